This is an optimization exercise on Yosys and OpenROAD, whose aim is small area, a short achievable clock period and few clock cycles, not a production implementation.
RTL that was checked went through simulation tests only; none was proved equivalent to the original.
Order is by start time. A run may have started before the one above it ended, and the first run may already hold edits.
The series may have gaps, and a smaller design here may also do less where the tests do not look.
Function not checked in run 2: the RTL went through the layout flow alone.

`flow/config.mk`:
```
export PLATFORM = sky130hd
export DESIGN_NAME = LASER
export DESIGN_NICKNAME = LASER
export VERILOG_FILES = /design/flow/design.v
export SDC_FILE = /design/flow/constraint.sdc
export NUM_CORES = 4
export LEC_CHECK = 0
export CAP_MARGIN = 20
export CORE_MARGIN = 2
export CORE_UTILIZATION = 40
export SLEW_MARGIN = 20
```
`flow/constraint.sdc`:
```
create_clock -name core_clock -period 10.0 [get_ports {CLK}]
set_input_delay 2.0000 -clock core_clock [delete_from_list [all_inputs] [get_ports {CLK}]]
set_output_delay 2.0000 -clock core_clock [all_outputs]
set_load 0.01 [all_outputs]
```
`flow/run.sh`:
```
#!/bin/bash
# synth_recipe.tcl (not shown) runs the flow's synth.tcl, then flattens the netlist and writes it again
# the make line also repeats each setting of config.mk as NAME=value (left out here)
make -C /OpenROAD-flow-scripts/flow DESIGN_CONFIG=/design/flow/config.mk WORK_HOME=/design/flow/orfs CLKGATE_MAP_FILE= SYNTH_SCRIPT=/design/flow/synth_recipe.tcl finish
```
`flow/design.v`:
```
module LASER (
input CLK,
input RST,
input [3:0] X,
input [3:0] Y,
output reg [3:0] C1X,
output reg [3:0] C1Y,
output reg [3:0] C2X,
output reg [3:0] C2Y,
output reg DONE);
reg [3:0] X_reg [0:39];
reg [3:0] Y_reg [0:39];
reg [2:0] c_state ,n_state ;
reg [7:0] c_counter, n_counter;
reg [5:0] c_counter1, n_counter1;
reg [5:0] cir_count,n_cir_count,cir_count_2;
reg [5:0] max_cir_count;
reg [6:0] old_cir_count;
reg [7:0] max_address;
wire [8:0] dis1,dis2;
reg  label_reg [0:39];
parameter IDLE = 3'd0, TAKE = 3'd1, FIND_1 = 3'd2,COMPARE = 3'd3,CONVERGE = 3'd4,LABEL = 3'd5,FINISH = 3'd7;
integer i;
always @(posedge CLK or posedge RST)begin
	if(RST)begin
		c_state <= IDLE;
	end
	else begin
		c_state <= n_state;
	end
end
always @(*)begin
	case(c_state)
		IDLE : 
			n_state = TAKE;
		TAKE :
			n_state = (c_counter == 6'd39) ? FIND_1 : TAKE;
		FIND_1 :
			n_state = (c_counter1 == 6'd38) ? COMPARE : FIND_1;
		COMPARE :
			n_state = (c_counter == 8'd255) ? CONVERGE : FIND_1;
		CONVERGE:
			n_state = (max_cir_count + cir_count_2 == old_cir_count) ? FINISH : LABEL;
		LABEL:
			n_state = (c_counter1 == 6'd38) ? FIND_1 : LABEL ;
		FINISH:
			n_state = IDLE;
		default:
			n_state = c_state;
	endcase
end
always @(posedge CLK or posedge RST)begin
	if(RST)begin
		for (i = 0 ; i <=39 ; i = i + 1)
			X_reg[i] <= 0;
	end
	else begin
		case(c_state)
			IDLE :
				X_reg[0] <= X;
			TAKE :
				X_reg[c_counter] <= X;
			default:
				for (i = 0 ; i <=39 ; i = i + 1)
					X_reg[i] <= X_reg[i];
		endcase
	end
end
always @(posedge CLK or posedge RST)begin
	if(RST)begin
		for (i = 0 ; i <=39 ; i = i + 1)
			Y_reg[i] <= 0;
	end
	else begin
		case(c_state)
			IDLE :
				Y_reg[0] <= Y;
			TAKE :
				Y_reg[c_counter] <= Y;
			default:
				for (i = 0 ; i <=39 ; i = i + 1)
					Y_reg[i] <= Y_reg[i];
		endcase
	end
end
always @(posedge CLK or posedge RST)begin
	if(RST)begin
		c_counter <= 1;
	end
	else begin
		c_counter <= n_counter;
	end
end
always @(*)begin
	case(c_state)
		TAKE : 
			n_counter = (c_counter == 6'd39) ? 0 : c_counter + 1;
		COMPARE :
			n_counter = (c_counter == 8'd255) ? 0 : c_counter + 1;
		CONVERGE :
			n_counter = {C1Y,C1X};
		LABEL :
			n_counter = (c_counter1 == 6'd38) ? 0 : c_counter; 
		FINISH :
			n_counter = 1;
		default:
			n_counter = c_counter;
	endcase
end
always @(posedge CLK or posedge RST)begin
	if(RST)begin
		c_counter1 <= 0;
	end
	else begin
		c_counter1 <= n_counter1;
	end
end
always @(*)begin
	case(c_state)
		FIND_1 :
			n_counter1 = (c_counter1 == 6'd38) ? 0 : c_counter1 + 2;
		LABEL :
			n_counter1 = (c_counter1 == 6'd38) ? 0 : c_counter1 + 2;
		FINISH :
			n_counter1 = 0;
		default:
			n_counter1 = c_counter1;
	endcase
end
assign dis1 = (X_reg[c_counter1] - c_counter[3:0]) * (X_reg[c_counter1] - c_counter[3:0])
+ (Y_reg[c_counter1] - c_counter[7:4]) * (Y_reg[c_counter1] - c_counter[7:4]) | {8{label_reg[c_counter1]}};
assign dis2 = (X_reg[c_counter1 + 1] - c_counter[3:0]) * (X_reg[c_counter1 + 1] - c_counter[3:0])
+ (Y_reg[c_counter1 + 1] - c_counter[7:4]) * (Y_reg[c_counter1 + 1] - c_counter[7:4]) | {8{label_reg[c_counter1 + 1]}};
always @(posedge CLK or posedge RST)begin
	if(RST)begin
		cir_count <= 0;
	end
	else begin
		cir_count <= n_cir_count;
	end
end
always @(posedge CLK or posedge RST)begin
	if(RST)begin
		cir_count_2 <= 0;
	end
	else begin
		case(c_state)
			CONVERGE:
				cir_count_2 <= max_cir_count;
			FINISH :
				cir_count_2 <= 0;
			default :
				cir_count_2 <= cir_count_2;
		endcase
	end
end
always @(*)begin
	case(c_state)
		FIND_1 :begin
			if((dis1 <= 5'd16) && (dis2 <= 5'd16))
				n_cir_count = cir_count + 2;
			else if((dis1 <= 5'd16) || (dis2 <= 5'd16))
				n_cir_count = cir_count + 1;
			else
				n_cir_count = cir_count;
		end
		COMPARE :
			n_cir_count = 0;
		default: 
			n_cir_count = cir_count;
	endcase
end
always @(posedge CLK or posedge RST)begin
	if(RST)begin
		max_cir_count <= 0;
	end
	else begin
		case(c_state)
			COMPARE:begin
				if(cir_count >= max_cir_count)
					max_cir_count <= cir_count ;
				else
					max_cir_count <= max_cir_count;
			end
			CONVERGE:begin
				max_cir_count <= 0;
			end
			default :
				max_cir_count <= max_cir_count;
		endcase
	end
end
always @(posedge CLK or posedge RST)begin
	if(RST)begin
		old_cir_count <= 0;
	end
	else begin
		case(c_state)
			CONVERGE:
				old_cir_count <= max_cir_count + cir_count_2;
			FINISH:
				old_cir_count <= 0;
			default :
				old_cir_count <= old_cir_count;
		endcase
	end
end
always @(posedge CLK or posedge RST)begin
	if(RST)begin
		max_address <= 0;
	end
	else begin
		case(c_state)
			COMPARE:begin
				if(cir_count  >= max_cir_count)
					max_address <= c_counter;
			end
			default
				max_address <= max_address;
		endcase
	end
end
always @(posedge CLK or posedge RST)begin
	if(RST)begin
		for(i = 0 ; i <=39 ; i = i + 1)
			label_reg[i] <= 0;
	end
	else begin
		case(c_state)
			CONVERGE:
				for(i = 0 ; i <=39 ; i = i + 1)
					label_reg[i] <= 0;			
			LABEL: begin
				if(dis1 <= 5'd16)
					label_reg[c_counter1] <= 1;
				else
					label_reg[c_counter1] <=label_reg[c_counter1];
				if(dis2 <= 5'd16)
					label_reg[c_counter1 + 1] <= 1;
				else
					label_reg[c_counter1 + 1] <=label_reg[c_counter1 + 1];				
			end
			default:
				for(i = 0 ; i <=39 ; i = i + 1)
						label_reg[i] <= label_reg[i];			
		endcase
	end
end
always @(posedge CLK or posedge RST)begin
	if(RST)begin
		C1X <= 0;
		C1Y <= 0;
	end
	else begin
		case(c_state)
			COMPARE :begin
				if(cir_count >= max_cir_count)begin
					C1X <= c_counter[3:0];
					C1Y <= c_counter[7:4];
				end
				else begin
					C1X <= C1X; 
					C1Y <= C1Y;
				end
			end
			default:begin
				C1X <= C1X; 
				C1Y <= C1Y;
			end
		endcase
	end
end
always @(posedge CLK or posedge RST)begin
	if(RST)begin
		C2X <= 0;
		C2Y <= 0;
	end
	else begin
		case(c_state)
			LABEL :begin
				C2X <= C1X; 
				C2Y <= C1Y;				
			end
			default:begin
				C2X <= C2X; 
				C2Y <= C2Y;
			end
		endcase
	end
end
always @(posedge CLK or posedge RST)begin
	if(RST)begin 
		DONE <= 0;
	end
	else begin
		if(c_state == CONVERGE)begin
			if(max_cir_count + cir_count_2 == old_cir_count)
				DONE <= 1;
			else begin
				DONE <= 0;
			end
		end
		else begin
			DONE <=0;
		end
	end
end
endmodule
```
==> run notes, run 1 <==
Die area - 0.0583 mm^2
Setup-failing EPs final - 0
Setup Skew - 0.0545 ns
Reg2reg setup slack - 0.67 ns
# Post-CTS Setup Buffers - 0
Share of cells above drive strength 1 - 23.6%
Synth Area in Simple Gates - 9.03%
Mapped Area - 0.0226 mm^2
Crit path max fanout - 19
Filler cells - 5169
FFs w/ async S/R, synth - 100%
Area grow syn2layout - 12.9%
Placed cells - 2699
Slew of the pin with the lowest slew margin - 1.14 ns
Post-synthesis compound-gate area fraction - 11.4%
Gr usage total - 22.6%
Slowest CP cell - dfrtp_1
H-tree levels - 2
RSZ-0062 raised after global routing - no
Final Instance Count excl. Fillers - 2781
Critical path data arrival time - 9.81 ns
Clock latency (worst-skew pair) - 0.62 ns
Mean post-synth cell area - 11.5 um^2
Pin count of the biggest net entering global routing - 180
Via count - 16100
Critical path type - flip-flop to flip-flop
Initial core utilization - 40.3%
Final number of max-transition violations - 0
Nets - 2146
Final Wtd Congestion - 0.885
Die width - 242 um
Final ANT Viol Nets - 0
Overflow after GRT - 0
Vias per inst - 5.77
Max clock buf depth - 3
FF+latch count, synth - 418
Total wire length - 66.0 mm
Number of antenna diodes - 0
CTS tree - done
Sequential Area - 0.0105 mm^2
Status - timing/DRC/antenna clean
Syn Nets - 2120
# port buffers - 26
Synthesized instance count - 1966
Final worst slack - 0.666 ns
Area of the multi-input gates - 0.0112 mm^2
Post-synth cell types - 70
DR WL/cell - 23.7 um
I/O pin cnt - 27
Total of warnings raised by yosys - 4
Max-Cap Viols - 0
Fmax - 107 MHz
First-pass GRT wire length - 101 mm
Fin crit share - 93.3%
Rows - 87
Post-CTS sizing - 0
Initial antenna violation count - 1
Main combinational cell family by area after synthesis - multiplexers
Worst min-delay path category - flip-flop to flip-flop
Final Critical Period - 9.33 ns
Worst EP required - 10.48 ns
DR iter-0 viols - 1418
Seq/Total Area, Yosys - 46.3%
Crit path launch type - flip-flop
Post-synth EDFFs - 0
First-pass DRT Iterations - 6
DR DRC count - 0
Post-synthesis mux area share - 16.9%
Final hold viol count - 0
Root Buffer - clkbuf_16
Vias in the first global route - 16300
DP Worst Slack - 0.759 ns
Post-synthesis adder-cell area fraction - 10.4%
Hold_buf cts - 0
DP HPWL - 44.6 mm
Critical path endpoint category - flip-flop
Largest stage delay, worst path - 0.67 ns
Die H - 242 um
Ys flop type - dfrtp_1
Clock Sinks - 418
Reg clk slew, reported paths - 0.06 ns
Synth Area in XOR/XNOR - 1.93%
Max_slew headroom - 23.7%
Setup_tns - 0 ns
CTS buffer count - 46
Core area - 0.0561 mm^2
## cells in the mapped netlist, drive strengths merged (6+ instances only)
cell type	number	share of area (%)
nor3	18	0.42
nand3	39	0.86
nor2	83	1.4
mux2	329	16
a21o	11	0.37
dfrtp	417	46
and3	7	0.19
nand2b	12	0.33
nand3b	6	0.20
or3	6	0.17
o21ai	56	1.2
nand4	40	1.1
a22oi	99	3.3
a221oi	26	1.0
xnor2	25	0.97
a22o	60	2.3
a222oi	7	0.31
nor2b	11	0.30
ha	75	4.2
mux2i	12	0.53
a21oi	35	0.78
a211oi	13	0.43
and2	6	0.17
nand2	177	2.9
clkbuf	93	1.5
buf	12	0.26
fa	69	6.1
inv	126	2.1
nor3b	7	0.23
xor2	17	0.66
## layer usage
metal	GRT usage (%)	share of wire [%]	up-vias
met3	4.89	7.2	135
met4	8.55	3.7	2
met5	0	0.018	-
met2	35.2	46	590
li1	-	-	7081
met1	30.9	44	8243
## cell usage in the layout (no fill, tap or decap), drive strengths merged, types with 26 or more instances in the layout
| master | count |
|---|---|
| dfrtp | 417 |
| mux2 | 329 |
| nand2 | 177 |
| inv | 126 |
| a22oi | 99 |
| nor2 | 83 |
| ha | 75 |
| fa | 69 |
| clkbuf | 65 |
| a22o | 60 |
| buf | 57 |
| o21ai | 56 |
| nand4 | 40 |
| nand3 | 39 |
| a21oi | 35 |
| a221oi | 26 |
| clkdlybuf4s50 | 26 |
## cell families after synthesis
| family | after synthesis |
|---|---|
| buffers and inverters | 232 |
| DFF | 418 |
| adders and majority gates | 147 |
| muxes | 341 |
| xor gates and xnor gates | 45 |
| AOI/OAI and AO/OA | 352 |
| and+or+nand+nor | 431 |
## path summary, 6_finish.rpt
check	end	depth (start not counted)	from
setup / recovery	cir_count[4]	33	c_counter1[5]
hold / removal	C2X[1]	2	C2X[1]
setup reg to reg	cir_count[4]	33	c_counter1[5]
hold reg to reg	C2X[1]	2	C2X[1]
max in group asynchronous	cir_count[3]	3	RST
min in group asynchronous	X_reg[7][2]	2	RST
## area by class of cell
type / count / area share (%)
Inverter: 127 / 1.89
Timing Repair Buffer: 83 / 2.93
Tap cell: 756 / 3.71
Clock inverter: 16 / 1.07
Multi-Input combinational cell: 1316 / 44.1
Clock buffer: 65 / 5.27
Sequential cell: 418 / 41.0
## critical path: cells and delay by family, from the launching register on
| kind | cells | cell delay [ns] |
|---|---|---|
| buf+inv | 6 | 0.55 |
| compound gates | 8 | 2.27 |
| simple gates | 10 | 2.32 |
| fa+ha+maj | 7 | 2.95 |
| flops | 1 | 0.67 |
| xor+xnor | 2 | 0.46 |
## per-stage QoR
| stage | util, % | cell area (um^2) | hold WS, ns |
|---|---|---|---|
| 2_1_floorplan | - | 22600 | 0.441 |
| 3_3_place_gp | 42.5 | 23800 | 0.456 |
| 3_5_place_dp | 42.5 | 23800 | 0.462 |
| 4_1_cts | 45.4 | 25500 | 0.476 |
| 5_1_grt | 45.5 | 25500 | 0.496 |
| 6_report | 45.5 | 25500 | 0.470 |
Testbench counts, summed over its fixed seeds: cycles 869,925.
Power of run 1 is not shown: the default activity estimate is doubtful for this run.
==> run 2, diff against run 1 <==
==> flow/design.v (replaced) <==
module LASER (
input CLK,
input RST,
input [3:0] X,
input [3:0] Y,
output [3:0] C1X,
output [3:0] C1Y,
output [3:0] C2X,
output [3:0] C2Y,
output reg DONE);
localparam S_LOAD = 3'd0, S_SCAN = 3'd1, S_DRAIN = 3'd2, S_LABEL = 3'd3, S_DONE = 3'd4;
reg [2:0] state;
reg [5:0] ld_cnt;
reg [4:0] seg;       
reg [3:0] rx [0:39];
reg [3:0] ry [0:39];
reg       rl [0:39];
reg        s2_valid;
reg [4:0] s2_seg;
reg [5:0]  cnt_r [0:7];
reg [5:0]  M, Mp1, Mp2;
reg [7:0]  B, Bp;
assign C1X = B[3:0];
assign C1Y = B[7:4];
assign C2X = Bp[3:0];
assign C2Y = Bp[7:4];
wire labeling = (state == S_LABEL);
wire [3:0] row = labeling ? B[7:4] : seg[4:1];
wire [0:0] half = labeling ? B[3:3] : seg[0:0];
wire [7:0] bx_oh = 8'd1 << B[2:0];
wire [7:0] mask [0:39];
wire [39:0] inside_b;
genvar gi, gj;
generate
for (gi = 0; gi < 40; gi = gi + 1) begin : pt
	wire [3:0] px = rx[gi];
	wire [3:0] py = ry[gi];
	wire [4:0] e = {1'b0, py} - {1'b0, row};
	reg c0, c12, c3, c4;
	always @(*) begin
		c0 = 1'b0; c12 = 1'b0; c3 = 1'b0; c4 = 1'b0;
		case (e)
			5'd0: c0 = 1'b1;
			5'd1, 5'd2, 5'd31, 5'd30: c12 = 1'b1;
			5'd3, 5'd29: c3 = 1'b1;
			5'd4, 5'd28: c4 = 1'b1;
			default: ;
		endcase
	end
	wire [2:0] r = c0 ? 3'd4 : c12 ? 3'd3 : c3 ? 3'd2 : 3'd0;
	wire near = c0 | c12 | c3 | c4;
	wire [4:0] lo = {1'b0, px} - {2'b00, r};
	wire [4:0] hi = {1'b0, px} + {2'b00, r};
	wire [7:0] tl, th;
	therm_le3 u_tl (.u(lo[2:0]), .t(tl));
	therm_ge3 u_th (.u(hi[2:0]), .t(th));
	wire [7:0] tl8 = half[0] ? (tl | {8{~lo[3]}}) : (tl & {8{~lo[3]}});
	wire [7:0] th8 = half[0] ? (th & {8{hi[3]}}) : (th | {8{hi[3]}});
	wire [7:0] m = (tl8 | {8{lo[4]}}) & (th8 | {8{hi[4]}}) & {8{near}};
	assign mask[gi] = m & {8{~rl[gi]}};
	assign inside_b[gi] = |(m & bx_oh);
end
endgenerate
wire [5:0] cnt [0:7];
generate
for (gj = 0; gj < 8; gj = gj + 1) begin : pcol
	wire [39:0] bits;
	for (gi = 0; gi < 40; gi = gi + 1) begin : b
		assign bits[gi] = mask[gi][gj];
	end
	pc40 u_pc (.a(bits), .s(cnt[gj]));
end
endgenerate
wire [5:0] lv_c [0:14];
wire [2:0] lv_i [0:14];
generate
for (gj = 0; gj < 8; gj = gj + 1) begin : lv0
	assign lv_c[gj] = cnt_r[gj];
	assign lv_i[gj] = gj;
end
for (gj = 0; gj < 7; gj = gj + 1) begin : lvn
	wire right = lv_c[2*gj+1] >= lv_c[2*gj];
	assign lv_c[8+gj] = right ? lv_c[2*gj+1] : lv_c[2*gj];
	assign lv_i[8+gj] = right ? lv_i[2*gj+1] : lv_i[2*gj];
end
endgenerate
wire [5:0] rmax = lv_c[14];
wire [2:0] rcol = lv_i[14];
wire take = (rmax >= M);
wire finish = take ? (rmax == Mp2) : (M == Mp2);
integer i, j;
always @(posedge CLK or posedge RST) begin
	if (RST) begin
		state <= S_LOAD;
		ld_cnt <= 6'd0;
		seg <= 5'd0;
		s2_valid <= 1'b0;
		s2_seg <= 5'd0;
		DONE <= 1'b0;
		M <= 6'd0;
		Mp1 <= 6'd0;
		Mp2 <= 6'd0;
		B <= 8'd0;
		Bp <= 8'd0;
	end else begin
		DONE <= 1'b0;
		s2_valid <= (state == S_SCAN);
		s2_seg <= seg;
		case (state)
			S_LOAD: begin
				ld_cnt <= ld_cnt + 6'd1;
				seg <= 5'd0;
				M <= 6'd0;
				Mp1 <= 6'd0;
				Mp2 <= 6'd0;
				if (ld_cnt == 6'd39) begin
					ld_cnt <= 6'd0;
					state <= S_SCAN;
				end
			end
			S_SCAN: begin
				seg <= seg + 5'd1;
				if (seg == {5{1'b1}})
					state <= S_DRAIN;
			end
			S_DRAIN: begin
				if (finish) begin
					DONE <= 1'b1;
					state <= S_DONE;
				end else
					state <= S_LABEL;
			end
			S_LABEL: begin
				Mp2 <= Mp1;
				Mp1 <= M;
				M <= 6'd0;
				Bp <= B;
				state <= S_SCAN;
			end
			default: begin
				state <= S_LOAD;
			end
		endcase
		if (s2_valid && take) begin
			M <= rmax;
			B <= {s2_seg, rcol};
		end
	end
end
always @(posedge CLK) begin
	for (j = 0; j < 8; j = j + 1)
		cnt_r[j] <= cnt[j];
	for (i = 1; i < 40; i = i + 1) begin
		rx[i] <= rx[i-1];
		ry[i] <= ry[i-1];
		rl[i] <= labeling ? inside_b[i-1] : rl[i-1];
	end
	if (state == S_LOAD) begin
		rx[0] <= X;
		ry[0] <= Y;
		rl[0] <= 1'b0;
	end else begin
		rx[0] <= rx[39];
		ry[0] <= ry[39];
		rl[0] <= labeling ? inside_b[39] : rl[39];
	end
end
endmodule
module therm_le3 (input [2:0] u, output [7:0] t);
wire [3:0] t2 = {1'b1, ~(u[1] & u[0]), ~u[1], ~(u[1] | u[0])};
assign t = {{4{~u[2]}} | t2, {4{~u[2]}} & t2};
endmodule
module therm_le4 (input [3:0] u, output [15:0] t);
wire [7:0] t3;
therm_le3 u3 (.u(u[2:0]), .t(t3));
assign t = {{8{~u[3]}} | t3, {8{~u[3]}} & t3};
endmodule
module therm_ge3 (input [2:0] u, output [7:0] t);
wire [7:0] n;
therm_le3 u_n (.u(~u), .t(n));
genvar k;
generate
for (k = 0; k < 8; k = k + 1) begin : rev
	assign t[k] = n[7 - k];
end
endgenerate
endmodule
module therm_ge4 (input [3:0] u, output [15:0] t);
wire [15:0] n;
therm_le4 u_n (.u(~u), .t(n));
genvar k;
generate
for (k = 0; k < 16; k = k + 1) begin : rev
	assign t[k] = n[15 - k];
end
endgenerate
endmodule
module pc40 (input [39:0] a, output [5:0] s);
	wire t1 = a[0] ^ a[1] ^ a[2];
	wire t2 = (a[0] & a[1]) | (a[0] & a[2]) | (a[1] & a[2]);
	wire t3 = a[3] ^ a[4] ^ a[5];
	wire t4 = (a[3] & a[4]) | (a[3] & a[5]) | (a[4] & a[5]);
	wire t5 = a[6] ^ a[7] ^ a[8];
	wire t6 = (a[6] & a[7]) | (a[6] & a[8]) | (a[7] & a[8]);
	wire t7 = a[9] ^ a[10] ^ a[11];
	wire t8 = (a[9] & a[10]) | (a[9] & a[11]) | (a[10] & a[11]);
	wire t9 = a[12] ^ a[13] ^ a[14];
	wire t10 = (a[12] & a[13]) | (a[12] & a[14]) | (a[13] & a[14]);
	wire t11 = a[15] ^ a[16] ^ a[17];
	wire t12 = (a[15] & a[16]) | (a[15] & a[17]) | (a[16] & a[17]);
	wire t13 = a[18] ^ a[19] ^ a[20];
	wire t14 = (a[18] & a[19]) | (a[18] & a[20]) | (a[19] & a[20]);
	wire t15 = a[21] ^ a[22] ^ a[23];
	wire t16 = (a[21] & a[22]) | (a[21] & a[23]) | (a[22] & a[23]);
	wire t17 = a[24] ^ a[25] ^ a[26];
	wire t18 = (a[24] & a[25]) | (a[24] & a[26]) | (a[25] & a[26]);
	wire t19 = a[27] ^ a[28] ^ a[29];
	wire t20 = (a[27] & a[28]) | (a[27] & a[29]) | (a[28] & a[29]);
	wire t21 = a[30] ^ a[31] ^ a[32];
	wire t22 = (a[30] & a[31]) | (a[30] & a[32]) | (a[31] & a[32]);
	wire t23 = a[33] ^ a[34] ^ a[35];
	wire t24 = (a[33] & a[34]) | (a[33] & a[35]) | (a[34] & a[35]);
	wire t25 = a[36] ^ a[37] ^ a[38];
	wire t26 = (a[36] & a[37]) | (a[36] & a[38]) | (a[37] & a[38]);
	wire t27 = t1 ^ t3 ^ t5;
	wire t28 = (t1 & t3) | (t1 & t5) | (t3 & t5);
	wire t29 = t7 ^ t9 ^ t11;
	wire t30 = (t7 & t9) | (t7 & t11) | (t9 & t11);
	wire t31 = t13 ^ t15 ^ t17;
	wire t32 = (t13 & t15) | (t13 & t17) | (t15 & t17);
	wire t33 = t19 ^ t21 ^ t23;
	wire t34 = (t19 & t21) | (t19 & t23) | (t21 & t23);
	wire t35 = t25 ^ a[39];
	wire t36 = t25 & a[39];
	wire t37 = t2 ^ t4 ^ t6;
	wire t38 = (t2 & t4) | (t2 & t6) | (t4 & t6);
	wire t39 = t8 ^ t10 ^ t12;
	wire t40 = (t8 & t10) | (t8 & t12) | (t10 & t12);
	wire t41 = t14 ^ t16 ^ t18;
	wire t42 = (t14 & t16) | (t14 & t18) | (t16 & t18);
	wire t43 = t20 ^ t22 ^ t24;
	wire t44 = (t20 & t22) | (t20 & t24) | (t22 & t24);
	wire t45 = t27 ^ t29 ^ t31;
	wire t46 = (t27 & t29) | (t27 & t31) | (t29 & t31);
	wire t47 = t33 ^ t35;
	wire t48 = t33 & t35;
	wire t49 = t28 ^ t30 ^ t32;
	wire t50 = (t28 & t30) | (t28 & t32) | (t30 & t32);
	wire t51 = t34 ^ t36 ^ t37;
	wire t52 = (t34 & t36) | (t34 & t37) | (t36 & t37);
	wire t53 = t39 ^ t41 ^ t43;
	wire t54 = (t39 & t41) | (t39 & t43) | (t41 & t43);
	wire t55 = t38 ^ t40 ^ t42;
	wire t56 = (t38 & t40) | (t38 & t42) | (t40 & t42);
	wire t57 = t45 ^ t47;
	wire t58 = t45 & t47;
	wire t59 = t46 ^ t48 ^ t49;
	wire t60 = (t46 & t48) | (t46 & t49) | (t48 & t49);
	wire t61 = t51 ^ t53 ^ t26;
	wire t62 = (t51 & t53) | (t51 & t26) | (t53 & t26);
	wire t63 = t50 ^ t52 ^ t54;
	wire t64 = (t50 & t52) | (t50 & t54) | (t52 & t54);
	wire t65 = t55 ^ t44;
	wire t66 = t55 & t44;
	wire t67 = t58 ^ t59 ^ t61;
	wire t68 = (t58 & t59) | (t58 & t61) | (t59 & t61);
	wire t69 = t60 ^ t62 ^ t63;
	wire t70 = (t60 & t62) | (t60 & t63) | (t62 & t63);
	wire t71 = t64 ^ t66 ^ t56;
	wire t72 = (t64 & t66) | (t64 & t56) | (t66 & t56);
	wire t73 = t68 ^ t69 ^ t65;
	wire t74 = (t68 & t69) | (t68 & t65) | (t69 & t65);
	wire t75 = t70 ^ t71;
	wire t76 = t70 & t71;
	wire t77 = t74 ^ t75;
	wire t78 = t74 & t75;
	wire t79 = t76 ^ t72;
	wire t80 = t76 & t72;
	wire t81 = t78 ^ t79;
	wire t82 = t78 & t79;
	wire t83 = t82 ^ t80;
	wire t84 = t82 & t80;
	assign s = {t83, t81, t77, t73, t67, t57};
endmodule
==> run 2 against run 1 <==
Still clean on timing, DRC and antenna. Register-to-register slack got worse by 0.15 ns. Clock skew decreased by 0.015 ns. Die area increased to 2.6 times the previous value. Utilization decreased by 2.0 points. Critical path depth decreased by 4. Count of clock-buffer cells in the layout increased by 16. Critical path type unchanged. Largest cell class unchanged. Highest routed layer is now met4.
==> run notes, run 2 <==
Post-synth EDFFs - 0
Vias in the first global route - 51700
Critical path's top delay family - adder cells
Most numerous cell in the Yosys netlist - inv_1
I/O pin cnt - 27
Synth cell count leaders - inv_1, nand2_1, nor2_1
First-pass DRT Iterations - 6
FFs w/ async S/R, synth - 11.9%
Final number of max-transition violations - 0
Vias per inst - 5.85
Setup_tns - 0 ns
Max clock buf depth - 3
Ys flop type - dfxtp_1
Initial antenna violation count - 9
Status - timing/DRC/antenna clean
DR DRC count - 0
Via count - 54700
Top cells by area, synth - dfxtp_1, fa_1, ha_1
Die H - 386 um
Syn Nets - 8479
Setup Skew - 0.0394 ns
DP HPWL - 156 mm
Die area - 0.149 mm^2
Max_slew headroom - 23.5%
Crit path launch type - flip-flop
Setup-failing EPs final - 0
Worst min-delay path category - flip-flop to flip-flop
Worst EP required - 10.58 ns
Mean post-synth cell area - 7.78 um^2
Crit path max fanout - 19
Root Buffer - clkbuf_16
# port buffers - 26
Clock Sinks - 463
Overflow after GRT - 0
Critical path endpoint category - flip-flop
Largest stage delay, worst path - 0.57 ns
Fmax - 105 MHz
CTS buffer count - 67
Final Wtd Congestion - 1.01
Most common cell after layout, fill and taps aside - inv_1
Synth top area share - 14.0%
Nets - 8359
DR iter-0 viols - 4957
Post-synth top area cell - dfxtp_1
CTS tree - done
Mapped Area - 0.0584 mm^2
Pin count of the biggest net entering global routing - 98
Synthesized instance count - 7498
Critical path type - flip-flop to flip-flop
Final ANT Viol Nets - 0
Clock latency (worst-skew pair) - 0.70 ns
Rows - 140
FF+latch count, synth - 463
Gr usage total - 26.2%
H-tree levels - 3
Reg clk slew, reported paths - 0.06 ns
DR WL/cell - 21.2 um
Total of warnings raised by yosys - 9
Initial core utilization - 40.2%
Buf/Inv on CP - 5
First-pass GRT wire length - 304 mm
Most common cell on crit path - fa_1
Max-Cap Viols - 0
Slew of the pin with the lowest slew margin - 1.14 ns
Fin crit share - 94.8%
Share of cells above drive strength 1 - 5.07%
Die width - 386 um
Final Critical Period - 9.48 ns
Most frequent cells in the layout - inv_1, nand2_1, ha_1, nor2_1, o21ai_0
Final hold viol count - 0
Slowest CP cell - fa_1
Hold_buf cts - 0
Final core occ - 43.4%
Seq/Total Area, Yosys - 16.4%
Critical path data arrival time - 10.06 ns
Total wire length - 198 mm
Area grow syn2layout - 8.08%
Post-synth cell types - 100
Core area - 0.145 mm^2
Placed cells - 9224
Final Instance Count excl. Fillers - 9348
## run 2: cell type report
cell class | instances | area, um^2
clock buffer | 81 | 1820
timing repair buffer | 113 | 1090
inverter | 943 | 3540
fill | 14400 | 82100
clock inverter | 39 | 531
tap | 1917 | 2400
sequential | 463 | 9550
multi-input combinational | 5790 | 44100
antenna | 2 | 5.00
## run 2: kinds of logic (layout without fill, tap and decap cells)
group,after synthesis,after routing,share of synthesized area [%]
and+or+nand+nor,2360,2360,20.0
AOI/OAI and AO/OA,2162,2162,24.7
buffers and inverters,1245,1176,8.30
adders and majority gates,1016,1016,26.6
DFF,463,463,16.4
xor gates and xnor gates,175,175,2.67
muxes,77,77,1.40
other,0,2,0
## run 2: worst paths after layout
kind,start,end,slack (ns),cells past startpoint
worst min register to register,ry[19][0],ry[20][0],0.35,0
worst max register to register,state[2],cnt_r[2][4],0.52,29
worst max-delay path,state[2],cnt_r[2][4],0.52,29
worst min-delay path,ry[19][0],ry[20][0],0.35,0
min in group asynchronous,RST,Bp[6],1.85,3
max in group asynchronous,RST,B[1],7.57,3
## run 2: worst reg2reg max path, delay by kind of cell, from the launching register on
| kind | cells | cell delay (ns) |
|---|---|---|
| AO/OA/AOI/OAI | 6 | 1.77 |
| flip-flops | 1 | 0.50 |
| adder cells (fa/ha/maj) | 11 | 4.58 |
| XOR/XNOR | 1 | 0.18 |
| buffers and inverters | 5 | 0.64 |
| multiplexers | 1 | 0.40 |
| AND/OR/NAND/NOR | 5 | 1.30 |
## run 2: through the flow
step,area [um^2],hold slack [ns],setup slack [ns]
floorplan,58400,0.326,0.0111
global route,63100,0.358,-0.00419
finish,63100,0.351,0.517
global placement,60600,0.339,0.446
detailed placement,60700,0.342,0.254
CTS,63000,0.354,0.227
## run 2: per-layer routing
layer | up-vias | track usage, % | share of wire (%)
li1 | 26100 | - | -
met1 | 26300 | 35.8 | 45
met2 | 1920 | 42.0 | 44
met3 | 347 | 3.95 | 7.1
met4 | 0 | 9.09 | 3.8
met5 | - | 0 | 0
## run 2: repair_timing
| item | 4_1_cts | 5_1_grt |
|---|---|---|
| endpoints found under the hold margin | 0 | 0 |
| buffers inserted | 0 | 2 |
| gates resized for setup | 0 | 13 |
| endpoints found under the setup margin | 0 | 15 |
Power of run 2 is not shown: the default activity estimate is doubtful for this run.
==> run 3, diff against run 2 <==
--- a/flow/design.v
+++ b/flow/design.v
@@ -12,11 +12,11 @@
 reg [2:0] state;
 reg [5:0] ld_cnt;
-reg [4:0] seg;       
+reg [3:0] cy;
 reg [3:0] rx [0:39];
 reg [3:0] ry [0:39];
 reg       rl [0:39];
 reg        s2_valid;
-reg [4:0] s2_seg;
-reg [5:0]  cnt_r [0:7];
+reg [3:0]  s2_row;
+reg [5:0]  cnt_r [0:15];
 reg [5:0]  M, Mp1, Mp2;
 reg [7:0]  B, Bp;
@@ -26,9 +26,8 @@
 assign C2Y = Bp[7:4];
 wire labeling = (state == S_LABEL);
-wire [3:0] row = labeling ? B[7:4] : seg[4:1];
-wire [0:0] half = labeling ? B[3:3] : seg[0:0];
-wire [7:0] bx_oh = 8'd1 << B[2:0];
-wire [7:0] mask [0:39];
+wire [3:0] row = labeling ? B[7:4] : cy;
+wire [15:0] mask [0:39];
 wire [39:0] inside_b;
+wire [15:0] bx_oh = 16'd1 << B[3:0];
 genvar gi, gj;
 generate
@@ -52,17 +51,15 @@
 	wire [4:0] lo = {1'b0, px} - {2'b00, r};
 	wire [4:0] hi = {1'b0, px} + {2'b00, r};
-	wire [7:0] tl, th;
-	therm_le3 u_tl (.u(lo[2:0]), .t(tl));
-	therm_ge3 u_th (.u(hi[2:0]), .t(th));
-	wire [7:0] tl8 = half[0] ? (tl | {8{~lo[3]}}) : (tl & {8{~lo[3]}});
-	wire [7:0] th8 = half[0] ? (th & {8{hi[3]}}) : (th | {8{hi[3]}});
-	wire [7:0] m = (tl8 | {8{lo[4]}}) & (th8 | {8{hi[4]}}) & {8{near}};
-	assign mask[gi] = m & {8{~rl[gi]}};
+	wire [15:0] tl, th;
+	therm_le u_tl (.u(lo[3:0]), .t(tl));
+	therm_ge u_th (.u(hi[3:0]), .t(th));
+	wire [15:0] m = (tl | {16{lo[4]}}) & (th | {16{hi[4]}}) & {16{near}};
+	assign mask[gi] = m & {16{~rl[gi]}};
 	assign inside_b[gi] = |(m & bx_oh);
 end
 endgenerate
-wire [5:0] cnt [0:7];
-generate
-for (gj = 0; gj < 8; gj = gj + 1) begin : pcol
+wire [5:0] cnt [0:15];
+generate
+for (gj = 0; gj < 16; gj = gj + 1) begin : pcol
 	wire [39:0] bits;
 	for (gi = 0; gi < 40; gi = gi + 1) begin : b
@@ -72,29 +69,29 @@
 end
 endgenerate
-wire [5:0] lv_c [0:14];
-wire [2:0] lv_i [0:14];
-generate
-for (gj = 0; gj < 8; gj = gj + 1) begin : lv0
+integer i, j;
+wire [5:0] lv_c [0:30];
+wire [3:0] lv_i [0:30];
+generate
+for (gj = 0; gj < 16; gj = gj + 1) begin : lv0
 	assign lv_c[gj] = cnt_r[gj];
 	assign lv_i[gj] = gj;
 end
-for (gj = 0; gj < 7; gj = gj + 1) begin : lvn
+for (gj = 0; gj < 15; gj = gj + 1) begin : lvn
 	wire right = lv_c[2*gj+1] >= lv_c[2*gj];
-	assign lv_c[8+gj] = right ? lv_c[2*gj+1] : lv_c[2*gj];
-	assign lv_i[8+gj] = right ? lv_i[2*gj+1] : lv_i[2*gj];
-end
-endgenerate
-wire [5:0] rmax = lv_c[14];
-wire [2:0] rcol = lv_i[14];
+	assign lv_c[16+gj] = right ? lv_c[2*gj+1] : lv_c[2*gj];
+	assign lv_i[16+gj] = right ? lv_i[2*gj+1] : lv_i[2*gj];
+end
+endgenerate
+wire [5:0] rmax = lv_c[30];
+wire [3:0] rcol = lv_i[30];
 wire take = (rmax >= M);
 wire finish = take ? (rmax == Mp2) : (M == Mp2);
-integer i, j;
 always @(posedge CLK or posedge RST) begin
 	if (RST) begin
 		state <= S_LOAD;
 		ld_cnt <= 6'd0;
-		seg <= 5'd0;
+		cy <= 4'd0;
 		s2_valid <= 1'b0;
-		s2_seg <= 5'd0;
+		s2_row <= 4'd0;
 		DONE <= 1'b0;
 		M <= 6'd0;
@@ -106,9 +103,9 @@
 		DONE <= 1'b0;
 		s2_valid <= (state == S_SCAN);
-		s2_seg <= seg;
+		s2_row <= cy;
 		case (state)
 			S_LOAD: begin
 				ld_cnt <= ld_cnt + 6'd1;
-				seg <= 5'd0;
+				cy <= 4'd0;
 				M <= 6'd0;
 				Mp1 <= 6'd0;
@@ -120,6 +117,6 @@
 			end
 			S_SCAN: begin
-				seg <= seg + 5'd1;
-				if (seg == {5{1'b1}})
+				cy <= cy + 4'd1;
+				if (cy == 4'd15)
 					state <= S_DRAIN;
 			end
@@ -144,10 +141,10 @@
 		if (s2_valid && take) begin
 			M <= rmax;
-			B <= {s2_seg, rcol};
+			B <= {s2_row, rcol};
 		end
 	end
 end
 always @(posedge CLK) begin
-	for (j = 0; j < 8; j = j + 1)
+	for (j = 0; j < 16; j = j + 1)
 		cnt_r[j] <= cnt[j];
 	for (i = 1; i < 40; i = i + 1) begin
@@ -166,33 +163,4 @@
 	end
 end
-endmodule
-module therm_le3 (input [2:0] u, output [7:0] t);
-wire [3:0] t2 = {1'b1, ~(u[1] & u[0]), ~u[1], ~(u[1] | u[0])};
-assign t = {{4{~u[2]}} | t2, {4{~u[2]}} & t2};
-endmodule
-module therm_le4 (input [3:0] u, output [15:0] t);
-wire [7:0] t3;
-therm_le3 u3 (.u(u[2:0]), .t(t3));
-assign t = {{8{~u[3]}} | t3, {8{~u[3]}} & t3};
-endmodule
-module therm_ge3 (input [2:0] u, output [7:0] t);
-wire [7:0] n;
-therm_le3 u_n (.u(~u), .t(n));
-genvar k;
-generate
-for (k = 0; k < 8; k = k + 1) begin : rev
-	assign t[k] = n[7 - k];
-end
-endgenerate
-endmodule
-module therm_ge4 (input [3:0] u, output [15:0] t);
-wire [15:0] n;
-therm_le4 u_n (.u(~u), .t(n));
-genvar k;
-generate
-for (k = 0; k < 16; k = k + 1) begin : rev
-	assign t[k] = n[15 - k];
-end
-endgenerate
 endmodule
 module pc40 (input [39:0] a, output [5:0] s);
@@ -283,2 +251,17 @@
 	assign s = {t83, t81, t77, t73, t67, t57};
 endmodule
+module therm_le (input [3:0] u, output [15:0] t);
+wire [3:0] t2 = {1'b1, ~(u[1] & u[0]), ~u[1], ~(u[1] | u[0])};
+wire [7:0] t3 = {{4{~u[2]}} | t2, {4{~u[2]}} & t2};
+assign t = {{8{~u[3]}} | t3, {8{~u[3]}} & t3};
+endmodule
+module therm_ge (input [3:0] u, output [15:0] t);
+wire [15:0] n;
+therm_le u_n (.u(~u), .t(n));
+genvar k;
+generate
+for (k = 0; k < 16; k = k + 1) begin : rev
+	assign t[k] = n[15 - k];
+end
+endgenerate
+endmodule
==> run 3 against run 2 <==
Global-route usage rose by 6.8 points. Count of clock-buffer cells in the layout grew 12. Via count up 14%. Routed wire length rose by 44%. Worst hold slack worse by 0.0034 ns. Flip-flop and latch count is 46 higher. Non-clock buffer count rose by 10. Utilization increased by 0.42 points. Worst setup slack worse by 0.088 ns. Critical path type unchanged.
==> run notes, run 3 <==
Post-synth top area cell - fa_1
I/O pin cnt - 27
Clock latency (worst-skew pair) - 0.69 ns
First-pass DRT Iterations - 9
Most common cell after layout, fill and taps aside - inv_1
Initial antenna violation count - 13
H-tree levels - 3
Syn Nets - 9660
Placed inst area - 0.0698 mm^2
Vias per inst - 5.91
Worst EP required - 10.58 ns
RSZ-0062 raised after global routing - no
Synth cell count leaders - inv_1, nor2_1, ha_1
Ys flop type - dfxtp_1
First-pass GRT wire length - 410 mm
Critical path type - flip-flop to flip-flop
Die area - 0.170 mm^2
CTS buffer count - 71
Setup-failing EPs final - 0
Final worst slack - 0.429 ns
Most frequent cells in the layout - inv_1, nor2_1, ha_1, fa_1, nand2_1
Final number of max-transition violations - 0
Worst Hold Launch - ry[31][0]
Fmax - 104 MHz
Overflow after GRT - 0
Root Buffer - clkbuf_16
Gr usage total - 33.0%
Reg clk slew, reported paths - 0.06 ns
Hold path depth - 0
Slowest CP cell - fa_1
Mean post-synth cell area - 8.05 um^2
Max-Cap Viols - 0
Initial core utilization - 40.4%
Final instance area - 0.0725 mm^2
Setup_tns - 0 ns
Seq/Total Area, Yosys - 15.7%
Max_slew headroom - 21.5%
DR DRC count - 0
DP Worst Slack - 0.202 ns
Vias in the first global route - 60300
Synthesized instance count - 8280
Max clock buf depth - 3
Rows - 149
Largest stage delay, worst path - 0.60 ns
Setup Skew - 0.0295 ns
FF+latch count, synth - 509
Pin count of the biggest net entering global routing - 54
Hold_buf cts - 0
DR iter-0 viols - 7373
Core area - 0.165 mm^2
Share of cells above drive strength 1 - 4.96%
Crit path launch type - flip-flop
Total wire length - 284 mm
Via count - 62200
Most numerous cell in the Yosys netlist - inv_1
Slew of the pin with the lowest slew margin - 1.17 ns
DP HPWL - 235 mm
Die H - 412 um
Status - timing/DRC/antenna clean
Fin crit share - 95.7%
Post-synth cell types - 97
DR WL/cell - 27.0 um
Worst-case reg-to-reg path depth - 38
Critical path origin - state[0]
Area grow syn2layout - 8.69%
Synth top area share - 19.9%
FFs w/ async S/R, synth - 10.4%
Nets - 9647
Mapped Area - 0.0667 mm^2
# port buffers - 26
Post-synth EDFFs - 0
Top cells by area, synth - fa_1, dfxtp_1, ha_1
Worst min-delay path category - flip-flop to flip-flop
Final Wtd Congestion - 1.09
Final ANT Viol Nets - 0
Critical path data arrival time - 10.16 ns
Final hold viol count - 0
Most common cell on crit path - fa_1
Clock Sinks - 509
Crit path max fanout - 12
Reg2reg start - state[0]
Critical path endpoint category - flip-flop
Reg2reg setup slack - 0.43 ns
Placed cells - 10400
Total of warnings raised by yosys - 9
Final Critical Period - 9.57 ns
CTS tree - done
Final Instance Count excl. Fillers - 10500
Die width - 412 um
## run 3: cell count changes after synthesis, sizes merged, moves of 78 or more
| cell | previous run | this run |
|---|---|---|
| ha | 582 | 706 |
| buf | 111 | 15 |
| xnor2 | 113 | 191 |
| nor2 | 588 | 977 |
| inv | 942 | 1191 |
| fa | 389 | 664 |
| o22ai | 49 | 140 |
| a21o | 80 | 205 |
## run 3: per-stage QoR
stage	utilization, %	hold WS (ns)
global route	43.8	0.358
finish	43.9	0.347
detailed placement	42.3	0.336
global placement	42.2	0.337
floorplan	-	0.329
CTS	43.8	0.349
## run 3: final timing paths
check | end
worst max-delay path | cnt_r[8][4]
worst min-delay path | ry[32][0]
worst max register to register | cnt_r[8][4]
worst min register to register | ry[32][0]
max in group asynchronous | M[1]
min in group asynchronous | Bp[7]
## run 3: layout make-up
type,count,area [um^2]
antenna,9,22.5
clock buffer,93,2040
clock inverter,32,437
fill,16400,92700
inverter,1193,4480
multi-input combinational,6369,51200
sequential,509,10500
tap,2189,2740
timing repair buffer,123,1080
## run 3: logic make-up (layout without fill, tap and decap cells)
kind of cell    Yosys count  count (layout)  synth area share, %
buf+inv                1402            1441                 7.92
compound gates         2073            2073                 20.3
xor+xnor                297             297                 3.91
fa+ha+maj              1373            1373                 33.2
simple gates           2537            2537                 17.5
mux                      89              89                 1.42
flops                   509             509                 15.7
other cells               0               9                    0
## run 3: per-layer routing
| metal | wire length, um | GRT usage [%] | up-vias | part of all wire [%] |
|---|---|---|---|---|
| met5 | 13 | 0 | - | 0.0046 |
| met4 | 13700 | 14.0 | 2 | 4.8 |
| met3 | 27000 | 6.48 | 646 | 9.5 |
| met2 | 121000 | 49.9 | 3172 | 43 |
| met1 | 122000 | 45.7 | 30300 | 43 |
| li1 | - | - | 28100 | - |
## run 3: what timing repair did
item                       4_1_cts  5_1_grt
setup endpoints to repair        0       49
gates resized for setup          0       30
buffers inserted                 0        2
## run 3: worst max-delay path: cells and delay by family (launching register included)
family	cells	cell delay, ns
fa+ha+maj	11	4.39
buf+inv	10	1.08
simple gates	12	2.65
flops	1	0.47
compound gates	3	0.44
xor+xnor	2	0.38
Testbench counts for the RTL of run 3, summed over its fixed seeds: cycles 4,818.
Power of run 3 is not shown: the default activity estimate is doubtful for this run.
==> run 4, diff against run 3 <==
--- a/flow/design.v
+++ b/flow/design.v
@@ -9,11 +9,14 @@
 output [3:0] C2Y,
 output reg DONE);
-localparam S_LOAD = 3'd0, S_SCAN = 3'd1, S_DRAIN = 3'd2, S_LABEL = 3'd3, S_DONE = 3'd4;
+localparam S_LOAD = 3'd0, S_SCAN = 3'd1, S_DRAIN = 3'd2, S_PRE = 3'd3, S_LABEL = 3'd4, S_DONE = 3'd5, S_FILL = 3'd6, S_DRAIN2 = 3'd7;
 reg [2:0] state;
 reg [5:0] ld_cnt;
-reg [3:0] cy;
+reg [3:0] row;           
+reg [3:0] nrow;          
 reg [3:0] rx [0:39];
 reg [3:0] ry [0:39];
 reg       rl [0:39];
+reg [3:0] rlo [0:39];
+reg [3:0] rhi [0:39];
 reg        s2_valid;
 reg [3:0]  s2_row;
@@ -26,34 +29,74 @@
 assign C2Y = Bp[7:4];
 wire labeling = (state == S_LABEL);
-wire [3:0] row = labeling ? B[7:4] : cy;
-wire [15:0] mask [0:39];
-wire [39:0] inside_b;
+wire loading = (state == S_LOAD);
 wire [15:0] bx_oh = 16'd1 << B[3:0];
+wire [3:0] in_x [0:39];
+wire [3:0] in_y [0:39];
+wire       in_l [0:39];
+wire [39:0] inside_b;
 genvar gi, gj;
 generate
+for (gi = 0; gi < 40; gi = gi + 1) begin : rin
+	if (gi == 0) begin : first
+		assign in_x[gi] = loading ? X : rx[39];
+		assign in_y[gi] = loading ? Y : ry[39];
+		assign in_l[gi] = loading ? 1'b0 : labeling ? inside_b[39] : rl[39];
+	end else begin : rest
+		assign in_x[gi] = rx[gi-1];
+		assign in_y[gi] = ry[gi-1];
+		assign in_l[gi] = labeling ? inside_b[gi-1] : rl[gi-1];
+	end
+end
+endgenerate
+wire [3:0] nlo [0:39];
+wire [3:0] nhi [0:39];
+wire gate_l = (state != S_PRE);    
+generate
+for (gi = 0; gi < 40; gi = gi + 1) begin : cls
+	wire [3:0] px = rx[(gi + 39) % 40];
+	wire [3:0] py = ry[(gi + 39) % 40];
+	wire [3:0] nr = ~nrow;
+	wire [4:0] sc;
+	wire [3:0] s;
+	assign sc[0] = 1'b1;
+	for (gj = 0; gj < 4; gj = gj + 1) begin : sb
+		assign s[gj] = py[gj] ^ nr[gj] ^ sc[gj];
+		assign sc[gj+1] = (py[gj] & nr[gj]) | (sc[gj] & (py[gj] ^ nr[gj]));
+	end
+	wire pos = sc[4];
+	wire lo4 = ~s[3] & ~s[2];
+	wire hi12 = s[3] & s[2];
+	wire c0  = pos & lo4 & ~s[1] & ~s[0];
+	wire c12 = pos & lo4 & (s[1] ^ s[0]) | ~pos & hi12 & s[1];
+	wire c3  = pos & lo4 & s[1] & s[0] | ~pos & hi12 & ~s[1] & s[0];
+	wire c4  = pos & ~s[3] & s[2] & ~s[1] & ~s[0] | ~pos & hi12 & ~s[1] & ~s[0];
+	wire on = (c0 | c12 | c3 | c4) & ~(gate_l & in_l[gi]);
+	wire [3:0] rr = {1'b0, c0, c12 | c3, c12};
+	wire [3:0] nrr = ~rr;
+	wire [4:0] ch, cl;
+	wire [3:0] lo, hi;
+	assign ch[0] = 1'b0;
+	assign cl[0] = 1'b1;
+	for (gj = 0; gj < 4; gj = gj + 1) begin : ad
+		assign hi[gj] = px[gj] ^ rr[gj] ^ ch[gj];
+		assign ch[gj+1] = (px[gj] & rr[gj]) | (ch[gj] & (px[gj] ^ rr[gj]));
+		assign lo[gj] = px[gj] ^ nrr[gj] ^ cl[gj];
+		assign cl[gj+1] = (px[gj] & nrr[gj]) | (cl[gj] & (px[gj] ^ nrr[gj]));
+	end
+	assign nlo[gi] = ~on ? 4'd15 : ~cl[4] ? 4'd0 : lo;
+	assign nhi[gi] = ~on ? 4'd0 : ch[4] ? 4'd15 : hi;
+end
+endgenerate
+wire [15:0] mask [0:39];
+generate
 for (gi = 0; gi < 40; gi = gi + 1) begin : pt
-	wire [3:0] px = rx[gi];
-	wire [3:0] py = ry[gi];
-	wire [4:0] e = {1'b0, py} - {1'b0, row};
-	reg c0, c12, c3, c4;
-	always @(*) begin
-		c0 = 1'b0; c12 = 1'b0; c3 = 1'b0; c4 = 1'b0;
-		case (e)
-			5'd0: c0 = 1'b1;
-			5'd1, 5'd2, 5'd31, 5'd30: c12 = 1'b1;
-			5'd3, 5'd29: c3 = 1'b1;
-			5'd4, 5'd28: c4 = 1'b1;
-			default: ;
-		endcase
+	wire [15:0] tl, tg;
+	therm_le4 u_tl (.u(rlo[gi]), .t(tg));    
+	therm_le4 u_th (.u(~rhi[gi]), .t(tl));   
+	wire [15:0] m;
+	for (gj = 0; gj < 16; gj = gj + 1) begin : col
+		assign m[gj] = tg[gj] & tl[15 - gj];
 	end
-	wire [2:0] r = c0 ? 3'd4 : c12 ? 3'd3 : c3 ? 3'd2 : 3'd0;
-	wire near = c0 | c12 | c3 | c4;
-	wire [4:0] lo = {1'b0, px} - {2'b00, r};
-	wire [4:0] hi = {1'b0, px} + {2'b00, r};
-	wire [15:0] tl, th;
-	therm_le u_tl (.u(lo[3:0]), .t(tl));
-	therm_ge u_th (.u(hi[3:0]), .t(th));
-	wire [15:0] m = (tl | {16{lo[4]}}) & (th | {16{hi[4]}}) & {16{near}};
-	assign mask[gi] = m & {16{~rl[gi]}};
+	assign mask[gi] = m;
 	assign inside_b[gi] = |(m & bx_oh);
 end
@@ -69,7 +112,23 @@
 end
 endgenerate
-integer i, j;
+function ge6;
+	input [5:0] a, b;
+	reg [5:0] g, e;
+	reg g10, e10, g32, e32, g54, e54;
+	begin
+		g = a & ~b;
+		e = ~(a ^ b);
+		g10 = g[1] | e[1] & (a[0] | ~b[0]);
+		g32 = g[3] | e[3] & g[2];  e32 = e[3] & e[2];
+		g54 = g[5] | e[5] & g[4];  e54 = e[5] & e[4];
+		ge6 = g54 | e54 & (g32 | e32 & g10);
+	end
+endfunction
 wire [5:0] lv_c [0:30];
 wire [3:0] lv_i [0:30];
+reg  [5:0] q_c [0:3];
+reg  [3:0] q_i [0:3];
+reg        s3_valid;
+reg  [3:0] s3_row;
 generate
 for (gj = 0; gj < 16; gj = gj + 1) begin : lv0
@@ -78,20 +137,41 @@
 end
 for (gj = 0; gj < 15; gj = gj + 1) begin : lvn
-	wire right = lv_c[2*gj+1] >= lv_c[2*gj];
-	assign lv_c[16+gj] = right ? lv_c[2*gj+1] : lv_c[2*gj];
-	assign lv_i[16+gj] = right ? lv_i[2*gj+1] : lv_i[2*gj];
+	wire [5:0] lc, rc;
+	wire [3:0] li, ri;
+	if (gj == 12 || gj == 13) begin : reg_in
+		assign lc = q_c[2*gj-24];
+		assign rc = q_c[2*gj-23];
+		assign li = q_i[2*gj-24];
+		assign ri = q_i[2*gj-23];
+	end else begin : comb_in
+		assign lc = lv_c[2*gj];
+		assign rc = lv_c[2*gj+1];
+		assign li = lv_i[2*gj];
+		assign ri = lv_i[2*gj+1];
+	end
+	wire right = ge6(rc, lc);
+	assign lv_c[16+gj] = right ? rc : lc;
+	assign lv_i[16+gj] = right ? ri : li;
 end
 endgenerate
+always @(posedge CLK) begin
+	q_c[0] <= lv_c[24]; q_c[1] <= lv_c[25]; q_c[2] <= lv_c[26]; q_c[3] <= lv_c[27];
+	q_i[0] <= lv_i[24]; q_i[1] <= lv_i[25]; q_i[2] <= lv_i[26]; q_i[3] <= lv_i[27];
+end
 wire [5:0] rmax = lv_c[30];
 wire [3:0] rcol = lv_i[30];
-wire take = (rmax >= M);
+wire take = ge6(rmax, M);
 wire finish = take ? (rmax == Mp2) : (M == Mp2);
+integer i, j;
 always @(posedge CLK or posedge RST) begin
 	if (RST) begin
 		state <= S_LOAD;
 		ld_cnt <= 6'd0;
-		cy <= 4'd0;
+		row <= 4'd0;
+		nrow <= 4'd0;
 		s2_valid <= 1'b0;
 		s2_row <= 4'd0;
+		s3_valid <= 1'b0;
+		s3_row <= 4'd0;
 		DONE <= 1'b0;
 		M <= 6'd0;
@@ -103,9 +183,12 @@
 		DONE <= 1'b0;
 		s2_valid <= (state == S_SCAN);
-		s2_row <= cy;
+		s2_row <= row;
+		s3_valid <= s2_valid;
+		s3_row <= s2_row;
 		case (state)
 			S_LOAD: begin
 				ld_cnt <= ld_cnt + 6'd1;
-				cy <= 4'd0;
+				row <= 4'd0;
+				nrow <= 4'd0;
 				M <= 6'd0;
 				Mp1 <= 6'd0;
@@ -113,18 +196,31 @@
 				if (ld_cnt == 6'd39) begin
 					ld_cnt <= 6'd0;
-					state <= S_SCAN;
+					state <= S_FILL;
 				end
 			end
+			S_FILL: begin
+				nrow <= 4'd1;
+				state <= S_SCAN;
+			end
 			S_SCAN: begin
-				cy <= cy + 4'd1;
-				if (cy == 4'd15)
+				row <= row + 4'd1;
+				nrow <= nrow + 4'd1;
+				if (row == 4'd15)
 					state <= S_DRAIN;
 			end
 			S_DRAIN: begin
+				state <= S_DRAIN2;
+			end
+			S_DRAIN2: begin
+				nrow <= (s3_valid && take) ? s3_row : B[7:4];
 				if (finish) begin
 					DONE <= 1'b1;
 					state <= S_DONE;
 				end else
-					state <= S_LABEL;
+					state <= S_PRE;
+			end
+			S_PRE: begin
+				nrow <= 4'd0;
+				state <= S_LABEL;
 			end
 			S_LABEL: begin
@@ -133,4 +229,6 @@
 				M <= 6'd0;
 				Bp <= B;
+				row <= 4'd0;
+				nrow <= 4'd1;
 				state <= S_SCAN;
 			end
@@ -139,7 +237,7 @@
 			end
 		endcase
-		if (s2_valid && take) begin
+		if (s3_valid && take) begin
 			M <= rmax;
-			B <= {s2_row, rcol};
+			B <= {s3_row, rcol};
 		end
 	end
@@ -148,20 +246,18 @@
 	for (j = 0; j < 16; j = j + 1)
 		cnt_r[j] <= cnt[j];
-	for (i = 1; i < 40; i = i + 1) begin
-		rx[i] <= rx[i-1];
-		ry[i] <= ry[i-1];
-		rl[i] <= labeling ? inside_b[i-1] : rl[i-1];
-	end
-	if (state == S_LOAD) begin
-		rx[0] <= X;
-		ry[0] <= Y;
-		rl[0] <= 1'b0;
-	end else begin
-		rx[0] <= rx[39];
-		ry[0] <= ry[39];
-		rl[0] <= labeling ? inside_b[39] : rl[39];
+	for (i = 0; i < 40; i = i + 1) begin
+		rx[i] <= in_x[i];
+		ry[i] <= in_y[i];
+		rl[i] <= in_l[i];
+		rlo[i] <= nlo[i];
+		rhi[i] <= nhi[i];
 	end
 end
 endmodule
+module therm_le4 (input [3:0] u, output [15:0] t);
+wire [3:0] t2 = {1'b1, ~(u[1] & u[0]), ~u[1], ~(u[1] | u[0])};
+wire [7:0] t3 = {{4{~u[2]}} | t2, {4{~u[2]}} & t2};
+assign t = {{8{~u[3]}} | t3, {8{~u[3]}} & t3};
+endmodule
 module pc40 (input [39:0] a, output [5:0] s);
 	wire t1 = a[0] ^ a[1] ^ a[2];
@@ -251,17 +347,2 @@
 	assign s = {t83, t81, t77, t73, t67, t57};
 endmodule
-module therm_le (input [3:0] u, output [15:0] t);
-wire [3:0] t2 = {1'b1, ~(u[1] & u[0]), ~u[1], ~(u[1] | u[0])};
-wire [7:0] t3 = {{4{~u[2]}} | t2, {4{~u[2]}} & t2};
-assign t = {{8{~u[3]}} | t3, {8{~u[3]}} & t3};
-endmodule
-module therm_ge (input [3:0] u, output [15:0] t);
-wire [15:0] n;
-therm_le u_n (.u(~u), .t(n));
-genvar k;
-generate
-for (k = 0; k < 16; k = k + 1) begin : rev
-	assign t[k] = n[15 - k];
-end
-endgenerate
-endmodule
--- a/flow/config.mk
+++ b/flow/config.mk
@@ -6,6 +6,8 @@
 export NUM_CORES = 4
 export LEC_CHECK = 0
+export ABC_CLOCK_PERIOD_IN_PS = 4500
 export CAP_MARGIN = 20
 export CORE_MARGIN = 2
 export CORE_UTILIZATION = 40
+export SETUP_SLACK_MARGIN = 5
 export SLEW_MARGIN = 20
==> run 4 against run 3 <==
Worst hold slack better by 0.0018 ns. Clock skew increased by 0.0096 ns. Sequential share of layout area grew 11 points. Non-clock buffer count up 26. Cell area down 0.16%. Area after synthesis down 5.2%. Count of clock-buffer cells in the layout rose by 35. Routed wire length fell by 16%. First-iteration DRC count decreased by 26%. Utilization increased by 2.3 points. Via count fell by 19%. Critical endpoint is now cnt_r[3][4]. Critical path depth decreased by 24.
==> run notes, run 4 <==
Most common cell after layout, fill and taps aside - inv_1
# port buffers - 26
Total wire length - 238 mm
RSZ-0062 raised after global routing - yes
Post-synth cell types - 75
Critical path's top delay family - adder cells
Clock Sinks - 870
Mapped Area - 0.0632 mm^2
Final Critical Period - 5.03 ns
Initial core utilization - 40.4%
H-tree levels - 3
CP Cell Sequence - nor2_1 -> a21boi_1 -> fa_2 -> fa_1 -> inv_1 -> fa_1 -> fa_1 -> fa_1 -> fa_1 -> inv_1 -> ha_1 -> inv_1 -> fa_1 -> inv_1
First-pass GRT wire length - 339 mm
Syn Nets - 7809
Buf/Inv on CP - 4
FFs w/ async S/R, synth - 7.13%
Status - timing/DRC/antenna clean
Fmax - 199 MHz
Critical path data arrival time - 5.64 ns
Rows - 145
Largest stage delay, worst path - 0.59 ns
Slowest CP cell - fa_2
Share of cells above drive strength 1 - 15.7%
Vias in the first global route - 49100
Synth cell count leaders - inv_1, fa_1, dfxtp_1
Most common cell on crit path - fa_1
Top cells by area, synth - fa_1, dfxtp_1, inv_1
Main combinational cell family by area after synthesis - adder cells
Area grow syn2layout - 14.5%
Final ANT Viol Nets - 0
Core area - 0.157 mm^2
Total of warnings raised by yosys - 17
Setup-failing EPs final - 0
Post-synthesis mux area share - 1.35%
Critical path type - flip-flop to flip-flop
Max-Cap Viols - 0
Ys flop type - dfxtp_1
Final hold viol count - 0
CTS buffer count - 100
Post-synthesis adder-cell area fraction - 32.0%
Post-synthesis compound-gate area fraction - 18.8%
Synthesized instance count - 6675
Post-synth EDFFs - 0
DR DRC count - 0
Final instance area - 0.0723 mm^2
Hold_buf cts - 0
Pin count of the biggest net entering global routing - 63
Post-synth top area cell - fa_1
Initial antenna violation count - 6
Max_slew headroom - 20.9%
Fin crit share - 50.3%
DP HPWL - 192 mm
Critical path endpoint category - flip-flop
Synth Area in Simple Gates - 10.8%
Most numerous cell in the Yosys netlist - inv_1
Most frequent cells in the layout - inv_1, fa_1, dfxtp_1, nand2_1, a21oi_1
FF+latch count, synth - 870
Seq/Total Area, Yosys - 28.0%
Placed inst area - 0.0655 mm^2
Nets - 7775
Slew of the pin with the lowest slew margin - 1.17 ns
I/O pin cnt - 27
Max clock buf depth - 3
Final number of max-transition violations - 0
Die H - 402 um
Overflow after GRT - 0
DR iter-0 viols - 5452
First-pass DRT Iterations - 6
CTS tree - done
Final Wtd Congestion - 1.09
Die width - 402 um
Die area - 0.161 mm^2
Root Buffer - clkbuf_16
Vias per inst - 5.73
Synth top area share - 26.1%
Synth Area in XOR/XNOR - 0.693%
Crit path max fanout - 11
Via count - 50300
Crit path launch type - flip-flop
Worst EP required - 10.61 ns
Clock latency (worst-skew pair) - 0.75 ns
Hold WS - 0.349 ns
Setup_tns - 0 ns
Reg clk slew, reported paths - 0.06 ns
Setup Skew - 0.0391 ns
Gr usage total - 29.0%
DR WL/cell - 27.1 um
Worst min-delay path category - flip-flop to flip-flop
Mean post-synth cell area - 9.47 um^2
==> run 4: cell types whose count changed in the layout (fill, tap and decap cells not counted), sizes merged, moves of 160 or more <==
cell / delta
a21oi: -171
dfxtp: +352
fa: +160
ha: -406
nor2: -648
o21ai: -192
==> run 4: cells by family after synthesis <==
group | Yosys count
fa+ha+maj | 1124
xor+xnor | 50
buf+inv | 1388
simple gates | 1464
mux | 81
flops | 870
compound gates | 1698
==> run 4: worst register-to-register path, delay by kind of cell (launching register included) <==
family | cells | cell delay [ns]
AND/OR/NAND/NOR | 1 | 0.14
AO/OA/AOI/OAI | 1 | 0.36
buffers and inverters | 4 | 0.34
flip-flops | 1 | 0.44
adder cells (fa/ha/maj) | 8 | 3.62
==> run 4: cell type report <==
| type | instances | area (um^2) |
|---|---|---|
| clock buffers | 128 | 2770 |
| diodes | 2 | 5.00 |
| repair buffers | 149 | 1260 |
| fillers | 14800 | 84200 |
| multi-input cells | 4418 | 42600 |
| clock inverters | 55 | 798 |
| flip-flops and latches | 870 | 18200 |
| inverters | 1102 | 4150 |
| well taps | 2058 | 2570 |
==> run 4: path summary, 6_finish.rpt <==
| check | endpoint | start | depth (start not counted) | slack (ns) |
|---|---|---|---|---|
| worst min register to register | s3_row[1] | s2_row[1] | 0 | 0.35 |
| worst max-delay path | cnt_r[3][4] | rhi[29][3] | 14 | 4.97 |
| max in group asynchronous | nrow[3] | RST | 3 | 7.61 |
| worst max register to register | cnt_r[3][4] | rhi[29][3] | 14 | 4.97 |
| min in group asynchronous | Bp[7] | RST | 3 | 1.83 |
| worst min-delay path | s3_row[1] | s2_row[1] | 0 | 0.35 |
==> run 4: layer usage <==
layer | GRT usage, % | up-vias | wire [um]
met1 | 39.5 | 25000 | 101000
met4 | 14.7 | 4 | 13900
li1 | - | 22500 | -
met5 | 0 | - | 24
met3 | 5.84 | 528 | 20200
met2 | 43.5 | 2330 | 103000
==> run 4: what timing repair did <==
action | in CTS | in global routing
endpoints found under the setup margin | 53 | 111
setup buffers | 24 | 46
cloned | 0 | 1
gates resized for setup | 393 | 455
pin swaps | 43 | 94
==> run 4: metrics by stage <==
stage | setup slack (ns) | util, % | std cells
after global placement | 3.99 | 41.8 | 8526
after global routing | 4.82 | 46.2 | 8780
after detailed placement | 3.98 | 41.8 | 8526
after floorplan | 5.01 | - | 6675
final | 4.97 | 46.2 | 8782
after CTS | 4.99 | 45.0 | 8733
Testbench counts for the RTL of run 4, summed over its fixed seeds: cycles 5,140.
Power of run 4 is not shown: the default activity estimate is doubtful for this run.
==> run 5, diff against run 4 <==
--- a/flow/design.v
+++ b/flow/design.v
@@ -51,5 +51,5 @@
 wire [3:0] nlo [0:39];
 wire [3:0] nhi [0:39];
-wire gate_l = (state != S_PRE);    
+wire gate_l = (state != S_PRE) && (state != S_DRAIN2);    
 generate
 for (gi = 0; gi < 40; gi = gi + 1) begin : cls
@@ -210,13 +210,18 @@
 			end
 			S_DRAIN: begin
+				nrow <= (s3_valid && take) ? s3_row : B[7:4];
 				state <= S_DRAIN2;
 			end
 			S_DRAIN2: begin
-				nrow <= (s3_valid && take) ? s3_row : B[7:4];
 				if (finish) begin
 					DONE <= 1'b1;
 					state <= S_DONE;
-				end else
+				end else if (take) begin
+					nrow <= s3_row;
 					state <= S_PRE;
+				end else begin
+					nrow <= 4'd0;
+					state <= S_LABEL;
+				end
 			end
 			S_PRE: begin
==> run 5 against run 4 <==
Non-clock buffer count grew 37. Synthesized cell count shrank 0.79%. Clock skew grew 0.015 ns. Global-route usage shrank 1.7 points. Worst setup slack lost 0.54 ns. Die area shrank 0.18%. Count of clock-buffer cells in the layout grew 2. Final cell count is essentially flat. Worst hold slack lost 0.0046 ns. Register-to-register slack lost 0.54 ns. Flip-flop and latch count is the same. Fmax shrank 9.7%. Critical path type unchanged.
==> run notes, run 5 <==
Clock Sinks - 870
Ys flop type - dfxtp_1
Reg2reg setup slack - 4.43 ns
First-pass DRT Iterations - 9
Die area - 0.161 mm^2
Core area - 0.156 mm^2
Final number of max-transition violations - 0
Share of cells above drive strength 1 - 16.6%
Final ANT Viol Nets - 0
Final Critical Period - 5.57 ns
Crit path launch type - flip-flop
Most common cell after layout, fill and taps aside - inv_1
Max_slew headroom - 17.7%
Critical path's top delay family - compound AO/OA/AOI/OAI gates
Fmax - 180 MHz
Filler cells - 14700
Setup_tns - 0 ns
Buf/Inv on CP - 10
Rows - 145
First-pass GRT wire length - 324 mm
FF+latch count, synth - 870
Final hold viol count - 0
CTS buffer count - 101
Overflow after GRT - 0
Max clock buf depth - 3
Worst Hold Launch - ry[22][3]
Final instance area - 0.0726 mm^2
Synthesized instance count - 6622
Die H - 401 um
Synth cell count leaders - inv_1, fa_1, dfxtp_1
FFs w/ async S/R, synth - 7.13%
M1 GR Usage - 37.5%
Area grow syn2layout - 15.1%
CTS tree - done
Worst min-delay path category - flip-flop to flip-flop
Initial antenna violation count - 15
Largest stage delay, worst path - 0.50 ns
Slew of the pin with the lowest slew margin - 1.23 ns
Synth top area share - 26.1%
Via count - 50000
Setup Skew - 0.0537 ns
DR iter-0 viols - 5197
Most numerous cell in the Yosys netlist - inv_1
RSZ-0062 raised after global routing - yes
Status - timing/DRC/antenna clean
Seq/Total Area, Yosys - 28.1%
GR Util met2 - 41.6%
Nets - 7770
Final Wtd Congestion - 1.04
Top cells by area, synth - fa_1, dfxtp_1, inv_1
Total of warnings raised by yosys - 17
Initial core utilization - 40.3%
Vias in the first global route - 48700
Critical path origin - q_c[2][3]
Critical path endpoint category - flip-flop
Hold_buf cts - 0
Pin count of the biggest net entering global routing - 63
Critical path data arrival time - 6.20 ns
Most frequent cells in the layout - inv_1, fa_1, dfxtp_1, nand2_1, nor2_1
Worst EP required - 10.63 ns
Reg clk slew, reported paths - 0.06 ns
Total wire length - 223 mm
Hold path depth - 0
Mapped Area - 0.0631 mm^2
Critical path type - flip-flop to flip-flop
Die width - 401 um
Fin crit share - 55.7%
Clock latency (worst-skew pair) - 0.75 ns
Root Buffer - clkbuf_16
Reg2reg start - q_c[2][3]
Max-Cap Viols - 0
Post-synth top area cell - fa_1
Placed inst area - 0.0655 mm^2
Syn Nets - 7756
Vias per inst - 5.69
Crit path depth - 28
RR Endpoint - nrow[2]
Most common cell on crit path - buf_4
H-tree levels - 3
Hold Path Sink - ry[23][3]
Crit path max fanout - 6
Top Usage Layer GRT - met2
Post-synth EDFFs - 0
Gr usage total - 27.3%
# port buffers - 26
Setup-failing EPs final - 0
Worst-case reg-to-reg path depth - 28
Global routing usage on met3 - 5.39%
Post-synth cell types - 85
Slowest CP cell - a211oi_2
DR DRC count - 0
DR WL/cell - 25.4 um
DP HPWL - 179 mm
I/O pin cnt - 27
Mean post-synth cell area - 9.53 um^2
## run 5: changes by cell type in the layout (fill, tap and decap cells not counted), sizes merged, moves of 10 or more
cell and change:
a2111oi -12, a21oi -57, a22oi -11, a31oi +10, buf +38, inv +15, mux2 -16, mux2i +42
nand2 -23, nor2b -12, o21ai -11
## run 5: cell families after synthesis
kind of cell | synth area share (%)
and+or+nand+nor | 10.8
xor gates and xnor gates | 0.676
buffers and inverters | 8.28
adders and majority gates | 32.1
muxes | 1.76
AOI/OAI and AO/OA | 18.3
DFF | 28.1
## run 5: repair_timing
item | 4_1_cts | 5_1_grt
gates cloned | 1 | 1
pin swaps | 34 | 97
endpoints found under the setup margin | 48 | 58
resized for setup | 297 | 549
buffers inserted | 38 | 70
## run 5: worst max-delay path by stage
stage	to	slack [ns]
after floorplan	nrow[3]	4.74
after global placement	nrow[0]	3.13
after detailed placement	nrow[0]	3.03
after CTS	nrow[2]	4.40
after global routing	nrow[2]	4.20
final	nrow[2]	4.43
## run 5: area by class of cell
cell class	count	area, um^2	area share (%)
Inverter	1112	4180	5.75
Clock buffer	130	2830	3.89
Antenna cell	1	2.50	0.00345
Timing Repair Buffer	186	1520	2.09
Tap cell	2058	2570	3.55
Multi-Input combinational cell	4365	42500	58.5
Sequential cell	870	18300	25.1
Clock inverter	59	752	1.04
## run 5: per-layer routing
| layer | routed length (um) | vias to the layer above |
|---|---|---|
| met5 | 73 | - |
| met4 | 11200 | 10 |
| met3 | 19000 | 524 |
| met2 | 98000 | 2176 |
| met1 | 94900 | 24800 |
| li1 | - | 22400 |
## run 5: metrics by stage
step / cells / setup slack (ns) / utilization [%] / hold WS, ns
after floorplan: 6622 / 4.74 / - / 0.331
after global placement: 8480 / 3.13 / 41.9 / 0.332
after detailed placement: 8481 / 3.03 / 41.9 / 0.335
after CTS: 8709 / 4.40 / 45.0 / 0.348
after global routing: 8780 / 4.20 / 46.4 / 0.352
final: 8781 / 4.43 / 46.4 / 0.345
Testbench counts for the RTL of run 5, summed over its fixed seeds: cycles 5,031.
Power of run 5 is not shown: the default activity estimate is doubtful for this run.
==> run 6, diff against run 5 <==
--- a/flow/design.v
+++ b/flow/design.v
@@ -24,4 +24,5 @@
 reg [5:0]  M, Mp1, Mp2;
 reg [7:0]  B, Bp;
+integer i, j;
 assign C1X = B[3:0];
 assign C1Y = B[7:4];
@@ -112,4 +113,8 @@
 end
 endgenerate
+always @(posedge CLK) begin
+	for (j = 0; j < 16; j = j + 1)
+		cnt_r[j] <= cnt[j];
+end
 function ge6;
 	input [5:0] a, b;
@@ -125,6 +130,6 @@
 	end
 endfunction
-wire [5:0] lv_c [0:30];
-wire [3:0] lv_i [0:30];
+wire [5:0] lv_c [0:27];
+wire [3:0] lv_i [0:27];
 reg  [5:0] q_c [0:3];
 reg  [3:0] q_i [0:3];
@@ -136,18 +141,7 @@
 	assign lv_i[gj] = gj;
 end
-for (gj = 0; gj < 15; gj = gj + 1) begin : lvn
-	wire [5:0] lc, rc;
-	wire [3:0] li, ri;
-	if (gj == 12 || gj == 13) begin : reg_in
-		assign lc = q_c[2*gj-24];
-		assign rc = q_c[2*gj-23];
-		assign li = q_i[2*gj-24];
-		assign ri = q_i[2*gj-23];
-	end else begin : comb_in
-		assign lc = lv_c[2*gj];
-		assign rc = lv_c[2*gj+1];
-		assign li = lv_i[2*gj];
-		assign ri = lv_i[2*gj+1];
-	end
+for (gj = 0; gj < 12; gj = gj + 1) begin : lvn
+	wire [5:0] lc = lv_c[2*gj], rc = lv_c[2*gj+1];
+	wire [3:0] li = lv_i[2*gj], ri = lv_i[2*gj+1];
 	wire right = ge6(rc, lc);
 	assign lv_c[16+gj] = right ? rc : lc;
@@ -156,12 +150,29 @@
 endgenerate
 always @(posedge CLK) begin
-	q_c[0] <= lv_c[24]; q_c[1] <= lv_c[25]; q_c[2] <= lv_c[26]; q_c[3] <= lv_c[27];
-	q_i[0] <= lv_i[24]; q_i[1] <= lv_i[25]; q_i[2] <= lv_i[26]; q_i[3] <= lv_i[27];
+	for (j = 0; j < 4; j = j + 1) begin
+		q_c[j] <= lv_c[24+j];
+		q_i[j] <= lv_i[24+j];
+	end
+end
+wire w01 = ge6(q_c[1], q_c[0]), w02 = ge6(q_c[2], q_c[0]), w03 = ge6(q_c[3], q_c[0]);
+wire w12 = ge6(q_c[2], q_c[1]), w13 = ge6(q_c[3], q_c[1]), w23 = ge6(q_c[3], q_c[2]);
+wire [3:0] sel;
+assign sel[0] = ~w01 & ~w02 & ~w03;
+assign sel[1] =  w01 & ~w12 & ~w13;
+assign sel[2] =  w02 &  w12 & ~w23;
+assign sel[3] =  w03 &  w13 &  w23;
+reg [5:0] rmax;
+reg [3:0] rcol;
+reg take, hitp;
+always @(*) begin
+	rmax = 6'd0; rcol = 4'd0; take = 1'b0; hitp = 1'b0;
+	for (j = 0; j < 4; j = j + 1) begin
+		rmax = rmax | ({6{sel[j]}} & q_c[j]);
+		rcol = rcol | ({4{sel[j]}} & q_i[j]);
+		take = take | (sel[j] & ge6(q_c[j], M));
+		hitp = hitp | (sel[j] & (q_c[j] == Mp2));
+	end
 end
-wire [5:0] rmax = lv_c[30];
-wire [3:0] rcol = lv_i[30];
-wire take = ge6(rmax, M);
-wire finish = take ? (rmax == Mp2) : (M == Mp2);
-integer i, j;
+wire finish = take ? hitp : (M == Mp2);
 always @(posedge CLK or posedge RST) begin
 	if (RST) begin
@@ -249,6 +260,4 @@
 end
 always @(posedge CLK) begin
-	for (j = 0; j < 16; j = j + 1)
-		cnt_r[j] <= cnt[j];
 	for (i = 0; i < 40; i = i + 1) begin
 		rx[i] <= in_x[i];
==> run 6 against run 5 <==
Clock skew fell by 0.010 ns. Area after synthesis rose by 3.2%. Non-clock buffer count fell by 91. Utilization fell by 1.7 points. First-iteration DRC count rose by 5.4%. Final cell count rose by 5.5%. Largest cell class unchanged.
==> run notes, run 6 <==
Status - timing/DRC/antenna clean
Largest stage delay, worst path - 0.60 ns
Mean post-synth cell area - 9.15 um^2
Fin crit share - 49.4%
Placed inst area - 0.0673 mm^2
Critical path endpoint category - flip-flop
Worst min-delay path category - flip-flop to flip-flop
FF+latch count, synth - 870
Crit path launch type - flip-flop
Rows - 148
Core area - 0.162 mm^2
DR DRC count - 0
Synthesized instance count - 7119
Final instance area - 0.0725 mm^2
Vias per inst - 5.62
Total wire length - 229 mm
Most common cell after layout, fill and taps aside - inv_1
Setup_tns - 0 ns
Most numerous cell in the Yosys netlist - inv_1
Overflow after GRT - 0
Final ANT Viol Nets - 0
Ys flop type - dfxtp_1
Max clock buf depth - 3
DR WL/cell - 24.7 um
Initial antenna violation count - 13
Reg clk slew, reported paths - 0.06 ns
Root Buffer - clkbuf_16
Reg2reg setup slack - 5.06 ns
Top cells by area, synth - dfxtp_1, fa_1, inv_1
Final core occ - 44.7%
Initial core utilization - 40.2%
Seq/Total Area, Yosys - 27.2%
I/O pin cnt - 27
FFs w/ async S/R, synth - 7.13%
Post-synth EDFFs - 0
CP Cell Sequence - nor2_1 -> a21boi_2 -> fa_1 -> fa_1 -> inv_1 -> fa_1 -> fa_1 -> fa_1 -> fa_1 -> inv_1 -> ha_1 -> inv_1 -> fa_1 -> inv_1
Area grow syn2layout - 11.4%
Most common cell on crit path - fa_1
Final number of max-transition violations - 0
DR iter-0 viols - 5477
Setup Skew - 0.0436 ns
CTS buffer count - 98
Critical path data arrival time - 5.57 ns
H-tree levels - 3
Clock latency (worst-skew pair) - 0.75 ns
Die H - 408 um
Nets - 8085
First-pass GRT wire length - 334 mm
Slew of the pin with the lowest slew margin - 1.21 ns
Synth top area share - 24.8%
Worst-case reg-to-reg path depth - 14
Total of warnings raised by yosys - 17
Fmax - 203 MHz
Synth cell count leaders - inv_1, dfxtp_1, fa_1
Clock Sinks - 870
RSZ-0062 raised after global routing - yes
# port buffers - 26
Most frequent cells in the layout - inv_1, fa_1, dfxtp_1, nor2_1, nand2_1
Mapped Area - 0.0651 mm^2
Syn Nets - 8202
Buf/Inv on CP - 4
Worst Hold Launch - ry[18][3]
Die area - 0.166 mm^2
Hold path depth - 0
Final Critical Period - 4.94 ns
RR Endpoint - cnt_r[3][4]
Worst EP required - 10.63 ns
Crit path max fanout - 10
Max_slew headroom - 19.0%
Max-Cap Viols - 0
Gr usage total - 27.2%
Final Wtd Congestion - 1.04
Hold Path Sink - ry[19][3]
Critical path type - flip-flop to flip-flop
Reg2reg start - rlo[27][2]
First-pass DRT Iterations - 8
Post-synth cell types - 90
Via count - 52000
DP HPWL - 187 mm
Setup-failing EPs final - 0
Vias in the first global route - 50600
Slowest CP cell - dfxtp_1
Final hold viol count - 0
Pin count of the biggest net entering global routing - 63
Share of cells above drive strength 1 - 10.7%
Post-synth top area cell - dfxtp_1
Critical path's top delay family - adder cells
CTS tree - done
Critical path origin - rlo[27][2]
Die width - 408 um
[run 6: through the flow]
stage | std cells | hold slack [ns] | setup WS [ns]
after global placement | 9062 | 0.333 | 4.38
after detailed placement | 9062 | 0.336 | 4.51
after global routing | 9260 | 0.353 | 4.92
final | 9264 | 0.350 | 5.06
after floorplan | 7119 | 0.331 | 5.03
after CTS | 9249 | 0.350 | 4.94
[run 6: timing repair]
item	CTS	global route
endpoints found under the hold margin	0	0
endpoints found under the setup margin	212	39
gates resized for setup	129	422
pin swaps	5	45
setup buffers	4	11
hold buffers	0	0
[run 6: cells by family (layout without fill, tap and decap cells)]
group | after synthesis | in the layout | synth area share (%)
other cells | 0 | 4 | 0
mux | 74 | 74 | 1.15
compound gates | 1684 | 1684 | 18.1
xor+xnor | 227 | 227 | 3.05
simple gates | 1653 | 1653 | 11.7
fa+ha+maj | 1138 | 1138 | 30.1
flops | 870 | 870 | 27.2
buf+inv | 1473 | 1439 | 8.74
[run 6: cell type report]
type	count	area (um^2)
fillers	15700	89700
multi-input cells	4776	43000
flip-flops and latches	870	18100
inverters	1161	4360
clock buffers	125	2810
well taps	2175	2720
repair buffers	95	782
clock inverters	58	763
diodes	4	10.0
[run 6: metal layers]
| metal | global-route usage, % | part of all wire [%] |
|---|---|---|
| met2 | 43.3 | 45 |
| met5 | 0 | 0.023 |
| met1 | 36.7 | 43 |
| met3 | 5.20 | 7.8 |
| met4 | 9.83 | 4.2 |
[run 6: how the worst max path moves through the flow]
stage | to | slack [ns] | depth (start not counted)
floorplan | cnt_r[1][4] | 5.03 | 17
global placement | cnt_r[1][4] | 4.38 | 14
detailed placement | cnt_r[1][4] | 4.51 | 16
CTS | cnt_r[3][4] | 4.94 | 15
global route | cnt_r[10][4] | 4.92 | 17
finish | cnt_r[3][4] | 5.06 | 14
Testbench counts for the RTL of run 6, summed over its fixed seeds: cycles 5,031.
Power of run 6 is not shown: the default activity estimate is doubtful for this run.
==> run 7, diff against run 6 <==
--- a/flow/design.v
+++ b/flow/design.v
@@ -103,17 +103,28 @@
 end
 endgenerate
-wire [5:0] cnt [0:15];
+wire [4:0] cnta [0:15];
+wire [4:0] cntb [0:15];
+reg  [4:0] cnta_r [0:15];
+reg  [4:0] cntb_r [0:15];
 generate
 for (gj = 0; gj < 16; gj = gj + 1) begin : pcol
-	wire [39:0] bits;
-	for (gi = 0; gi < 40; gi = gi + 1) begin : b
-		assign bits[gi] = mask[gi][gj];
+	wire [19:0] bitsa, bitsb;
+	for (gi = 0; gi < 20; gi = gi + 1) begin : b
+		assign bitsa[gi] = mask[gi][gj];
+		assign bitsb[gi] = mask[gi + 20][gj];
 	end
-	pc40 u_pc (.a(bits), .s(cnt[gj]));
+	pc20 u_pca (.a(bitsa), .s(cnta[gj]));
+	pc20 u_pcb (.a(bitsb), .s(cntb[gj]));
 end
 endgenerate
 always @(posedge CLK) begin
+	for (j = 0; j < 16; j = j + 1) begin
+		cnta_r[j] <= cnta[j];
+		cntb_r[j] <= cntb[j];
+	end
+end
+always @(*) begin
 	for (j = 0; j < 16; j = j + 1)
-		cnt_r[j] <= cnt[j];
+		cnt_r[j] = {1'b0, cnta_r[j]} + {1'b0, cntb_r[j]};
 end
 function ge6;
@@ -274,5 +285,5 @@
 assign t = {{8{~u[3]}} | t3, {8{~u[3]}} & t3};
 endmodule
-module pc40 (input [39:0] a, output [5:0] s);
+module pc20 (input [19:0] a, output [4:0] s);
 	wire t1 = a[0] ^ a[1] ^ a[2];
 	wire t2 = (a[0] & a[1]) | (a[0] & a[2]) | (a[1] & a[2]);
@@ -287,76 +298,34 @@
 	wire t11 = a[15] ^ a[16] ^ a[17];
 	wire t12 = (a[15] & a[16]) | (a[15] & a[17]) | (a[16] & a[17]);
-	wire t13 = a[18] ^ a[19] ^ a[20];
-	wire t14 = (a[18] & a[19]) | (a[18] & a[20]) | (a[19] & a[20]);
-	wire t15 = a[21] ^ a[22] ^ a[23];
-	wire t16 = (a[21] & a[22]) | (a[21] & a[23]) | (a[22] & a[23]);
-	wire t17 = a[24] ^ a[25] ^ a[26];
-	wire t18 = (a[24] & a[25]) | (a[24] & a[26]) | (a[25] & a[26]);
-	wire t19 = a[27] ^ a[28] ^ a[29];
-	wire t20 = (a[27] & a[28]) | (a[27] & a[29]) | (a[28] & a[29]);
-	wire t21 = a[30] ^ a[31] ^ a[32];
-	wire t22 = (a[30] & a[31]) | (a[30] & a[32]) | (a[31] & a[32]);
-	wire t23 = a[33] ^ a[34] ^ a[35];
-	wire t24 = (a[33] & a[34]) | (a[33] & a[35]) | (a[34] & a[35]);
-	wire t25 = a[36] ^ a[37] ^ a[38];
-	wire t26 = (a[36] & a[37]) | (a[36] & a[38]) | (a[37] & a[38]);
-	wire t27 = t1 ^ t3 ^ t5;
-	wire t28 = (t1 & t3) | (t1 & t5) | (t3 & t5);
-	wire t29 = t7 ^ t9 ^ t11;
-	wire t30 = (t7 & t9) | (t7 & t11) | (t9 & t11);
-	wire t31 = t13 ^ t15 ^ t17;
-	wire t32 = (t13 & t15) | (t13 & t17) | (t15 & t17);
-	wire t33 = t19 ^ t21 ^ t23;
-	wire t34 = (t19 & t21) | (t19 & t23) | (t21 & t23);
-	wire t35 = t25 ^ a[39];
-	wire t36 = t25 & a[39];
-	wire t37 = t2 ^ t4 ^ t6;
-	wire t38 = (t2 & t4) | (t2 & t6) | (t4 & t6);
-	wire t39 = t8 ^ t10 ^ t12;
-	wire t40 = (t8 & t10) | (t8 & t12) | (t10 & t12);
-	wire t41 = t14 ^ t16 ^ t18;
-	wire t42 = (t14 & t16) | (t14 & t18) | (t16 & t18);
-	wire t43 = t20 ^ t22 ^ t24;
-	wire t44 = (t20 & t22) | (t20 & t24) | (t22 & t24);
-	wire t45 = t27 ^ t29 ^ t31;
-	wire t46 = (t27 & t29) | (t27 & t31) | (t29 & t31);
-	wire t47 = t33 ^ t35;
-	wire t48 = t33 & t35;
-	wire t49 = t28 ^ t30 ^ t32;
-	wire t50 = (t28 & t30) | (t28 & t32) | (t30 & t32);
-	wire t51 = t34 ^ t36 ^ t37;
-	wire t52 = (t34 & t36) | (t34 & t37) | (t36 & t37);
-	wire t53 = t39 ^ t41 ^ t43;
-	wire t54 = (t39 & t41) | (t39 & t43) | (t41 & t43);
-	wire t55 = t38 ^ t40 ^ t42;
-	wire t56 = (t38 & t40) | (t38 & t42) | (t40 & t42);
-	wire t57 = t45 ^ t47;
-	wire t58 = t45 & t47;
-	wire t59 = t46 ^ t48 ^ t49;
-	wire t60 = (t46 & t48) | (t46 & t49) | (t48 & t49);
-	wire t61 = t51 ^ t53 ^ t26;
-	wire t62 = (t51 & t53) | (t51 & t26) | (t53 & t26);
-	wire t63 = t50 ^ t52 ^ t54;
-	wire t64 = (t50 & t52) | (t50 & t54) | (t52 & t54);
-	wire t65 = t55 ^ t44;
-	wire t66 = t55 & t44;
-	wire t67 = t58 ^ t59 ^ t61;
-	wire t68 = (t58 & t59) | (t58 & t61) | (t59 & t61);
-	wire t69 = t60 ^ t62 ^ t63;
-	wire t70 = (t60 & t62) | (t60 & t63) | (t62 & t63);
-	wire t71 = t64 ^ t66 ^ t56;
-	wire t72 = (t64 & t66) | (t64 & t56) | (t66 & t56);
-	wire t73 = t68 ^ t69 ^ t65;
-	wire t74 = (t68 & t69) | (t68 & t65) | (t69 & t65);
-	wire t75 = t70 ^ t71;
-	wire t76 = t70 & t71;
-	wire t77 = t74 ^ t75;
-	wire t78 = t74 & t75;
-	wire t79 = t76 ^ t72;
-	wire t80 = t76 & t72;
-	wire t81 = t78 ^ t79;
-	wire t82 = t78 & t79;
-	wire t83 = t82 ^ t80;
-	wire t84 = t82 & t80;
-	assign s = {t83, t81, t77, t73, t67, t57};
+	wire t13 = a[18] ^ a[19];
+	wire t14 = a[18] & a[19];
+	wire t15 = t1 ^ t3 ^ t5;
+	wire t16 = (t1 & t3) | (t1 & t5) | (t3 & t5);
+	wire t17 = t7 ^ t9 ^ t11;
+	wire t18 = (t7 & t9) | (t7 & t11) | (t9 & t11);
+	wire t19 = t2 ^ t4 ^ t6;
+	wire t20 = (t2 & t4) | (t2 & t6) | (t4 & t6);
+	wire t21 = t8 ^ t10 ^ t12;
+	wire t22 = (t8 & t10) | (t8 & t12) | (t10 & t12);
+	wire t23 = t15 ^ t17 ^ t13;
+	wire t24 = (t15 & t17) | (t15 & t13) | (t17 & t13);
+	wire t25 = t16 ^ t18 ^ t19;
+	wire t26 = (t16 & t18) | (t16 & t19) | (t18 & t19);
+	wire t27 = t21 ^ t14;
+	wire t28 = t21 & t14;
+	wire t29 = t20 ^ t22;
+	wire t30 = t20 & t22;
+	wire t31 = t24 ^ t25 ^ t27;
+	wire t32 = (t24 & t25) | (t24 & t27) | (t25 & t27);
+	wire t33 = t26 ^ t28 ^ t29;
+	wire t34 = (t26 & t28) | (t26 & t29) | (t28 & t29);
+	wire t35 = t32 ^ t33;
+	wire t36 = t32 & t33;
+	wire t37 = t34 ^ t30;
+	wire t38 = t34 & t30;
+	wire t39 = t36 ^ t37;
+	wire t40 = t36 & t37;
+	wire t41 = t40 ^ t38;
+	wire t42 = t40 & t38;
+	assign s = {t41, t39, t35, t31, t23};
 endmodule
==> flow/flow/run.sh (new file) <==
#!/bin/bash
# The standard layout, with timing repair aiming further below the clock period
# (the constraints are unchanged). make's full output goes to layout.log.
set -euo pipefail
bash standard.sh SETUP_SLACK_MARGIN=6 finish > layout.log 2>&1
==> flow/standard.sh (new file) <==
#!/bin/bash
# synth_recipe.tcl (not shown) runs the flow's synth.tcl, then flattens the netlist and writes it again
# the make line also repeats each setting of config.mk as NAME=value (left out here)
make -C /OpenROAD-flow-scripts/flow DESIGN_CONFIG=/design/flow/config.mk WORK_HOME=/design/flow/orfs CLKGATE_MAP_FILE= SYNTH_SCRIPT=/design/flow/synth_recipe.tcl "${@:-finish}"
--- a/flow/config.mk
+++ b/flow/config.mk
@@ -6,8 +6,7 @@
 export NUM_CORES = 4
 export LEC_CHECK = 0
-export ABC_CLOCK_PERIOD_IN_PS = 4500
+export ABC_CLOCK_PERIOD_IN_PS = 4000
 export CAP_MARGIN = 20
 export CORE_MARGIN = 2
 export CORE_UTILIZATION = 40
-export SETUP_SLACK_MARGIN = 5
 export SLEW_MARGIN = 20
removed: flow/run.sh
==> run 7 against run 6 <==
First-iteration DRC count is 2.9% higher. Worst hold slack worse by 0.0021 ns. Area after synthesis is 2.3% higher.
==> run notes, run 7 <==
Most common cell after layout, fill and taps aside - inv_1
Critical path's top delay family - adder cells
Initial antenna violation count - 15
Setup-failing EPs final - 0
Final Critical Period - 4.22 ns
First-pass DRT Iterations - 6
Most common cell on crit path - fa_2
Seq/Total Area, Yosys - 28.5%
RSZ-0062 raised after global routing - yes
Top cells by area, synth - dfxtp_1, fa_1, ha_1
CP Cell Sequence - buf_12 -> buf_12 -> buf_6 -> buf_6 -> ha_4 -> inv_2 -> fa_2 -> fa_2 -> fa_1 -> and3b_1 -> a21o_1 -> a22o_1 -> ha_2 -> fa_2 -> inv_2 -> fa_2 -> a21boi_1
Vias per inst - 5.71
Most numerous cell in the Yosys netlist - inv_1
Buf/Inv on CP - 6
H-tree levels - 3
Worst EP required - 10.66 ns
Critical path data arrival time - 4.88 ns
RR Endpoint - rhi[29][2]
Die width - 412 um
Die H - 412 um
FFs w/ async S/R, synth - 6.64%
Synth cell count leaders - inv_1, dfxtp_1, fa_1
Gr usage total - 27.2%
DR DRC count - 0
Via count - 53500
Final hold viol count - 0
Status - timing/DRC/antenna clean
Clock Sinks - 934
Total wire length - 237 mm
Final Wtd Congestion - 1.06
Worst-case reg-to-reg path depth - 17
DR WL/cell - 25.3 um
Pin count of the biggest net entering global routing - 63
CTS tree - done
# port buffers - 26
Post-synth top area cell - dfxtp_1
Synthesized instance count - 7041
Total of warnings raised by yosys - 21
Critical path type - flip-flop to flip-flop
Post-synth cell types - 90
Post-synth EDFFs - 0
Hold path depth - 0
Reg2reg start - nrow[0]
Max clock buf depth - 3
Met1 wire length - 104 mm
Slew of the pin with the lowest slew margin - 1.06 ns
Final ANT Viol Nets - 0
Mapped Area - 0.0667 mm^2
Area grow syn2layout - 18.1%
Mean post-synth cell area - 9.47 um^2
Clock latency (worst-skew pair) - 0.76 ns
Setup Skew - 0.0438 ns
FF+latch count, synth - 934
Routed wire length on met2 - 102 mm
Final number of max-transition violations - 0
DP HPWL - 184 mm
Ys flop type - dfxtp_1
Max-Cap Viols - 0
Top routing layer in use - met5
CTS buffer count - 105
Syn Nets - 8276
Crit path launch type - flip-flop
Nets - 8340
Share of cells above drive strength 1 - 22.9%
Hold Path Sink - s3_valid
Reg clk slew, reported paths - 0.06 ns
Rows - 149
Critical path endpoint category - flip-flop
Overflow after GRT - 0
I/O pin cnt - 27
Root Buffer - clkbuf_16
First-pass GRT wire length - 341 mm
Worst Hold Launch - s2_valid
Fin crit share - 42.2%
Crit path max fanout - 5
Largest stage delay, worst path - 0.52 ns
Setup_tns - 0 ns
DR iter-0 viols - 5636
Vias in the first global route - 52100
Synth top area share - 26.2%
Initial core utilization - 40.4%
Critical path origin - nrow[0]
Metal3 WL - 20.5 mm
Core area - 0.165 mm^2
Worst min-delay path category - flip-flop to flip-flop
Max_slew headroom - 29.2%
Reg2reg setup slack - 5.78 ns
Die area - 0.170 mm^2
Slowest CP cell - dfrtp_4
Fmax - 237 MHz
Most frequent cells in the layout - inv_1, dfxtp_1, fa_1, nand2_1, nor2_1
[run 7: cell types whose count changed after synthesis, moves of 18 or more]
| cell | before | now |
|---|---|---|
| inv_1 | 1161 | 1066 |
| mux2i_1 | 66 | 29 |
| fa_1 | 738 | 776 |
| o22ai_1 | 143 | 94 |
| a21oi_1 | 227 | 280 |
| maj3_1 | 65 | 3 |
| nor2_1 | 574 | 539 |
| xnor2_1 | 167 | 92 |
| dfxtp_1 | 808 | 872 |
| xor2_1 | 60 | 23 |
| and3b_1 | 21 | 39 |
| ha_1 | 335 | 449 |
| o21ai_0 | 342 | 323 |
[run 7: kinds of logic (layout without fill, tap and decap cells)]
group	count (synthesis)	after routing	share of synthesized area, %
buffers and inverters	1350	1499	7.64
muxes	46	46	0.723
DFF	934	934	28.5
AOI/OAI and AO/OA	1748	1748	18.5
adders and majority gates	1229	1229	31.8
other	0	4	0
and+or+nand+nor	1619	1619	11.3
xor gates and xnor gates	115	115	1.51
[run 7: cell type report]
type | count | area [um^2]
Antenna cell | 4 | 10.0
Clock buffer | 132 | 2890
Clock inverter | 60 | 676
Fill cell | 15400 | 86500
Inverter | 1066 | 4020
Multi-Input combinational cell | 4757 | 46900
Sequential cell | 934 | 19200
Tap cell | 2189 | 2740
Timing Repair Buffer | 241 | 2310
[run 7: through the flow]
step | setup WS (ns) | util (%) | hold WS [ns] | cells | cell area [um^2]
floorplan | 5.42 | - | 0.331 | 7041 | 67400
global placement | 4.97 | 42.3 | 0.332 | 9018 | 69800
detailed placement | 4.89 | 42.3 | 0.335 | 9018 | 69800
CTS | 5.83 | 45.7 | 0.348 | 9287 | 75500
global route | 5.64 | 47.7 | 0.350 | 9380 | 78700
finish | 5.78 | 47.7 | 0.348 | 9383 | 78700
[run 7: worst max path at each step]
stage	cells after the start	endpoint	slack (ns)
after floorplan	14	rlo[34][2]	5.42
final	17	rhi[29][2]	5.78
after global placement	16	rlo[34][2]	4.97
after global routing	18	rlo[34][2]	5.64
after CTS	16	rlo[30][2]	5.83
after detailed placement	16	rlo[37][2]	4.89
[run 7: timing repair]
| item | 4_1_cts | 5_1_grt |
|---|---|---|
| buffers inserted | 74 | 91 |
| hold buffers | 0 | 0 |
| gates resized for setup | 479 | 847 |
| hold endpoints to repair | 0 | 0 |
| gates cloned | 3 | 1 |
| pin swaps | 187 | 379 |
| setup endpoints to repair | 378 | 352 |
[run 7: metal layers]
metal | track usage (%) | vias to the layer above
li1 | - | 24000
met1 | 38.4 | 26600
met2 | 40.5 | 2437
met3 | 5.44 | 492
met4 | 11.7 | 10
met5 | 0 | -
Testbench counts for the RTL of run 7, summed over its fixed seeds: cycles 5,031.
Power of run 7 is not shown: the default activity estimate is doubtful for this run.
==> run 8, diff against run 7 <==
--- a/flow/config.mk
+++ b/flow/config.mk
@@ -9,4 +9,4 @@
 export CAP_MARGIN = 20
 export CORE_MARGIN = 2
-export CORE_UTILIZATION = 40
+export CORE_UTILIZATION = 55
 export SLEW_MARGIN = 20
==> run 8 against run 7 <==
Still clean. Critical path depth up 2. Utilization rose by 17 points. Area after synthesis unchanged. Count of clock-buffer cells in the layout increased by 4. Via count is 0.42% higher. Clock skew is 0.011 ns lower. Fmax is 0.48% higher. Final cell count down 6.1%. Global-route usage increased by 8.7 points. Die area decreased by 27%. Routed wire length is 3.0% lower. Worst hold slack about the same. Critical endpoint is now rlo[37][2]. Largest cell class unchanged.
==> run notes, run 8 <==
GR Util met2 - 51.4%
Vias per inst - 6.10
Max_slew headroom - 11.9%
Fmax - 238 MHz
CTS tree - done
DP HPWL - 177 mm
Crit path launch type - flip-flop
Setup Skew - 0.0332 ns
Total wire length - 230 mm
Die width - 352 um
Seq/Total Area, Yosys - 28.5%
Synth cell count leaders - inv_1, dfxtp_1, fa_1
Overflow after GRT - 0
I/O pin cnt - 27
Status - timing/DRC/antenna clean
Final Instance Count excl. Fillers - 8812
Final ANT Viol Nets - 0
Final instance area - 0.0777 mm^2
Critical path data arrival time - 4.81 ns
Total of warnings raised by yosys - 21
Synth top area share - 26.2%
Top cells by area, synth - dfxtp_1, fa_1, ha_1
First-pass GRT wire length - 330 mm
Mapped Area - 0.0667 mm^2
Final hold viol count - 0
Die area - 0.124 mm^2
Global routing usage on met3 - 13.7%
Ys flop type - dfxtp_1
Most numerous cell in the Yosys netlist - inv_1
Final number of max-transition violations - 0
Share of cells above drive strength 1 - 22.0%
Core area - 0.120 mm^2
Hold_buf cts - 0
Top Usage Layer GRT - met2
Crit path max fanout - 5
Initial core utilization - 55.5%
Gr usage total - 35.9%
Reg clk slew, reported paths - 0.06 ns
Vias in the first global route - 51700
Post-synth top area cell - dfxtp_1
Synthesized instance count - 7041
DR DRC count - 0
Setup-failing EPs final - 0
M1 GR Usage - 48.7%
Final Critical Period - 4.20 ns
H-tree levels - 3
Syn Nets - 8276
Die H - 352 um
FF+latch count, synth - 934
Most frequent cells in the layout - inv_1, dfxtp_1, fa_1, nand2_1, nor2_1
Initial antenna violation count - 15
CTS buffer count - 101
Critical path type - flip-flop to flip-flop
Fin crit share - 42.0%
Critical path endpoint category - flip-flop
DR WL/cell - 26.1 um
FFs w/ async S/R, synth - 6.64%
Worst min-delay path category - flip-flop to flip-flop
Setup_tns - 0 ns
Pin count of the biggest net entering global routing - 63
First-pass DRT Iterations - 11
Slew of the pin with the lowest slew margin - 1.29 ns
Max clock buf depth - 3
Rows - 127
Post-synth cell types - 90
Most common cell after layout, fill and taps aside - inv_1
Area grow syn2layout - 16.5%
Post-synth EDFFs - 0
Placed cells - 8453
Placed inst area - 0.0692 mm^2
Final Wtd Congestion - 1.12
DR iter-0 viols - 5800
Max-Cap Viols - 0
Clock Sinks - 934
Clock latency (worst-skew pair) - 0.74 ns
Root Buffer - clkbuf_16
Mean post-synth cell area - 9.47 um^2
# port buffers - 26
Via count - 53800
RSZ-0062 raised after global routing - yes
Nets - 8348
Worst EP required - 10.62 ns
-- run 8: cell count changes in the layout (fill, tap and decap cells not counted), sizes merged --
cell	delta
clkinv	-5
inv	-3
bufinv	+2
clkinvlp	-3
buf	+10
clkbuf	+6
diode	-1
-- run 8: worst paths after layout --
check	from	end	slack [ns]	cells after the start
hold / removal	s2_valid	s3_valid	0.35	0
setup reg to reg	nrow[0]	rlo[37][2]	5.80	19
max in group asynchronous	RST	B[3]	7.59	3
min in group asynchronous	RST	ld_cnt[4]	1.82	3
setup / recovery	nrow[0]	rlo[37][2]	5.80	19
hold reg to reg	s2_valid	s3_valid	0.35	0
-- run 8: cell type report --
type	instances	area (um^2)
Sequential cell	934	19200
Timing Repair Buffer	253	2530
Inverter	1066	4010
Fill cell	9953	42500
Multi-Input combinational cell	4757	46300
Clock buffer	136	2870
Tap cell	1612	2020
Antenna cell	3	7.51
Clock inverter	51	691
-- run 8: cell families (layout without fill, tap and decap cells) --
group / after synthesis / in the layout / synth area share [%]
compound gates: 1748 / 1748 / 18.5
xor+xnor: 115 / 115 / 1.51
fa+ha+maj: 1229 / 1229 / 31.8
buf+inv: 1350 / 1506 / 7.64
flops: 934 / 934 / 28.5
mux: 46 / 46 / 0.723
other cells: 0 / 3 / 0
simple gates: 1619 / 1619 / 11.3
-- run 8: stage by stage --
stage / utilization [%] / setup slack (ns) / hold WS (ns)
final: 64.7 / 5.80 / 0.348
after global routing: 64.7 / 5.70 / 0.360
after CTS: 61.9 / 5.80 / 0.348
after detailed placement: 57.6 / 5.00 / 0.336
after global placement: 57.6 / 5.10 / 0.336
after floorplan: - / 5.42 / 0.331
-- run 8: routing by layer --
metal  vias up  routed length [um]
li1      23900                   -
met1     26400               94400
met2      2804               95900
met3       579               28500
met4        10               11300
met5         -                 115
-- run 8: what timing repair did --
item | in CTS | in global routing
setup buffers | 59 | 104
resized for setup | 350 | 897
endpoints found under the setup margin | 372 | 341
pin swaps | 127 | 336
gates cloned | 3 | 3
-- run 8: worst max-delay path, stage by stage (launching register included) --
cell      delay, ns
dfrtp_2        0.38
buf_12         0.16
buf_12         0.12
buf_16         0.14
buf_12         0.12
ha_4           0.12
inv_2          0.03
fa_2           0.35
fa_2           0.37
fa_1           0.53
nand2b_4       0.15
nor2_4         0.04
a21o_1         0.15
a22o_1         0.25
ha_2           0.19
fa_2           0.38
inv_2          0.06
fa_1           0.40
o21ai_1        0.08
nand2_1        0.06
Power of run 8 is not shown: the default activity estimate is doubtful for this run.
==> run 9, diff against run 8 <==
--- a/flow/design.v
+++ b/flow/design.v
@@ -9,5 +9,5 @@
 output [3:0] C2Y,
 output reg DONE);
-localparam S_LOAD = 3'd0, S_SCAN = 3'd1, S_DRAIN = 3'd2, S_PRE = 3'd3, S_LABEL = 3'd4, S_DONE = 3'd5, S_FILL = 3'd6, S_DRAIN2 = 3'd7;
+localparam S_LOAD = 3'd0, S_SCAN = 3'd1, S_DRAIN = 3'd2, S_PRE = 3'd3, S_LABEL = 3'd4, S_DONE = 3'd5, S_FILL = 3'd6, S_LAB = 3'd7;
 reg [2:0] state;
 reg [5:0] ld_cnt;
@@ -24,4 +24,5 @@
 reg [5:0]  M, Mp1, Mp2;
 reg [7:0]  B, Bp;
+reg [7:0]  Bs;            
 integer i, j;
 assign C1X = B[3:0];
@@ -29,7 +30,7 @@
 assign C2X = Bp[3:0];
 assign C2Y = Bp[7:4];
-wire labeling = (state == S_LABEL);
+wire labeling = (state == S_LABEL) || (state == S_LAB);
 wire loading = (state == S_LOAD);
-wire [15:0] bx_oh = 16'd1 << B[3:0];
+wire [15:0] bx_oh = 16'd1 << Bs[3:0];
 wire [3:0] in_x [0:39];
 wire [3:0] in_y [0:39];
@@ -52,5 +53,5 @@
 wire [3:0] nlo [0:39];
 wire [3:0] nhi [0:39];
-wire gate_l = (state != S_PRE) && (state != S_DRAIN2);    
+wire gate_l = (state != S_PRE) && (state != S_DRAIN);    
 generate
 for (gi = 0; gi < 40; gi = gi + 1) begin : cls
@@ -93,6 +94,11 @@
 for (gi = 0; gi < 40; gi = gi + 1) begin : pt
 	wire [15:0] tl, tg;
-	therm_le4 u_tl (.u(rlo[gi]), .t(tg));    
-	therm_le4 u_th (.u(~rhi[gi]), .t(tl));   
+	wire [3:0] ul = rlo[gi], uh = ~rhi[gi];
+	wire [3:0] tg2 = {1'b1, ~(ul[1] & ul[0]), ~ul[1], ~(ul[1] | ul[0])};
+	wire [7:0] tg3 = {{4{~ul[2]}} | tg2, {4{~ul[2]}} & tg2};
+	assign tg = {{8{~ul[3]}} | tg3, {8{~ul[3]}} & tg3};
+	wire [3:0] tl2 = {1'b1, ~(uh[1] & uh[0]), ~uh[1], ~(uh[1] | uh[0])};
+	wire [7:0] tl3 = {{4{~uh[2]}} | tl2, {4{~uh[2]}} & tl2};
+	assign tl = {{8{~uh[3]}} | tl3, {8{~uh[3]}} & tl3};
 	wire [15:0] m;
 	for (gj = 0; gj < 16; gj = gj + 1) begin : col
@@ -146,4 +152,5 @@
 reg  [3:0] q_i [0:3];
 reg        s3_valid;
+reg        s2_first, s3_first;    
 reg  [3:0] s3_row;
 generate
@@ -186,4 +193,7 @@
 end
 wire finish = take ? hitp : (M == Mp2);
+wire take_e = s3_first | take;
+wire [7:0] B_next = (s3_valid && take_e) ? {s3_row, rcol} : B;
+wire [5:0] M_next = (s3_valid && take_e) ? rmax : M;
 always @(posedge CLK or posedge RST) begin
 	if (RST) begin
@@ -193,6 +203,8 @@
 		nrow <= 4'd0;
 		s2_valid <= 1'b0;
+		s2_first <= 1'b0;
 		s2_row <= 4'd0;
 		s3_valid <= 1'b0;
+		s3_first <= 1'b0;
 		s3_row <= 4'd0;
 		DONE <= 1'b0;
@@ -202,10 +214,15 @@
 		B <= 8'd0;
 		Bp <= 8'd0;
+		Bs <= 8'd0;
 	end else begin
 		DONE <= 1'b0;
 		s2_valid <= (state == S_SCAN);
+		s2_first <= (state == S_SCAN) && (row == 4'd0);
 		s2_row <= row;
 		s3_valid <= s2_valid;
+		s3_first <= s2_first;
 		s3_row <= s2_row;
+		M <= M_next;
+		B <= B_next;
 		case (state)
 			S_LOAD: begin
@@ -213,5 +230,4 @@
 				row <= 4'd0;
 				nrow <= 4'd0;
-				M <= 6'd0;
 				Mp1 <= 6'd0;
 				Mp2 <= 6'd0;
@@ -228,21 +244,31 @@
 				row <= row + 4'd1;
 				nrow <= nrow + 4'd1;
-				if (row == 4'd15)
+				if (row == 4'd15) begin
+					Bs <= B_next;
+					nrow <= B_next[7:4];
 					state <= S_DRAIN;
+				end
 			end
 			S_DRAIN: begin
-				nrow <= (s3_valid && take) ? s3_row : B[7:4];
-				state <= S_DRAIN2;
+				nrow <= 4'd0;
+				state <= S_LAB;
 			end
-			S_DRAIN2: begin
+			S_LAB: begin
 				if (finish) begin
 					DONE <= 1'b1;
 					state <= S_DONE;
-				end else if (take) begin
-					nrow <= s3_row;
-					state <= S_PRE;
 				end else begin
-					nrow <= 4'd0;
-					state <= S_LABEL;
+					Mp2 <= Mp1;
+					Mp1 <= M_next;
+					Bp <= B_next;
+					if (B_next == Bs) begin
+						row <= 4'd0;
+						nrow <= 4'd1;
+						state <= S_SCAN;
+					end else begin
+						Bs <= B_next;
+						nrow <= B_next[7:4];
+						state <= S_PRE;
+					end
 				end
 			end
@@ -252,8 +278,4 @@
 			end
 			S_LABEL: begin
-				Mp2 <= Mp1;
-				Mp1 <= M;
-				M <= 6'd0;
-				Bp <= B;
 				row <= 4'd0;
 				nrow <= 4'd1;
@@ -264,8 +286,4 @@
 			end
 		endcase
-		if (s3_valid && take) begin
-			M <= rmax;
-			B <= {s3_row, rcol};
-		end
 	end
 end
@@ -286,46 +304,48 @@
 endmodule
 module pc20 (input [19:0] a, output [4:0] s);
-	wire t1 = a[0] ^ a[1] ^ a[2];
-	wire t2 = (a[0] & a[1]) | (a[0] & a[2]) | (a[1] & a[2]);
-	wire t3 = a[3] ^ a[4] ^ a[5];
-	wire t4 = (a[3] & a[4]) | (a[3] & a[5]) | (a[4] & a[5]);
-	wire t5 = a[6] ^ a[7] ^ a[8];
-	wire t6 = (a[6] & a[7]) | (a[6] & a[8]) | (a[7] & a[8]);
-	wire t7 = a[9] ^ a[10] ^ a[11];
-	wire t8 = (a[9] & a[10]) | (a[9] & a[11]) | (a[10] & a[11]);
-	wire t9 = a[12] ^ a[13] ^ a[14];
-	wire t10 = (a[12] & a[13]) | (a[12] & a[14]) | (a[13] & a[14]);
-	wire t11 = a[15] ^ a[16] ^ a[17];
-	wire t12 = (a[15] & a[16]) | (a[15] & a[17]) | (a[16] & a[17]);
-	wire t13 = a[18] ^ a[19];
-	wire t14 = a[18] & a[19];
-	wire t15 = t1 ^ t3 ^ t5;
-	wire t16 = (t1 & t3) | (t1 & t5) | (t3 & t5);
-	wire t17 = t7 ^ t9 ^ t11;
-	wire t18 = (t7 & t9) | (t7 & t11) | (t9 & t11);
-	wire t19 = t2 ^ t4 ^ t6;
-	wire t20 = (t2 & t4) | (t2 & t6) | (t4 & t6);
-	wire t21 = t8 ^ t10 ^ t12;
-	wire t22 = (t8 & t10) | (t8 & t12) | (t10 & t12);
-	wire t23 = t15 ^ t17 ^ t13;
-	wire t24 = (t15 & t17) | (t15 & t13) | (t17 & t13);
-	wire t25 = t16 ^ t18 ^ t19;
-	wire t26 = (t16 & t18) | (t16 & t19) | (t18 & t19);
-	wire t27 = t21 ^ t14;
-	wire t28 = t21 & t14;
-	wire t29 = t20 ^ t22;
-	wire t30 = t20 & t22;
-	wire t31 = t24 ^ t25 ^ t27;
-	wire t32 = (t24 & t25) | (t24 & t27) | (t25 & t27);
-	wire t33 = t26 ^ t28 ^ t29;
-	wire t34 = (t26 & t28) | (t26 & t29) | (t28 & t29);
-	wire t35 = t32 ^ t33;
-	wire t36 = t32 & t33;
-	wire t37 = t34 ^ t30;
-	wire t38 = t34 & t30;
-	wire t39 = t36 ^ t37;
-	wire t40 = t36 & t37;
-	wire t41 = t40 ^ t38;
-	wire t42 = t40 & t38;
-	assign s = {t41, t39, t35, t31, t23};
+	wire t1, t2;
+	add3 u_t1 (.a(a[0]), .b(a[10]), .c(a[11]), .s(t1), .co(t2));
+	wire t3, t4;
+	add3 u_t3 (.a(a[12]), .b(a[13]), .c(a[14]), .s(t3), .co(t4));
+	wire t5, t6;
+	add3 u_t5 (.a(a[15]), .b(a[16]), .c(a[17]), .s(t5), .co(t6));
+	wire t7, t8;
+	add3 u_t7 (.a(a[18]), .b(a[19]), .c(a[1]), .s(t7), .co(t8));
+	wire t9, t10;
+	add3 u_t9 (.a(a[2]), .b(a[3]), .c(a[4]), .s(t9), .co(t10));
+	wire t11, t12;
+	add3 u_t11 (.a(a[5]), .b(a[6]), .c(a[7]), .s(t11), .co(t12));
+	wire t13, t14;
+	add3 u_t13 (.a(a[8]), .b(a[9]), .c(t1), .s(t13), .co(t14));
+	wire t15, t16;
+	add3 u_t15 (.a(t11), .b(t3), .c(t5), .s(t15), .co(t16));
+	wire t17, t18;
+	add3 u_t17 (.a(t7), .b(t9), .c(t13), .s(t17), .co(t18));
+	wire t19, t20;
+	add2 u_t19 (.a(t15), .b(t17), .s(t19), .co(t20));
+	wire t21, t22;
+	add3 u_t21 (.a(t10), .b(t12), .c(t2), .s(t21), .co(t22));
+	wire t23, t24;
+	add3 u_t23 (.a(t4), .b(t6), .c(t8), .s(t23), .co(t24));
+	wire t25, t26;
+	add3 u_t25 (.a(t14), .b(t16), .c(t21), .s(t25), .co(t26));
+	wire t27, t28;
+	add3 u_t27 (.a(t23), .b(t18), .c(t25), .s(t27), .co(t28));
+	wire t29, t30;
+	add2 u_t29 (.a(t20), .b(t27), .s(t29), .co(t30));
+	wire t31, t32;
+	add3 u_t31 (.a(t22), .b(t24), .c(t26), .s(t31), .co(t32));
+	wire t33, t34;
+	add3 u_t33 (.a(t28), .b(t31), .c(t30), .s(t33), .co(t34));
+	wire t35, t36;
+	add2 u_t35 (.a(t32), .b(t34), .s(t35), .co(t36));
+	assign s = {t36, t35, t33, t29, t19};
+endmodule
+module add3 (input a, b, c, output s, co);
+assign s = a ^ b ^ c;
+assign co = (a & b) | (a & c) | (b & c);
+endmodule
+module add2 (input a, b, output s, co);
+assign s = a ^ b;
+assign co = a & b;
 endmodule
==> run 9 against run 8 <==
Non-clock buffer count up 29. Clock skew fell by 0.00072 ns. Via count up 2.5%. Count of clock-buffer cells in the layout shrank 2. Area after synthesis about the same. Final cell count is essentially flat. Sequential share of layout area fell by 0.059 points. Critical endpoint is now rhi[26][2]. Highest routed layer unchanged.
==> run notes, run 9 <==
Status - timing/DRC/antenna clean
Die H - 352 um
Vias in the first global route - 52300
CTS tree - done
Die area - 0.124 mm^2
Max clock buf depth - 3
Post-synth top area cell - dfxtp_1
Gr usage total - 36.9%
Nets - 8309
CP Cell Sequence - buf_12 -> buf_12 -> buf_16 -> buf_12 -> ha_4 -> fa_2 -> inv_2 -> fa_2 -> inv_2 -> fa_1 -> or3_4 -> o22ai_4 -> ha_2 -> fa_2 -> fa_2 -> o21a_1
FF+latch count, synth - 944
Clock Sinks - 944
DR DRC count - 0
Area grow syn2layout - 20.5%
Via count - 55100
Overflow after GRT - 0
Synth top area share - 26.2%
Initial core utilization - 55.5%
Reg clk slew, reported paths - 0.06 ns
Root Buffer - clkbuf_16
Hold WS - 0.347 ns
Post-synth EDFFs - 0
Critical path data arrival time - 4.80 ns
Synth cell count leaders - inv_1, dfxtp_1, fa_1
Max_slew headroom - 16.2%
Most frequent cells in the layout - inv_1, dfxtp_1, nand2_1, fa_1, fa_2
Mapped Area - 0.0667 mm^2
RSZ-0062 raised after global routing - yes
Filler cells - 9468
DR iter-0 viols - 6490
Most common cell on crit path - fa_2
Hold_buf cts - 0
Syn Nets - 8216
Post-synth cell types - 85
DP HPWL - 180 mm
FFs w/ async S/R, synth - 7.63%
Worst-case reg-to-reg path depth - 16
Reg2reg setup slack - 5.82 ns
Fmax - 239 MHz
Core area - 0.120 mm^2
Initial antenna violation count - 9
Critical path type - flip-flop to flip-flop
Placed inst area - 0.0691 mm^2
Clock latency (worst-skew pair) - 0.74 ns
Critical path endpoint category - flip-flop
# port buffers - 26
Slowest CP cell - dfrtp_4
Fin crit share - 41.8%
Vias per inst - 6.26
Share of cells above drive strength 1 - 27.4%
Setup Skew - 0.0325 ns
Seq/Total Area, Yosys - 28.9%
Rows - 127
Final ANT Viol Nets - 0
Mean post-synth cell area - 9.51 um^2
Most common cell after layout, fill and taps aside - inv_1
First-pass GRT wire length - 339 mm
Setup_tns - 0 ns
Final instance area - 0.0803 mm^2
Crit path launch type - flip-flop
H-tree levels - 3
Most numerous cell in the Yosys netlist - inv_1
Ys flop type - dfxtp_1
Final Wtd Congestion - 1.12
Max-Cap Viols - 0
Slew of the pin with the lowest slew margin - 1.24 ns
Die width - 352 um
Synthesized instance count - 7008
DR WL/cell - 27.0 um
Hold path depth - 0
Crit path max fanout - 4
Final number of max-transition violations - 0
Setup-failing EPs final - 0
Final hold viol count - 0
Top cells by area, synth - dfxtp_1, fa_1, ha_1
CTS buffer count - 105
I/O pin cnt - 27
Final Critical Period - 4.18 ns
Total wire length - 238 mm
Worst EP required - 10.62 ns
First-pass DRT Iterations - 7
Total of warnings raised by yosys - 21
Largest stage delay, worst path - 0.55 ns
Pin count of the biggest net entering global routing - 73
Worst min-delay path category - flip-flop to flip-flop
==> run 9: cell count changes in the layout (fill, tap and decap cells not counted), moves of 53 or more <==
cell | previous run | this run
a22oi_1 | 36 | 113
dfxtp_1 | 746 | 673
dfxtp_4 | 10 | 111
fa_1 | 506 | 443
fa_2 | 270 | 333
ha_4 | 40 | 93
inv_1 | 948 | 883
nand2b_4 | 79 | 0
nor2_1 | 445 | 290
o21a_1 | 12 | 91
o21ai_0 | 216 | 148
==> run 9: cell families (layout without fill, tap and decap cells) <==
family / Yosys count / in the layout / synth area share [%]
AO/OA/AOI/OAI: 1820 / 1820 / 19.0
XOR/XNOR: 131 / 131 / 1.75
adder cells (fa/ha/maj): 1198 / 1198 / 31.2
buffers and inverters: 1357 / 1537 / 7.65
flip-flops: 944 / 944 / 28.9
multiplexers: 47 / 47 / 0.726
other: 0 / 4 / 0
AND/OR/NAND/NOR: 1511 / 1511 / 10.7
==> run 9: worst paths after layout <==
check	startpoint	to
max	nrow[0]	rhi[26][2]
min in group asynchronous	RST	s2_row[0]
min	ry[15][1]	ry[16][1]
max in group asynchronous	RST	nrow[3]
min reg2reg	ry[15][1]	ry[16][1]
max reg2reg	nrow[0]	rhi[26][2]
==> run 9: stage by stage <==
step                utilization (%)  worst slack, ns  std cells
floorplan                         -             5.94       7008
global placement               57.5             5.27       8399
detailed placement             57.5             5.10       8400
CTS                            62.9             5.78       8653
global route                   66.8             5.72       8801
finish                         66.9             5.82       8804
==> run 9: layout make-up <==
type,count,area (um^2),area share [%]
Inverter,1061,4020,5.01
Multi-Input combinational cell,4707,48200,60.0
Timing Repair Buffer,282,2620,3.26
Clock inverter,60,787,0.980
Tap cell,1612,2020,2.51
Antenna cell,4,10.0,0.0125
Sequential cell,944,19800,24.7
Clock buffer,134,2900,3.61
==> run 9: worst max-delay path, delay by kind of cell, from the launching register on <==
family	cells	cell delay (ns)
buffers and inverters	6	0.69
DFF	1	0.55
and+or+nand+nor	1	0.45
adders and majority gates	7	1.94
AOI/OAI and AO/OA	2	0.41
==> run 9: metal layers <==
| layer | up-vias | track usage, % | part of all wire (%) |
|---|---|---|---|
| met2 | 3135 | 52.9 | 42 |
| met4 | 6 | 14.7 | 4.4 |
| li1 | 24200 | - | - |
| met1 | 27100 | 50.2 | 41 |
| met3 | 685 | 14.2 | 13 |
| met5 | - | 0.115 | 0.014 |
==> run 9: timing repair <==
action / CTS / global route
gates resized for setup: 691 / 1076
buffers inserted: 56 / 146
cloned: 3 / 0
pin swaps: 166 / 434
endpoints found under the setup margin: 443 / 431
Testbench counts for the RTL of run 9, summed over its fixed seeds: cycles 4,928.
Power of run 9 is not shown: the default activity estimate is doubtful for this run.
==> run 10, diff against run 9 <==
==> flow/flow/run.sh (replaced) <==
#!/bin/bash
# The standard layout, with timing repair aiming further below the clock period
# (the constraints are unchanged). make's full output goes to layout.log.
set -euo pipefail
bash standard.sh SETUP_SLACK_MARGIN=5.75 finish > layout.log 2>&1
==> run 10 against run 9 <==
Sequential share of layout area increased by 1.9 points. Fmax decreased by 0.66%. Via count decreased by 3.3%. Die area unchanged. Synthesized cell count unchanged. Critical path type unchanged. Register-to-register slack got worse by 0.03 ns. Final cell count decreased by 2.2%. Still clean. Worst hold slack improved by 0.0021 ns. Cell area decreased by 9.0%. Utilization decreased by 6.0 points.
==> run notes, run 10 <==
Synth cell count leaders - inv_1, dfxtp_1, fa_1
Syn Nets - 8216
Initial antenna violation count - 10
Fin crit share - 42.1%
Max_slew headroom - 26.1%
I/O pin cnt - 27
Setup Skew - 0.0223 ns
DP HPWL - 180 mm
Seq/Total Area, Yosys - 28.9%
Post-synth cell types - 85
Clock Sinks - 944
Synth top area share - 26.2%
Die area - 0.124 mm^2
Final hold viol count - 0
First-pass GRT wire length - 329 mm
Mapped Area - 0.0667 mm^2
CTS buffer count - 104
Synthesized instance count - 7008
Status - timing/DRC/antenna clean
Post-synthesis mux area share - 0.726%
Reg clk slew, reported paths - 0.06 ns
Clock latency (worst-skew pair) - 0.72 ns
H-tree levels - 3
Total of warnings raised by yosys - 21
FFs w/ async S/R, synth - 7.63%
Post-synth top area cell - dfxtp_1
Critical path endpoint category - flip-flop
Root Buffer - clkbuf_16
Slowest CP cell - fa_1
Ys flop type - dfxtp_1
First-pass DRT Iterations - 7
Slew of the pin with the lowest slew margin - 1.09 ns
Final ANT Viol Nets - 0
CTS tree - done
Synth Area in XOR/XNOR - 1.75%
Post-synthesis compound-gate area fraction - 19.0%
Crit path max fanout - 7
Vias in the first global route - 51100
Critical path origin - rlo[10][1]
CP Cell Sequence - or2_2 -> a31oi_1 -> fa_1 -> inv_1 -> fa_1 -> fa_1 -> fa_1 -> inv_1 -> ha_1 -> inv_1 -> fa_1 -> inv_1 -> ha_1
Die H - 352 um
Critical path type - flip-flop to flip-flop
Synth Area in Simple Gates - 10.7%
Most frequent cells in the layout - inv_1, dfxtp_1, fa_1, nand2_1, ha_1
Crit path launch type - flip-flop
Die width - 352 um
Initial core utilization - 55.5%
Share of cells above drive strength 1 - 9.40%
Setup-failing EPs final - 0
Max-Cap Viols - 0
Total wire length - 226 mm
Nets - 8117
DR iter-0 viols - 6856
# port buffers - 26
RSZ-0062 raised after global routing - yes
Rows - 127
Fmax - 238 MHz
Largest stage delay, worst path - 0.51 ns
Area grow syn2layout - 9.67%
Post-synth EDFFs - 0
Max clock buf depth - 3
Core area - 0.120 mm^2
Worst min-delay path category - flip-flop to flip-flop
Pin count of the biggest net entering global routing - 73
Critical path's top delay family - adder cells
Final number of max-transition violations - 0
Most common cell on crit path - fa_1
Main combinational cell family by area after synthesis - adder cells
Mean post-synth cell area - 9.51 um^2
Final Wtd Congestion - 1.12
Overflow after GRT - 0
Buf/Inv on CP - 4
Worst Hold Launch - s2_row[3]
Via count - 53300
Top cells by area, synth - dfxtp_1, fa_1, ha_1
Final Critical Period - 4.21 ns
Vias per inst - 6.19
DR WL/cell - 26.3 um
Most common cell after layout, fill and taps aside - inv_1
Setup_tns - 0 ns
Most numerous cell in the Yosys netlist - inv_1
Worst EP required - 10.60 ns
Post-synthesis adder-cell area fraction - 31.2%
Gr usage total - 35.8%
FF+latch count, synth - 944
Hold_buf cts - 0
Critical path data arrival time - 4.81 ns
DR DRC count - 0
Reg2reg start - rlo[10][1]
==> run 10: cell types whose count changed in the layout (fill, tap and decap cells not counted), sizes merged <==
| cell | delta |
|---|---|
| buf | -190 |
| clkinvlp | -10 |
| bufinv | -6 |
| clkbuf | +5 |
| clkinv | +3 |
| inv | +2 |
| diode | -1 |
==> run 10: final timing paths <==
check                           endpoint  slack [ns]  cells after the start
hold / removal                 s3_row[3]        0.35                      0
max in group asynchronous        nrow[0]        7.42                      3
hold reg to reg                s3_row[3]        0.35                      0
min in group asynchronous         row[1]        1.85                      3
setup / recovery           cnta_r[12][3]        5.79                     13
setup reg to reg           cnta_r[12][3]        5.79                     13
==> run 10: logic make-up (layout without fill, tap and decap cells) <==
logic type | after synthesis | after routing
adder cells (fa/ha/maj) | 1198 | 1198
AO/OA/AOI/OAI | 1820 | 1820
flip-flops | 944 | 944
multiplexers | 47 | 47
buffers and inverters | 1357 | 1341
AND/OR/NAND/NOR | 1511 | 1511
other | 0 | 3
XOR/XNOR | 131 | 131
==> run 10: final cells by class <==
class                   instances  area [um^2]
diodes                          3         7.51
clock inverters                49          551
clock buffers                 140         2900
well taps                    1612         2020
repair buffers                 91          827
inverters                    1061         3990
flip-flops and latches        944        19400
fillers                     10400        47000
multi-input cells            4707        43400
==> run 10: routing by layer <==
| metal | GRT usage (%) | part of all wire (%) |
|---|---|---|
| met4 | 13.4 | 4.3 |
| met3 | 13.5 | 13 |
| met2 | 50.8 | 41 |
| met1 | 49.6 | 42 |
| met5 | 0.308 | 0.042 |
==> run 10: stage by stage <==
stage	instances	setup slack (ns)	instance area, um^2	hold WS [ns]	util, %
detailed placement	8401	5.23	68400	0.336	56.9
global placement	8401	5.29	68400	0.332	56.9
global route	8604	5.66	73100	0.352	60.8
finish	8607	5.79	73100	0.349	60.8
CTS	8594	5.73	72100	0.348	60.0
floorplan	7008	5.77	66800	0.331	-
==> run 10: timing repair <==
action                     4_1_cts  5_1_grt
cloned                           0        1
setup buffers                    4        9
setup endpoints to repair      266      260
pin swaps                        1       17
gates resized for setup         51      311
==> run 10: worst register-to-register path: stages, from the launching register on <==
cell and delay, ns:
dfxtp_2 0.38, or2_2 0.35, a31oi_1 0.42, fa_1 0.51
inv_1 0.17, fa_1 0.48, fa_1 0.44, fa_1 0.46
inv_1 0.06, ha_1 0.13, inv_1 0.05, fa_1 0.37
inv_1 0.07, ha_1 0.21
Power of run 10 is not shown: the default activity estimate is doubtful for this run.
==> run 11, diff against run 10 <==
==> flow/flow/run.sh (replaced) <==
#!/bin/bash
# The standard layout, with timing repair aiming further below the clock period
# (the constraints are unchanged). make's full output goes to layout.log.
set -euo pipefail
bash standard.sh SETUP_SLACK_MARGIN=5.5 finish > layout.log 2>&1
==> run 11 against run 10 <==
Still clean. First-iteration DRC count up 1.9%. Die area is the same. Critical path depth is the same. Routed wire length decreased by 0.29%. Flip-flop and latch count unchanged. Worst hold slack better by 0.00099 ns. Fmax shrank 4.5%. Cell area decreased by 1.2%.
==> run notes, run 11 <==
Clock Sinks - 944
DR DRC count - 0
Fmax - 227 MHz
Filler cells - 10500
FF+latch count, synth - 944
DP Worst Slack - 5.14 ns
Crit path launch type - flip-flop
Slew of the pin with the lowest slew margin - 1.08 ns
CP Cell Sequence - nor2_1 -> a311oi_1 -> fa_1 -> inv_1 -> fa_1 -> fa_1 -> fa_1 -> inv_1 -> ha_1 -> inv_1 -> fa_1 -> inv_1 -> ha_1
Nets - 8113
Synth top area share - 26.2%
Post-synth EDFFs - 0
Die H - 352 um
Ys flop type - dfxtp_1
Gr usage total - 35.9%
Most numerous cell in the Yosys netlist - inv_1
Pin count of the biggest net entering global routing - 73
Vias in the first global route - 50700
Worst min-delay path category - flip-flop to flip-flop
Sequential Area - 0.0193 mm^2
Mapped Area - 0.0667 mm^2
FFs w/ async S/R, synth - 7.63%
Final number of max-transition violations - 0
Mean post-synth cell area - 9.51 um^2
RSZ-0062 raised after global routing - yes
Initial core utilization - 55.5%
DR WL/cell - 26.2 um
Total wire length - 225 mm
DR iter-0 viols - 6983
Reg clk slew, reported paths - 0.07 ns
Die area - 0.124 mm^2
Placed cells - 8403
Most common cell on crit path - fa_1
Final hold viol count - 0
Status - timing/DRC/antenna clean
Most common cell after layout, fill and taps aside - inv_1
Via count - 52900
Setup_tns - 0 ns
I/O pin cnt - 27
Synth cell count leaders - inv_1, dfxtp_1, fa_1
Setup Skew - 0.0353 ns
Total of warnings raised by yosys - 21
Seq/Total Area, Yosys - 28.9%
Critical path data arrival time - 5.03 ns
First-pass DRT Iterations - 9
Post-synth cell types - 85
Final Instance Count excl. Fillers - 8605
Max_slew headroom - 26.8%
Critical path type - flip-flop to flip-flop
Crit path max fanout - 10
Max clock buf depth - 3
Area grow syn2layout - 8.35%
Die width - 352 um
Area of the multi-input gates - 0.0426 mm^2
Max-Cap Viols - 0
CTS tree - done
Overflow after GRT - 0
Final ANT Viol Nets - 0
Share of cells above drive strength 1 - 5.92%
Final Critical Period - 4.41 ns
Root Buffer - clkbuf_16
Most frequent cells in the layout - inv_1, dfxtp_1, fa_1, nand2_1, ha_1
H-tree levels - 3
Final worst slack - 5.59 ns
Vias per inst - 6.15
Rows - 127
Critical path endpoint category - flip-flop
Fin crit share - 44.1%
Largest stage delay, worst path - 0.63 ns
Initial antenna violation count - 6
DP HPWL - 180 mm
Clock latency (worst-skew pair) - 0.73 ns
Post-synth top area cell - dfxtp_1
CTS buffer count - 101
Syn Nets - 8216
Setup-failing EPs final - 0
First-pass GRT wire length - 328 mm
Worst EP required - 10.62 ns
Synthesized instance count - 7008
Top cells by area, synth - dfxtp_1, fa_1, ha_1
Final Wtd Congestion - 1.11
# port buffers - 26
Core area - 0.120 mm^2
Slowest CP cell - a311oi_1
run 11: final cells by class:
| class | instances | area share, % |
|---|---|---|
| inverter | 1061 | 5.52 |
| sequential | 944 | 26.7 |
| multi-input combinational | 4707 | 59.0 |
| timing repair buffer | 90 | 1.07 |
| antenna | 1 | 0.00347 |
| tap | 1612 | 2.79 |
| clock buffer | 146 | 4.23 |
| clock inverter | 44 | 0.729 |
run 11: critical path, delay by kind of cell, from the launching register on:
kind / cells / cell delay, ns
adder cells (fa/ha/maj): 7 / 2.62
flip-flops: 1 / 0.50
AO/OA/AOI/OAI: 1 / 0.63
buffers and inverters: 4 / 0.40
AND/OR/NAND/NOR: 1 / 0.14
run 11: repair_timing:
item | CTS | global route
pin swaps | 0 | 1
gates resized for setup | 12 | 43
buffers inserted | 2 | 8
endpoints found under the setup margin | 205 | 114
hold buffers | 0 | 0
run 11: worst paths after layout:
path / start / endpoint / slack, ns / depth (start not counted)
setup / recovery: rhi[11][1] / cnta_r[13][3] / 5.59 / 13
hold / removal: ry[25][3] / ry[26][3] / 0.35 / 0
setup reg to reg: rhi[11][1] / cnta_r[13][3] / 5.59 / 13
hold reg to reg: ry[25][3] / ry[26][3] / 0.35 / 0
max in group asynchronous: RST / nrow[3] / 7.45 / 3
min in group asynchronous: RST / s2_row[1] / 1.88 / 3
run 11: stage by stage:
stage                     hold WS, ns  cell area [um^2]  utilization [%]
final                           0.350             72200             60.1
after global routing            0.356             72200             60.1
after CTS                       0.350             72000             59.9
after detailed placement        0.336             68300             56.9
after global placement          0.332             68300             56.9
after floorplan                 0.331             66700                -
run 11: kinds of logic (layout without fill, tap and decap cells):
family / Yosys count / after routing / share of synthesized area (%)
buffers and inverters: 1357 / 1341 / 7.65
other: 0 / 1 / 0
adder cells (fa/ha/maj): 1198 / 1198 / 31.2
flip-flops: 944 / 944 / 28.9
multiplexers: 47 / 47 / 0.726
AND/OR/NAND/NOR: 1511 / 1511 / 10.7
XOR/XNOR: 131 / 131 / 1.75
AO/OA/AOI/OAI: 1820 / 1820 / 19.0
run 11: layer usage:
metal | global-route usage (%) | up-vias | wire (um)
met5 | 0 | - | 8
met4 | 14.5 | 2 | 10300
met3 | 13.0 | 506 | 28300
met2 | 51.3 | 2813 | 92700
met1 | 49.5 | 25900 | 94100
li1 | - | 23700 | -
Power of run 11 is not shown: the default activity estimate is doubtful for this run.
==> run 12, diff against run 11 <==
--- a/flow/design.v
+++ b/flow/design.v
@@ -25,4 +25,5 @@
 reg [7:0]  B, Bp;
 reg [7:0]  Bs;            
+reg        spec0;         
 integer i, j;
 assign C1X = B[3:0];
@@ -53,5 +54,5 @@
 wire [3:0] nlo [0:39];
 wire [3:0] nhi [0:39];
-wire gate_l = (state != S_PRE) && (state != S_DRAIN);    
+wire gate_l = (state != S_PRE) && !(state == S_SCAN && row == 4'd15);    
 generate
 for (gi = 0; gi < 40; gi = gi + 1) begin : cls
@@ -196,4 +197,5 @@
 wire [7:0] B_next = (s3_valid && take_e) ? {s3_row, rcol} : B;
 wire [5:0] M_next = (s3_valid && take_e) ? rmax : M;
+wire spec_miss = (B_next != Bs);
 always @(posedge CLK or posedge RST) begin
 	if (RST) begin
@@ -215,4 +217,5 @@
 		Bp <= 8'd0;
 		Bs <= 8'd0;
+		spec0 <= 1'b0;
 	end else begin
 		DONE <= 1'b0;
@@ -225,4 +228,5 @@
 		M <= M_next;
 		B <= B_next;
+		spec0 <= 1'b0;
 		case (state)
 			S_LOAD: begin
@@ -244,33 +248,37 @@
 				row <= row + 4'd1;
 				nrow <= nrow + 4'd1;
-				if (row == 4'd15) begin
+				if (row == 4'd14) begin
 					Bs <= B_next;
 					nrow <= B_next[7:4];
-					state <= S_DRAIN;
 				end
-			end
-			S_DRAIN: begin
-				nrow <= 4'd0;
-				state <= S_LAB;
-			end
-			S_LAB: begin
-				if (finish) begin
-					DONE <= 1'b1;
-					state <= S_DONE;
-				end else begin
-					Mp2 <= Mp1;
-					Mp1 <= M_next;
-					Bp <= B_next;
-					if (B_next == Bs) begin
-						row <= 4'd0;
-						nrow <= 4'd1;
-						state <= S_SCAN;
+				if (row == 4'd15) begin
+					nrow <= 4'd0;
+					state <= S_LAB;
+				end
+				if (spec0) begin
+					if (finish) begin
+						DONE <= 1'b1;
+						s2_valid <= 1'b0;
+						state <= S_DONE;
 					end else begin
-						Bs <= B_next;
-						nrow <= B_next[7:4];
-						state <= S_PRE;
+						Mp2 <= Mp1;
+						Mp1 <= M_next;
+						Bp <= B_next;
+						if (spec_miss) begin
+							s2_valid <= 1'b0;
+							Bs <= B_next;
+							nrow <= B_next[7:4];
+							row <= 4'd0;
+							state <= S_PRE;
+						end
 					end
 				end
 			end
+			S_LAB: begin
+				row <= 4'd0;
+				nrow <= 4'd1;
+				spec0 <= 1'b1;
+				state <= S_SCAN;
+			end
 			S_PRE: begin
 				nrow <= 4'd0;
==> flow/flow/run.sh (replaced) <==
#!/bin/bash
# The standard layout, with timing repair aiming further below the clock period
# (the constraints are unchanged). make's full output goes to layout.log.
set -euo pipefail
bash standard.sh SETUP_SLACK_MARGIN=5.75 finish > layout.log 2>&1
==> run 12 against run 11 <==
Still clean on timing, DRC and antenna. Die area down 0.22%. Sequential share of layout area fell by 0.39 points. Largest cell class unchanged. Final cell count fell by 0.13%. Utilization rose by 1.4 points. Non-clock buffer count grew 32. Worst hold slack worse by 0.0013 ns. Synthesized cell count shrank 0.73%.
==> run notes, run 12 <==
FF+latch count, synth - 945
Core area - 0.120 mm^2
Post-synth top area cell - dfxtp_1
# port buffers - 26
Top cells by area, synth - dfxtp_1, fa_1, ha_1
Fin crit share - 42.1%
Syn Nets - 8166
Synth top area share - 26.3%
FFs w/ async S/R, synth - 7.72%
Placed cells - 8360
Crit path max fanout - 13
Gr usage total - 36.2%
Nets - 8104
Fmax - 238 MHz
Max_slew headroom - 16.0%
Critical path data arrival time - 4.81 ns
Total of warnings raised by yosys - 21
Most numerous cell in the Yosys netlist - inv_1
Synth cell count leaders - inv_1, dfxtp_1, fa_1
Setup-failing EPs final - 0
Worst min-delay path category - flip-flop to flip-flop
Worst Hold Launch - s2_valid
CTS buffer count - 102
Area grow syn2layout - 10.9%
Final number of max-transition violations - 0
Filler cells - 10200
Final hold viol count - 0
Post-synth cell types - 85
Slew of the pin with the lowest slew margin - 1.23 ns
Global routing usage on met3 - 12.3%
Share of cells above drive strength 1 - 11.0%
Most common cell after layout, fill and taps aside - inv_1
Initial core utilization - 55.4%
DR DRC count - 0
Rows - 127
Worst EP required - 10.60 ns
CTS tree - done
Critical path endpoint category - flip-flop
Setup Skew - 0.0267 ns
RSZ-0062 raised after global routing - yes
Total wire length - 224 mm
Root Buffer - clkbuf_16
Max-Cap Viols - 0
Reg clk slew, reported paths - 0.06 ns
Most frequent cells in the layout - inv_1, dfxtp_1, fa_1, nand2_1, ha_1
Initial antenna violation count - 5
Synthesized instance count - 6957
First-pass DRT Iterations - 8
Clock latency (worst-skew pair) - 0.74 ns
Status - timing/DRC/antenna clean
Mean post-synth cell area - 9.56 um^2
Critical path origin - rhi[5][3]
Final Instance Count excl. Fillers - 8594
Overflow after GRT - 0
Crit path launch type - flip-flop
Max clock buf depth - 3
Setup_tns - 0 ns
Ys flop type - dfxtp_1
Post-synth EDFFs - 0
Vias per inst - 6.09
Critical path type - flip-flop to flip-flop
Final Critical Period - 4.21 ns
GR Util met2 - 51.9%
Via count - 52300
I/O pin cnt - 27
Final Wtd Congestion - 1.09
Vias in the first global route - 50500
Reg2reg start - rhi[5][3]
Final ANT Viol Nets - 0
DR iter-0 viols - 5977
Clock Sinks - 945
DP HPWL - 178 mm
DR WL/cell - 26.0 um
M1 GR Usage - 49.9%
Die H - 352 um
Top Usage Layer GRT - met2
Die width - 352 um
Die area - 0.124 mm^2
Seq/Total Area, Yosys - 29.0%
Mapped Area - 0.0665 mm^2
First-pass GRT wire length - 326 mm
H-tree levels - 3
Pin count of the biggest net entering global routing - 74
==> run 12: cell count changes after synthesis, sizes merged, moves of 13 or more <==
| cell | change |
|---|---|
| clkbuf | -13 |
| nand3 | -13 |
| o21a | -19 |
| mux2 | +16 |
| o211ai | -19 |
| nand4 | -14 |
| a22oi | -14 |
==> run 12: critical path: stages (launching register included) <==
cell	delay (ns)
dfxtp_2	0.46
nand2_1	0.15
a311o_1	0.43
fa_1	0.58
fa_1	0.48
fa_1	0.54
fa_1	0.42
inv_1	0.07
ha_1	0.16
inv_1	0.05
fa_1	0.46
inv_1	0.09
ha_1	0.21
==> run 12: cell families (layout without fill, tap and decap cells) <==
logic type               count (synthesis)  after routing  synth area share, %
AND/OR/NAND/NOR                       1507           1507                 10.7
XOR/XNOR                               134            134                 1.78
AO/OA/AOI/OAI                         1756           1757                 18.5
flip-flops                             945            945                 29.0
other                                    0              3                    0
adder cells (fa/ha/maj)               1199           1199                 31.3
buffers and inverters                 1346           1367                 7.61
multiplexers                            70             70                 1.10
==> run 12: cell type report <==
cell class                      count  area, um^2  area share [%]
Inverter                         1057        3970            5.39
Antenna cell                        3        7.51          0.0102
Clock inverter                     61         773            1.05
Timing Repair Buffer              122        1060            1.44
Tap cell                         1612        2020            2.74
Sequential cell                   945       19400            26.3
Multi-Input combinational cell   4667       43800            59.3
Clock buffer                      127        2770            3.75
==> run 12: repair_timing <==
item                                    4_1_cts  5_1_grt
buffers inserted                             13       28
pin swaps                                     6       32
endpoints found under the setup margin      280      288
cloned                                        1        0
resized for setup                            80      362
hold buffers                                  0        0
==> run 12: final timing paths <==
| kind | slack (ns) | cells past startpoint | endpoint |
|---|---|---|---|
| min in group asynchronous | 1.86 | 3 | ld_cnt[5] |
| worst min register to register | 0.35 | 0 | s3_valid |
| worst max-delay path | 5.79 | 12 | cnta_r[13][3] |
| worst min-delay path | 0.35 | 0 | s3_valid |
| worst max register to register | 5.79 | 12 | cnta_r[13][3] |
| max in group asynchronous | 7.45 | 3 | nrow[3] |
==> run 12: metal layers <==
layer	up-vias	part of all wire [%]
met2	2547	41
li1	23600	-
met1	25700	42
met5	-	0.0031
met3	491	12
met4	2	4.7
==> run 12: stage by stage <==
| step | utilization [%] | hold slack (ns) | cell area, um^2 | setup slack (ns) |
|---|---|---|---|---|
| after detailed placement | 56.9 | 0.335 | 68300 | 4.89 |
| after global routing | 61.5 | 0.358 | 73700 | 5.63 |
| after floorplan | - | 0.331 | 66600 | 5.75 |
| after CTS | 60.2 | 0.348 | 72300 | 5.73 |
| final | 61.5 | 0.348 | 73700 | 5.79 |
| after global placement | 56.9 | 0.336 | 68300 | 4.91 |
Testbench counts for the RTL of run 12, summed over its fixed seeds: cycles 4,846.
Power of run 12 is not shown: the default activity estimate is doubtful for this run.
==> run 13, diff against run 12 <==
--- a/flow/design.v
+++ b/flow/design.v
@@ -87,6 +87,29 @@
 		assign cl[gj+1] = (px[gj] & nrr[gj]) | (cl[gj] & (px[gj] ^ nrr[gj]));
 	end
-	assign nlo[gi] = ~on ? 4'd15 : ~cl[4] ? 4'd0 : lo;
-	assign nhi[gi] = ~on ? 4'd0 : ch[4] ? 4'd15 : hi;
+	wire [3:0] clo = ~on ? 4'd15 : ~cl[4] ? 4'd0 : lo;
+	wire [3:0] chi = ~on ? 4'd0 : ch[4] ? 4'd15 : hi;
+	if (gi == 0) begin : inp
+		wire [3:0] qx = X;
+		wire [3:0] qy = Y;
+		wire q0 = (qy == 4'd0), q12 = (qy == 4'd1) | (qy == 4'd2), q3 = (qy == 4'd3), q4 = (qy == 4'd4);
+		wire qon = q0 | q12 | q3 | q4;
+		wire [3:0] qr = {1'b0, q0, q12 | q3, q12};
+		wire [3:0] nqr = ~qr;
+		wire [4:0] qch, qcl;
+		wire [3:0] qlo, qhi;
+		assign qch[0] = 1'b0;
+		assign qcl[0] = 1'b1;
+		for (gj = 0; gj < 4; gj = gj + 1) begin : qad
+			assign qhi[gj] = qx[gj] ^ qr[gj] ^ qch[gj];
+			assign qch[gj+1] = (qx[gj] & qr[gj]) | (qch[gj] & (qx[gj] ^ qr[gj]));
+			assign qlo[gj] = qx[gj] ^ nqr[gj] ^ qcl[gj];
+			assign qcl[gj+1] = (qx[gj] & nqr[gj]) | (qcl[gj] & (qx[gj] ^ nqr[gj]));
+		end
+		assign nlo[gi] = loading ? (~qon ? 4'd15 : ~qcl[4] ? 4'd0 : qlo) : clo;
+		assign nhi[gi] = loading ? (~qon ? 4'd0 : qch[4] ? 4'd15 : qhi) : chi;
+	end else begin : ring
+		assign nlo[gi] = clo;
+		assign nhi[gi] = chi;
+	end
 end
 endgenerate
@@ -238,5 +261,6 @@
 				if (ld_cnt == 6'd39) begin
 					ld_cnt <= 6'd0;
-					state <= S_FILL;
+					nrow <= 4'd1;
+					state <= S_SCAN;
 				end
 			end
==> run 13 against run 12 <==
Still clean on timing, DRC and antenna. Sequential share of layout area is 0.13 points lower. Worst hold slack better by 0.00098 ns. Critical path type unchanged. Worst setup slack worse by 0.0092 ns. Utilization is 0.19 points higher. Largest cell class unchanged. Fmax is 0.22% lower. Count of clock-buffer cells in the layout is 12 higher. Area after synthesis is 0.46% higher. Synthesized cell count is 0.88% higher. Highest routed layer unchanged. Critical path depth is 1 higher. Global-route usage is 0.28 points lower. Clock skew is 0.0027 ns higher. Flip-flop and latch count stayed put.
==> run notes, run 13 <==
Post-synth cell types - 79
Critical path data arrival time - 4.83 ns
Final ANT Viol Nets - 0
Via count - 53100
Hold WS - 0.349 ns
Fmax - 237 MHz
First-pass GRT wire length - 329 mm
Vias per inst - 6.13
# port buffers - 26
Setup_tns - 0 ns
Setup Skew - 0.0293 ns
Pin count of the biggest net entering global routing - 74
DR DRC count - 0
Die area - 0.124 mm^2
Gr usage total - 35.9%
Most common cell after layout, fill and taps aside - inv_1
Area grow syn2layout - 10.9%
Die width - 353 um
Reg clk slew, reported paths - 0.06 ns
DR WL/cell - 26.1 um
Slew of the pin with the lowest slew margin - 1.20 ns
Max-Cap Viols - 0
Critical path endpoint category - flip-flop
Synth top area share - 26.1%
H-tree levels - 3
Root Buffer - clkbuf_16
Final core occ - 61.7%
Nets - 8179
Seq/Total Area, Yosys - 28.9%
CP Cell Sequence - o311ai_1 -> fa_1 -> inv_1 -> fa_1 -> inv_1 -> fa_1 -> fa_1 -> inv_1 -> ha_1 -> inv_1 -> fa_1 -> inv_1 -> ha_1
FF+latch count, synth - 945
Clock latency (worst-skew pair) - 0.74 ns
Synth cell count leaders - inv_1, dfxtp_1, fa_1
Total of warnings raised by yosys - 21
Reg2reg start - rhi[3][2]
Core area - 0.120 mm^2
Worst Hold Launch - s2_row[2]
CTS tree - done
Top cells by area, synth - dfxtp_1, fa_1, ha_1
Worst min-delay path category - flip-flop to flip-flop
RSZ-0062 raised after global routing - yes
Placed inst area - 0.0687 mm^2
Hold Path Sink - s3_row[2]
Status - timing/DRC/antenna clean
Initial core utilization - 55.6%
Clock Sinks - 945
Initial antenna violation count - 3
Most numerous cell in the Yosys netlist - inv_1
DP HPWL - 180 mm
Die H - 353 um
Mean post-synth cell area - 9.52 um^2
Final number of max-transition violations - 0
Reg2reg setup slack - 5.78 ns
Post-synth top area cell - dfxtp_1
Largest stage delay, worst path - 0.65 ns
First-pass DRT Iterations - 10
Syn Nets - 8233
Ys flop type - dfxtp_1
Final hold viol count - 0
Vias in the first global route - 51100
Overflow after GRT - 0
RR Endpoint - cnta_r[2][3]
Crit path launch type - flip-flop
Final Wtd Congestion - 1.09
Share of cells above drive strength 1 - 11.3%
Total wire length - 226 mm
I/O pin cnt - 27
Fin crit share - 42.2%
Final instance area - 0.0741 mm^2
Slowest CP cell - o311ai_1
Post-synth EDFFs - 0
Rows - 127
Hold path depth - 0
CTS buffer count - 103
Crit path max fanout - 11
Most frequent cells in the layout - inv_1, dfxtp_1, fa_1, nand2_1, ha_1
Synthesized instance count - 7018
Worst EP required - 10.61 ns
Setup-failing EPs final - 0
Critical path type - flip-flop to flip-flop
Final Critical Period - 4.22 ns
Worst-case reg-to-reg path depth - 13
Max clock buf depth - 3
Mapped Area - 0.0668 mm^2
Max_slew headroom - 19.1%
DR iter-0 viols - 6219
FFs w/ async S/R, synth - 7.72%
run 13: cell types whose count changed in the layout (fill, tap and decap cells not counted), sizes merged, moves of 10 or more:
cell / before / now
nor2: 373 / 398
o21ai: 314 / 331
clkbuf: 127 / 141
mux2i: 46 / 59
inv: 1063 / 1075
nand2: 492 / 504
o22ai: 138 / 150
a31oi: 56 / 67
nor2b: 61 / 51
or2: 88 / 78
run 13: timing repair:
item,CTS,global route
setup endpoints to repair,322,304
cloned,1,1
hold buffers,0,0
gates resized for setup,76,396
hold endpoints to repair,0,0
pin swaps,4,60
setup buffers,9,30
run 13: worst max-delay path by stage:
| stage | slack (ns) | depth (start not counted) | from | end |
|---|---|---|---|---|
| after detailed placement | 4.85 | 13 | q_c[1][3] | Bs[3] |
| after global placement | 4.85 | 13 | q_c[1][3] | Bs[3] |
| after floorplan | 5.75 | 12 | nrow[2] | rhi[39][1] |
| after global routing | 5.66 | 13 | rhi[20][2] | cntb_r[1][3] |
| after CTS | 5.65 | 13 | rhi[11][3] | cnta_r[13][3] |
| final | 5.78 | 13 | rhi[3][2] | cnta_r[2][3] |
run 13: cell type report:
cell class              count  area [um^2]
multi-input cells        4715        44000
clock buffers             139         2950
diodes                      2         5.00
well taps                1612         2020
flip-flops and latches    945        19400
clock inverters            51          533
repair buffers            129         1200
inverters                1070         4020
fillers                 10200        46100
run 13: worst max-delay path: cells and delay by family (launching register included):
| kind | cells | cell delay (ns) |
|---|---|---|
| buffers and inverters | 5 | 0.43 |
| adder cells (fa/ha/maj) | 7 | 2.59 |
| AO/OA/AOI/OAI | 1 | 0.65 |
| flip-flops | 1 | 0.42 |
run 13: routing by layer:
| layer | vias up | share of wire (%) | GRT usage [%] |
|---|---|---|---|
| met5 | - | 0.019 | 0.192 |
| met4 | 6 | 5.2 | 15.1 |
| met3 | 565 | 12 | 13.1 |
| met2 | 2708 | 41 | 50.6 |
| met1 | 26100 | 42 | 49.6 |
| li1 | 23800 | - | - |
run 13: kinds of logic (layout without fill, tap and decap cells):
| logic type | after synthesis | in the layout | share of synthesized area [%] |
|---|---|---|---|
| simple gates | 1507 | 1507 | 10.5 |
| xor+xnor | 128 | 128 | 1.68 |
| compound gates | 1792 | 1793 | 18.7 |
| buf+inv | 1359 | 1389 | 7.66 |
| mux | 82 | 82 | 1.27 |
| other cells | 0 | 2 | 0 |
| flops | 945 | 945 | 28.9 |
| fa+ha+maj | 1205 | 1205 | 31.3 |
run 13: per-stage QoR:
| step | cells | setup slack, ns |
|---|---|---|
| after floorplan | 7018 | 5.75 |
| after global placement | 8430 | 4.85 |
| after detailed placement | 8430 | 4.85 |
| after CTS | 8630 | 5.65 |
| after global routing | 8661 | 5.66 |
| final | 8663 | 5.78 |
Testbench counts for the RTL of run 13, summed over its fixed seeds: cycles 4,798.
Power of run 13 is not shown: the default activity estimate is doubtful for this run.
==> run 14, diff against run 13 <==
--- a/flow/config.mk
+++ b/flow/config.mk
@@ -7,6 +7,6 @@
 export LEC_CHECK = 0
 export ABC_CLOCK_PERIOD_IN_PS = 4000
-export CAP_MARGIN = 20
+export CAP_MARGIN = 5
 export CORE_MARGIN = 2
 export CORE_UTILIZATION = 55
-export SLEW_MARGIN = 20
+export SLEW_MARGIN = 5
==> run 14 against run 13 <==
Still clean on timing, DRC and antenna. Worst setup slack improved by 0.038 ns. Routed wire length about the same. Area after synthesis unchanged. Worst hold slack got worse by 0.0011 ns. Critical path depth unchanged. Cell area increased by 0.30%. Clock skew decreased by 0.0013 ns. Highest routed layer unchanged.
==> run notes, run 14 <==
Status - timing/DRC/antenna clean
Crit path launch type - flip-flop
Initial core utilization - 55.6%
Pin count of the biggest net entering global routing - 74
Worst min-delay path category - flip-flop to flip-flop
CTS tree - done
# port buffers - 26
H-tree levels - 3
Post-synth top area cell - dfxtp_1
Filler cells - 10200
Placed cells - 8430
Gr usage total - 35.9%
DR DRC count - 0
Final hold viol count - 0
Synthesized instance count - 7018
RSZ-0062 raised after global routing - yes
Max_slew headroom - 8.81%
Most frequent cells in the layout - inv_1, dfxtp_1, fa_1, nand2_1, ha_1
Core area - 0.120 mm^2
Area grow syn2layout - 11.2%
Max clock buf depth - 3
Vias in the first global route - 51600
Reg clk slew, reported paths - 0.06 ns
Worst EP required - 10.60 ns
Synth cell count leaders - inv_1, dfxtp_1, fa_1
Most numerous cell in the Yosys netlist - inv_1
Fin crit share - 41.8%
CTS buffer count - 104
FF+latch count, synth - 945
DR iter-0 viols - 5965
Seq/Total Area, Yosys - 28.9%
First-pass DRT Iterations - 10
Slew of the pin with the lowest slew margin - 1.35 ns
Nets - 8168
Final ANT Viol Nets - 0
Most common cell after layout, fill and taps aside - inv_1
Fmax - 239 MHz
Clock Sinks - 945
Mean post-synth cell area - 9.52 um^2
Rows - 127
First-pass GRT wire length - 330 mm
Die width - 353 um
Die H - 353 um
Total wire length - 226 mm
Mapped Area - 0.0668 mm^2
Vias per inst - 6.13
Post-synth EDFFs - 0
Top cells by area, synth - dfxtp_1, fa_1, ha_1
Via count - 53100
Setup_tns - 0 ns
Critical path data arrival time - 4.78 ns
DR WL/cell - 26.1 um
Syn Nets - 8233
Final Critical Period - 4.18 ns
Synth top area share - 26.1%
I/O pin cnt - 27
Overflow after GRT - 0
Setup-failing EPs final - 0
Critical path type - flip-flop to flip-flop
Die area - 0.124 mm^2
Final number of max-transition violations - 0
Setup Skew - 0.0280 ns
Ys flop type - dfxtp_1
Critical path endpoint category - flip-flop
DP HPWL - 180 mm
Max-Cap Viols - 0
Final Wtd Congestion - 1.09
FFs w/ async S/R, synth - 7.72%
Final Instance Count excl. Fillers - 8658
Post-synth cell types - 79
Root Buffer - clkbuf_16
Crit path max fanout - 11
Total of warnings raised by yosys - 21
Clock latency (worst-skew pair) - 0.73 ns
Initial antenna violation count - 7
Share of cells above drive strength 1 - 11.3%
run 14: routing by layer:
metal | vias to the layer above | wire length (um) | global-route usage (%)
met4 | 4 | 10900 | 15.5
met3 | 585 | 28200 | 13.2
li1 | 23800 | - | -
met1 | 25900 | 94500 | 49.1
met2 | 2738 | 92600 | 51.0
met5 | - | 26 | 0.154
run 14: final cells by class:
type	instances	area [um^2]	share of cell area [%]
multi-input combinational	4715	43900	59.1
sequential	945	19400	26.1
inverter	1070	4030	5.42
clock buffer	144	2980	4.00
tap	1612	2020	2.71
timing repair buffer	117	1100	1.48
clock inverter	52	826	1.11
antenna	3	7.51	0.0101
run 14: cells by family (layout without fill, tap and decap cells):
group           Yosys count  after routing  share of synthesized area, %
compound gates         1792           1793                          18.7
simple gates           1507           1507                          10.5
buf+inv                1359           1383                          7.66
fa+ha+maj              1205           1205                          31.3
flops                   945            945                          28.9
xor+xnor                128            128                          1.68
mux                      82             82                          1.27
other cells               0              3                             0
run 14: critical path, stage by stage (launching register included):
cell	delay, ns
dfxtp_1	0.42
o311ai_1	0.63
fa_1	0.29
inv_1	0.18
fa_1	0.58
inv_1	0.05
fa_1	0.50
fa_1	0.41
inv_1	0.06
ha_1	0.14
inv_1	0.05
fa_1	0.45
inv_1	0.09
ha_1	0.22
run 14: through the flow:
stage | utilization, % | setup slack, ns | hold WS, ns | cell area [um^2]
floorplan | - | 5.75 | 0.331 | 66900
global placement | 57.2 | 4.85 | 0.335 | 68700
detailed placement | 57.2 | 4.87 | 0.335 | 68700
CTS | 60.6 | 5.69 | 0.347 | 72800
global route | 61.8 | 5.67 | 0.358 | 74300
finish | 61.8 | 5.82 | 0.348 | 74300
run 14: repair_timing:
| action | 4_1_cts | 5_1_grt |
|---|---|---|
| gates resized for setup | 82 | 399 |
| endpoints found under the hold margin | 0 | 0 |
| hold buffers | 0 | 0 |
| gates cloned | 1 | 1 |
| endpoints found under the setup margin | 323 | 322 |
| pin swaps | 2 | 62 |
| buffers inserted | 9 | 18 |
run 14: worst paths after layout:
check | depth (start not counted) | start | to | slack [ns]
max | 13 | rhi[3][2] | cnta_r[2][3] | 5.82
min | 0 | ry[16][3] | ry[17][3] | 0.35
max reg2reg | 13 | rhi[3][2] | cnta_r[2][3] | 5.82
min reg2reg | 0 | ry[16][3] | ry[17][3] | 0.35
max in group asynchronous | 3 | RST | nrow[0] | 7.43
min in group asynchronous | 3 | RST | ld_cnt[2] | 1.85
Power of run 14 is not shown: the default activity estimate is doubtful for this run.
==> run 15, diff against run 14 <==
--- a/flow/config.mk
+++ b/flow/config.mk
@@ -7,6 +7,7 @@
 export LEC_CHECK = 0
 export ABC_CLOCK_PERIOD_IN_PS = 4000
-export CAP_MARGIN = 5
+export CAP_MARGIN = 20
 export CORE_MARGIN = 2
 export CORE_UTILIZATION = 55
-export SLEW_MARGIN = 5
+export SLEW_MARGIN = 20
+export TNS_END_PERCENT = 10
==> run 15 against run 14 <==
Critical path type unchanged. Die area stayed put. Area after synthesis unchanged. Cell area shrank 1.3%. Worst setup slack lost 0.17 ns. Via count is 0.22% lower. Utilization down 0.78 points.
==> run notes, run 15 <==
Crit path max fanout - 9
Area grow syn2layout - 9.81%
DR iter-0 viols - 6086
Final Wtd Congestion - 1.13
Final Critical Period - 4.35 ns
Total wire length - 226 mm
Setup Skew - 0.0393 ns
H-tree levels - 3
Share of cells above drive strength 1 - 8.21%
Slew of the pin with the lowest slew margin - 1.20 ns
Root Buffer - clkbuf_16
CTS tree - done
Worst min-delay path category - flip-flop to flip-flop
Setup_tns - 0 ns
Final number of max-transition violations - 0
Crit path launch type - flip-flop
Mapped Area - 0.0668 mm^2
Hold_buf cts - 0
Synthesized instance count - 7018
First-pass GRT wire length - 330 mm
Synth top area share - 26.1%
Seq/Total Area, Yosys - 28.9%
Post-synth top area cell - dfxtp_1
Final hold viol count - 0
First-pass DRT Iterations - 9
Max-Cap Viols - 0
Mean post-synth cell area - 9.52 um^2
Post-synth cell types - 79
Placed cells - 8424
Die width - 353 um
Vias per inst - 6.13
Vias in the first global route - 51300
Max_slew headroom - 19.9%
Final ANT Viol Nets - 0
Top cells by area, synth - dfxtp_1, fa_1, ha_1
Ys flop type - dfxtp_1
Die H - 353 um
Reg clk slew, reported paths - 0.06 ns
Syn Nets - 8233
Post-synth EDFFs - 0
DR DRC count - 0
CTS buffer count - 102
Nets - 8153
Status - timing/DRC/antenna clean
Via count - 53000
FF+latch count, synth - 945
DP HPWL - 180 mm
RSZ-0062 raised after global routing - yes
Pin count of the biggest net entering global routing - 74
Rows - 127
Die area - 0.124 mm^2
Core area - 0.120 mm^2
Gr usage total - 36.0%
Filler cells - 10400
Total of warnings raised by yosys - 21
Max clock buf depth - 3
Overflow after GRT - 0
Most common cell after layout, fill and taps aside - inv_1
Hold WS - 0.347 ns
Final Instance Count excl. Fillers - 8638
Synth cell count leaders - inv_1, dfxtp_1, fa_1
Clock Sinks - 945
Reg2reg setup slack - 5.65 ns
Fin crit share - 43.5%
Critical path data arrival time - 4.96 ns
Critical path type - flip-flop to flip-flop
DR WL/cell - 26.2 um
Worst EP required - 10.62 ns
# port buffers - 26
Final worst slack - 5.65 ns
Clock latency (worst-skew pair) - 0.75 ns
Fmax - 230 MHz
Initial antenna violation count - 4
Worst-case reg-to-reg path depth - 15
I/O pin cnt - 27
Sequential Area - 0.0193 mm^2
Setup-failing EPs final - 0
FFs w/ async S/R, synth - 7.72%
Most numerous cell in the Yosys netlist - inv_1
Most frequent cells in the layout - inv_1, dfxtp_1, fa_1, nand2_1, ha_1
Area of the multi-input gates - 0.0433 mm^2
Initial core utilization - 55.6%
Critical path endpoint category - flip-flop
DP Worst Slack - 5.14 ns
Hold path depth - 0
==> run 15: stage by stage <==
| step | area, um^2 | util [%] |
|---|---|---|
| floorplan | 66900 | - |
| global placement | 68600 | 57.1 |
| detailed placement | 68600 | 57.1 |
| CTS | 72600 | 60.5 |
| global route | 73400 | 61.1 |
| finish | 73400 | 61.1 |
==> run 15: final timing paths <==
path                                  from           end
worst max-delay path            rhi[20][1]  cntb_r[5][3]
worst min-delay path             ry[23][1]     ry[24][1]
worst max register to register  rhi[20][1]  cntb_r[5][3]
worst min register to register   ry[23][1]     ry[24][1]
max in group asynchronous              RST       nrow[3]
min in group asynchronous              RST     ld_cnt[3]
==> run 15: logic make-up after synthesis <==
family | Yosys count | share of synthesized area, %
mux | 82 | 1.27
buf+inv | 1359 | 7.66
simple gates | 1507 | 10.5
flops | 945 | 28.9
compound gates | 1792 | 18.7
xor+xnor | 128 | 1.68
fa+ha+maj | 1205 | 31.3
==> run 15: timing repair <==
| item | 4_1_cts | 5_1_grt |
|---|---|---|
| pin swaps | 2 | 11 |
| setup buffers | 11 | 8 |
| cloned | 3 | 0 |
| gates resized for setup | 35 | 200 |
| setup endpoints to repair | 314 | 368 |
==> run 15: routing by layer <==
metal / share of wire [%] / up-vias / track usage, %
met5: 0.12 / - / 1.19
met4: 4.8 / 12 / 15.6
li1: - / 23800 / -
met2: 41 / 2638 / 50.8
met1: 41 / 26000 / 48.2
met3: 13 / 546 / 15.1
==> run 15: area by class of cell <==
| class | instances | share of cell area (%) |
|---|---|---|
| timing repair buffer | 104 | 1.37 |
| tap | 1612 | 2.75 |
| clock buffer | 143 | 4.12 |
| antenna | 1 | 0.00341 |
| inverter | 1070 | 5.48 |
| clock inverter | 48 | 0.849 |
| sequential | 945 | 26.3 |
| multi-input combinational | 4715 | 59.1 |
==> run 15: critical path, stage by stage (launching register included) <==
cell and delay [ns]:
dfxtp_1 0.47, nor2_1 0.15, inv_1 0.07, a21oi_1 0.06
a211oi_1 0.57, fa_1 0.55, inv_1 0.14, fa_1 0.46
fa_1 0.41, fa_1 0.46, inv_1 0.06, ha_1 0.14
inv_1 0.05, fa_1 0.36, inv_1 0.06, ha_1 0.21
Power of run 15 is not shown: the default activity estimate is doubtful for this run.

-- port drivers added, routing unchanged --
How much do the figures lean on ideal ports? The routed layouts below were timed once more, with nothing changed but the port constraints. Step 1, drivers: a clkbuf_16 drives CLK and a buf_2 each remaining input, both assumed. Step 2, shift: input delay + t, output delay - t, t = (earliest + latest rising clock arrival at the registers) / 2. This alone moves slack from input paths to output paths. Slacks: ideal ports / drivers / drivers and shift; pairs: ideal ports / drivers.
run | t, ns | setup slack, ns | worst setup path after step 2 | worst register clock-pin slew, ns | pins driven straight from the clock port
run 1 | 0.646 | 0.666 / 0.666 / 0.666 | register to register | 0.06 / 0.06 | 1
run 2 | 0.755 | 0.517 / 0.517 / 0.517 | register to register | 0.06 / 0.06 | 1
run 3 | 0.770 | 0.429 / 0.429 / 0.429 | register to register | 0.07 / 0.07 | 1
run 4 | 0.804 | 4.971 / 4.971 / 4.971 | register to register | 0.07 / 0.07 | 1
run 5 | 0.801 | 4.433 / 4.433 / 4.433 | register to register | 0.08 / 0.08 | 1
run 6 | 0.802 | 5.065 / 5.065 / 5.065 | register to register | 0.07 / 0.07 | 1
run 7 | 0.818 | 5.783 / 5.783 / 5.783 | register to register | 0.08 / 0.08 | 1
run 8 | 0.800 | 5.803 / 5.803 / 5.803 | register to register | 0.07 / 0.07 | 1
run 9 | 0.799 | 5.819 / 5.819 / 5.819 | register to register | 0.07 / 0.07 | 1
run 10 | 0.782 | 5.792 / 5.792 / 5.792 | register to register | 0.07 / 0.07 | 1
run 11 | 0.790 | 5.591 / 5.591 / 5.591 | register to register | 0.07 / 0.07 | 1
run 12 | 0.800 | 5.793 / 5.793 / 5.793 | register to register | 0.07 / 0.07 | 1
run 13 | 0.810 | 5.784 / 5.784 / 5.641 | input to register | 0.07 / 0.07 | 1
run 14 | 0.792 | 5.822 / 5.822 / 5.631 | input to register | 0.07 / 0.07 | 1
run 15 | 0.814 | 5.654 / 5.654 / 5.613 | input to register | 0.07 / 0.07 | 1
After both steps every run listed still meets setup and hold. For run 14, which loses most, drivers alone change the setup slack by 0.000 ns; drivers and shift together by -0.191 ns.
